What follows belongs to an exercise in optimizing a design on an open flow for small area; a production flow would make more cautious choices.
At most, simulation tests tie the RTL to the original design; equivalence was not proved.
Runs are listed by start time; runs that overlapped did not see each other's results, and the first one shown may already differ from the original design.
Some runs may be left out. An edit can pass the tests and still lose a function that they never use.
The RTL of runs 15, 18, 19 and 21 to 23 was laid out without a check of its function.
No driver is modelled on the clock port, so clocking that relies on it looks cheaper here than on a real chip.
Power is estimated from default activity; no workload was simulated.

--- flow/design.v ---
`timescale 1ns / 1ps
module home_automation (
    input clk, 
    input rst, 
    output trig,
    input echo,
    output scl,
    input sda_i,
    output sda_o,
    input [3:0] sw,
    output [2:0] led,
    output [7:0] temp
);
    parameter CLK_FREQ = 20_000;
    parameter DISTANCE_THRESHOLD = 50; 
    parameter TEMP_THRESHOLD = 25; 
    parameter CORRECT_CODE = 4'b1010; 
    parameter BME280_ADDR = 8'b11101110; 
    parameter TEMP_REG = 8'hFA; 
    parameter CALIB_00 = 8'h88; 
    parameter [2:0] IDLE       = 3'b000;
    parameter [2:0] START      = 3'b001;
    parameter [2:0] SEND_ADDR  = 3'b010;
    parameter [2:0] SEND_REG   = 3'b011;
    parameter [2:0] REPEAT_START = 3'b100;
    parameter [2:0] READ_ADDR  = 3'b101;
    parameter [2:0] READ_DATA  = 3'b110;
    parameter [2:0] STOP       = 3'b111;
    reg trigger_pulse;
    reg [31:0] echo_duration;
    reg [31:0] distance_cm;
    reg distance_valid;
    reg [7:0] temperature;
    reg [19:0] temperature_raw;
    reg [15:0] dig_T1;
    reg [16:0] dig_T2;
    reg [16:0] dig_T3;
    reg [7:0] calib_data [0:5];
    reg calib_read_done;
    reg [2:0] state;
    reg [3:0] bit_count;
    reg [7:0] i2c_data;
    reg scl_out;
    reg sda_out;
    reg [31:0] delay_counter;
    reg [2:0] read_phase;
    reg [7:0] temp_data [0:2]; 
    reg code_correct;
    reg [31:0] blink_counter;
    reg blink_led;
    reg light_on;
    reg fan_on;
    assign scl = scl_out;
    assign sda_o = sda_out;
    reg [31:0] trigger_counter;
    always @(posedge clk or posedge rst) begin
        if (rst) begin
            trigger_pulse <= 0;
            trigger_counter <= 0;
        end else begin
            if (trigger_counter < 1000) begin 
                trigger_pulse <= 1;
                trigger_counter <= trigger_counter + 1;
            end else if (trigger_counter < CLK_FREQ) begin
                trigger_pulse <= 0;
                trigger_counter <= trigger_counter + 1;
            end else begin
                trigger_counter <= 0;
            end
        end
    end
    assign trig = trigger_pulse;
    reg measuring;
    always @(posedge clk or posedge rst) begin
        if (rst) begin
            echo_duration <= 0;
            distance_cm <= 0;
            distance_valid <= 0;
            measuring <= 0;
        end else begin
            if (echo && !measuring) begin
                measuring <= 1;
                echo_duration <= 0;
            end else if (echo && measuring) begin
                echo_duration <= echo_duration + 1;
            end else if (!echo && measuring) begin
                measuring <= 0;
                distance_valid <= 1;
                distance_cm <= (echo_duration * 343) / (2 * (CLK_FREQ / 100));
            end
        end
    end
    wire [31:0] var_temp1 = (temperature_raw / 16) - (dig_T1 * 2);
    wire [31:0] var_temp2 = (var_temp1 * dig_T2) / 2048;
    wire [31:0] var_temp3 = (var_temp2 + (dig_T3 * var_temp2) / 4096) / 1024;
    wire signed [31:0] var_temp3_s = var_temp3;
    wire signed [31:0] temp_div = var_temp3_s / 100;
    always @(posedge clk or posedge rst) begin
        if (rst) begin
            state <= IDLE;
            scl_out <= 1;
            sda_out <= 1;
            bit_count <= 0;
            delay_counter <= 0;
            read_phase <= 0;
            calib_read_done <= 0;
            temperature <= 0;
            temperature_raw <= 0;
            dig_T1 <= 0;
            dig_T2 <= 0;
            dig_T3 <= 0;
        end else begin
            case (state)
                IDLE: begin
                    if (delay_counter < CLK_FREQ/10) begin 
                        delay_counter <= delay_counter + 1;
                    end else begin
                        delay_counter <= 0;
                        state <= START;
                        i2c_data <= {BME280_ADDR, 1'b0}; 
                    end
                end
                START: begin
                    if (delay_counter < CLK_FREQ/1000) begin 
                        delay_counter <= delay_counter + 1;
                    end else begin
                        delay_counter <= 0;
                        sda_out <= 0;
                        state <= SEND_ADDR;
                        bit_count <= 7;
                    end
                end
                SEND_ADDR: begin
                    if (delay_counter < CLK_FREQ/10000) begin 
                        delay_counter <= delay_counter + 1;
                    end else begin
                        delay_counter <= 0;
                        scl_out <= ~scl_out;
                        if (scl_out) begin
                            sda_out <= i2c_data[bit_count];
                        end else begin
                            if (bit_count == 0) begin
                                scl_out <= 1;
                                state <= SEND_REG;
                                if (!calib_read_done) begin
                                    i2c_data <= CALIB_00; 
                                end else begin
                                    i2c_data <= TEMP_REG; 
                                end
                                bit_count <= 7;
                            end else begin
                                bit_count <= bit_count - 1;
                            end
                        end
                    end
                end
                SEND_REG: begin
                    if (delay_counter < CLK_FREQ/10000) begin 
                        delay_counter <= delay_counter + 1;
                    end else begin
                        delay_counter <= 0;
                        scl_out <= ~scl_out;
                        if (scl_out) begin
                            sda_out <= i2c_data[bit_count];
                        end else begin
                            if (bit_count == 0) begin
                                scl_out <= 1;
                                state <= REPEAT_START;
                            end else begin
                                bit_count <= bit_count - 1;
                            end
                        end
                    end
                end
                REPEAT_START: begin
                    if (delay_counter < CLK_FREQ/1000) begin 
                        delay_counter <= delay_counter + 1;
                    end else begin
                        delay_counter <= 0;
                        sda_out <= 1;
                        scl_out <= 1;
                        state <= READ_ADDR;
                        i2c_data <= {BME280_ADDR, 1'b1}; 
                        bit_count <= 7;
                    end
                end
                READ_ADDR: begin
                    if (delay_counter < CLK_FREQ/10000) begin 
                        delay_counter <= delay_counter + 1;
                    end else begin
                        delay_counter <= 0;
                        scl_out <= ~scl_out;
                        if (!scl_out) begin
                            if (bit_count == 0) begin
                                scl_out <= 1;
                                state <= READ_DATA;
                                bit_count <= 7;
                                if (!calib_read_done) begin
                                    read_phase <= 0;
                                end else begin
                                    read_phase <= 3;
                                end
                            end else begin
                                bit_count <= bit_count - 1;
                            end
                        end
                    end
                end
                READ_DATA: begin
                    if (delay_counter < CLK_FREQ/10000) begin 
                        delay_counter <= delay_counter + 1;
                    end else begin
                        delay_counter <= 0;
                        scl_out <= ~scl_out;
                        if (scl_out) begin
                            if (!calib_read_done) begin
                                calib_data[read_phase][bit_count] <= sda_i;
                            end else if (read_phase > 0) begin
                                temp_data[read_phase-1][bit_count] <= sda_i;
                            end
                        end else begin
                            if (bit_count == 0) begin
                                if (!calib_read_done) begin
                                    if (read_phase < 5) begin
                                        read_phase <= read_phase + 1;
                                        bit_count <= 7;
                                    end else begin
                                        dig_T1 <= {calib_data[1], calib_data[0]};
                                        dig_T2 <= {calib_data[3], calib_data[2]};
                                        dig_T3 <= {calib_data[5], calib_data[4]};
                                        calib_read_done <= 1;
                                        state <= STOP;
                                    end
                                end else if (read_phase > 1) begin
                                    read_phase <= read_phase - 1;
                                    bit_count <= 7;
                                end else begin
                                    temperature_raw <= {temp_data[0], temp_data[1], temp_data[2][7:4]};
                                    state <= STOP;
                                end
                            end else begin
                                bit_count <= bit_count - 1;
                            end
                        end
                    end
                end
                STOP: begin
                    if (delay_counter < CLK_FREQ/1000) begin  
                        delay_counter <= delay_counter + 1;
                    end else begin
                        delay_counter <= 0;
                        sda_out <= 0;
                        scl_out <= 0;
                        state <= IDLE;
                        temperature <= temp_div[7:0];
                    end
                end
            endcase
        end
    end
    always @(posedge clk or posedge rst) begin
        if (rst) begin
            code_correct <= 0;
        end else begin
            code_correct <= (sw == CORRECT_CODE);
        end
    end
    always @(posedge clk or posedge rst) begin
        if (rst) begin
            blink_counter <= 0;
            blink_led <= 0;
        end else if (!code_correct) begin
            if (blink_counter < CLK_FREQ / 2) begin
                blink_counter <= blink_counter + 1;
                blink_led <= 1;
            end else if (blink_counter < CLK_FREQ) begin
                blink_counter <= blink_counter + 1;
                blink_led <= 0;
            end else begin
                blink_counter <= 0;
            end
        end else begin
            blink_led <= 0;
        end
    end
    always @(posedge clk or posedge rst) begin
        if (rst) begin
            light_on <= 0;
            fan_on <= 0;
        end else begin
            if (distance_valid && distance_cm < DISTANCE_THRESHOLD && code_correct) begin
                light_on <= 1;
                fan_on <= 1;
            end else begin
                light_on <= 0;
            end
            if (temperature > TEMP_THRESHOLD && code_correct) begin
                fan_on <= 1;
            end else if (distance_cm >= DISTANCE_THRESHOLD) begin
                fan_on <= 0;
            end
        end
    end
    assign led[0] = light_on; 
    assign led[1] = fan_on; 
    assign led[2] = blink_led; 
    assign temp = temperature;
endmodule
--- flow/run.sh ---
#!/bin/bash
# synth_recipe.tcl (not shown) runs the flow's synth.tcl, then flattens the netlist and writes it again
# the make line also repeats each setting of config.mk as NAME=value (left out here)
make -C /OpenROAD-flow-scripts/flow DESIGN_CONFIG=/design/flow/config.mk WORK_HOME=/design/flow/orfs CLKGATE_MAP_FILE= SYNTH_SCRIPT=/design/flow/synth_recipe.tcl finish
--- flow/config.mk ---
export PLATFORM = sky130hd
export DESIGN_NAME = home_automation
export DESIGN_NICKNAME = home_automation
export VERILOG_FILES = /design/flow/design.v
export SDC_FILE = /design/flow/constraint.sdc
export NUM_CORES = 4
export LEC_CHECK = 0
export CAP_MARGIN = 20
export CORE_MARGIN = 2
export CORE_UTILIZATION = 40
export SLEW_MARGIN = 20
--- flow/constraint.sdc ---
create_clock -name core_clock -period 30.0 [get_ports {clk}]
set_input_delay 6.0000 -clock core_clock [delete_from_list [all_inputs] [get_ports {clk}]]
set_output_delay 6.0000 -clock core_clock [all_outputs]
set_load 0.01 [all_outputs]
==> impl_metrics.ini, run 1 <==
[power]
total_leakage_power_nw = 22.35
power_density_nw_per_um2 = 28.78
finalPower_mw = 1.360
max-vdd-ir-drop_mv = 0.05063

[timing]
finalCriticalPeriod_ns = 21.50
fin_setup_tns_ns = 0
transition_time_of_the_tightest_slew_check_pin_ns = 1.082
final_cycle_utilization_of_the_critical_path_pct = 71.65
maxSlewViolCount = 0
max_clock_freq_mhz = 46.52
finClkSkew_ns = 0.02490
count_of_endpoints_failing_setup_in_the_final_report = 0
final_hold_viol_count = 0
rsz0062_at_grt = no
final_critical_path_setup_slack_ns = 8.504
slew_headroom_pct = 27.81

[synthesis]
netlist_top_cells_area = sky130_fd_sc_hd__fa_1, sky130_fd_sc_hd__dfrtp_1, sky130_fd_sc_hd__ha_1
ys.flop_type = sky130_fd_sc_hd__dfrtp_1
synth_fa_ha_area_share_pct = 37.79
synth_cells = 4764
post-synth-top-area-cell = sky130_fd_sc_hd__fa_1
synth_top_family_by_area = adder cells
postSynthRegisterBits = 309
post_synth_and_or_nand_nor_area_fraction_pct = 15.67
yosys.area_share.xor_xnor_pct = 4.144
asyncSetResetFlopFracSynth_pct = 77.99
post_synth.cell_area_avg_um2 = 9.259
synthesis.area_um2 = 44110
ys_warn_count = 3
synth-edff-count = 68
synth_compound_gate_area_share_pct = 13.23
synth_cell_types = 132
ys_top_cells_by_count = sky130_fd_sc_hd__inv_1, sky130_fd_sc_hd__fa_1, sky130_fd_sc_hd__nand2_1
synth-seq-area-share_pct = 18.31
synth_top_area_share_pct = 28.64
synthMuxAreaShare_pct = 2.794
yosysMostFrequentCell = sky130_fd_sc_hd__inv_1

[die]
io-pin-count = 22
rows = 121
design.core.area_um2 = 109200
floorplan.initialDensity_pct = 40.41
fp.dieW_um = 336.1
die_area_um2 = 112900
die_y_um = 336.1

[global_route]
groute.layer.met1.usage_pct = 26.88
antenna_found_initial = 5
first_global_vias = 33883
global_route.usage.met3_pct = 2.607
grt_use_met2_pct = 30.96
grt.busiest_layer = met2
grt_use_total_pct = 18.98
gr-total-overflow = 0
pin_count_of_the_biggest_net_entering_global_routing = 122
global_route_wire_length_before_repair_um = 176300

[drt]
final_antenna_net_count = 0
detail_route.drc_violations = 0
avgViaCountPerCell = 5.281
routed_wire_length_per_instance_um = 16.70
drt-initial-drc-count = 2152
drt-pass1-iter-count = 6
total_via_count_in_the_routed_design = 32924
post_route_wl_um = 104100

[worst_setup_path]
worst_ep_arrival_time_ns = 21.91
worst_flop_to_flop_path_startpoint = temperature_raw[7]$_DFFE_PP0P_
crit_path_start_kind = flop
worstSetupStartpoint = temperature_raw[7]$_DFFE_PP0P_
setup.reg_to_reg.worst_slack_ns = 8.50
critical_path.most_common_cell = sky130_fd_sc_hd__o21a_1
crit_buf_inv = 14
critPathSlowestCell = sky130_fd_sc_hd__fa_1
cp-end-kind = flop
path_class = flop to flop
worst_path_dominant_cell_family = compound AO/OA/AOI/OAI gates
critical_path_required_ns = 30.41
rr_worst_depth = 94
critPathMaxFanout = 17
timing.rr.end = temperature[1]$_DFFE_PP0P_
worst_path_largest_cell_delay_ns = 0.53

[clock_network]
cts_resized = 0
cts_htree_levels = 2
post_cts_hold_buffer_count = 0
cts.sink_count = 309
tritoncts.num_buffers = 39
worst_skew_pair.late_latency_ns = 0.59
post-cts-setup-buffer-count = 0
cts_root_buffer = sky130_fd_sc_hd__clkbuf_16
cts.clk_slew.worst_paths_ns = 0.06
tritoncts = built
clock_tree.buffer_depth = 3

[hold_path]
worstHoldPathCells = 2
hp-start = dig_T3[8]$_DFFE_PP0P_
min_to = dig_T3[8]$_DFFE_PP0P_
worstHoldPathType = flop to flop

[layout]
synthToLayoutAreaGrowth_pct = 7.179
final_design_area_no_fill_um2 = 47280
post-route-util_pct = 43.31
final_layout_size_suffix_gt1_share_pct = 6.768
finalNetCount = 5685

[placed_design]
buffer_ports.inserted = 19
dpl-instance-area_um2 = 45990
detailedPlacementHpwl_um = 79660
gp_congestion = 0.8591
dp_worst_setup_slack_ns = 8.585

[run]
max_cap_viol_count = 0

[status]
status = complete, no violations
==> stage by stage <==
step | hold WS (ns) | instances
after floorplan | 0.4498 | 4803
after global placement | 0.4693 | 6163
after detailed placement | 0.4720 | 6163
after CTS | 0.4933 | 6233
after global routing | 0.5170 | 6234
final | 0.4859 | 6235
==> sequential cells by signal, summed over array words and instances, names as in the netlist, 3 cells and up <==
name             flops
calib_data          48
blink_counter       32
delay_counter       32
echo_duration       32
trigger_counter     32
distance_cm         23
dig_T1              16
dig_T2              16
dig_T3              16
temp_data           16
temperature_raw     16
temperature          6
bit_count            4
i2c_data             4
read_phase           3
state                3
==> power breakdown <==
group | switching [mW] | internal (mW) | total (mW)
logic | 0.204 | 0.119 | 0.322
clock network | 0.202 | 0.272 | 0.475
registers | 0.0461 | 0.517 | 0.563
==> kinds of logic after synthesis <==
family	after synthesis
multiplexers	112
buffers and inverters	924
flip-flops	309
XOR/XNOR	198
AND/OR/NAND/NOR	1479
other	1
AO/OA/AOI/OAI	786
adder cells (fa/ha/maj)	955
==> per-layer routing <==
| metal | up-vias | part of all wire (%) |
|---|---|---|
| li1 | 15505 | - |
| met1 | 16569 | 47 |
| met2 | 718 | 47 |
| met3 | 126 | 4.8 |
| met4 | 6 | 1.8 |
| met5 | - | 0.034 |
==> placed cells by master, fill, tap and decap left out, drive strengths merged, types with 22 or more instances in the layout <==
master,instances
a211oi,31
a21o,91
a21oi,153
a31oi,40
and2,200
and3,22
buf,68
clkbuf,47
conb,40
dfrtp,239
edfxtp,68
fa,631
ha,317
inv,721
mux2,80
mux2i,32
nand2,593
nand2b,27
nand3,75
nand4,36
nor2,305
nor2b,26
nor3,78
nor4,35
o211ai,46
o21a,52
o21ai,125
or2,26
or3,26
xnor2,128
xor2,70
==> tightest hold or removal path, cell delays in order (launching register included) <==
cell and delay, ns:
sky130_fd_sc_hd__dfrtp_1 0.34, sky130_fd_sc_hd__nand2_1 0.05, sky130_fd_sc_hd__o21ai_0 0.06
==> worst max-delay path by stage <==
stage	cells past startpoint	slack, ns	to
final	94	8.50	temperature[1]$_DFFE_PP0P_
after global routing	97	6.80	temperature[0]$_DFFE_PP0P_
after CTS	94	8.55	temperature[0]$_DFFE_PP0P_
after detailed placement	94	8.58	temperature[0]$_DFFE_PP0P_
after global placement	93	9.05	temperature[0]$_DFFE_PP0P_
after floorplan	94	9.70	temperature[0]$_DFFE_PP0P_
==> cell type report <==
class	count	area, um^2
antenna	1	2.502
clock buffer	46	1023
clock inverter	24	246.5
fill	10598	61880
inverter	721	2714
multi-input combinational	3570	32660
sequential	309	8075
tap	1476	1847
timing repair buffer	88	708.2
==> inputs of run 2 (changes only) <==
==> flow/design.v (replaced) <==
`timescale 1ns / 1ps
module home_automation (
    input clk,
    input rst,
    output trig,
    input echo,
    output scl,
    input sda_i,
    output sda_o,
    input [3:0] sw,
    output [2:0] led,
    output [7:0] temp
);
    localparam [2:0] IDLE = 3'd0, START = 3'd1, SEND_ADDR = 3'd2, SEND_REG = 3'd3,
                     REPEAT_START = 3'd4, READ_ADDR = 3'd5, READ_DATA = 3'd6, STOP = 3'd7;
    reg [14:0] tcnt;
    reg trig_r;
    always @(posedge clk or posedge rst) begin
        if (rst) begin
            tcnt <= 0;
            trig_r <= 0;
        end else begin
            if (tcnt < 15'd1000) begin
                trig_r <= 1;
                tcnt <= tcnt + 1'b1;
            end else if (tcnt < 15'd20000) begin
                trig_r <= 0;
                tcnt <= tcnt + 1'b1;
            end else begin
                tcnt <= 0;
            end
        end
    end
    assign trig = trig_r;
    reg meas;
    reg [5:0] dur;
    reg dvalid;
    reg near;
    always @(posedge clk or posedge rst) begin
        if (rst) begin
            meas <= 0;
            dur <= 0;
            dvalid <= 0;
            near <= 1;
        end else begin
            meas <= echo;
            if (echo && !meas) begin
                dur <= 0;
            end else if (echo && meas) begin
                if (dur != 6'd59) dur <= dur + 1'b1;
            end else if (!echo && meas) begin
                dvalid <= 1;
                near <= (dur != 6'd59);
            end
        end
    end
    reg [2:0] state;
    reg [10:0] dc;
    reg [2:0] bc;
    reg [2:0] rp;
    reg cal_done;
    reg scl_out, sda_out;
    reg [4:0] tempr;
    wire tick = (dc[1:0] == 2'd2);
    wire rd = (state == READ_DATA);
    wire sample = rd && tick && scl_out;
    wire adv = rd && tick && !scl_out;
    wire [7:0] sdata = (state == SEND_ADDR) ? 8'hDC : (cal_done ? 8'hFA : 8'h88);
    always @(posedge clk or posedge rst) begin
        if (rst) begin
            state <= IDLE;
            scl_out <= 1;
            sda_out <= 1;
            bc <= 0;
            dc <= 0;
            rp <= 0;
            cal_done <= 0;
        end else begin
            case (state)
                IDLE: begin
                    if (dc < 11'd2000) dc <= dc + 1'b1;
                    else begin
                        dc <= 0;
                        state <= START;
                    end
                end
                START, REPEAT_START: begin
                    if (dc < 11'd20) dc <= dc + 1'b1;
                    else begin
                        dc <= 0;
                        bc <= 7;
                        if (state == START) begin
                            sda_out <= 0;
                            state <= SEND_ADDR;
                        end else begin
                            sda_out <= 1;
                            scl_out <= 1;
                            state <= READ_ADDR;
                        end
                    end
                end
                SEND_ADDR, SEND_REG: begin
                    if (!tick) dc <= dc + 1'b1;
                    else begin
                        dc <= 0;
                        scl_out <= ~scl_out;
                        if (scl_out) sda_out <= sdata[bc];
                        else if (bc == 0) begin
                            bc <= 7;
                            state <= (state == SEND_ADDR) ? SEND_REG : REPEAT_START;
                        end else bc <= bc - 1'b1;
                    end
                end
                READ_ADDR: begin
                    if (!tick) dc <= dc + 1'b1;
                    else begin
                        dc <= 0;
                        scl_out <= ~scl_out;
                        if (!scl_out) begin
                            if (bc == 0) begin
                                state <= READ_DATA;
                                bc <= 7;
                                rp <= cal_done ? 3'd3 : 3'd0;
                            end else bc <= bc - 1'b1;
                        end
                    end
                end
                READ_DATA: begin
                    if (!tick) dc <= dc + 1'b1;
                    else begin
                        dc <= 0;
                        scl_out <= ~scl_out;
                        if (!scl_out) begin
                            if (bc == 0) begin
                                bc <= 7;
                                if (!cal_done) begin
                                    if (rp != 3'd5) rp <= rp + 1'b1;
                                    else begin
                                        cal_done <= 1;
                                        state <= STOP;
                                    end
                                end else if (rp != 3'd1) begin
                                    rp <= rp - 1'b1;
                                end else begin
                                    state <= STOP;
                                end
                            end else bc <= bc - 1'b1;
                        end
                    end
                end
                STOP: begin
                    if (dc < 11'd20) dc <= dc + 1'b1;
                    else begin
                        dc <= 0;
                        sda_out <= 0;
                        scl_out <= 0;
                        state <= IDLE;
                    end
                end
            endcase
        end
    end
    assign scl = scl_out;
    assign sda_o = sda_out;
    reg [15:0] t1r, t2r, t3r;
    reg [31:0] p;
    reg [20:0] x;
    wire [15:0] t2 = {t2r[7:0], t2r[15:8]};
    wire ph0 = rd && tick && (cal_done ? (rp == 3'd3) : (rp == 3'd4)) && (bc[2] || (bc == 3'd3 && scl_out));
    wire lo = sample && (cal_done ? (rp == 3'd2) : (rp == 3'd5));
    wire hi = sample && cal_done && (rp == 3'd1);
    wire shr8 = adv && cal_done && (rp == 3'd2) && (bc == 0);
    wire cap = sample && (bc == 0) && (cal_done ? (rp == 3'd1) : (rp == 3'd5));
    wire cph = (state == STOP) && !dc[4];
    wire last = (state == STOP) && (dc == 11'd20);
    wire t1bit = t1r[7] && !(lo && bc == 0);
    wire rbit = lo && cal_done && sda_i;
    wire dig_en = (ph0 || lo) && (t1bit ^ rbit);
    wire dig_neg = (ph0 || lo) && t1bit && !rbit;
    reg [34:0] yv;
    always @(*) begin
        yv = 35'd0;
        if (ph0 || lo) yv[31:0] = {{16{dig_neg}}, ({16{dig_en}} & t2) ^ {16{dig_neg}}};
        if (hi && sda_i) yv[23:8] = t2;
        if (cph && t3r[7]) yv[20:0] = x;
        if (last) yv[33:13] = x;
    end
    wire [34:0] s = {2'b00, p, 1'b0} + yv + {34'd0, dig_neg};
    wire step = ph0 || lo || hi || cph;
    always @(posedge clk) begin
        if (state == IDLE || cap) p <= 32'd0;
        else if (shr8) p <= {8'd0, p[31:8]};
        else if (step) p <= s[31:0];
        if (cap) x <= s[31:11];
        if (sample && !cal_done && rp[2:1] == 2'b00) t1r <= {t1r[14:0], sda_i};
        else if (ph0 || (lo && bc != 0)) t1r <= {t1r[14:0], t1r[15]};
        if (sample && !cal_done && rp[2:1] == 2'b01) t2r <= {t2r[14:0], sda_i};
        if (sample && !cal_done && rp[2:1] == 2'b10) t3r <= {t3r[14:0], sda_i};
        else if (cph) t3r <= {t3r[14:0], t3r[15]};
    end
    wire [9:0] u = s[34:25];
    wire [4:0] q = u / 5'd25;
    always @(posedge clk or posedge rst) begin
        if (rst) tempr <= 0;
        else if (last) tempr <= q;
    end
    assign temp = {3'b000, tempr};
    reg code_ok;
    reg [14:0] bcnt;
    reg blink_r;
    reg light_r, fan_r;
    always @(posedge clk or posedge rst) begin
        if (rst) code_ok <= 0;
        else code_ok <= (sw == 4'b1010);
    end
    always @(posedge clk or posedge rst) begin
        if (rst) begin
            bcnt <= 0;
            blink_r <= 0;
        end else if (!code_ok) begin
            if (bcnt < 15'd10000) begin
                bcnt <= bcnt + 1'b1;
                blink_r <= 1;
            end else if (bcnt < 15'd20000) begin
                bcnt <= bcnt + 1'b1;
                blink_r <= 0;
            end else begin
                bcnt <= 0;
            end
        end else begin
            blink_r <= 0;
        end
    end
    always @(posedge clk or posedge rst) begin
        if (rst) begin
            light_r <= 0;
            fan_r <= 0;
        end else begin
            if (dvalid && near && code_ok) begin
                light_r <= 1;
                fan_r <= 1;
            end else begin
                light_r <= 0;
            end
            if (tempr > 5'd25 && code_ok) fan_r <= 1;
            else if (!near) fan_r <= 0;
        end
    end
    assign led = {blink_r, fan_r, light_r};
endmodule
==> run 2 against run 1 <==
Flip-flop and latch count is 136 lower. Maximum frequency is 63% higher. Die area is 74% lower. Setup slack better by 8.3 ns. Sequential power is 54% lower. First-iteration DRC count is 68% lower. Clock skew is 0.0059 ns lower. Clock power is 52% lower. Via count is 72% lower. Synthesized cell count is 74% lower. Global-route usage is 1.3 points higher. Final cell count is 75% lower. Critical endpoint is now tempr[0]$_DFFE_PP0P_. Highest routed layer is now met4.
==> impl_metrics.ini, run 2 <==
[timing]
rsz0062_at_grt = no
finClkSkew_ns = 0.01901
max_clock_freq_mhz = 75.97
maxSlewViolCount = 0
transition_time_of_the_tightest_slew_check_pin_ns = 0.8947
count_of_endpoints_failing_setup_in_the_final_report = 0
final_cycle_utilization_of_the_critical_path_pct = 43.88
finalCriticalPeriod_ns = 13.16
slew_headroom_pct = 39.86
fin_setup_tns_ns = 0
final_hold_viol_count = 0

[placed_design]
gp_congestion = 0.9295
detailedPlacementHpwl_um = 20900
buffer_ports.inserted = 18
placedCellCount = 1551
dpl-instance-area_um2 = 11480

[layout]
largest_registers = p x32, x x21
most-common-layout-cells = sky130_fd_sc_hd__nor2_1, sky130_fd_sc_hd__nand2_1, sky130_fd_sc_hd__a21oi_1
max_flop_register = p
synthToLayoutAreaGrowth_pct = 9.214
number_of_flip_flops_under_the_largest_register_name = 32
commonest_non_fill_non_tap_cell_in_the_layout = sky130_fd_sc_hd__nor2_1
finalNetCount = 1287
final_layout_size_suffix_gt1_share_pct = 7.327
final_design_area_no_fill_um2 = 12090
instances_no_fill = 1583
insertedDiodeCount = 0

[power]
max-vdd-ir-drop_mv = 0.03790
p_int_mw = 0.3766
power_density_nw_per_um2 = 42.16
pwr-share-seq_pct = 50.9
power.switching_mw = 0.1330
swShare_pct = 26.09
pwr-share-clk_pct = 44.8
total_leakage_power_nw = 4.732
power.combinational.fraction_pct = 4.3

[global_route]
global_route_wire_length_before_repair_um = 46780
gr-total-overflow = 0
pin_count_of_the_biggest_net_entering_global_routing = 50
antenna_found_initial = 0
grt_use_total_pct = 20.29
first_global_vias = 8829

[die]
die_y_um = 170.3
design.core.area_um2 = 27030
die_area_um2 = 29010
floorplan.initialDensity_pct = 40.95
io-pin-count = 22
fp.dieW_um = 170.3
rows = 60

[worst_setup_path]
crit_path_start_kind = primary input
cp-end-kind = flop
path_class = primary input to flop
timing.rr.end = tempr[0]$_DFFE_PP0P_
critPathSlowestCell = sky130_fd_sc_hd__nand3_1
worst_ep_arrival_time_ns = 13.53
critical_path.most_common_cell = sky130_fd_sc_hd__a21oi_1
setup.reg_to_reg.worst_slack_ns = 21.12
worst_path_largest_cell_delay_ns = 0.63
critical_path_required_ns = 30.37
worst_flop_to_flop_path_startpoint = state[1]$_DFFE_PP0P_
rr_worst_depth = 33
critPathMaxFanout = 22

[clock_network]
clock_tree.buffer_depth = 2
cts.sink_count = 173
worst_skew_pair.late_latency_ns = 0.44
post_cts_hold_buffer_count = 0
cts_root_buffer = sky130_fd_sc_hd__clkbuf_16
cts.clk_slew.worst_paths_ns = 0.08
cts_htree_levels = 4
cts_resized = 0
tritoncts.num_buffers = 17
tritoncts = built
post-cts-setup-buffer-count = 0

[run]
max_cap_viol_count = 0

[drt]
final_antenna_net_count = 0
total_via_count_in_the_routed_design = 9377
avgViaCountPerCell = 5.924
detail_route.drc_violations = 0
routed_wire_length_per_instance_um = 18.09
drt-pass1-iter-count = 10
drt-initial-drc-count = 682
post_route_wl_um = 28640

[status]
status = complete, no violations

[synthesis]
post-synth-top-area-cell = sky130_fd_sc_hd__edfxtp_1
post_synth.cell_area_avg_um2 = 8.911
synth_top_area_share_pct = 18.72
synth-seq-area-share_pct = 40.83
synth_cells = 1242
synthesis.area_um2 = 11070
synth-edff-count = 69
ys_warn_count = 1
ys.flop_type = sky130_fd_sc_hd__edfxtp_1
netlist_top_cells_area = sky130_fd_sc_hd__edfxtp_1, sky130_fd_sc_hd__dfrtp_1, sky130_fd_sc_hd__dfxtp_1
yosysMostFrequentCell = sky130_fd_sc_hd__nor2_1
postSynthRegisterBits = 173
synth_cell_types = 95
ys_top_cells_by_count = sky130_fd_sc_hd__nor2_1, sky130_fd_sc_hd__nand2_1, sky130_fd_sc_hd__a21oi_1
asyncSetResetFlopFracSynth_pct = 41.62

[hold_path]
worstHoldPathCells = 0
worstHoldPathType = flop to flop
min_to = t3r[2]$_DFFE_PP_
hp-start = t3r[1]$_DFFE_PP_
==> run 2: changes by cell type in the layout (fill, tap and decap cells not counted), sizes merged, moves of 58 or more <==
| cell | change |
|---|---|
| inv | -681 |
| fa | -630 |
| nand2 | -455 |
| ha | -268 |
| and2 | -185 |
| dfrtp | -170 |
| nor2 | -158 |
| xnor2 | -96 |
| a21o | -78 |
| mux2 | -75 |
| o21ai | -61 |
| buf | -58 |
==> run 2: final cells by class <==
| class | instances | area (um^2) |
|---|---|---|
| Fill cell | 2602 | 14940 |
| Multi-Input combinational cell | 978 | 6163 |
| Sequential cell | 173 | 4518 |
| Tap cell | 341 | 426.7 |
| Clock buffer | 17 | 425.4 |
| Timing Repair Buffer | 28 | 255.2 |
| Clock inverter | 15 | 181.4 |
| Inverter | 31 | 116.4 |
==> run 2: metal layers <==
| layer | up-vias | track usage, % | part of all wire [%] |
|---|---|---|---|
| met5 | - | 0 | 0 |
| met4 | 0 | 4.831 | 1.3 |
| met3 | 28 | 3.326 | 5.2 |
| met2 | 280 | 31.83 | 46 |
| met1 | 4528 | 29.26 | 48 |
| li1 | 4541 | - | - |
==> run 2: kinds of logic (layout without fill, tap and decap cells) <==
group                      count (synthesis)  count (layout)  share of synthesized area [%]
and+or+nand+nor                          489             489                          21.27
AOI/OAI and AO/OA                        358             358                          21.93
DFF                                      173             173                          40.83
buffers and inverters                     93              91                          3.776
xor gates and xnor gates                  65              65                          5.212
adders and majority gates                 50              50                          5.721
muxes                                     13              13                          1.232
other                                      1               3                        0.03388
==> run 2: worst max-delay path by stage <==
stage	startpoint	endpoint	slack (ns)	cells after the start
floorplan	sda_i	tempr[0]$_DFFE_PP0P_	18.15	30
global placement	sda_i	tempr[0]$_DFFE_PP0P_	16.62	29
detailed placement	sda_i	tempr[0]$_DFFE_PP0P_	16.47	30
CTS	sda_i	tempr[0]$_DFFE_PP0P_	16.94	30
global route	sda_i	tempr[0]$_DFFE_PP0P_	16.14	29
finish	sda_i	tempr[0]$_DFFE_PP0P_	16.84	29
==> run 2: worst max-delay path: cells and delay by family <==
| family | cells | cell delay (ns) |
|---|---|---|
| buffers and inverters | 3 | 0.80 |
| AO/OA/AOI/OAI | 15 | 3.49 |
| XOR/XNOR | 1 | 0.17 |
| AND/OR/NAND/NOR | 7 | 2.05 |
| adder cells (fa/ha/maj) | 3 | 0.99 |
==> run 2: power by group through the flow <==
stage	combinational, mW	clock (mW)	sequential, mW
global route	0.0258	0.243	0.261
finish	0.0218	0.228	0.259
floorplan	0.0180	0	0.263
detailed placement	0.0220	0	0.265
global placement	0.0214	0	0.264
CTS	0.0223	0.234	0.259
==> run 2: stage by stage <==
stage	setup WS [ns]	utilization [%]	power, mW	hold WS (ns)
2_1_floorplan	18.15	-	0.2806	0.4003
3_3_place_gp	16.62	42.46	0.2856	0.4029
3_5_place_dp	16.47	42.48	0.2866	0.4045
4_1_cts	16.94	44.72	0.5162	0.4224
5_1_grt	16.14	44.72	0.5300	0.4299
6_report	16.84	44.72	0.5096	0.4220
==> inputs of run 3 (changes only) <==
--- a/flow/design.v
+++ b/flow/design.v
@@ -171,25 +171,41 @@
     wire hi = sample && cal_done && (rp == 3'd1);
     wire shr8 = adv && cal_done && (rp == 3'd2) && (bc == 0);
     wire cap = sample && (bc == 0) && (cal_done ? (rp == 3'd1) : (rp == 3'd5));
-    wire cph = (state == STOP) && !dc[4];
-    wire last = (state == STOP) && (dc == 11'd20);
+    wire cph = (rd && !scl_out && bc == 0 && (cal_done ? (rp == 3'd1) : (rp == 3'd5))) ||
+               ((state == STOP) && (dc[4:0] < 5'd13));
+    wire dsum = (state == STOP) && (dc[4:0] == 5'd13);
+    wire dstep = (state == STOP) && (dc[4:0] >= 5'd14) && (dc[4:0] <= 5'd18);
+    wire last = (state == STOP) && (dc[4:0] == 5'd20);
     wire t1bit = t1r[7] && !(lo && bc == 0);
     wire rbit = lo && cal_done && sda_i;
     wire dig_en = (ph0 || lo) && (t1bit ^ rbit);
     wire dig_neg = (ph0 || lo) && t1bit && !rbit;
+    wire dq = (p[9:0] >= 10'd400);
     reg [34:0] yv;
     always @(*) begin
         yv = 35'd0;
         if (ph0 || lo) yv[31:0] = {{16{dig_neg}}, ({16{dig_en}} & t2) ^ {16{dig_neg}}};
         if (hi && sda_i) yv[23:8] = t2;
         if (cph && t3r[7]) yv[20:0] = x;
-        if (last) yv[33:13] = x;
-    end
-    wire [34:0] s = {2'b00, p, 1'b0} + yv + {34'd0, dig_neg};
-    wire step = ph0 || lo || hi || cph;
+        if (dsum) yv[33:13] = x;
+        if (dstep && dq) yv[9:0] = 10'd225;
+    end
+    wire [34:0] av = {2'b00, p, 1'b0};
+    wire [35:0] cy;
+    wire [34:0] s;
+    assign cy[0] = dig_neg;
+    genvar gi;
+    generate
+        for (gi = 0; gi < 35; gi = gi + 1) begin : rca
+            assign s[gi] = av[gi] ^ yv[gi] ^ cy[gi];
+            assign cy[gi + 1] = (av[gi] & yv[gi]) | (av[gi] & cy[gi]) | (yv[gi] & cy[gi]);
+        end
+    endgenerate
+    wire step = ph0 || lo || hi || cph || dstep;
     always @(posedge clk) begin
         if (state == IDLE || cap) p <= 32'd0;
         else if (shr8) p <= {8'd0, p[31:8]};
+        else if (dsum) p[9:0] <= s[34:25];
         else if (step) p <= s[31:0];
         if (cap) x <= s[31:11];
         if (sample && !cal_done && rp[2:1] == 2'b00) t1r <= {t1r[14:0], sda_i};
@@ -198,11 +214,9 @@
         if (sample && !cal_done && rp[2:1] == 2'b10) t3r <= {t3r[14:0], sda_i};
         else if (cph) t3r <= {t3r[14:0], t3r[15]};
     end
-    wire [9:0] u = s[34:25];
-    wire [4:0] q = u / 5'd25;
     always @(posedge clk or posedge rst) begin
         if (rst) tempr <= 0;
-        else if (last) tempr <= q;
+        else if (last) tempr <= p[4:0];
     end
     assign temp = {3'b000, tempr};
     reg code_ok;
==> run 3 against run 2 <==
Sequential share of layout area up 7.5 points. Sequential power hardly changed. Largest cell class is now registers. Synthesized cell count shrank 31%. Largest power group unchanged. Still clean on timing, DRC and antenna. Highest routed layer unchanged. Register-to-register slack got worse by 5.3 ns. Critical endpoint is now p[8]$_SDFFE_PP0P_.
==> impl_metrics.ini, run 3 <==
[global_route]
global_route_wire_length_before_repair_um = 33340
antenna_found_initial = 0
pin_count_of_the_biggest_net_entering_global_routing = 73
first_global_vias = 6209
gr-total-overflow = 0
grt_use_total_pct = 17.63

[drt]
detail_route.drc_violations = 0
post_route_wl_um = 19930
drt-pass1-iter-count = 5
total_via_count_in_the_routed_design = 6333
drt-initial-drc-count = 565
avgViaCountPerCell = 5.464
routed_wire_length_per_instance_um = 17.20
final_antenna_net_count = 0

[timing]
fin_setup_tns_ns = 0
final_hold_viol_count = 0
finClkSkew_ns = 0.01053
slew_headroom_pct = 38.25
rsz0062_at_grt = no
final_cycle_utilization_of_the_critical_path_pct = 62.90
maxSlewViolCount = 0
finalCriticalPeriod_ns = 18.87
max_clock_freq_mhz = 52.99
transition_time_of_the_tightest_slew_check_pin_ns = 0.9263
whs_ns = 0.4184
count_of_endpoints_failing_setup_in_the_final_report = 0

[synthesis]
synth_top_area_share_pct = 22.75
synth-edff-count = 69
netlist_top_cells_area = sky130_fd_sc_hd__edfxtp_1, sky130_fd_sc_hd__dfrtp_1, sky130_fd_sc_hd__dfxtp_1
ys.flop_type = sky130_fd_sc_hd__edfxtp_1
yosysMostFrequentCell = sky130_fd_sc_hd__nor2_1
synth_cells = 857
synth-seq-area-share_pct = 49.61
ys_top_cells_by_count = sky130_fd_sc_hd__nor2_1, sky130_fd_sc_hd__nand2_1, sky130_fd_sc_hd__dfrtp_1, sky130_fd_sc_hd__edfxtp_1, sky130_fd_sc_hd__o21ai_0
post-synth-top-area-cell = sky130_fd_sc_hd__edfxtp_1
asyncSetResetFlopFracSynth_pct = 41.62
post_synth.cell_area_avg_um2 = 10.63
synthesis.area_um2 = 9107
postSynthRegisterBits = 173
synth_cell_types = 75
ys_warn_count = 1

[power]
total_leakage_power_nw = 3.948
power_density_nw_per_um2 = 48.87
max-vdd-ir-drop_mv = 0.02611

[placed_design]
gp_congestion = 0.8896
buffer_ports.inserted = 18
detailedPlacementHpwl_um = 13870

[worst_setup_path]
worst_path_largest_cell_delay_ns = 0.57
path_class = primary input to flop
cp-end-kind = flop
worst_flop_to_flop_path_startpoint = state[1]$_DFFE_PP0P_
critical_path_required_ns = 30.31
worst_ep_arrival_time_ns = 19.18
critPathSlowestCell = sky130_fd_sc_hd__clkdlybuf4s50_1
critical_path.most_common_cell = sky130_fd_sc_hd__fa_1
rr_worst_depth = 47
worstSetupStartpoint = sda_i
critPathMaxFanout = 12
crit_end = p[8]$_SDFFE_PP0P_
setup.reg_to_reg.worst_slack_ns = 15.83
crit_path_start_kind = primary input
timing.rr.end = p[8]$_SDFFE_PP0P_

[clock_network]
tritoncts.num_buffers = 17
post-cts-setup-buffer-count = 0
tritoncts = built
cts_root_buffer = sky130_fd_sc_hd__clkbuf_16
clock_tree.buffer_depth = 2
cts.clk_slew.worst_paths_ns = 0.07
post_cts_hold_buffer_count = 0
cts_htree_levels = 4
cts_resized = 0
cts.sink_count = 173
worst_skew_pair.late_latency_ns = 0.43

[layout]
finalNetCount = 918
final_layout_size_suffix_gt1_share_pct = 8.238
insertedDiodeCount = 0
commonest_non_fill_non_tap_cell_in_the_layout = sky130_fd_sc_hd__nor2_1
number_of_flip_flops_under_the_largest_register_name = 32
most-common-layout-cells = sky130_fd_sc_hd__nor2_1, sky130_fd_sc_hd__nand2_1, sky130_fd_sc_hd__dfrtp_1, sky130_fd_sc_hd__edfxtp_1, sky130_fd_sc_hd__o21ai_0
synthToLayoutAreaGrowth_pct = 10.52
largest_registers = p x32, x x21
max_flop_register = p

[hold_path]
worstHoldPathType = flop to flop

[die]
fp.dieW_um = 154.9
design.core.area_um2 = 22500
rows = 55
floorplan.initialDensity_pct = 40.47
io-pin-count = 22
die_y_um = 154.9
die_area_um2 = 23990

[run]
max_cap_viol_count = 0

[status]
status = complete, no violations
-- run 3: per-stage QoR --
stage / total power [mW] / cells / instance area [um^2] / setup slack [ns] / util, %
2_1_floorplan: 0.2767 / 859 / 9115 / 12.31 / -
3_3_place_gp: 0.2822 / 1127 / 9500 / 10.94 / 42.22
3_5_place_dp: 0.2825 / 1127 / 9500 / 10.72 / 42.22
4_1_cts: 0.4986 / 1159 / 10070 / 11.23 / 44.73
5_1_grt: 0.5135 / 1159 / 10070 / 10.38 / 44.73
6_report: 0.4920 / 1159 / 10070 / 11.13 / 44.73
-- run 3: cells by family (layout without fill, tap and decap cells) --
| group | Yosys count | after routing | synth area share [%] |
|---|---|---|---|
| AOI/OAI and AO/OA | 201 | 201 | 14.23 |
| muxes | 37 | 37 | 4.190 |
| adders and majority gates | 49 | 49 | 9.369 |
| xor gates and xnor gates | 33 | 33 | 3.173 |
| buffers and inverters | 79 | 94 | 3.957 |
| other | 1 | 3 | 0.04117 |
| DFF | 173 | 173 | 49.61 |
| and+or+nand+nor | 284 | 284 | 15.43 |
-- run 3: worst min path at each step --
stage | to | depth (start not counted) | startpoint | slack, ns
floorplan | t1r[10]$_DFFE_PP_ | 0 | t1r[9]$_DFFE_PP_ | 0.40
global placement | t3r[12]$_DFFE_PP_ | 0 | t3r[11]$_DFFE_PP_ | 0.40
detailed placement | t3r[1]$_DFFE_PP_ | 0 | t3r[0]$_DFFE_PP_ | 0.40
CTS | t3r[13]$_DFFE_PP_ | 0 | t3r[12]$_DFFE_PP_ | 0.42
global route | t3r[13]$_DFFE_PP_ | 0 | t3r[12]$_DFFE_PP_ | 0.42
finish | t3r[13]$_DFFE_PP_ | 0 | t3r[12]$_DFFE_PP_ | 0.42
-- run 3: power by group --
part | leakage (nW) | total [mW] | switching [mW] | internal [mW]
logic | 1.91 | 0.0211 | 0.0113 | 0.00976
clock network | 0.277 | 0.215 | 0.103 | 0.112
registers | 1.76 | 0.256 | 0.00629 | 0.250
total | 3.95 | 0.492 | 0.120 | 0.372
-- run 3: cell type report --
cell class	count	area, um^2
fill	2106	12440
tap	285	356.6
inverter	36	135.1
sequential	173	4518
multi-input combinational	607	4250
clock inverter	14	126.4
timing repair buffer	26	240.2
clock buffer	18	439.2
-- run 3: critical path: cells and delay by family --
family | cells | cell delay (ns)
compound gates | 4 | 0.87
fa+ha+maj | 34 | 10.72
buf+inv | 6 | 1.14
simple gates | 3 | 0.47
-- run 3: layer usage --
layer,GRT usage [%],share of wire [%],up-vias
li1,-,-,3073
met1,24.46,46,3092
met2,27.56,47,134
met3,3.426,3.8,34
met4,6.614,2.5,0
met5,0,0,-
==> inputs of run 4 (changes only) <==
==> flow/design.v (replaced) <==
`timescale 1ns / 1ps
module home_automation (
    input clk,
    input rst,
    output trig,
    input echo,
    output scl,
    input sda_i,
    output sda_o,
    input [3:0] sw,
    output [2:0] led,
    output [7:0] temp
);
    reg [14:0] tl;
    reg trig_r;
    wire tl_z = (tl == 15'h0000);
    wire tl_e = (tl == 15'h46c7);
    always @(posedge clk or posedge rst) begin
        if (rst) begin
            tl <= 0;
            trig_r <= 0;
        end else begin
            tl <= {tl[13] ^ tl_e, tl[12:0], ~(tl[14] ^ tl[9] ^ tl[6] ^ tl[4])};
            trig_r <= tl_z | (trig_r & !tl_e);
        end
    end
    assign trig = trig_r;
    reg meas;
    reg [5:0] dur;
    reg dvalid;
    reg near;
    always @(posedge clk or posedge rst) begin
        if (rst) begin
            meas <= 0;
            dvalid <= 0;
            near <= 1;
        end else begin
            meas <= echo;
            if (!echo && meas) begin
                dvalid <= 1;
                near <= (dur != 6'd59);
            end
        end
    end
    always @(posedge clk) begin
        if (echo && !meas) dur <= 0;
        else if (echo && dur != 6'd59) dur <= dur + 1'b1;
    end
    localparam [2:0] S_IDLE = 3'b000, S_START = 3'b001, S_RS = 3'b010, S_STOP = 3'b011,
                     S_SA = 3'b100, S_SR = 3'b101, S_RA = 3'b110, S_RD = 3'b111;
    reg [2:0] state;
    reg [10:0] dc;
    reg [2:0] bc;
    reg [2:0] bn;
    reg cal_done;
    reg scl_out, sda_out;
    reg [4:0] tempr;
    wire bus = state[2];
    wire tick = bus && dc[1];
    wire wdone = (state == S_IDLE) ? (dc[10] & dc[9] & dc[8] & dc[7] & dc[6] & dc[4]) : (dc[4] & dc[2]);
    wire rd = (state == S_RD);
    wire sample = rd && tick && scl_out;
    wire adv = rd && tick && !scl_out;
    wire bdec = tick && !scl_out;
    wire bend = bdec && (bc == 3'd0);
    wire [7:0] sdata = (state == S_SA) ? 8'hDC : (cal_done ? 8'hFA : 8'h88);
    always @(posedge clk or posedge rst) begin
        if (rst) begin
            state <= S_IDLE;
            scl_out <= 1;
            sda_out <= 1;
            dc <= 0;
            bc <= 3'd7;
            cal_done <= 0;
        end else begin
            dc <= (bus ? dc[1] : wdone) ? 11'd0 : dc + 1'b1;
            if (tick) scl_out <= ~scl_out;
            if (bdec) bc <= bc - 1'b1;
            if (tick && scl_out && !state[1]) sda_out <= sdata[bc];
            if (!bus && wdone) begin
                case (state)
                    S_IDLE: state <= S_START;
                    S_START: begin state <= S_SA; sda_out <= 0; end
                    S_RS: begin state <= S_RA; sda_out <= 1; end
                    default: begin state <= S_IDLE; sda_out <= 0; scl_out <= 0; end
                endcase
            end
            if (bend) begin
                case (state)
                    S_SA: state <= S_SR;
                    S_SR: state <= S_RS;
                    S_RA: state <= S_RD;
                    default: if (bn == 3'd5) begin
                        state <= S_STOP;
                        cal_done <= 1;
                    end
                endcase
            end
        end
    end
    always @(posedge clk) begin
        if (bend) bn <= (state == S_RA) ? {1'b0, cal_done, cal_done} : bn + 1'b1;
    end
    assign scl = scl_out;
    assign sda_o = sda_out;
    reg [15:0] t1r, t2r, t3r;
    reg [31:0] p;
    reg [20:0] x;
    wire [15:0] t2 = {t2r[7:0], t2r[15:8]};
    wire ph0 = rd && tick && (cal_done ? (bn == 3'd3) : (bn == 3'd4)) && (bc[2] || (bc == 3'd3 && scl_out));
    wire lo = sample && (cal_done ? (bn == 3'd4) : (bn == 3'd5));
    wire hi = sample && cal_done && (bn == 3'd5);
    wire shr8 = adv && cal_done && (bn == 3'd4) && (bc == 0);
    wire cap = sample && (bc == 0) && (bn == 3'd5);
    wire cph = (rd && !scl_out && bc == 0 && bn == 3'd5) ||
               ((state == S_STOP) && !dc[4] && !(dc[3] && dc[2] && (dc[1] || dc[0])));
    wire dsum = (state == S_STOP) && (dc[4:0] == 5'd13);
    wire dstep = (state == S_STOP) && (dc[4:0] >= 5'd14) && (dc[4:0] <= 5'd18);
    wire last = (state == S_STOP) && dc[4] && dc[2];
    wire t1bit = t1r[7] && !(lo && bc == 0);
    wire rbit = lo && cal_done && sda_i;
    wire dig_en = (ph0 || lo) && (t1bit ^ rbit);
    wire dig_neg = (ph0 || lo) && t1bit && !rbit;
    wire dq = (p[9:0] >= 10'd400);
    reg [34:0] yv;
    always @(*) begin
        yv = 35'd0;
        if (ph0 || lo) yv[31:0] = {{16{dig_neg}}, ({16{dig_en}} & t2) ^ {16{dig_neg}}};
        if (hi && sda_i) yv[23:8] = t2;
        if (cph && t3r[7]) yv[20:0] = x;
        if (dsum) yv[33:13] = x;
        if (dstep && dq) yv[9:0] = 10'd225;
    end
    wire [34:0] av = {2'b00, p, 1'b0};
    wire [35:0] cy;
    wire [34:0] s;
    assign cy[0] = dig_neg;
    genvar gi;
    generate
        for (gi = 0; gi < 35; gi = gi + 1) begin : rca
            assign s[gi] = av[gi] ^ yv[gi] ^ cy[gi];
            assign cy[gi + 1] = (av[gi] & yv[gi]) | (av[gi] & cy[gi]) | (yv[gi] & cy[gi]);
        end
    endgenerate
    wire step = ph0 || lo || hi || cph || dstep;
    wire pclr = (state == S_IDLE) || cap;
    wire pen = pclr || shr8 || dsum || step;
    wire [31:0] pd = ({32{shr8}} & {8'd0, p[31:8]}) | ({32{dsum}} & {p[31:10], s[34:25]}) |
                     ({32{step && !pclr}} & s[31:0]);
    always @(posedge clk) begin
        if (pen) p <= pd;
        if (cap) x <= s[31:11];
        if (sample && !cal_done && bn[2:1] == 2'b00) t1r <= {t1r[14:0], sda_i};
        else if (ph0 || (lo && bc != 0)) t1r <= {t1r[14:0], t1r[15]};
        if (sample && !cal_done && bn[2:1] == 2'b01) t2r <= {t2r[14:0], sda_i};
        if (sample && !cal_done && bn[2:1] == 2'b10) t3r <= {t3r[14:0], sda_i};
        else if (cph) t3r <= {t3r[14:0], t3r[15]};
    end
    always @(posedge clk or posedge rst) begin
        if (rst) tempr <= 0;
        else if (last) tempr <= p[4:0];
    end
    assign temp = {3'b000, tempr};
    reg code_ok;
    reg [14:0] bl;
    reg bh;
    reg blink_r;
    reg light_r, fan_r;
    always @(posedge clk or posedge rst) begin
        if (rst) code_ok <= 0;
        else code_ok <= (sw == 4'b1010);
    end
    wire bl_e = (bl == 15'h24f5);
    wire bl_h = (bl == 15'h495d);
    wire bl_w = (bl == 15'h4000);
    always @(posedge clk or posedge rst) begin
        if (rst) begin
            bl <= 0;
            bh <= 1;
            blink_r <= 0;
        end else begin
            blink_r <= !code_ok && bh;
            if (!code_ok) begin
                bl <= {bl[13:0], ~(bl[14] ^ bl[13]) ^ bl_e};
                if (bl_h) bh <= 0;
                else if (bl_w) bh <= 1;
            end
        end
    end
    always @(posedge clk or posedge rst) begin
        if (rst) begin
            light_r <= 0;
            fan_r <= 0;
        end else begin
            if (dvalid && near && code_ok) begin
                light_r <= 1;
                fan_r <= 1;
            end else begin
                light_r <= 0;
            end
            if (tempr > 5'd25 && code_ok) fan_r <= 1;
            else if (!near) fan_r <= 0;
        end
    end
    assign led = {blink_r, fan_r, light_r};
endmodule
==> run 4 against run 3 <==
Still clean on timing, DRC and antenna. Global-route usage fell by 0.22 points. Synthesized cell count fell by 19%. Routed wire length fell by 5.9%. Sequential power rose by 6%. Final cell count fell by 14%. Critical path type unchanged. Critical endpoint is now p[8]$_DFFE_PP_. Largest power group unchanged.
==> impl_metrics.ini, run 4 <==
[clock_network]
worst_skew_pair.late_latency_ns = 0.44
cts.sink_count = 174
clock_tree.buffer_depth = 2
cts_htree_levels = 4
post-cts-setup-buffer-count = 0
cts.clk_slew.worst_paths_ns = 0.08
tritoncts = built
cts_root_buffer = sky130_fd_sc_hd__clkbuf_16
tritoncts.num_buffers = 17
post_cts_hold_buffer_count = 0
cts_resized = 0

[synthesis]
post-synth-top-area-cell = sky130_fd_sc_hd__edfxtp_1
ys_warn_count = 1
ys.flop_type = sky130_fd_sc_hd__edfxtp_1
ys_top_cells_by_count = sky130_fd_sc_hd__edfxtp_1, sky130_fd_sc_hd__dfrtp_1, sky130_fd_sc_hd__inv_1
synth_cell_types = 70
synthesis.area_um2 = 8648
synth-edff-count = 104
synth-seq-area-share_pct = 56.12
synth_top_area_share_pct = 36.11
yosysMostFrequentCell = sky130_fd_sc_hd__edfxtp_1
asyncSetResetFlopFracSynth_pct = 36.78
synth_cells = 698
netlist_top_cells_area = sky130_fd_sc_hd__edfxtp_1, sky130_fd_sc_hd__dfrtp_1, sky130_fd_sc_hd__fa_1
post_synth.cell_area_avg_um2 = 12.39
postSynthRegisterBits = 174

[die]
rows = 53
fp.dieW_um = 151.0
design.core.area_um2 = 21150
io-pin-count = 22
floorplan.initialDensity_pct = 40.88
die_y_um = 151.0
die_area_um2 = 22810

[global_route]
antenna_found_initial = 0
grt_use_total_pct = 17.41
pin_count_of_the_biggest_net_entering_global_routing = 65
first_global_vias = 5463
global_route_wire_length_before_repair_um = 30140
gr-total-overflow = 0

[placed_design]
dpl-instance-area_um2 = 9059
placedCellCount = 962
dp_worst_setup_slack_ns = 9.413
gp_congestion = 0.8738
detailedPlacementHpwl_um = 13090
buffer_ports.inserted = 18

[worst_setup_path]
crit_buf_inv = 7
critPathMaxFanout = 18
path_class = primary input to flop
critPathSlowestCell = sky130_fd_sc_hd__nor3_2
cp-end-kind = flop
critical_path.most_common_cell = sky130_fd_sc_hd__fa_1
worst_path_dominant_cell_family = adder cells
critical_path_required_ns = 30.18
crit_path_start_kind = primary input
worst_ep_arrival_time_ns = 20.38
worst_path_largest_cell_delay_ns = 0.84
setup.reg_to_reg.worst_slack_ns = 14.85

[drt]
post_route_wl_um = 18760
total_via_count_in_the_routed_design = 5567
drt-initial-drc-count = 447
avgViaCountPerCell = 5.595
final_antenna_net_count = 0
drt-pass1-iter-count = 5
detail_route.drc_violations = 0
routed_wire_length_per_instance_um = 18.85

[timing]
count_of_endpoints_failing_setup_in_the_final_report = 0
finalCriticalPeriod_ns = 20.20
fin_setup_tns_ns = 0
max_clock_freq_mhz = 49.51
finClkSkew_ns = 0.01401
final_critical_path_setup_slack_ns = 9.801
final_cycle_utilization_of_the_critical_path_pct = 67.33
whs_ns = 0.3868
final_hold_viol_count = 0
slew_headroom_pct = 33.07
maxSlewViolCount = 0
rsz0062_at_grt = no
transition_time_of_the_tightest_slew_check_pin_ns = 0.9985

[run]
max_cap_viol_count = 0

[layout]
number_of_flip_flops_under_the_largest_register_name = 32
final_layout_size_suffix_gt1_share_pct = 11.94
instances_no_fill = 995
max_flop_register = p
synthToLayoutAreaGrowth_pct = 11.73
num-fill-cells = 1901
post-route-util_pct = 45.68
largest_registers = p x32, x x21
commonest_non_fill_non_tap_cell_in_the_layout = sky130_fd_sc_hd__edfxtp_1
insertedDiodeCount = 0
final_design_area_no_fill_um2 = 9663
finalNetCount = 763
most-common-layout-cells = sky130_fd_sc_hd__edfxtp_1, sky130_fd_sc_hd__dfrtp_1, sky130_fd_sc_hd__inv_1

[status]
status = complete, no violations

[power]
max-vdd-ir-drop_mv = 0.03209
total_leakage_power_nw = 3.678
finalPower_mw = 0.5097
power_density_nw_per_um2 = 52.75

[hold_path]
worstHoldPathType = flop to flop
[run 4: layer usage]
layer | global-route usage (%) | vias up | part of all wire (%)
met1 | 24.53 | 2802 | 46
met3 | 3.825 | 22 | 5.6
met5 | 0 | - | 0
li1 | - | 2590 | -
met4 | 5.234 | 0 | 1.6
met2 | 27.16 | 153 | 47
[run 4: logic make-up after synthesis]
logic type	share of synthesized area, %
and+or+nand+nor	10.68
DFF	56.12
AOI/OAI and AO/OA	14.11
buffers and inverters	4.543
adders and majority gates	9.722
muxes	3.270
xor gates and xnor gates	1.519
other	0.04336
[run 4: area by class of cell]
cell class	instances	area (um^2)	area share (%)
Clock buffer	19	454.2	4.700
Clock inverter	13	142.6	1.476
Inverter	51	191.4	1.981
Multi-Input combinational cell	436	3430	35.49
Sequential cell	174	4853	50.23
Tap cell	275	344.1	3.561
Timing Repair Buffer	27	247.7	2.564
[run 4: power by group]
part           internal [mW]  leakage (nW)  total [mW]  switching [mW]
logic                 0.0115          1.54      0.0180         0.00648
clock network          0.116         0.288       0.220           0.104
registers              0.262          1.85       0.272          0.0100
total                  0.389          3.68       0.510           0.120
[run 4: final timing paths]
check                                         from                 end  depth (start not counted)
max in group asynchronous                      rst     tl[2]$_DFF_PP0_                          3
worst max-delay path                         sda_i      p[8]$_DFFE_PP_                         47
min in group asynchronous                      rst  bl[14]$_DFFE_PP0N_                          3
worst max register to register  state[1]$_DFF_PP0_      p[8]$_DFFE_PP_                         47
worst min register to register     tl[8]$_DFF_PP0_     tl[9]$_DFF_PP0_                          0
worst min-delay path               tl[8]$_DFF_PP0_     tl[9]$_DFF_PP0_                          0
==> inputs of run 5 (changes only) <==
--- a/flow/config.mk
+++ b/flow/config.mk
@@ -8,4 +8,5 @@
 export CAP_MARGIN = 20
 export CORE_MARGIN = 2
 export CORE_UTILIZATION = 40
+export CTS_BUF_LIST = sky130_fd_sc_hd__clkbuf_8
 export SLEW_MARGIN = 20
==> run 5 against run 4 <==
Clock power is 25% lower. Still clean on timing, DRC and antenna. Critical path depth unchanged. Largest cell class unchanged. Clock skew rose by 0.00053 ns. Maximum frequency up 0.24%. Critical path type unchanged.
==> impl_metrics.ini, run 5 <==
[status]
status = complete, no violations

[global_route]
antenna_found_initial = 0
first_global_vias = 5428
gr-total-overflow = 0
pin_count_of_the_biggest_net_entering_global_routing = 65
grt_use_total_pct = 17.34
global_route_wire_length_before_repair_um = 29840

[drt]
drt-initial-drc-count = 455
post_route_wl_um = 18680
final_antenna_net_count = 0
routed_wire_length_per_instance_um = 18.77
drt-pass1-iter-count = 5
total_via_count_in_the_routed_design = 5570
avgViaCountPerCell = 5.598
detail_route.drc_violations = 0

[timing]
slew_headroom_pct = 33.92
finClkSkew_ns = 0.01454
maxSlewViolCount = 0
fin_setup_tns_ns = 0
final_cycle_utilization_of_the_critical_path_pct = 67.17
rsz0062_at_grt = no
max_clock_freq_mhz = 49.63
transition_time_of_the_tightest_slew_check_pin_ns = 0.9859
final_hold_viol_count = 0
finalCriticalPeriod_ns = 20.15
count_of_endpoints_failing_setup_in_the_final_report = 0

[layout]
number_of_flip_flops_under_the_largest_register_name = 32
num-fill-cells = 1921
largest_registers = p x32, x x21
final-seq-area_um2 = 4853
max_flop_register = p
insertedDiodeCount = 0
instances_no_fill = 995
post-route-util_pct = 44.80
area_occupied_by_multi_input_gates_um2 = 3430
synthToLayoutAreaGrowth_pct = 9.578
finalNetCount = 763
final_layout_size_suffix_gt1_share_pct = 11.94
commonest_non_fill_non_tap_cell_in_the_layout = sky130_fd_sc_hd__edfxtp_1
most-common-layout-cells = sky130_fd_sc_hd__edfxtp_1, sky130_fd_sc_hd__dfrtp_1, sky130_fd_sc_hd__inv_1

[die]
rows = 53
die_area_um2 = 22810
fp.dieW_um = 151.0
io-pin-count = 22
die_y_um = 151.0
floorplan.initialDensity_pct = 40.88
design.core.area_um2 = 21150

[hold_path]
hp-start = tl[8]$_DFF_PP0_
worstHoldPathCells = 0
worstHoldPathType = flop to flop
min_to = tl[9]$_DFF_PP0_

[synthesis]
ys.flop_type = sky130_fd_sc_hd__edfxtp_1
synthesis.area_um2 = 8648
synth-edff-count = 104
synth_cells = 698
post-synth-top-area-cell = sky130_fd_sc_hd__edfxtp_1
synth-seq-area-share_pct = 56.12
yosysMostFrequentCell = sky130_fd_sc_hd__edfxtp_1
post_synth.cell_area_avg_um2 = 12.39
postSynthRegisterBits = 174
asyncSetResetFlopFracSynth_pct = 36.78
synth_top_area_share_pct = 36.11
netlist_top_cells_area = sky130_fd_sc_hd__edfxtp_1, sky130_fd_sc_hd__dfrtp_1, sky130_fd_sc_hd__fa_1
ys_warn_count = 1
synth_cell_types = 70
ys_top_cells_by_count = sky130_fd_sc_hd__edfxtp_1, sky130_fd_sc_hd__dfrtp_1, sky130_fd_sc_hd__inv_1

[clock_network]
post_cts_hold_buffer_count = 0
cts.sink_count = 174
post-cts-setup-buffer-count = 0
tritoncts.num_buffers = 17
cts_htree_levels = 4
worst_skew_pair.late_latency_ns = 0.47
clock_tree.buffer_depth = 2
cts_root_buffer = sky130_fd_sc_hd__clkbuf_8
cts_resized = 0
tritoncts = built
cts.clk_slew.worst_paths_ns = 0.10

[worst_setup_path]
crit_path_start_kind = primary input
timing.rr.end = p[8]$_DFFE_PP_
worstSetupStartpoint = sda_i
worst_ep_arrival_time_ns = 20.37
path_class = primary input to flop
worst_path_largest_cell_delay_ns = 0.83
critical_path.most_common_cell = sky130_fd_sc_hd__fa_1
critical_path_required_ns = 30.22
setup.reg_to_reg.worst_slack_ns = 14.87
critPathMaxFanout = 18
worst_flop_to_flop_path_startpoint = state[1]$_DFF_PP0_
critPathSlowestCell = sky130_fd_sc_hd__nor3_2
rr_worst_depth = 47
cp-end-kind = flop

[placed_design]
detailedPlacementHpwl_um = 13090
placedCellCount = 962
buffer_ports.inserted = 18
gp_congestion = 0.8738

[run]
max_cap_viol_count = 0

[power]
power_density_nw_per_um2 = 48.10
total_leakage_power_nw = 3.597
max-vdd-ir-drop_mv = 0.02448
[run 5: cell counts after synthesis]
No cell type changed its count.
[run 5: logic make-up after synthesis]
group                      count (synthesis)  share of synthesized area (%)
DFF                                      174                          56.12
and+or+nand+nor                          175                          10.68
muxes                                     25                          3.270
xor gates and xnor gates                  15                          1.519
other                                      1                        0.04336
adders and majority gates                 48                          9.722
AOI/OAI and AO/OA                        170                          14.11
buffers and inverters                     90                          4.543
[run 5: power breakdown]
group / switching [mW] / total, mW / internal (mW)
Clock: 0.0958 / 0.166 / 0.0700
Sequential: 0.0101 / 0.272 / 0.262
Combinational: 0.00648 / 0.0180 / 0.0115
[run 5: layout make-up]
type | count | share of cell area [%]
clock buffers | 17 | 2.469
clock inverters | 15 | 1.862
inverters | 51 | 2.020
multi-input cells | 436 | 36.19
flip-flops and latches | 174 | 51.21
well taps | 275 | 3.631
repair buffers | 27 | 2.614
[run 5: worst max-delay path, delay by kind of cell]
kind                       cells  cell delay (ns)
AOI/OAI and AO/OA              4             0.52
adders and majority gates     33            11.64
buffers and inverters          7             0.95
and+or+nand+nor                3             1.29
[run 5: per-stage QoR]
step	hold WS, ns	setup WS [ns]	total power, mW	cell area (um^2)
6_report	0.3946	9.850	0.4558	9477
5_1_grt	0.4085	9.243	0.4746	9477
4_1_cts	0.3987	9.920	0.4624	9469
3_5_place_dp	0.3723	9.413	0.2956	9059
3_3_place_gp	0.3601	9.651	0.2942	9059
2_1_floorplan	0.3540	10.84	0.2893	8656
[run 5: routing by layer]
metal  vias to the layer above  global-route usage (%)  part of all wire [%]
li1                       2589                       -                     -
met1                      2832                   24.33                    47
met2                       135                   27.16                    48
met3                        14                   4.127                   4.8
met4                         0                   4.673                   1.2
met5                         -                       0                     0
[run 5: how the worst max path moves through the flow]
stage / to
final: p[8]$_DFFE_PP_
after global routing: p[8]$_DFFE_PP_
after CTS: p[8]$_DFFE_PP_
after detailed placement: p[8]$_DFFE_PP_
after global placement: p[8]$_DFFE_PP_
after floorplan: p[8]$_DFFE_PP_
==> inputs of run 6 (changes only) <==
--- a/flow/config.mk
+++ b/flow/config.mk
@@ -5,8 +5,8 @@
 export SDC_FILE = /design/flow/constraint.sdc
 export NUM_CORES = 4
 export LEC_CHECK = 0
-export CAP_MARGIN = 20
+export CAP_MARGIN = 0
 export CORE_MARGIN = 2
 export CORE_UTILIZATION = 40
 export CTS_BUF_LIST = sky130_fd_sc_hd__clkbuf_8
-export SLEW_MARGIN = 20
+export SLEW_MARGIN = 0
==> run 6 against run 5 <==
Die area unchanged. Utilization about the same. Combinational power about the same. Cell area about the same. Worst hold slack got worse by 0.013 ns. Largest power group unchanged.
==> impl_metrics.ini, run 6 <==
[status]
status = complete, no violations

[die]
design.core.area_um2 = 21150
die_area_um2 = 22810
floorplan.initialDensity_pct = 40.88
io-pin-count = 22
die_y_um = 151.0
rows = 53
fp.dieW_um = 151.0

[worst_setup_path]
setup.reg_to_reg.worst_slack_ns = 14.82
cp-end-kind = flop
critical_path.most_common_cell = sky130_fd_sc_hd__fa_1
rr_worst_depth = 47
worst_path_largest_cell_delay_ns = 0.85
critPathSlowestCell = sky130_fd_sc_hd__nor3_2
worstSetupStartpoint = sda_i
worst_ep_arrival_time_ns = 20.42
path_class = primary input to flop
critical_path_required_ns = 30.18
critPathMaxFanout = 18
crit_path_start_kind = primary input
worst_flop_to_flop_path_startpoint = state[1]$_DFF_PP0_

[drt]
avgViaCountPerCell = 5.665
final_antenna_net_count = 0
post_route_wl_um = 18750
detail_route.drc_violations = 0
total_via_count_in_the_routed_design = 5631
routed_wire_length_per_instance_um = 18.86
drt-pass1-iter-count = 5
drt-initial-drc-count = 457

[clock_network]
post-cts-setup-buffer-count = 0
tritoncts = built
post_cts_hold_buffer_count = 0
cts_resized = 0
cts.clk_slew.worst_paths_ns = 0.11
tritoncts.num_buffers = 17
cts_root_buffer = sky130_fd_sc_hd__clkbuf_8
worst_skew_pair.late_latency_ns = 0.48
cts.sink_count = 174
clock_tree.buffer_depth = 2
cts_htree_levels = 4

[synthesis]
post-synth-top-area-cell = sky130_fd_sc_hd__edfxtp_1
synth-seq-area-share_pct = 56.12
synth-edff-count = 104
ys.flop_type = sky130_fd_sc_hd__edfxtp_1
yosysMostFrequentCell = sky130_fd_sc_hd__edfxtp_1
synth_cells = 698
asyncSetResetFlopFracSynth_pct = 36.78
synth_cell_types = 70
synthesis.area_um2 = 8648
synth_top_area_share_pct = 36.11
netlist_top_cells_area = sky130_fd_sc_hd__edfxtp_1, sky130_fd_sc_hd__dfrtp_1, sky130_fd_sc_hd__fa_1
postSynthRegisterBits = 174
ys_warn_count = 1
post_synth.cell_area_avg_um2 = 12.39
ys_top_cells_by_count = sky130_fd_sc_hd__edfxtp_1, sky130_fd_sc_hd__dfrtp_1, sky130_fd_sc_hd__inv_1

[timing]
maxSlewViolCount = 0
slew_headroom_pct = 9.952
count_of_endpoints_failing_setup_in_the_final_report = 0
rsz0062_at_grt = no
fin_setup_tns_ns = 0
final_hold_viol_count = 0
finClkSkew_ns = 0.01817
final_cycle_utilization_of_the_critical_path_pct = 67.47
transition_time_of_the_tightest_slew_check_pin_ns = 1.337
finalCriticalPeriod_ns = 20.24
max_clock_freq_mhz = 49.41

[hold_path]
hp-start = tl[5]$_DFF_PP0_
worstHoldPathType = flop to flop
worstHoldPathCells = 0

[layout]
commonest_non_fill_non_tap_cell_in_the_layout = sky130_fd_sc_hd__edfxtp_1
num-fill-cells = 1921
final_design_area_no_fill_um2 = 9483
number_of_flip_flops_under_the_largest_register_name = 32
finalNetCount = 762
area_occupied_by_multi_input_gates_um2 = 3430
max_flop_register = p
most-common-layout-cells = sky130_fd_sc_hd__edfxtp_1, sky130_fd_sc_hd__dfrtp_1, sky130_fd_sc_hd__inv_1
insertedDiodeCount = 0
synthToLayoutAreaGrowth_pct = 9.650
final_layout_size_suffix_gt1_share_pct = 11.96
final-seq-area_um2 = 4853
largest_registers = p x32, x x21

[placed_design]
detailedPlacementHpwl_um = 13120
buffer_ports.inserted = 18
dpl-instance-area_um2 = 9059
gp_congestion = 0.8738

[global_route]
pin_count_of_the_biggest_net_entering_global_routing = 65
grt_use_total_pct = 17.36
global_route_wire_length_before_repair_um = 30090
gr-total-overflow = 0
first_global_vias = 5442
antenna_found_initial = 0

[power]
power_density_nw_per_um2 = 48.91
max-vdd-ir-drop_mv = 0.03210
total_leakage_power_nw = 3.598

[run]
max_cap_viol_count = 0
==> run 6: cell types whose count changed in the layout (fill, tap and decap cells not counted) <==
| cell | previous run | this run |
|---|---|---|
| sky130_fd_sc_hd__clkinv_4 | 3 | 1 |
| sky130_fd_sc_hd__inv_12 | 0 | 2 |
| sky130_fd_sc_hd__inv_8 | 3 | 5 |
| sky130_fd_sc_hd__buf_4 | 9 | 8 |
| sky130_fd_sc_hd__clkinv_2 | 0 | 1 |
| sky130_fd_sc_hd__clkinv_8 | 3 | 2 |
| sky130_fd_sc_hd__inv_1 | 51 | 50 |
| sky130_fd_sc_hd__inv_6 | 3 | 2 |
| sky130_fd_sc_hd__o21ai_0 | 42 | 43 |
| sky130_fd_sc_hd__o21ai_1 | 1 | 0 |
==> run 6: cells by family (layout without fill, tap and decap cells) <==
group	Yosys count	after routing	share of synthesized area (%)
AOI/OAI and AO/OA	170	170	14.11
xor gates and xnor gates	15	15	1.519
adders and majority gates	48	48	9.722
buffers and inverters	90	109	4.543
DFF	174	174	56.12
muxes	25	25	3.270
other	1	3	0.04336
and+or+nand+nor	175	175	10.68
==> run 6: metrics by stage <==
step	std cells	worst slack [ns]	util [%]	power, mW	hold WS [ns]
after CTS	994	9.913	44.83	0.4691	0.3852
final	994	9.760	44.83	0.4638	0.3811
after floorplan	700	10.84	-	0.2893	0.3540
after global routing	994	9.189	44.83	0.4820	0.4091
after detailed placement	962	9.380	42.82	0.2956	0.3715
after global placement	962	9.651	42.82	0.2942	0.3601
==> run 6: worst paths after layout <==
kind                                      end
setup / recovery               p[8]$_DFFE_PP_
hold reg to reg               tl[6]$_DFF_PP0_
hold / removal                tl[6]$_DFF_PP0_
min in group asynchronous  bl[13]$_DFFE_PP0N_
setup reg to reg               p[8]$_DFFE_PP_
max in group asynchronous     tl[4]$_DFF_PP0_
==> run 6: power by group <==
| part | switching [mW] | internal, mW |
|---|---|---|
| Combinational | 0.00651 | 0.0115 |
| Clock | 0.101 | 0.0723 |
| Sequential | 0.0101 | 0.262 |
| Total | 0.118 | 0.346 |
==> run 6: area by class of cell <==
class	instances	area share [%]
clock buffers	17	2.467
clock inverters	15	2.006
inverters	51	2.019
multi-input cells	436	36.17
flip-flops and latches	174	51.18
well taps	275	3.628
repair buffers	26	2.533
==> run 6: layer usage <==
metal / routed length (um) / up-vias / GRT usage [%] / share of wire, %
met4: 248 / 0 / 5.374 / 1.3
met2: 8952 / 159 / 26.77 / 48
li1: - / 2588 / - / -
met5: 0 / - / 0 / 0
met3: 855 / 16 / 3.524 / 4.6
met1: 8693 / 2868 / 24.83 / 46
==> run 6: critical path, delay by kind of cell <==
family | cells | cell delay, ns
adder cells (fa/ha/maj) | 33 | 11.65
AO/OA/AOI/OAI | 4 | 0.52
AND/OR/NAND/NOR | 3 | 1.32
buffers and inverters | 7 | 0.95
==> inputs of run 7 (changes only) <==
--- a/flow/config.mk
+++ b/flow/config.mk
@@ -5,8 +5,8 @@
 export SDC_FILE = /design/flow/constraint.sdc
 export NUM_CORES = 4
 export LEC_CHECK = 0
-export CAP_MARGIN = 0
+export CAP_MARGIN = 20
 export CORE_MARGIN = 2
-export CORE_UTILIZATION = 40
+export CORE_UTILIZATION = 65
 export CTS_BUF_LIST = sky130_fd_sc_hd__clkbuf_8
-export SLEW_MARGIN = 0
+export SLEW_MARGIN = 20
==> run 7 against run 6 <==
Clock-buffer cell count unchanged. Final cell count decreased by 9.8%. Register-to-register slack about the same. Synthesized cell count unchanged. Critical endpoint unchanged. Largest cell class unchanged. Highest routed layer unchanged.
==> impl_metrics.ini, run 7 <==
[clock_network]
clock_tree.buffer_depth = 2
cts_htree_levels = 4
cts.clk_slew.worst_paths_ns = 0.09
tritoncts = built
cts_root_buffer = sky130_fd_sc_hd__clkbuf_8
cts_resized = 0
worst_skew_pair.late_latency_ns = 0.45
tritoncts.num_buffers = 17
cts.sink_count = 174
post_cts_hold_buffer_count = 0
post-cts-setup-buffer-count = 0

[global_route]
pin_count_of_the_biggest_net_entering_global_routing = 65
gr-total-overflow = 0
antenna_found_initial = 1
first_global_vias = 5531
global_route_wire_length_before_repair_um = 28890
grt_use_total_pct = 26.64

[timing]
slew_headroom_pct = 37.71
finClkSkew_ns = 0.01175
max_clock_freq_mhz = 49.25
maxSlewViolCount = 0
final_hold_viol_count = 0
whs_ns = 0.3801
finalCriticalPeriod_ns = 20.31
rsz0062_at_grt = no
count_of_endpoints_failing_setup_in_the_final_report = 0
final_cycle_utilization_of_the_critical_path_pct = 67.68
fin_setup_tns_ns = 0
transition_time_of_the_tightest_slew_check_pin_ns = 0.9293

[synthesis]
synth_top_area_share_pct = 36.11
yosysMostFrequentCell = sky130_fd_sc_hd__edfxtp_1
ys_top_cells_by_count = sky130_fd_sc_hd__edfxtp_1, sky130_fd_sc_hd__dfrtp_1, sky130_fd_sc_hd__inv_1
asyncSetResetFlopFracSynth_pct = 36.78
post_synth.cell_area_avg_um2 = 12.39
postSynthRegisterBits = 174
synth_cells = 698
synth_cell_types = 70
post-synth-top-area-cell = sky130_fd_sc_hd__edfxtp_1
ys.flop_type = sky130_fd_sc_hd__edfxtp_1
synth-edff-count = 104
ys_warn_count = 1
netlist_top_cells_area = sky130_fd_sc_hd__edfxtp_1, sky130_fd_sc_hd__dfrtp_1, sky130_fd_sc_hd__fa_1
synthesis.area_um2 = 8648
synth-seq-area-share_pct = 56.12

[die]
io-pin-count = 22
rows = 42
floorplan.initialDensity_pct = 65.83
die_area_um2 = 14240
fp.dieW_um = 119.3
design.core.area_um2 = 13140
die_y_um = 119.3

[worst_setup_path]
critical_path.most_common_cell = sky130_fd_sc_hd__fa_1
crit_path_start_kind = primary input
critical_path_required_ns = 30.20
worst_path_largest_cell_delay_ns = 0.78
critPathMaxFanout = 18
worst_ep_arrival_time_ns = 20.51
path_class = primary input to flop
cp-end-kind = flop
critPathSlowestCell = sky130_fd_sc_hd__nor3_2

[drt]
total_via_count_in_the_routed_design = 5657
routed_wire_length_per_instance_um = 19.99
post_route_wl_um = 17930
drt-initial-drc-count = 592
drt-pass1-iter-count = 5
detail_route.drc_violations = 0
avgViaCountPerCell = 6.307
final_antenna_net_count = 0

[placed_design]
detailedPlacementHpwl_um = 12610
buffer_ports.inserted = 18
dpl-instance-area_um2 = 8935
gp_congestion = 0.9127

[layout]
most-common-layout-cells = sky130_fd_sc_hd__edfxtp_1, sky130_fd_sc_hd__dfrtp_1, sky130_fd_sc_hd__inv_1
num-fill-cells = 945
final_layout_size_suffix_gt1_share_pct = 11.94
number_of_flip_flops_under_the_largest_register_name = 32
commonest_non_fill_non_tap_cell_in_the_layout = sky130_fd_sc_hd__edfxtp_1
area_occupied_by_multi_input_gates_um2 = 3430
finalNetCount = 763
final-seq-area_um2 = 4853
largest_registers = p x32, x x21
final_design_area_no_fill_um2 = 9318
synthToLayoutAreaGrowth_pct = 7.740
max_flop_register = p

[power]
total_leakage_power_nw = 3.574
power_density_nw_per_um2 = 47.72
max-vdd-ir-drop_mv = 0.04006

[status]
status = complete, no violations

[hold_path]
worstHoldPathType = flop to flop

[run]
max_cap_viol_count = 0
## run 7: cell count changes in the layout (fill, tap and decap cells not counted), moves of 2 or more
cell / previous run / this run
sky130_fd_sc_hd__clkinv_4: 1 / 3
sky130_fd_sc_hd__inv_8: 5 / 2
sky130_fd_sc_hd__inv_12: 2 / 0
sky130_fd_sc_hd__clkinv_8: 2 / 0
## run 7: layout make-up
type,count,area share (%)
antenna,1,0.02686
clock buffer,17,2.511
clock inverter,15,1.491
inverter,51,2.055
multi-input combinational,436,36.81
sequential,174,52.09
tap,176,2.363
timing repair buffer,27,2.659
## run 7: path summary, 6_finish.rpt
check	slack, ns	from	depth (start not counted)	end
worst max-delay path	9.69	sda_i	47	p[8]$_DFFE_PP_
worst min-delay path	0.38	tl[3]$_DFF_PP0_	0	tl[4]$_DFF_PP0_
worst max register to register	14.81	state[1]$_DFF_PP0_	47	p[8]$_DFFE_PP_
worst min register to register	0.38	tl[3]$_DFF_PP0_	0	tl[4]$_DFF_PP0_
max in group asynchronous	23.43	rst	3	tempr[4]$_DFFE_PP0P_
min in group asynchronous	6.09	rst	3	state[1]$_DFF_PP0_
## run 7: worst max-delay path, delay by kind of cell
| kind | cells | cell delay, ns |
|---|---|---|
| adders and majority gates | 33 | 11.80 |
| and+or+nand+nor | 3 | 1.24 |
| buffers and inverters | 7 | 0.99 |
| AOI/OAI and AO/OA | 4 | 0.51 |
## run 7: logic make-up after synthesis
| logic type | count (synthesis) | share of synthesized area [%] |
|---|---|---|
| adder cells (fa/ha/maj) | 48 | 9.722 |
| other | 1 | 0.04336 |
| flip-flops | 174 | 56.12 |
| buffers and inverters | 90 | 4.543 |
| AND/OR/NAND/NOR | 175 | 10.68 |
| AO/OA/AOI/OAI | 170 | 14.11 |
| XOR/XNOR | 15 | 1.519 |
| multiplexers | 25 | 3.270 |
## run 7: power by group
part,internal (mW),leakage (nW),switching [mW],total [mW]
logic,0.0115,1.54,0.00711,0.0186
clock network,0.0669,0.184,0.0863,0.153
registers,0.262,1.85,0.0108,0.273
## run 7: stage by stage
stage	instances	util (%)	worst slack [ns]	power, mW
after floorplan	700	-	10.84	0.2893
after global placement	863	68.01	9.736	0.2941
after detailed placement	863	68.01	9.305	0.2960
after CTS	895	70.85	9.795	0.4481
after global routing	896	70.90	9.126	0.4610
final	897	70.92	9.695	0.4446
## run 7: per-layer routing
layer  vias up  global-route usage [%]  part of all wire (%)
li1       2592                       -                     -
met1      2810                   36.53                    43
met2       212                   40.55                    47
met3        43                   6.753                   6.7
met4         0                   12.28                   3.6
met5         -                       0                     0
==> inputs of run 8 (changes only) <==
--- a/flow/config.mk
+++ b/flow/config.mk
@@ -7,6 +7,6 @@
 export LEC_CHECK = 0
 export CAP_MARGIN = 20
 export CORE_MARGIN = 2
-export CORE_UTILIZATION = 65
+export CORE_UTILIZATION = 80
 export CTS_BUF_LIST = sky130_fd_sc_hd__clkbuf_8
 export SLEW_MARGIN = 20
==> run 8 against run 7 <==
Clock-buffer cell count up 2. Die area down 18%. Critical path depth unchanged. Largest power group unchanged.
==> impl_metrics.ini, run 8 <==
[status]
status = complete, no violations

[drt]
drt-pass1-iter-count = 8
final_antenna_net_count = 0
drt-initial-drc-count = 812
post_route_wl_um = 21050
detail_route.drc_violations = 0
avgViaCountPerCell = 7.184
total_via_count_in_the_routed_design = 6157
routed_wire_length_per_instance_um = 24.57

[clock_network]
clock_tree.buffer_depth = 2
cts_root_buffer = sky130_fd_sc_hd__clkbuf_8
worst_skew_pair.late_latency_ns = 0.48
cts.sink_count = 174
tritoncts.num_buffers = 17
post-cts-setup-buffer-count = 0
cts_htree_levels = 4
cts.clk_slew.worst_paths_ns = 0.08
tritoncts = built
cts_resized = 0
post_cts_hold_buffer_count = 0

[layout]
max_flop_register = p
number_of_flip_flops_under_the_largest_register_name = 32
area_occupied_by_multi_input_gates_um2 = 3430
final_design_area_no_fill_um2 = 9309
largest_registers = p x32, x x21
finalNetCount = 764
most-common-layout-cells = sky130_fd_sc_hd__edfxtp_1, sky130_fd_sc_hd__dfrtp_1, sky130_fd_sc_hd__inv_1
commonest_non_fill_non_tap_cell_in_the_layout = sky130_fd_sc_hd__edfxtp_1
num-fill-cells = 423
insertedDiodeCount = 0
synthToLayoutAreaGrowth_pct = 7.639
final_layout_size_suffix_gt1_share_pct = 11.51
final-seq-area_um2 = 4853

[worst_setup_path]
timing.rr.end = p[8]$_DFFE_PP_
crit_path_start_kind = primary input
critical_path_required_ns = 30.22
worst_ep_arrival_time_ns = 20.83
path_class = primary input to flop
rr_worst_depth = 47
cp-end-kind = flop
worst_flop_to_flop_path_startpoint = state[1]$_DFF_PP0_
critPathSlowestCell = sky130_fd_sc_hd__nor3_2
worst_path_largest_cell_delay_ns = 0.79
setup.reg_to_reg.worst_slack_ns = 14.46
critical_path.most_common_cell = sky130_fd_sc_hd__fa_1
critPathMaxFanout = 18

[synthesis]
synth-edff-count = 104
synth_top_area_share_pct = 36.11
netlist_top_cells_area = sky130_fd_sc_hd__edfxtp_1, sky130_fd_sc_hd__dfrtp_1, sky130_fd_sc_hd__fa_1
ys_top_cells_by_count = sky130_fd_sc_hd__edfxtp_1, sky130_fd_sc_hd__dfrtp_1, sky130_fd_sc_hd__inv_1
yosysMostFrequentCell = sky130_fd_sc_hd__edfxtp_1
synth_compound_gate_area_share_pct = 14.11
synth-seq-area-share_pct = 56.12
synthesis.area_um2 = 8648
asyncSetResetFlopFracSynth_pct = 36.78
yosys.area_share.xor_xnor_pct = 1.519
synthMuxAreaShare_pct = 3.270
post_synth_and_or_nand_nor_area_fraction_pct = 10.68
synth_fa_ha_area_share_pct = 9.722
postSynthRegisterBits = 174
ys_warn_count = 1
post_synth.cell_area_avg_um2 = 12.39
synth_cell_types = 70
synth_top_family_by_area = compound AO/OA/AOI/OAI gates
ys.flop_type = sky130_fd_sc_hd__edfxtp_1
post-synth-top-area-cell = sky130_fd_sc_hd__edfxtp_1
synth_cells = 698

[timing]
maxSlewViolCount = 0
finalCriticalPeriod_ns = 20.61
max_clock_freq_mhz = 48.51
final_cycle_utilization_of_the_critical_path_pct = 68.71
fin_setup_tns_ns = 0
count_of_endpoints_failing_setup_in_the_final_report = 0
slew_headroom_pct = 37.61
final_critical_path_setup_slack_ns = 9.387
rsz0062_at_grt = no
final_hold_viol_count = 0
finClkSkew_ns = 0.008905
transition_time_of_the_tightest_slew_check_pin_ns = 0.9307
whs_ns = 0.3809

[die]
die_y_um = 108.0
die_area_um2 = 11660
floorplan.initialDensity_pct = 83.03
rows = 37
io-pin-count = 22
fp.dieW_um = 108.0
design.core.area_um2 = 10420

[hold_path]
worstHoldPathType = flop to flop
min_to = tl[9]$_DFF_PP0_
hp-start = tl[8]$_DFF_PP0_
worstHoldPathCells = 0

[run]
max_cap_viol_count = 0

[global_route]
global_route_wire_length_before_repair_um = 33030
antenna_found_initial = 0
grt_use_total_pct = 39.11
gr-total-overflow = 0
first_global_vias = 6142
pin_count_of_the_biggest_net_entering_global_routing = 65

[placed_design]
dp_worst_setup_slack_ns = 9.285
detailedPlacementHpwl_um = 13440
gp_congestion = 1.006
dpl-instance-area_um2 = 8892
buffer_ports.inserted = 18

[power]
finalPower_mw = 0.4630
power_density_nw_per_um2 = 49.74
total_leakage_power_nw = 3.609
max-vdd-ir-drop_mv = 0.05278
-- run 8: cell counts after synthesis --
Identical to the previous run, type by type.
-- run 8: worst max-delay path: cells and delay by family --
family                   cells  cell delay [ns]
adder cells (fa/ha/maj)     33            12.07
AND/OR/NAND/NOR              3             1.25
buffers and inverters        7             0.96
AO/OA/AOI/OAI                4             0.53
-- run 8: report_power, final --
group          internal [mW]  switching (mW)  total [mW]
Clock                 0.0856          0.0835       0.169
Sequential             0.262          0.0118       0.274
Combinational         0.0116         0.00866      0.0202
Total                  0.359           0.104       0.463
-- run 8: stage by stage --
stage / utilization [%] / std cells
global route: 89.37 / 857
floorplan: - / 700
detailed placement: 85.37 / 824
global placement: 85.37 / 824
CTS: 89.30 / 856
finish: 89.37 / 857
-- run 8: how the worst max path moves through the flow --
stage / endpoint / start / depth (start not counted) / slack, ns
after floorplan: p[8]$_DFFE_PP_ / sda_i / 47 / 10.84
after global placement: p[8]$_DFFE_PP_ / sda_i / 47 / 9.73
after detailed placement: p[8]$_DFFE_PP_ / sda_i / 47 / 9.29
after CTS: p[8]$_DFFE_PP_ / sda_i / 47 / 9.59
after global routing: p[8]$_DFFE_PP_ / sda_i / 47 / 9.04
final: p[8]$_DFFE_PP_ / sda_i / 47 / 9.39
-- run 8: area by class of cell --
type	count	area share (%)
multi-input combinational	436	36.84
tap	136	1.828
sequential	174	52.14
inverter	51	2.056
clock inverter	13	1.586
timing repair buffer	28	2.742
clock buffer	19	2.809
-- run 8: metal layers --
metal  wire length (um)  up-vias  global-route usage, %  part of all wire (%)
met5                  0        -                      0                     0
met4               1178        0                  20.42                   5.6
met3               2242      118                  12.84                    11
met2              10060      472                  62.22                    48
met1               7569     2979                  48.35                    36
li1                   -     2588                      -                     -
-- run 8: cell families (layout without fill, tap and decap cells) --
logic type      after synthesis  in the layout
simple gates                175            175
buf+inv                      90            111
fa+ha+maj                    48             48
compound gates              170            170
xor+xnor                     15             15
mux                          25             25
other cells                   1              3
flops                       174            174
==> inputs of run 9 (changes only) <==
--- a/flow/design.v
+++ b/flow/design.v
@@ -49,7 +49,7 @@
     localparam [2:0] S_IDLE = 3'b000, S_START = 3'b001, S_RS = 3'b010, S_STOP = 3'b011,
                      S_SA = 3'b100, S_SR = 3'b101, S_RA = 3'b110, S_RD = 3'b111;
     reg [2:0] state;
-    reg [10:0] dc;
+    reg [4:0] dc;
     reg [2:0] bc;
     reg [2:0] bn;
     reg cal_done;
@@ -57,7 +57,9 @@
     reg [4:0] tempr;
     wire bus = state[2];
     wire tick = bus && dc[1];
-    wire wdone = (state == S_IDLE) ? (dc[10] & dc[9] & dc[8] & dc[7] & dc[6] & dc[4]) : (dc[4] & dc[2]);
+    wire idle = (state == S_IDLE);
+    wire iblk = idle && (dc == 5'd31);
+    wire wdone = idle ? (bn == 3'd5 && bc == 3'd1 && dc == 5'd16) : (dc[4] & dc[2]);
     wire rd = (state == S_RD);
     wire sample = rd && tick && scl_out;
     wire adv = rd && tick && !scl_out;
@@ -71,11 +73,13 @@
             sda_out <= 1;
             dc <= 0;
             bc <= 3'd7;
+            bn <= 3'd6;
             cal_done <= 0;
         end else begin
-            dc <= (bus ? dc[1] : wdone) ? 11'd0 : dc + 1'b1;
+            dc <= (bus ? dc[1] : wdone) ? 5'd0 : dc + 1'b1;
             if (tick) scl_out <= ~scl_out;
-            if (bdec) bc <= bc - 1'b1;
+            if (bdec || iblk) bc <= bc - 1'b1;
+            else if (state == S_START && wdone) bc <= 3'd7;
             if (tick && scl_out && !state[1]) sda_out <= sdata[bc];
             if (!bus && wdone) begin
                 case (state)
@@ -85,6 +89,8 @@
                     default: begin state <= S_IDLE; sda_out <= 0; scl_out <= 0; end
                 endcase
             end
+            if (bend) bn <= (state == S_RA) ? {1'b0, cal_done, cal_done} : bn + 1'b1;
+            else if (iblk && bc == 3'd0) bn <= bn + 1'b1;
             if (bend) begin
                 case (state)
                     S_SA: state <= S_SR;
@@ -97,9 +103,6 @@
                 endcase
             end
         end
-    end
-    always @(posedge clk) begin
-        if (bend) bn <= (state == S_RA) ? {1'b0, cal_done, cal_done} : bn + 1'b1;
     end
     assign scl = scl_out;
     assign sda_o = sda_out;
--- a/flow/config.mk
+++ b/flow/config.mk
@@ -7,6 +7,6 @@
 export LEC_CHECK = 0
 export CAP_MARGIN = 20
 export CORE_MARGIN = 2
-export CORE_UTILIZATION = 80
+export CORE_UTILIZATION = 65
 export CTS_BUF_LIST = sky130_fd_sc_hd__clkbuf_8
 export SLEW_MARGIN = 20
==> run 9 against run 8 <==
Cell area fell by 1.8%. Sequential share of layout area fell by 0.82 points. Clock power fell by 11%. Clock-buffer cell count fell by 2. Register-to-register slack improved by 0.34 ns. Critical path type unchanged. Critical endpoint unchanged. Still clean on timing, DRC and antenna. Setup slack improved by 0.47 ns. Utilization fell by 18 points.
==> impl_metrics.ini, run 9 <==
[status]
status = complete, no violations

[synthesis]
post_synth.cell_area_avg_um2 = 12.82
asyncSetResetFlopFracSynth_pct = 36.31
synth-edff-count = 101
ys_warn_count = 1
synth_top_area_share_pct = 35.58
synth-seq-area-share_pct = 55.04
netlist_top_cells_area = sky130_fd_sc_hd__edfxtp_1, sky130_fd_sc_hd__dfrtp_1, sky130_fd_sc_hd__fa_1
synthesis.area_um2 = 8523
ys.flop_type = sky130_fd_sc_hd__edfxtp_1
yosysMostFrequentCell = sky130_fd_sc_hd__edfxtp_1
post-synth-top-area-cell = sky130_fd_sc_hd__edfxtp_1
ys_top_cells_by_count = sky130_fd_sc_hd__edfxtp_1, sky130_fd_sc_hd__dfrtp_1, sky130_fd_sc_hd__nand2_1
postSynthRegisterBits = 168
synth_cell_types = 69
synth_cells = 665

[worst_setup_path]
critical_path_required_ns = 30.24
rr_worst_depth = 49
timing.rr.end = p[8]$_DFFE_PP_
critPathSlowestCell = sky130_fd_sc_hd__clkdlybuf4s50_1
cp-end-kind = flop
worst_path_largest_cell_delay_ns = 0.58
critical_path.most_common_cell = sky130_fd_sc_hd__fa_1
worstSetupStartpoint = sda_i
worst_ep_arrival_time_ns = 20.39
setup.reg_to_reg.worst_slack_ns = 14.80
path_class = primary input to flop
worst_flop_to_flop_path_startpoint = bc[1]$_DFFE_PP1P_
crit_path_start_kind = primary input
critPathMaxFanout = 9

[die]
rows = 41
io-pin-count = 22
design.core.area_um2 = 12720
die_y_um = 118.5
floorplan.initialDensity_pct = 66.99
fp.dieW_um = 118.5
die_area_um2 = 14040

[clock_network]
worst_skew_pair.late_latency_ns = 0.48
cts.clk_slew.worst_paths_ns = 0.09
clock_tree.buffer_depth = 2
post-cts-setup-buffer-count = 0
cts_root_buffer = sky130_fd_sc_hd__clkbuf_8
cts_htree_levels = 4
cts.sink_count = 168
post_cts_hold_buffer_count = 0
cts_resized = 0
tritoncts = built
tritoncts.num_buffers = 17

[timing]
final_hold_viol_count = 0
count_of_endpoints_failing_setup_in_the_final_report = 0
max_clock_freq_mhz = 49.65
maxSlewViolCount = 0
fin_setup_tns_ns = 0
slew_headroom_pct = 22.62
rsz0062_at_grt = no
finalCriticalPeriod_ns = 20.14
whs_ns = 0.3892
transition_time_of_the_tightest_slew_check_pin_ns = 1.159
finClkSkew_ns = 0.01052
final_cycle_utilization_of_the_critical_path_pct = 67.14

[layout]
insertedDiodeCount = 0
number_of_flip_flops_under_the_largest_register_name = 32
synthToLayoutAreaGrowth_pct = 7.237
final_layout_size_suffix_gt1_share_pct = 12.85
largest_registers = p x32, x x21
most-common-layout-cells = sky130_fd_sc_hd__edfxtp_1, sky130_fd_sc_hd__dfrtp_1, sky130_fd_sc_hd__nand2_1
max_flop_register = p
finalNetCount = 730
commonest_non_fill_non_tap_cell_in_the_layout = sky130_fd_sc_hd__edfxtp_1

[drt]
total_via_count_in_the_routed_design = 5436
avgViaCountPerCell = 6.343
final_antenna_net_count = 0
post_route_wl_um = 17770
routed_wire_length_per_instance_um = 20.73
detail_route.drc_violations = 0
drt-pass1-iter-count = 5
drt-initial-drc-count = 493

[placed_design]
buffer_ports.inserted = 18
detailedPlacementHpwl_um = 12410
gp_congestion = 0.8936

[hold_path]
worstHoldPathCells = 0
worstHoldPathType = flop to flop
min_to = tl[4]$_DFF_PP0_
hp-start = tl[3]$_DFF_PP0_

[global_route]
antenna_found_initial = 0
pin_count_of_the_biggest_net_entering_global_routing = 58
grt_use_total_pct = 27.21
gr-total-overflow = 0
global_route_wire_length_before_repair_um = 29070
first_global_vias = 5434

[power]
max-vdd-ir-drop_mv = 0.04537
power_density_nw_per_um2 = 47.29
total_leakage_power_nw = 3.802

[run]
max_cap_viol_count = 0
run 9: cell types whose count changed after synthesis, moves of 7 or more:
cell / change
sky130_fd_sc_hd__nor2_1: -17
sky130_fd_sc_hd__clkbuf_1: -8
sky130_fd_sc_hd__nor2b_1: +7
sky130_fd_sc_hd__o21ai_0: -21
sky130_fd_sc_hd__nand2_1: +11
sky130_fd_sc_hd__a22oi_1: -23
sky130_fd_sc_hd__a21o_1: +25
sky130_fd_sc_hd__a22o_1: +28
sky130_fd_sc_hd__inv_1: -21
run 9: power breakdown:
part,total [mW],leakage [nW],switching [mW],internal [mW]
registers,0.263,1.78,0.0101,0.253
clock network,0.150,0.181,0.0844,0.0655
logic,0.0189,1.84,0.00753,0.0113
run 9: per-layer routing:
metal	GRT usage [%]	vias up	wire length, um
li1	-	2494	-
met1	39.24	2717	7955
met2	40.72	190	8138
met3	6.612	35	1293
met4	9.896	0	380
met5	0	-	0
run 9: worst max-delay path, delay by kind of cell:
family | cells | cell delay [ns]
buffers and inverters | 7 | 0.97
AO/OA/AOI/OAI | 5 | 1.00
adder cells (fa/ha/maj) | 34 | 11.92
AND/OR/NAND/NOR | 2 | 0.48
run 9: logic make-up after synthesis:
kind of cell,after synthesis,synth area share (%)
fa+ha+maj,50,10.16
xor+xnor,6,0.6166
compound gates,172,15.59
flops,168,55.04
mux,29,3.773
other cells,1,0.04400
simple gates,169,10.83
buf+inv,70,3.949
run 9: area by class of cell:
type                            count  area, um^2
Clock buffer                       17       234.0
Multi-Input combinational cell    429        3516
Clock inverter                     15       131.4
Sequential cell                   168        4691
Inverter                           30       112.6
Tap cell                          172       215.2
Fill cell                         914        3582
Timing Repair Buffer               26       240.2
run 9: how the worst max path moves through the flow:
stage / end / cells after the start
final: p[8]$_DFFE_PP_ / 48
after CTS: p[8]$_DFFE_PP_ / 48
after detailed placement: p[8]$_DFFE_PP_ / 48
after floorplan: p[8]$_DFFE_PP_ / 47
after global placement: p[8]$_DFFE_PP_ / 48
after global routing: p[8]$_DFFE_PP_ / 48
run 9: through the flow:
| stage | power, mW | instances | setup slack (ns) | instance area (um^2) | util [%] |
|---|---|---|---|---|---|
| 2_1_floorplan | 0.2805 | 667 | 10.76 | 8531 | - |
| 3_3_place_gp | 0.2854 | 824 | 9.737 | 8767 | 68.91 |
| 3_5_place_dp | 0.2874 | 824 | 9.435 | 8767 | 68.91 |
| 4_1_cts | 0.4355 | 856 | 9.949 | 9133 | 71.78 |
| 5_1_grt | 0.4489 | 857 | 9.197 | 9140 | 71.84 |
| 6_report | 0.4323 | 857 | 9.858 | 9140 | 71.84 |
==> inputs of run 10 (changes only) <==
--- a/flow/design.v
+++ b/flow/design.v
@@ -49,7 +49,7 @@
     localparam [2:0] S_IDLE = 3'b000, S_START = 3'b001, S_RS = 3'b010, S_STOP = 3'b011,
                      S_SA = 3'b100, S_SR = 3'b101, S_RA = 3'b110, S_RD = 3'b111;
     reg [2:0] state;
-    reg [4:0] dc;
+    reg [10:0] dc;
     reg [2:0] bc;
     reg [2:0] bn;
     reg cal_done;
@@ -57,9 +57,7 @@
     reg [4:0] tempr;
     wire bus = state[2];
     wire tick = bus && dc[1];
-    wire idle = (state == S_IDLE);
-    wire iblk = idle && (dc == 5'd31);
-    wire wdone = idle ? (bn == 3'd5 && bc == 3'd1 && dc == 5'd16) : (dc[4] & dc[2]);
+    wire wdone = (state == S_IDLE) ? (dc[10] & dc[9] & dc[8] & dc[7] & dc[6] & dc[4]) : (dc[4] & dc[2]);
     wire rd = (state == S_RD);
     wire sample = rd && tick && scl_out;
     wire adv = rd && tick && !scl_out;
@@ -73,13 +71,11 @@
             sda_out <= 1;
             dc <= 0;
             bc <= 3'd7;
-            bn <= 3'd6;
             cal_done <= 0;
         end else begin
-            dc <= (bus ? dc[1] : wdone) ? 5'd0 : dc + 1'b1;
+            dc <= (bus ? dc[1] : wdone) ? 11'd0 : dc + 1'b1;
             if (tick) scl_out <= ~scl_out;
-            if (bdec || iblk) bc <= bc - 1'b1;
-            else if (state == S_START && wdone) bc <= 3'd7;
+            if (bdec) bc <= bc - 1'b1;
             if (tick && scl_out && !state[1]) sda_out <= sdata[bc];
             if (!bus && wdone) begin
                 case (state)
@@ -89,8 +85,6 @@
                     default: begin state <= S_IDLE; sda_out <= 0; scl_out <= 0; end
                 endcase
             end
-            if (bend) bn <= (state == S_RA) ? {1'b0, cal_done, cal_done} : bn + 1'b1;
-            else if (iblk && bc == 3'd0) bn <= bn + 1'b1;
             if (bend) begin
                 case (state)
                     S_SA: state <= S_SR;
@@ -103,6 +97,9 @@
                 endcase
             end
         end
+    end
+    always @(posedge clk) begin
+        if (bend) bn <= (state == S_RA) ? {1'b0, cal_done, cal_done} : bn + 1'b1;
     end
     assign scl = scl_out;
     assign sda_o = sda_out;
==> flow/flow/run.sh (new file) <==
#!/bin/bash
export BUFFER_PORTS_ARGS="-buffer_cell sky130_fd_sc_hd__buf_1"
bash standard.sh > standard_flow.log 2>&1
==> flow/standard.sh (new file) <==
#!/bin/bash
# synth_recipe.tcl (not shown) runs the flow's synth.tcl, then flattens the netlist and writes it again
# the make line also repeats each setting of config.mk as NAME=value (left out here)
make -C /OpenROAD-flow-scripts/flow DESIGN_CONFIG=/design/flow/config.mk WORK_HOME=/design/flow/orfs CLKGATE_MAP_FILE= SYNTH_SCRIPT=/design/flow/synth_recipe.tcl "${@:-finish}"
removed: flow/run.sh
==> run 10 against run 9 <==
Flip-flop and latch count up 6. Critical path depth down 1. Non-clock buffer count up 1. Final cell count up 4.6%. Cell area up 0.71%. Maximum frequency up 1.1%. Area after synthesis up 1.5%. Die area up 1.4%. Setup slack better by 0.23 ns.
==> impl_metrics.ini, run 10 <==
[timing]
rsz0062_at_grt = no
count_of_endpoints_failing_setup_in_the_final_report = 0
final_cycle_utilization_of_the_critical_path_pct = 66.38
fin_setup_tns_ns = 0
maxSlewViolCount = 0
whs_ns = 0.3829
final_hold_viol_count = 0
max_clock_freq_mhz = 50.22
finalCriticalPeriod_ns = 19.91
final_critical_path_setup_slack_ns = 10.09
slew_headroom_pct = 38.42
finClkSkew_ns = 0.01381
transition_time_of_the_tightest_slew_check_pin_ns = 0.9186

[power]
p_int_mw = 0.3393
power.combinational.fraction_pct = 4.0
power.switching_mw = 0.1023
power_density_nw_per_um2 = 47.97
max-vdd-ir-drop_mv = 0.04106
pwr-share-clk_pct = 34.4
total_leakage_power_nw = 3.526
pwr-share-seq_pct = 61.7
swShare_pct = 23.16
finalPower_mw = 0.4415

[global_route]
grt_use_total_pct = 27.07
pin_count_of_the_biggest_net_entering_global_routing = 65
gr-total-overflow = 0
first_global_vias = 5485
global_route_wire_length_before_repair_um = 29150
antenna_found_initial = 0

[layout]
number_of_flip_flops_under_the_largest_register_name = 32
instances_no_fill = 896
finalNetCount = 763
final_layout_size_suffix_gt1_share_pct = 11.94
insertedDiodeCount = 0
post-route-util_pct = 70.07
commonest_non_fill_non_tap_cell_in_the_layout = sky130_fd_sc_hd__edfxtp_1
max_flop_register = p
final_design_area_no_fill_um2 = 9205
largest_registers = p x32, x x21
most-common-layout-cells = sky130_fd_sc_hd__edfxtp_1, sky130_fd_sc_hd__dfrtp_1, sky130_fd_sc_hd__inv_1
num-fill-cells = 950
synthToLayoutAreaGrowth_pct = 6.438

[drt]
drt-pass1-iter-count = 6
routed_wire_length_per_instance_um = 20.02
post_route_wl_um = 17940
total_via_count_in_the_routed_design = 5689
met3_wirelength_um = 1148
wirelength_met1_um = 7839
met2RoutedLength_um = 8448
final_antenna_net_count = 0
avgViaCountPerCell = 6.349
drt-initial-drc-count = 570
routed.top_layer = met4
detail_route.drc_violations = 0

[clock_network]
cts_resized = 0
tritoncts = built
clock_tree.buffer_depth = 2
cts.sink_count = 174
worst_skew_pair.late_latency_ns = 0.46
tritoncts.num_buffers = 17
cts_htree_levels = 4
post_cts_hold_buffer_count = 0
post-cts-setup-buffer-count = 0
cts.clk_slew.worst_paths_ns = 0.09
cts_root_buffer = sky130_fd_sc_hd__clkbuf_8

[placed_design]
dpl-instance-area_um2 = 8822
gp_congestion = 0.9204
buffer_ports.inserted = 18
detailedPlacementHpwl_um = 12780
dp_worst_setup_slack_ns = 9.728
placedCellCount = 863

[hold_path]
min_to = tl[6]$_DFF_PP0_
worstHoldPathCells = 0
worstHoldPathType = flop to flop
hp-start = tl[5]$_DFF_PP0_

[synthesis]
yosysMostFrequentCell = sky130_fd_sc_hd__edfxtp_1
synth-seq-area-share_pct = 56.12
ys_top_cells_by_count = sky130_fd_sc_hd__edfxtp_1, sky130_fd_sc_hd__dfrtp_1, sky130_fd_sc_hd__inv_1
post_synth.cell_area_avg_um2 = 12.39
ys.flop_type = sky130_fd_sc_hd__edfxtp_1
netlist_top_cells_area = sky130_fd_sc_hd__edfxtp_1, sky130_fd_sc_hd__dfrtp_1, sky130_fd_sc_hd__fa_1
synth_cell_types = 70
synth_top_area_share_pct = 36.11
synth-edff-count = 104
ys_warn_count = 1
asyncSetResetFlopFracSynth_pct = 36.78
postSynthRegisterBits = 174
synthesis.area_um2 = 8648
synth_cells = 698
post-synth-top-area-cell = sky130_fd_sc_hd__edfxtp_1

[worst_setup_path]
worst_ep_arrival_time_ns = 20.12
worst_path_largest_cell_delay_ns = 0.77
crit_buf_inv = 7
crit_path_start_kind = primary input
critPathSlowestCell = sky130_fd_sc_hd__nor3_2
critical_path.most_common_cell = sky130_fd_sc_hd__fa_1
worst_path_dominant_cell_family = adder cells
setup.reg_to_reg.worst_slack_ns = 14.75
worst_flop_to_flop_path_startpoint = state[1]$_DFF_PP0_
rr_worst_depth = 47
timing.rr.end = p[8]$_DFFE_PP_
cp-end-kind = flop
path_class = primary input to flop
critPathMaxFanout = 18
critical_path_required_ns = 30.21

[die]
rows = 42
floorplan.initialDensity_pct = 65.83
io-pin-count = 22
die_y_um = 119.3
die_area_um2 = 14240
design.core.area_um2 = 13140
fp.dieW_um = 119.3

[run]
max_cap_viol_count = 0

[status]
status = complete, no violations
-- run 10: cell types whose count changed in the layout (fill, tap and decap cells not counted), sizes merged, moves of 20 or more --
cell   previous run  this run
o21ai            23        43
a22oi             3        27
buf               7        27
inv              33        56
a22o             39        11
a21o             37        12
-- run 10: kinds of logic after synthesis --
| logic type | count (synthesis) | synth area share (%) |
|---|---|---|
| compound gates | 170 | 14.11 |
| mux | 25 | 3.270 |
| other cells | 1 | 0.04336 |
| simple gates | 175 | 10.68 |
| buf+inv | 90 | 4.543 |
| xor+xnor | 15 | 1.519 |
| fa+ha+maj | 48 | 9.722 |
| flops | 174 | 56.12 |
-- run 10: power by group through the flow --
stage / logic [mW] / clock network, mW / registers (mW)
floorplan: 0.0155 / 0 / 0.274
global placement: 0.0170 / 0 / 0.276
detailed placement: 0.0179 / 0 / 0.277
CTS: 0.0180 / 0.155 / 0.272
global route: 0.0197 / 0.166 / 0.274
finish: 0.0176 / 0.152 / 0.272
-- run 10: cell type report --
| type | count | area (um^2) | share of cell area [%] |
|---|---|---|---|
| sequential | 174 | 4853 | 52.73 |
| clock buffer | 17 | 234.0 | 2.542 |
| tap | 176 | 220.2 | 2.392 |
| timing repair buffer | 27 | 138.9 | 1.509 |
| clock inverter | 15 | 137.6 | 1.495 |
| multi-input combinational | 436 | 3430 | 37.26 |
| inverter | 51 | 191.4 | 2.080 |
-- run 10: how the worst max path moves through the flow --
stage / depth (start not counted) / to / slack, ns / start
global placement: 47 / p[8]$_DFFE_PP_ / 10.08 / sda_i
detailed placement: 47 / p[8]$_DFFE_PP_ / 9.73 / sda_i
global route: 47 / p[8]$_DFFE_PP_ / 9.54 / sda_i
finish: 47 / p[8]$_DFFE_PP_ / 10.09 / sda_i
floorplan: 47 / p[8]$_DFFE_PP_ / 10.84 / sda_i
CTS: 47 / p[8]$_DFFE_PP_ / 10.21 / sda_i
-- run 10: per-layer routing --
metal  GRT usage, %  up-vias
li1               -     2586
met1          38.78     2827
met2          41.38      233
met3          5.412       43
met4          10.66        0
met5              0        -
==> inputs of run 11 (changes only) <==
--- a/flow/design.v
+++ b/flow/design.v
@@ -49,7 +49,7 @@
     localparam [2:0] S_IDLE = 3'b000, S_START = 3'b001, S_RS = 3'b010, S_STOP = 3'b011,
                      S_SA = 3'b100, S_SR = 3'b101, S_RA = 3'b110, S_RD = 3'b111;
     reg [2:0] state;
-    reg [10:0] dc;
+    reg [4:0] dc;
     reg [2:0] bc;
     reg [2:0] bn;
     reg cal_done;
@@ -57,7 +57,9 @@
     reg [4:0] tempr;
     wire bus = state[2];
     wire tick = bus && dc[1];
-    wire wdone = (state == S_IDLE) ? (dc[10] & dc[9] & dc[8] & dc[7] & dc[6] & dc[4]) : (dc[4] & dc[2]);
+    wire idle = (state == S_IDLE);
+    wire iblk = idle && (dc == 5'd31);
+    wire wdone = idle ? (bn == 3'd5 && bc == 3'd1 && dc == 5'd16) : (dc[4] & dc[2]);
     wire rd = (state == S_RD);
     wire sample = rd && tick && scl_out;
     wire adv = rd && tick && !scl_out;
@@ -71,11 +73,13 @@
             sda_out <= 1;
             dc <= 0;
             bc <= 3'd7;
+            bn <= 3'd6;
             cal_done <= 0;
         end else begin
-            dc <= (bus ? dc[1] : wdone) ? 11'd0 : dc + 1'b1;
+            dc <= (bus ? dc[1] : wdone) ? 5'd0 : dc + 1'b1;
             if (tick) scl_out <= ~scl_out;
-            if (bdec) bc <= bc - 1'b1;
+            if (bdec || iblk) bc <= bc - 1'b1;
+            else if (state == S_START && wdone) bc <= 3'd7;
             if (tick && scl_out && !state[1]) sda_out <= sdata[bc];
             if (!bus && wdone) begin
                 case (state)
@@ -85,6 +89,8 @@
                     default: begin state <= S_IDLE; sda_out <= 0; scl_out <= 0; end
                 endcase
             end
+            if (bend) bn <= (state == S_RA) ? {1'b0, cal_done, cal_done} : bn + 1'b1;
+            else if (iblk && bc == 3'd0) bn <= bn + 1'b1;
             if (bend) begin
                 case (state)
                     S_SA: state <= S_SR;
@@ -97,9 +103,6 @@
                 endcase
             end
         end
-    end
-    always @(posedge clk) begin
-        if (bend) bn <= (state == S_RA) ? {1'b0, cal_done, cal_done} : bn + 1'b1;
     end
     assign scl = scl_out;
     assign sda_o = sda_out;
@@ -121,11 +124,12 @@
     wire rbit = lo && cal_done && sda_i;
     wire dig_en = (ph0 || lo) && (t1bit ^ rbit);
     wire dig_neg = (ph0 || lo) && t1bit && !rbit;
+    wire dig_pos = (ph0 || lo) && !t1bit && rbit;
     wire dq = (p[9:0] >= 10'd400);
     reg [34:0] yv;
     always @(*) begin
         yv = 35'd0;
-        if (ph0 || lo) yv[31:0] = {{16{dig_neg}}, ({16{dig_en}} & t2) ^ {16{dig_neg}}};
+        if (ph0 || lo) yv[31:0] = {{16{dig_neg}}, (t2 & {16{dig_pos}}) | (~t2 & {16{dig_neg}})};
         if (hi && sda_i) yv[23:8] = t2;
         if (cph && t3r[7]) yv[20:0] = x;
         if (dsum) yv[33:13] = x;
--- a/flow/config.mk
+++ b/flow/config.mk
@@ -9,4 +9,6 @@
 export CORE_MARGIN = 2
 export CORE_UTILIZATION = 65
 export CTS_BUF_LIST = sky130_fd_sc_hd__clkbuf_8
+export CTS_CLUSTER_DIAMETER = 300
+export CTS_CLUSTER_SIZE = 40
 export SLEW_MARGIN = 20
==> run 11 against run 10 <==
Still clean. Register-to-register slack better by 0.11 ns. Utilization up 1.4 points. Final cell count down 4.4%. Cell area down 1.6%. Flip-flop and latch count down 6. Largest cell class unchanged. Largest power group unchanged.
==> impl_metrics.ini, run 11 <==
[global_route]
pin_count_of_the_biggest_net_entering_global_routing = 52
antenna_found_initial = 0
first_global_vias = 5268
gr-total-overflow = 0
grt_use_total_pct = 26.19
global_route_wire_length_before_repair_um = 28130

[synthesis]
asyncSetResetFlopFracSynth_pct = 36.31
synth-edff-count = 101
yosysMostFrequentCell = sky130_fd_sc_hd__edfxtp_1
netlist_top_cells_area = sky130_fd_sc_hd__edfxtp_1, sky130_fd_sc_hd__dfrtp_1, sky130_fd_sc_hd__fa_1
postSynthRegisterBits = 168
synthesis.area_um2 = 8443
post_synth.cell_area_avg_um2 = 12.79
ys_warn_count = 1
post-synth-top-area-cell = sky130_fd_sc_hd__edfxtp_1
synth_cells = 660
ys.flop_type = sky130_fd_sc_hd__edfxtp_1
synth_top_area_share_pct = 35.92
synth_cell_types = 65
synth-seq-area-share_pct = 55.56
ys_top_cells_by_count = sky130_fd_sc_hd__edfxtp_1, sky130_fd_sc_hd__nand2_1, sky130_fd_sc_hd__dfrtp_1

[timing]
count_of_endpoints_failing_setup_in_the_final_report = 0
final_critical_path_setup_slack_ns = 10.34
fin_setup_tns_ns = 0
rsz0062_at_grt = no
slew_headroom_pct = 30.47
final_hold_viol_count = 0
transition_time_of_the_tightest_slew_check_pin_ns = 1.035
finalCriticalPeriod_ns = 19.66
final_cycle_utilization_of_the_critical_path_pct = 65.53
maxSlewViolCount = 0
max_clock_freq_mhz = 50.87
finClkSkew_ns = 0.01288

[run]
max_cap_viol_count = 0

[power]
power_density_nw_per_um2 = 49.90
max-vdd-ir-drop_mv = 0.04650
power.switching_mw = 0.1036
pwr-share-clk_pct = 37.7
p_int_mw = 0.3482
total_leakage_power_nw = 3.883
pwr-share-seq_pct = 58.3
power.combinational.fraction_pct = 4.0
swShare_pct = 22.92

[placed_design]
gp_congestion = 0.9143
buffer_ports.inserted = 18
dp_worst_setup_slack_ns = 9.943
detailedPlacementHpwl_um = 11990

[drt]
final_antenna_net_count = 0
post_route_wl_um = 17020
total_via_count_in_the_routed_design = 5433
avgViaCountPerCell = 6.340
routed_wire_length_per_instance_um = 19.86
detail_route.drc_violations = 0
drt-pass1-iter-count = 5
drt-initial-drc-count = 482

[worst_setup_path]
critPathMaxFanout = 9
worst_ep_arrival_time_ns = 19.88
crit_path_start_kind = primary input
critical_path.most_common_cell = sky130_fd_sc_hd__fa_1
worst_path_largest_cell_delay_ns = 0.41
critPathSlowestCell = sky130_fd_sc_hd__fa_1
critical_path_required_ns = 30.22
path_class = primary input to flop
cp-end-kind = flop

[layout]
max_flop_register = p
finalNetCount = 730
largest_registers = p x32, x x21
commonest_non_fill_non_tap_cell_in_the_layout = sky130_fd_sc_hd__edfxtp_1
final_layout_size_suffix_gt1_share_pct = 12.99
synthToLayoutAreaGrowth_pct = 7.247
most-common-layout-cells = sky130_fd_sc_hd__edfxtp_1, sky130_fd_sc_hd__nand2_1, sky130_fd_sc_hd__dfrtp_1
number_of_flip_flops_under_the_largest_register_name = 32
insertedDiodeCount = 0

[clock_network]
post_cts_hold_buffer_count = 0
clock_tree.buffer_depth = 2
worst_skew_pair.late_latency_ns = 0.46
tritoncts.num_buffers = 17
post-cts-setup-buffer-count = 0
cts_resized = 0
cts_root_buffer = sky130_fd_sc_hd__clkbuf_8
cts.sink_count = 168
tritoncts = built
cts_htree_levels = 4
cts.clk_slew.worst_paths_ns = 0.09

[die]
io-pin-count = 22
die_y_um = 118.0
fp.dieW_um = 118.0
design.core.area_um2 = 12670
floorplan.initialDensity_pct = 66.63
rows = 41
die_area_um2 = 13920

[hold_path]
worstHoldPathType = flop to flop

[status]
status = complete, no violations
-- run 11: cell count changes after synthesis, moves of 10 or more --
cell and delta:
sky130_fd_sc_hd__a211o_1 +12, sky130_fd_sc_hd__nand2_1 +20, sky130_fd_sc_hd__a22o_1 +28, sky130_fd_sc_hd__a22oi_1 -24
sky130_fd_sc_hd__nor2_1 -12, sky130_fd_sc_hd__a21o_1 +13, sky130_fd_sc_hd__nand3_1 -10, sky130_fd_sc_hd__inv_1 -18
sky130_fd_sc_hd__o21ai_0 -30
-- run 11: cells by family after synthesis --
kind of cell             Yosys count  share of synthesized area (%)
multiplexers                      33                          4.268
adder cells (fa/ha/maj)           50                          10.25
AND/OR/NAND/NOR                  172                          10.65
buffers and inverters             69                          3.645
AO/OA/AOI/OAI                    160                          14.85
XOR/XNOR                           7                         0.7262
flip-flops                       168                          55.56
other                              1                        0.04441
-- run 11: power groups by stage --
stage               registers, mW  logic (mW)  clock network [mW]
global route                0.265      0.0207               0.185
finish                      0.263      0.0180               0.170
CTS                         0.263      0.0184               0.175
floorplan                   0.265      0.0159                   0
global placement            0.268      0.0173                   0
detailed placement          0.268      0.0181                   0
-- run 11: stage by stage --
| step | util (%) | cells | instance area, um^2 | hold slack [ns] | total power [mW] |
|---|---|---|---|---|---|
| final | 71.46 | 857 | 9055 | 0.3847 | 0.4518 |
| after global routing | 71.46 | 857 | 9055 | 0.3990 | 0.4711 |
| after CTS | 71.46 | 857 | 9055 | 0.3856 | 0.4563 |
| after detailed placement | 68.13 | 825 | 8633 | 0.3602 | 0.2865 |
| after global placement | 68.13 | 825 | 8633 | 0.3610 | 0.2851 |
| after floorplan | - | 662 | 8451 | 0.3540 | 0.2811 |
-- run 11: critical path, delay by kind of cell --
kind / cells / cell delay [ns]
buf+inv: 7 / 0.54
simple gates: 2 / 0.60
mux: 1 / 0.18
compound gates: 4 / 0.70
fa+ha+maj: 34 / 11.83
-- run 11: area by class of cell --
cell class | count | area [um^2]
flip-flops and latches | 168 | 4691
fillers | 873 | 3616
multi-input cells | 425 | 3468
clock buffers | 17 | 234.0
well taps | 172 | 215.2
clock inverters | 15 | 187.7
repair buffers | 27 | 135.1
inverters | 33 | 123.9
-- run 11: path summary, 6_finish.rpt --
| kind | cells after the start | slack [ns] | to | startpoint |
|---|---|---|---|---|
| setup reg to reg | 48 | 14.86 | p[8]$_DFFE_PP_ | bn[1]$_DFFE_PP1P_ |
| setup / recovery | 48 | 10.34 | p[8]$_DFFE_PP_ | sda_i |
| max in group asynchronous | 3 | 23.58 | bh$_DFFE_PP1P_ | rst |
| min in group asynchronous | 2 | 5.56 | bn[0]$_DFFE_PP0P_ | rst |
| hold reg to reg | 0 | 0.38 | tl[12]$_DFF_PP0_ | tl[11]$_DFF_PP0_ |
| hold / removal | 0 | 0.38 | tl[12]$_DFF_PP0_ | tl[11]$_DFF_PP0_ |
-- run 11: metal layers --
| metal | share of wire (%) | vias up | track usage (%) |
|---|---|---|---|
| li1 | - | 2471 | - |
| met2 | 48 | 201 | 40.77 |
| met1 | 44 | 2738 | 37.73 |
| met4 | 1.6 | 0 | 7.154 |
| met5 | 0 | - | 0 |
| met3 | 6.2 | 23 | 5.814 |
==> inputs of run 12 (changes only) <==
==> flow/flow/run.sh (replaced) <==
#!/bin/bash
export BUFFER_PORTS_ARGS="-buffer_cell sky130_fd_sc_hd__buf_1"
export CTS_ARGS="-sink_clustering_enable -sink_clustering_size 40 -sink_clustering_max_diameter 300 -sink_buffer_max_cap_derate 1.0 -buf_list sky130_fd_sc_hd__clkbuf_8 -repair_clock_nets"
bash standard.sh > standard_flow.log 2>&1
==> run 12 against run 11 <==
Still clean on timing, DRC and antenna. Combinational power barely moved. Global-route usage did not move. Register-to-register slack barely moved. Clock-buffer cell count did not move. Utilization did not move. Flip-flop and latch count did not move. Die area did not move. Sequential share of layout area did not move. Worst hold slack did not move. Critical path depth did not move. Largest cell class unchanged.
==> impl_metrics.ini, run 12 <==
[power]
p_int_mw = 0.3482
power_density_nw_per_um2 = 49.90
max-vdd-ir-drop_mv = 0.04650
total_leakage_power_nw = 3.883
power.combinational.fraction_pct = 4.0
swShare_pct = 22.92
pwr-share-seq_pct = 58.3
pwr-share-clk_pct = 37.7
power.switching_mw = 0.1036

[layout]
insertedDiodeCount = 0
finalNetCount = 730
number_of_flip_flops_under_the_largest_register_name = 32
max_flop_register = p
largest_registers = p x32, x x21
final_layout_size_suffix_gt1_share_pct = 12.99
synthToLayoutAreaGrowth_pct = 7.247
most-common-layout-cells = sky130_fd_sc_hd__edfxtp_1, sky130_fd_sc_hd__nand2_1, sky130_fd_sc_hd__dfrtp_1
num-fill-cells = 873
final_design_area_no_fill_um2 = 9055
commonest_non_fill_non_tap_cell_in_the_layout = sky130_fd_sc_hd__edfxtp_1

[drt]
avgViaCountPerCell = 6.340
drt-pass1-iter-count = 5
final_antenna_net_count = 0
drt-initial-drc-count = 482
total_via_count_in_the_routed_design = 5433
post_route_wl_um = 17020
routed_wire_length_per_instance_um = 19.86
detail_route.drc_violations = 0

[die]
fp.dieW_um = 118.0
die_area_um2 = 13920
die_y_um = 118.0
io-pin-count = 22
floorplan.initialDensity_pct = 66.63
design.core.area_um2 = 12670
rows = 41

[timing]
slew_headroom_pct = 30.47
final_hold_viol_count = 0
finClkSkew_ns = 0.01288
finalCriticalPeriod_ns = 19.66
rsz0062_at_grt = no
maxSlewViolCount = 0
count_of_endpoints_failing_setup_in_the_final_report = 0
max_clock_freq_mhz = 50.87
transition_time_of_the_tightest_slew_check_pin_ns = 1.035
final_cycle_utilization_of_the_critical_path_pct = 65.53
fin_setup_tns_ns = 0

[synthesis]
netlist_top_cells_area = sky130_fd_sc_hd__edfxtp_1, sky130_fd_sc_hd__dfrtp_1, sky130_fd_sc_hd__fa_1
asyncSetResetFlopFracSynth_pct = 36.31
yosysMostFrequentCell = sky130_fd_sc_hd__edfxtp_1
synthesis.area_um2 = 8443
ys_top_cells_by_count = sky130_fd_sc_hd__edfxtp_1, sky130_fd_sc_hd__nand2_1, sky130_fd_sc_hd__dfrtp_1
post-synth-top-area-cell = sky130_fd_sc_hd__edfxtp_1
synth_cell_types = 65
synth-edff-count = 101
synth-seq-area-share_pct = 55.56
ys.flop_type = sky130_fd_sc_hd__edfxtp_1
ys_warn_count = 1
postSynthRegisterBits = 168
synth_cells = 660
synth_top_area_share_pct = 35.92
post_synth.cell_area_avg_um2 = 12.79

[hold_path]
worstHoldPathType = flop to flop

[clock_network]
clock_tree.buffer_depth = 2
cts_htree_levels = 4
tritoncts = built
post-cts-setup-buffer-count = 0
cts.sink_count = 168
cts_root_buffer = sky130_fd_sc_hd__clkbuf_8
post_cts_hold_buffer_count = 0
cts.clk_slew.worst_paths_ns = 0.09
tritoncts.num_buffers = 17
cts_resized = 0
worst_skew_pair.late_latency_ns = 0.46

[placed_design]
detailedPlacementHpwl_um = 11990
buffer_ports.inserted = 18
dpl-instance-area_um2 = 8633
gp_congestion = 0.9143

[global_route]
grt_use_total_pct = 26.19
gr-total-overflow = 0
global_route_wire_length_before_repair_um = 28130
pin_count_of_the_biggest_net_entering_global_routing = 52
first_global_vias = 5268
antenna_found_initial = 0

[worst_setup_path]
cp-end-kind = flop
path_class = primary input to flop
critPathSlowestCell = sky130_fd_sc_hd__fa_1
worst_path_largest_cell_delay_ns = 0.41
critPathMaxFanout = 9
worst_ep_arrival_time_ns = 19.88
crit_path_start_kind = primary input
critical_path.most_common_cell = sky130_fd_sc_hd__fa_1
critical_path_required_ns = 30.22

[status]
status = complete, no violations

[run]
max_cap_viol_count = 0
-- run 12: cell counts after synthesis --
Identical to the previous run, type by type.
-- run 12: cells by family (layout without fill, tap and decap cells) --
kind of cell | count (synthesis) | in the layout | share of synthesized area, %
AO/OA/AOI/OAI | 160 | 160 | 14.85
XOR/XNOR | 7 | 7 | 0.7262
adder cells (fa/ha/maj) | 50 | 50 | 10.25
buffers and inverters | 69 | 92 | 3.645
flip-flops | 168 | 168 | 55.56
multiplexers | 33 | 33 | 4.268
other | 1 | 3 | 0.04441
AND/OR/NAND/NOR | 172 | 172 | 10.65
-- run 12: path summary, 6_finish.rpt --
kind	start	to	slack, ns	cells after the start
setup / recovery	sda_i	p[8]$_DFFE_PP_	10.34	48
hold / removal	tl[11]$_DFF_PP0_	tl[12]$_DFF_PP0_	0.38	0
setup reg to reg	bn[1]$_DFFE_PP1P_	p[8]$_DFFE_PP_	14.86	48
hold reg to reg	tl[11]$_DFF_PP0_	tl[12]$_DFF_PP0_	0.38	0
max in group asynchronous	rst	bh$_DFFE_PP1P_	23.58	3
min in group asynchronous	rst	bn[0]$_DFFE_PP0P_	5.56	2
-- run 12: worst max-delay path: cells and delay by family --
| family | cells | cell delay, ns |
|---|---|---|
| AO/OA/AOI/OAI | 4 | 0.70 |
| AND/OR/NAND/NOR | 2 | 0.60 |
| multiplexers | 1 | 0.18 |
| adder cells (fa/ha/maj) | 34 | 11.83 |
| buffers and inverters | 7 | 0.54 |
-- run 12: power groups by stage --
stage	combinational, mW	clock, mW	sequential (mW)
CTS	0.0184	0.175	0.263
global placement	0.0173	0	0.268
detailed placement	0.0181	0	0.268
finish	0.0180	0.170	0.263
floorplan	0.0159	0	0.265
global route	0.0207	0.185	0.265
-- run 12: area by class of cell --
| cell class | instances | area [um^2] | area share (%) |
|---|---|---|---|
| Clock buffer | 17 | 234.0 | 2.584 |
| Tap cell | 172 | 215.2 | 2.377 |
| Inverter | 33 | 123.9 | 1.368 |
| Clock inverter | 15 | 187.7 | 2.073 |
| Multi-Input combinational cell | 425 | 3468 | 38.30 |
| Sequential cell | 168 | 4691 | 51.80 |
| Timing Repair Buffer | 27 | 135.1 | 1.492 |
-- run 12: routing by layer --
layer	wire length [um]	part of all wire (%)	vias up	track usage [%]
li1	-	-	2471	-
met1	7573	44	2738	37.73
met2	8126	48	201	40.77
met3	1053	6.2	23	5.814
met4	270	1.6	0	7.154
met5	0	0	-	0
-- run 12: stage by stage --
step | hold WS, ns | total power, mW | utilization (%) | std cells | worst slack, ns
after floorplan | 0.3540 | 0.2811 | - | 662 | 10.79
after global placement | 0.3610 | 0.2851 | 68.13 | 825 | 10.14
after detailed placement | 0.3602 | 0.2865 | 68.13 | 825 | 9.943
after CTS | 0.3856 | 0.4563 | 71.46 | 857 | 10.43
after global routing | 0.3990 | 0.4711 | 71.46 | 857 | 9.790
final | 0.3847 | 0.4518 | 71.46 | 857 | 10.34
==> inputs of run 13 (changes only) <==
==> flow/flow/run.sh (replaced) <==
#!/bin/bash
export BUFFER_PORTS_ARGS="-buffer_cell sky130_fd_sc_hd__buf_1"
export CTS_ARGS="-sink_clustering_enable -sink_clustering_size 30 -sink_clustering_max_diameter 200 -sink_buffer_max_cap_derate 0.5 -dont_use_dummy_load -buf_list sky130_fd_sc_hd__clkbuf_8 -repair_clock_nets"
bash standard.sh > standard_flow.log 2>&1
==> run 13 against run 12 <==
Still clean on timing, DRC and antenna. Clock-buffer cell count stayed put. Routed wire length is 0.31% lower. Sequential power hardly changed. Critical path depth stayed put. Cell area is 2.1% lower. Maximum frequency is 0.20% lower. Clock skew is 0.0099 ns higher. Combinational power hardly changed. Non-clock buffer count stayed put. Utilization is 1.5 points lower. Critical path type unchanged. Critical endpoint unchanged. Largest power group unchanged. Highest routed layer unchanged.
==> impl_metrics.ini, run 13 <==
[synthesis]
ys_warn_count = 1
yosysMostFrequentCell = sky130_fd_sc_hd__edfxtp_1
ys_top_cells_by_count = sky130_fd_sc_hd__edfxtp_1, sky130_fd_sc_hd__nand2_1, sky130_fd_sc_hd__dfrtp_1
netlist_top_cells_area = sky130_fd_sc_hd__edfxtp_1, sky130_fd_sc_hd__dfrtp_1, sky130_fd_sc_hd__fa_1
synth_cell_types = 65
postSynthRegisterBits = 168
synthesis.area_um2 = 8443
asyncSetResetFlopFracSynth_pct = 36.31
synth_top_area_share_pct = 35.92
synth-seq-area-share_pct = 55.56
post-synth-top-area-cell = sky130_fd_sc_hd__edfxtp_1
synth_cells = 660
synth-edff-count = 101
post_synth.cell_area_avg_um2 = 12.79
ys.flop_type = sky130_fd_sc_hd__edfxtp_1

[timing]
count_of_endpoints_failing_setup_in_the_final_report = 0
maxSlewViolCount = 0
transition_time_of_the_tightest_slew_check_pin_ns = 1.030
slew_headroom_pct = 30.78
finClkSkew_ns = 0.02281
fin_setup_tns_ns = 0
final_cycle_utilization_of_the_critical_path_pct = 65.66
final_hold_viol_count = 0
max_clock_freq_mhz = 50.77
finalCriticalPeriod_ns = 19.70
final_critical_path_setup_slack_ns = 10.30
rsz0062_at_grt = no

[drt]
drt-pass1-iter-count = 5
drt-initial-drc-count = 461
routed_wire_length_per_instance_um = 20.16
total_via_count_in_the_routed_design = 5365
post_route_wl_um = 16970
detail_route.drc_violations = 0
final_antenna_net_count = 0
avgViaCountPerCell = 6.372

[worst_setup_path]
path_class = primary input to flop
timing.rr.end = p[8]$_DFFE_PP_
crit_end = p[8]$_DFFE_PP_
rr_worst_depth = 48
cp-end-kind = flop
critPathSlowestCell = sky130_fd_sc_hd__fa_1
crit_path_start_kind = primary input
worst_flop_to_flop_path_startpoint = bn[1]$_DFFE_PP1P_
worst_ep_arrival_time_ns = 19.90
setup.reg_to_reg.worst_slack_ns = 14.86
critPathMaxFanout = 9
worst_path_largest_cell_delay_ns = 0.41
worstSetupStartpoint = sda_i
critical_path.most_common_cell = sky130_fd_sc_hd__fa_1
critical_path_required_ns = 30.21

[clock_network]
post-cts-setup-buffer-count = 0
cts_root_buffer = sky130_fd_sc_hd__clkbuf_8
cts_resized = 0
cts.sink_count = 168
cts_htree_levels = 4
post_cts_hold_buffer_count = 0
tritoncts.num_buffers = 17
cts.clk_slew.worst_paths_ns = 0.08
worst_skew_pair.late_latency_ns = 0.44
clock_tree.buffer_depth = 2
tritoncts = built

[run]
max_cap_viol_count = 0

[placed_design]
dp_worst_setup_slack_ns = 9.943
detailedPlacementHpwl_um = 11990
placedCellCount = 825
gp_congestion = 0.9143
dpl-instance-area_um2 = 8633
buffer_ports.inserted = 18

[power]
max-vdd-ir-drop_mv = 0.03778
power_density_nw_per_um2 = 45.02
p_int_mw = 0.3142
pwr-share-clk_pct = 29.5
pwr-share-seq_pct = 66.0
power.combinational.fraction_pct = 4.5
total_leakage_power_nw = 3.794
finalPower_mw = 0.3992
power.switching_mw = 0.08492
swShare_pct = 21.27

[layout]
commonest_non_fill_non_tap_cell_in_the_layout = sky130_fd_sc_hd__edfxtp_1
insertedDiodeCount = 0
most-common-layout-cells = sky130_fd_sc_hd__edfxtp_1, sky130_fd_sc_hd__nand2_1, sky130_fd_sc_hd__dfrtp_1
final-seq-area_um2 = 4691
finalNetCount = 730
area_occupied_by_multi_input_gates_um2 = 3468
final_design_area_no_fill_um2 = 8867
final_layout_size_suffix_gt1_share_pct = 11.19
instances_no_fill = 842
synthToLayoutAreaGrowth_pct = 5.024
num-fill-cells = 897
max_flop_register = p
number_of_flip_flops_under_the_largest_register_name = 32
largest_registers = p x32, x x21

[hold_path]
hp-start = tl[3]$_DFF_PP0_
worstHoldPathType = flop to flop

[die]
design.core.area_um2 = 12670
rows = 41
floorplan.initialDensity_pct = 66.63
die_y_um = 118.0
die_area_um2 = 13920
io-pin-count = 22
fp.dieW_um = 118.0

[global_route]
global_route_wire_length_before_repair_um = 27900
grt_use_total_pct = 26.01
first_global_vias = 5237
antenna_found_initial = 0
gr-total-overflow = 0
pin_count_of_the_biggest_net_entering_global_routing = 52

[status]
status = complete, no violations
## run 13: logic make-up after synthesis
| logic type | Yosys count | synth area share [%] |
|---|---|---|
| and+or+nand+nor | 172 | 10.65 |
| DFF | 168 | 55.56 |
| AOI/OAI and AO/OA | 160 | 14.85 |
| buffers and inverters | 69 | 3.645 |
| adders and majority gates | 50 | 10.25 |
| muxes | 33 | 4.268 |
| xor gates and xnor gates | 7 | 0.7262 |
| other | 1 | 0.04441 |
## run 13: metal layers
metal / vias to the layer above / part of all wire [%] / wire [um] / track usage [%]
met4: 0 / 1.2 / 199 / 7.380
met1: 2710 / 45 / 7614 / 37.45
met5: - / 0 / 0 / 0
li1: 2453 / - / - / -
met3: 19 / 5.7 / 959 / 5.378
met2: 183 / 48 / 8198 / 40.70
## run 13: critical path: cells and delay by family
| family | cells | cell delay, ns |
|---|---|---|
| adder cells (fa/ha/maj) | 34 | 11.87 |
| AO/OA/AOI/OAI | 4 | 0.70 |
| buffers and inverters | 7 | 0.54 |
| multiplexers | 1 | 0.18 |
| AND/OR/NAND/NOR | 2 | 0.60 |
## run 13: how the worst min path moves through the flow
stage                                   to  depth (start not counted)
after detailed placement   tl[4]$_DFF_PP0_                          0
after global routing       tl[4]$_DFF_PP0_                          0
after floorplan            tl[9]$_DFF_PP0_                          0
after CTS                  tl[4]$_DFF_PP0_                          0
after global placement    tl[12]$_DFF_PP0_                          0
final                      tl[4]$_DFF_PP0_                          0
## run 13: power groups by stage
stage / registers [mW] / clock network, mW / logic, mW
floorplan: 0.265 / 0 / 0.0159
global placement: 0.268 / 0 / 0.0173
detailed placement: 0.268 / 0 / 0.0181
CTS: 0.264 / 0.121 / 0.0183
global route: 0.266 / 0.131 / 0.0207
finish: 0.264 / 0.118 / 0.0179
## run 13: metrics by stage
step / utilization, % / hold slack, ns
finish: 69.98 / 0.3695
CTS: 69.98 / 0.3767
global route: 69.98 / 0.3843
global placement: 68.13 / 0.3610
floorplan: - / 0.3540
detailed placement: 68.13 / 0.3602
## run 13: layout make-up
type / instances / area share (%)
repair buffers: 27 / 1.524
flip-flops and latches: 168 / 52.90
inverters: 33 / 1.397
clock buffers: 17 / 2.639
well taps: 172 / 2.427
multi-input cells: 425 / 39.11
==> inputs of run 14 (changes only) <==
==> flow/flow/run.sh (replaced) <==
#!/bin/bash
export BUFFER_PORTS_ARGS="-buffer_cell sky130_fd_sc_hd__buf_1"
export CTS_ARGS="-sink_clustering_enable -dont_use_dummy_load -root_buf sky130_fd_sc_hd__clkbuf_8 -buf_list \"sky130_fd_sc_hd__clkbuf_4 sky130_fd_sc_hd__clkbuf_8\" -repair_clock_nets"
bash standard.sh > standard_flow.log 2>&1
==> run 14 against run 13 <==
First-iteration DRC count did not move. Largest cell class unchanged. Synthesized cell count did not move. Worst hold slack did not move. Combinational power barely moved. Sequential power barely moved. Critical path depth did not move. Critical endpoint unchanged. Still clean. Global-route usage did not move.
==> impl_metrics.ini, run 14 <==
[worst_setup_path]
worst_ep_arrival_time_ns = 19.90
crit_buf_inv = 7
critical_path.most_common_cell = sky130_fd_sc_hd__fa_1
critPathSlowestCell = sky130_fd_sc_hd__fa_1
crit_path_start_kind = primary input
critPathMaxFanout = 9
critical_path_required_ns = 30.21
cp-end-kind = flop
worst_path_dominant_cell_family = adder cells
worst_path_largest_cell_delay_ns = 0.41
path_class = primary input to flop

[drt]
post_route_wl_um = 16970
drt-pass1-iter-count = 5
total_via_count_in_the_routed_design = 5365
avgViaCountPerCell = 6.372
drt-initial-drc-count = 461
routed_wire_length_per_instance_um = 20.16
final_antenna_net_count = 0
detail_route.drc_violations = 0

[synthesis]
synth-edff-count = 101
postSynthRegisterBits = 168
synth-seq-area-share_pct = 55.56
synthesis.area_um2 = 8443
asyncSetResetFlopFracSynth_pct = 36.31
synth_cells = 660
ys_warn_count = 1
synth_top_area_share_pct = 35.92
netlist_top_cells_area = sky130_fd_sc_hd__edfxtp_1, sky130_fd_sc_hd__dfrtp_1, sky130_fd_sc_hd__fa_1
ys_top_cells_by_count = sky130_fd_sc_hd__edfxtp_1, sky130_fd_sc_hd__nand2_1, sky130_fd_sc_hd__dfrtp_1
synth_cell_types = 65
ys.flop_type = sky130_fd_sc_hd__edfxtp_1
yosysMostFrequentCell = sky130_fd_sc_hd__edfxtp_1
post_synth.cell_area_avg_um2 = 12.79
post-synth-top-area-cell = sky130_fd_sc_hd__edfxtp_1

[global_route]
first_global_vias = 5237
grt_use_total_pct = 26.01
global_route_wire_length_before_repair_um = 27900
antenna_found_initial = 0
pin_count_of_the_biggest_net_entering_global_routing = 52
gr-total-overflow = 0

[placed_design]
gp_congestion = 0.9143
dp_worst_setup_slack_ns = 9.943
dpl-instance-area_um2 = 8633
detailedPlacementHpwl_um = 11990
buffer_ports.inserted = 18

[die]
io-pin-count = 22
design.core.area_um2 = 12670
die_y_um = 118.0
floorplan.initialDensity_pct = 66.63
die_area_um2 = 13920
rows = 41
fp.dieW_um = 118.0

[layout]
insertedDiodeCount = 0
synthToLayoutAreaGrowth_pct = 5.024
finalNetCount = 730
commonest_non_fill_non_tap_cell_in_the_layout = sky130_fd_sc_hd__edfxtp_1
max_flop_register = p
number_of_flip_flops_under_the_largest_register_name = 32
most-common-layout-cells = sky130_fd_sc_hd__edfxtp_1, sky130_fd_sc_hd__nand2_1, sky130_fd_sc_hd__dfrtp_1
largest_registers = p x32, x x21
final_layout_size_suffix_gt1_share_pct = 11.19
final_design_area_no_fill_um2 = 8867

[power]
total_leakage_power_nw = 3.794
max-vdd-ir-drop_mv = 0.03778
pwr-share-seq_pct = 66.0
power.combinational.fraction_pct = 4.5
p_int_mw = 0.3142
power_density_nw_per_um2 = 45.02
power.switching_mw = 0.08492
swShare_pct = 21.27
pwr-share-clk_pct = 29.5

[timing]
transition_time_of_the_tightest_slew_check_pin_ns = 1.030
final_hold_viol_count = 0
finClkSkew_ns = 0.02281
finalCriticalPeriod_ns = 19.70
final_critical_path_setup_slack_ns = 10.30
maxSlewViolCount = 0
rsz0062_at_grt = no
final_cycle_utilization_of_the_critical_path_pct = 65.66
fin_setup_tns_ns = 0
slew_headroom_pct = 30.78
count_of_endpoints_failing_setup_in_the_final_report = 0
max_clock_freq_mhz = 50.77

[clock_network]
cts_htree_levels = 4
clock_tree.buffer_depth = 2
tritoncts.num_buffers = 17
tritoncts = built
cts_resized = 0
post-cts-setup-buffer-count = 0
cts_root_buffer = sky130_fd_sc_hd__clkbuf_8
post_cts_hold_buffer_count = 0
worst_skew_pair.late_latency_ns = 0.44
cts.clk_slew.worst_paths_ns = 0.08
cts.sink_count = 168

[run]
max_cap_viol_count = 0

[status]
status = complete, no violations

[hold_path]
worstHoldPathType = flop to flop
## run 14: cell counts in the layout (fill, tap and decap cells not counted)
No cell type changed its count.
## run 14: kinds of logic (layout without fill, tap and decap cells)
group                    Yosys count  in the layout  share of synthesized area, %
AND/OR/NAND/NOR                  172            172                         10.65
flip-flops                       168            168                         55.56
AO/OA/AOI/OAI                    160            160                         14.85
buffers and inverters             69             77                         3.645
adder cells (fa/ha/maj)           50             50                         10.25
multiplexers                      33             33                         4.268
XOR/XNOR                           7              7                        0.7262
other                              1              3                       0.04441
## run 14: power by group through the flow
stage / registers [mW] / clock network, mW / logic (mW)
after floorplan: 0.265 / 0 / 0.0159
after CTS: 0.264 / 0.121 / 0.0183
after global routing: 0.266 / 0.131 / 0.0207
after global placement: 0.268 / 0 / 0.0173
final: 0.264 / 0.118 / 0.0179
after detailed placement: 0.268 / 0 / 0.0181
## run 14: metrics by stage
step | utilization [%] | instances | hold WS, ns | power [mW]
finish | 69.98 | 842 | 0.3695 | 0.3992
CTS | 69.98 | 842 | 0.3767 | 0.4033
global route | 69.98 | 842 | 0.3843 | 0.4174
detailed placement | 68.13 | 825 | 0.3602 | 0.2865
floorplan | - | 662 | 0.3540 | 0.2811
global placement | 68.13 | 825 | 0.3610 | 0.2851
## run 14: worst paths after layout
path	from	to	slack [ns]	cells past startpoint
min reg2reg	tl[3]$_DFF_PP0_	tl[4]$_DFF_PP0_	0.37	0
min	tl[3]$_DFF_PP0_	tl[4]$_DFF_PP0_	0.37	0
max reg2reg	bn[1]$_DFFE_PP1P_	p[8]$_DFFE_PP_	14.86	48
max	sda_i	p[8]$_DFFE_PP_	10.30	48
max in group asynchronous	rst	bh$_DFFE_PP1P_	23.56	3
min in group asynchronous	rst	bn[0]$_DFFE_PP0P_	5.58	2
## run 14: per-layer routing
layer / GRT usage, % / vias up / part of all wire (%)
li1: - / 2453 / -
met1: 37.45 / 2710 / 45
met2: 40.70 / 183 / 48
met3: 5.378 / 19 / 5.7
met4: 7.380 / 0 / 1.2
met5: 0 / - / 0
## run 14: cell type report
cell class	instances	area [um^2]
sequential	168	4691
fill	897	3804
multi-input combinational	425	3468
clock buffer	17	234.0
tap	172	215.2
timing repair buffer	27	135.1
inverter	33	123.9
## run 14: worst reg2reg max path, delay by kind of cell, from the launching register on
family                     cells  cell delay, ns
AOI/OAI and AO/OA              4            1.22
muxes                          1            0.31
buffers and inverters          7            0.46
and+or+nand+nor                1            0.20
DFF                            1            0.58
adders and majority gates     35           12.13
==> inputs of run 15 (changes only) <==
--- a/flow/design.v
+++ b/flow/design.v
@@ -13,15 +13,15 @@
 );
     reg [14:0] tl;
     reg trig_r;
-    wire tl_z = (tl == 15'h0000);
-    wire tl_e = (tl == 15'h46c7);
-    always @(posedge clk or posedge rst) begin
-        if (rst) begin
-            tl <= 0;
+    wire tl_s = (tl == 15'h24f5);
+    wire tl_c = (tl == 15'h74ac);
+    always @(posedge clk or posedge rst) begin
+        if (rst) begin
+            tl <= 15'h24f5;
             trig_r <= 0;
         end else begin
-            tl <= {tl[13] ^ tl_e, tl[12:0], ~(tl[14] ^ tl[9] ^ tl[6] ^ tl[4])};
-            trig_r <= tl_z | (trig_r & !tl_e);
+            tl <= {tl[13:0], ~(tl[14] ^ tl[13]) ^ tl_s};
+            trig_r <= tl_s | (trig_r & !tl_c);
         end
     end
     assign trig = trig_r;
@@ -149,8 +149,7 @@
     wire step = ph0 || lo || hi || cph || dstep;
     wire pclr = (state == S_IDLE) || cap;
     wire pen = pclr || shr8 || dsum || step;
-    wire [31:0] pd = ({32{shr8}} & {8'd0, p[31:8]}) | ({32{dsum}} & {p[31:10], s[34:25]}) |
-                     ({32{step && !pclr}} & s[31:0]);
+    wire [31:0] pd = shr8 ? {8'd0, p[31:8]} : ({32{!pclr}} & (dsum ? {s[31:10], s[34:25]} : s[31:0]));
     always @(posedge clk) begin
         if (pen) p <= pd;
         if (cap) x <= s[31:11];
@@ -175,11 +174,10 @@
         else code_ok <= (sw == 4'b1010);
     end
     wire bl_e = (bl == 15'h24f5);
-    wire bl_h = (bl == 15'h495d);
-    wire bl_w = (bl == 15'h4000);
-    always @(posedge clk or posedge rst) begin
-        if (rst) begin
-            bl <= 0;
+    wire bl_h = (bl == 15'h7843);
+    always @(posedge clk or posedge rst) begin
+        if (rst) begin
+            bl <= 15'h49eb;
             bh <= 1;
             blink_r <= 0;
         end else begin
@@ -187,7 +185,7 @@
             if (!code_ok) begin
                 bl <= {bl[13:0], ~(bl[14] ^ bl[13]) ^ bl_e};
                 if (bl_h) bh <= 0;
-                else if (bl_w) bh <= 1;
+                else if (bl_e) bh <= 1;
             end
         end
     end
==> flow/flow/run.sh (replaced) <==
#!/bin/bash
export BUFFER_PORTS_ARGS="-buffer_cell sky130_fd_sc_hd__buf_1"
export CTS_ARGS="-sink_clustering_enable -sink_clustering_size 30 -sink_clustering_max_diameter 200 -sink_buffer_max_cap_derate 0.5 -dont_use_dummy_load -buf_list sky130_fd_sc_hd__clkbuf_8 -repair_clock_nets"
bash standard.sh > standard_flow.log 2>&1
==> run 15 against run 14 <==
Still clean on timing, DRC and antenna. Flip-flop and latch count is the same. Register-to-register slack improved by 0.06 ns. Cell area down 1.1%. Global-route usage rose by 0.54 points. Clock-buffer cell count stayed put. Non-clock buffer count is 1 lower. Critical path depth fell by 1. Setup slack worse by 0.092 ns. Routed wire length up 1.9%. Sequential share of layout area grew 0.83 points. Final cell count grew 0.24%. First-iteration DRC count increased by 33%. Highest routed layer unchanged.
==> impl_metrics.ini, run 15 <==
[status]
status = complete, no violations

[timing]
count_of_endpoints_failing_setup_in_the_final_report = 0
finClkSkew_ns = 0.01861
final_hold_viol_count = 0
slew_headroom_pct = 36.40
final_cycle_utilization_of_the_critical_path_pct = 65.97
finalCriticalPeriod_ns = 19.79
max_clock_freq_mhz = 50.53
whs_ns = 0.3764
fin_setup_tns_ns = 0
transition_time_of_the_tightest_slew_check_pin_ns = 0.9469
maxSlewViolCount = 0
rsz0062_at_grt = no

[clock_network]
cts.sink_count = 168
cts.clk_slew.worst_paths_ns = 0.08
cts_resized = 0
worst_skew_pair.late_latency_ns = 0.44
post_cts_hold_buffer_count = 0
cts_root_buffer = sky130_fd_sc_hd__clkbuf_8
post-cts-setup-buffer-count = 0
clock_tree.buffer_depth = 2
cts_htree_levels = 4
tritoncts = built
tritoncts.num_buffers = 17

[worst_setup_path]
critPathMaxFanout = 25
worst_path_largest_cell_delay_ns = 0.54
critical_path_required_ns = 30.18
crit_buf_inv = 7
cp-end-kind = flop
worst_ep_arrival_time_ns = 19.97
crit_path_start_kind = primary input
critPathSlowestCell = sky130_fd_sc_hd__a22o_1
path_class = primary input to flop
critical_path.most_common_cell = sky130_fd_sc_hd__fa_1
worst_path_dominant_cell_family = adder cells

[synthesis]
synth_top_family_by_area = simple AND/OR/NAND/NOR gates
synth_compound_gate_area_share_pct = 11.82
synth_cells = 665
synthMuxAreaShare_pct = 4.225
synth_cell_types = 72
synth-edff-count = 101
post-synth-top-area-cell = sky130_fd_sc_hd__edfxtp_1
synth_top_area_share_pct = 36.32
yosysMostFrequentCell = sky130_fd_sc_hd__edfxtp_1
ys_warn_count = 1
post_synth_and_or_nand_nor_area_fraction_pct = 12.90
ys.flop_type = sky130_fd_sc_hd__edfxtp_1
yosys.area_share.xor_xnor_pct = 0.4195
netlist_top_cells_area = sky130_fd_sc_hd__edfxtp_1, sky130_fd_sc_hd__dfrtp_1, sky130_fd_sc_hd__dfstp_2
asyncSetResetFlopFracSynth_pct = 36.31
ys_top_cells_by_count = sky130_fd_sc_hd__edfxtp_1, sky130_fd_sc_hd__nand2_1, sky130_fd_sc_hd__nor2_1
post_synth.cell_area_avg_um2 = 12.56
synthesis.area_um2 = 8351
synth_fa_ha_area_share_pct = 10.37
synth-seq-area-share_pct = 56.43
postSynthRegisterBits = 168

[die]
floorplan.initialDensity_pct = 66.44
design.core.area_um2 = 12570
die_area_um2 = 13770
die_y_um = 117.3
rows = 41
fp.dieW_um = 117.3
io-pin-count = 22

[power]
total_leakage_power_nw = 3.662
power_density_nw_per_um2 = 45.89
finalPower_mw = 0.4025
max-vdd-ir-drop_mv = 0.04114

[drt]
final_antenna_net_count = 0
routed_wire_length_per_instance_um = 20.48
drt-initial-drc-count = 614
avgViaCountPerCell = 6.431
detail_route.drc_violations = 0
post_route_wl_um = 17290
total_via_count_in_the_routed_design = 5428
drt-pass1-iter-count = 5

[layout]
largest_registers = p x32, x x21
finalNetCount = 732
synthToLayoutAreaGrowth_pct = 5.019
commonest_non_fill_non_tap_cell_in_the_layout = sky130_fd_sc_hd__edfxtp_1
final-seq-area_um2 = 4712
max_flop_register = p
instances_no_fill = 844
final_layout_size_suffix_gt1_share_pct = 13.54
num-fill-cells = 912
number_of_flip_flops_under_the_largest_register_name = 32
insertedDiodeCount = 0
most-common-layout-cells = sky130_fd_sc_hd__edfxtp_1, sky130_fd_sc_hd__nand2_1, sky130_fd_sc_hd__nor2_1
area_occupied_by_multi_input_gates_um2 = 3361

[hold_path]
worstHoldPathType = flop to flop

[placed_design]
buffer_ports.inserted = 18
placedCellCount = 827
detailedPlacementHpwl_um = 12160
gp_congestion = 0.9419

[global_route]
grt_use_total_pct = 26.55
pin_count_of_the_biggest_net_entering_global_routing = 62
global_route_wire_length_before_repair_um = 28100
first_global_vias = 5301
gr-total-overflow = 0
antenna_found_initial = 0

[run]
max_cap_viol_count = 0
==> run 15: cell count changes in the layout (fill, tap and decap cells not counted), sizes merged, moves of 9 or more <==
cell / previous run / this run
a22o: 39 / 23
a21o: 25 / 16
dfrtp: 52 / 35
a211o: 12 / 1
nand2: 57 / 73
dfstp: 9 / 26
a211oi: 0 / 12
==> run 15: report_power, final <==
group	internal (mW)	switching (mW)
combinational	0.0114	0.00716
sequential	0.258	0.00954
clock	0.0500	0.0661
==> run 15: routing by layer <==
metal	part of all wire, %	GRT usage, %	routed length [um]	vias up
met1	44	39.58	7534	2704
met4	2.1	8.283	363	0
met5	0	0	0	-
met3	8.6	7.344	1481	40
met2	46	38.49	7908	261
li1	-	-	-	2423
==> run 15: through the flow <==
step / utilization, % / worst slack (ns) / area [um^2]
2_1_floorplan: - / 11.10 / 8358
3_3_place_gp: 67.86 / 10.26 / 8529
3_5_place_dp: 67.91 / 9.900 / 8536
4_1_cts: 69.78 / 10.36 / 8770
5_1_grt: 69.78 / 9.657 / 8770
6_report: 69.78 / 10.21 / 8770
==> run 15: cell type report <==
class	instances	area share (%)
clock buffer	17	2.668
timing repair buffer	26	1.455
multi-input combinational	429	38.32
sequential	168	53.73
tap	172	2.454
inverter	32	1.370
==> run 15: worst paths after layout <==
| kind | startpoint | to | slack [ns] | depth (start not counted) |
|---|---|---|---|---|
| max in group asynchronous | rst | state[0]$_DFF_PP0_ | 23.78 | 3 |
| worst max-delay path | sda_i | p[8]$_DFFE_PP_ | 10.21 | 47 |
| worst min register to register | tl[4]$_DFF_PP1_ | tl[5]$_DFF_PP1_ | 0.38 | 0 |
| worst max register to register | bn[1]$_DFFE_PP1P_ | p[8]$_DFFE_PP_ | 14.92 | 49 |
| worst min-delay path | tl[4]$_DFF_PP1_ | tl[5]$_DFF_PP1_ | 0.38 | 0 |
| min in group asynchronous | rst | dc[2]$_DFF_PP0_ | 5.74 | 3 |
==> run 15: kinds of logic (layout without fill, tap and decap cells) <==
family	count (synthesis)	count (layout)
AND/OR/NAND/NOR	205	205
flip-flops	168	168
AO/OA/AOI/OAI	135	135
buffers and inverters	70	75
adder cells (fa/ha/maj)	50	50
multiplexers	32	32
XOR/XNOR	4	4
other	1	3
==> inputs of run 16 (changes only) <==
--- a/flow/design.v
+++ b/flow/design.v
@@ -13,15 +13,15 @@
 );
     reg [14:0] tl;
     reg trig_r;
-    wire tl_s = (tl == 15'h24f5);
-    wire tl_c = (tl == 15'h74ac);
-    always @(posedge clk or posedge rst) begin
-        if (rst) begin
-            tl <= 15'h24f5;
+    wire tl_z = (tl == 15'h0000);
+    wire tl_e = (tl == 15'h46c7);
+    always @(posedge clk or posedge rst) begin
+        if (rst) begin
+            tl <= 0;
             trig_r <= 0;
         end else begin
-            tl <= {tl[13:0], ~(tl[14] ^ tl[13]) ^ tl_s};
-            trig_r <= tl_s | (trig_r & !tl_c);
+            tl <= {tl[13] ^ tl_e, tl[12:0], ~(tl[14] ^ tl[9] ^ tl[6] ^ tl[4])};
+            trig_r <= tl_z | (trig_r & !tl_e);
         end
     end
     assign trig = trig_r;
@@ -174,10 +174,11 @@
         else code_ok <= (sw == 4'b1010);
     end
     wire bl_e = (bl == 15'h24f5);
-    wire bl_h = (bl == 15'h7843);
-    always @(posedge clk or posedge rst) begin
-        if (rst) begin
-            bl <= 15'h49eb;
+    wire bl_h = (bl == 15'h495d);
+    wire bl_w = (bl == 15'h4000);
+    always @(posedge clk or posedge rst) begin
+        if (rst) begin
+            bl <= 0;
             bh <= 1;
             blink_r <= 0;
         end else begin
@@ -185,7 +186,7 @@
             if (!code_ok) begin
                 bl <= {bl[13:0], ~(bl[14] ^ bl[13]) ^ bl_e};
                 if (bl_h) bh <= 0;
-                else if (bl_e) bh <= 1;
+                else if (bl_w) bh <= 1;
             end
         end
     end
--- a/flow/config.mk
+++ b/flow/config.mk
@@ -5,10 +5,9 @@
 export SDC_FILE = /design/flow/constraint.sdc
 export NUM_CORES = 4
 export LEC_CHECK = 0
+export ABC_AREA = 1
 export CAP_MARGIN = 20
 export CORE_MARGIN = 2
 export CORE_UTILIZATION = 65
 export CTS_BUF_LIST = sky130_fd_sc_hd__clkbuf_8
-export CTS_CLUSTER_DIAMETER = 300
-export CTS_CLUSTER_SIZE = 40
 export SLEW_MARGIN = 20
==> run 16 against run 15 <==
Cell area increased by 0.46%. Synthesized cell count increased by 22%. Via count increased by 5.2%. Die area about the same. Routed wire length fell by 0.80%. Sequential share of layout area is 0.49 points lower. Area after synthesis hardly changed. Final cell count is 19% higher. Maximum frequency rose by 1.9%. Clock power about the same. Register-to-register slack worse by 0.28 ns. Critical endpoint unchanged. Worst hold slack got worse by 0.015 ns.
==> impl_metrics.ini, run 16 <==
[status]
status = complete, no violations

[clock_network]
cts_htree_levels = 4
post_cts_hold_buffer_count = 0
tritoncts = built
worst_skew_pair.late_latency_ns = 0.45
cts_root_buffer = sky130_fd_sc_hd__clkbuf_8
post-cts-setup-buffer-count = 0
cts.sink_count = 168
clock_tree.buffer_depth = 2
cts_resized = 0
tritoncts.num_buffers = 17
cts.clk_slew.worst_paths_ns = 0.09

[drt]
final_antenna_net_count = 0
detail_route.drc_violations = 0
post_route_wl_um = 17150
drt-initial-drc-count = 547
routed_wire_length_per_instance_um = 17.08
total_via_count_in_the_routed_design = 5710
drt-pass1-iter-count = 5
avgViaCountPerCell = 5.687

[placed_design]
detailedPlacementHpwl_um = 12600
gp_congestion = 0.9407
buffer_ports.inserted = 18

[worst_setup_path]
crit_path_start_kind = primary input
critical_path.most_common_cell = sky130_fd_sc_hd__fa_1
cp-end-kind = flop
path_class = primary input to flop
critPathSlowestCell = sky130_fd_sc_hd__fa_1
critical_path_required_ns = 30.18
worst_path_largest_cell_delay_ns = 0.42
worst_ep_arrival_time_ns = 19.61
critPathMaxFanout = 11

[layout]
final_layout_size_suffix_gt1_share_pct = 6.971
largest_registers = p x32, x x21
max_flop_register = p
most-common-layout-cells = sky130_fd_sc_hd__nand2_1, sky130_fd_sc_hd__inv_1, sky130_fd_sc_hd__edfxtp_1
commonest_non_fill_non_tap_cell_in_the_layout = sky130_fd_sc_hd__nand2_1
number_of_flip_flops_under_the_largest_register_name = 32
insertedDiodeCount = 0
finalNetCount = 892
synthToLayoutAreaGrowth_pct = 5.404

[global_route]
global_route.usage.met3_pct = 5.204
global_route_wire_length_before_repair_um = 28780
antenna_found_initial = 0
grt_use_met2_pct = 41.30
first_global_vias = 5617
grt.busiest_layer = met2
pin_count_of_the_biggest_net_entering_global_routing = 42
groute.layer.met1.usage_pct = 39.18
grt_use_total_pct = 26.88
gr-total-overflow = 0

[timing]
rsz0062_at_grt = no
fin_setup_tns_ns = 0
transition_time_of_the_tightest_slew_check_pin_ns = 0.8890
finClkSkew_ns = 0.03038
count_of_endpoints_failing_setup_in_the_final_report = 0
final_hold_viol_count = 0
slew_headroom_pct = 40.10
final_cycle_utilization_of_the_critical_path_pct = 64.77
maxSlewViolCount = 0
finalCriticalPeriod_ns = 19.43
max_clock_freq_mhz = 51.47

[synthesis]
ys.flop_type = sky130_fd_sc_hd__edfxtp_1
synth_cells = 813
postSynthRegisterBits = 168
asyncSetResetFlopFracSynth_pct = 36.31
ys_warn_count = 1
synthesis.area_um2 = 8358
yosysMostFrequentCell = sky130_fd_sc_hd__nand2_1
synth-seq-area-share_pct = 56.12
netlist_top_cells_area = sky130_fd_sc_hd__edfxtp_1, sky130_fd_sc_hd__dfrtp_1, sky130_fd_sc_hd__fa_1
synth_cell_types = 43
synth_top_area_share_pct = 36.29
synth-edff-count = 101
ys_top_cells_by_count = sky130_fd_sc_hd__nand2_1, sky130_fd_sc_hd__inv_1, sky130_fd_sc_hd__edfxtp_1
post_synth.cell_area_avg_um2 = 10.28
post-synth-top-area-cell = sky130_fd_sc_hd__edfxtp_1

[die]
die_area_um2 = 13780
fp.dieW_um = 117.4
rows = 41
io-pin-count = 22
die_y_um = 117.4
design.core.area_um2 = 12570
floorplan.initialDensity_pct = 66.50

[power]
power_density_nw_per_um2 = 45.30
finalPower_mw = 0.3991
total_leakage_power_nw = 3.668
max-vdd-ir-drop_mv = 0.03577

[run]
max_cap_viol_count = 0

[hold_path]
worstHoldPathType = flop to flop
-- run 16: cell count changes in the layout (fill, tap and decap cells not counted), moves of 16 or more --
cell,previous run,this run
sky130_fd_sc_hd__and2_1,17,0
sky130_fd_sc_hd__nor2_1,36,68
sky130_fd_sc_hd__inv_1,30,102
sky130_fd_sc_hd__a21o_1,16,0
sky130_fd_sc_hd__dfstp_2,26,9
sky130_fd_sc_hd__nand2_1,73,149
sky130_fd_sc_hd__o21ai_0,15,79
sky130_fd_sc_hd__mux2_2,25,0
sky130_fd_sc_hd__dfrtp_1,35,52
sky130_fd_sc_hd__nand3_1,13,36
-- run 16: kinds of logic (layout without fill, tap and decap cells) --
group,count (synthesis),count (layout),synth area share [%]
xor+xnor,6,6,0.6287
buf+inv,131,148,6.437
compound gates,147,147,10.09
simple gates,310,310,16.32
fa+ha+maj,50,50,10.36
flops,168,168,56.12
other cells,1,3,0.04487
-- run 16: layout make-up --
cell class	count	area [um^2]
Sequential cell	168	4691
Fill cell	951	3759
Multi-Input combinational cell	516	3148
Inverter	105	394.1
Clock buffer	17	234.0
Tap cell	172	215.2
Timing Repair Buffer	26	127.6
-- run 16: final timing paths --
path,end,cells past startpoint,slack (ns),start
max,p[8]$_DFFE_PP_,51,10.57,sda_i
min,tl[13]$_DFF_PP0_,0,0.36,tl[12]$_DFF_PP0_
max reg2reg,p[8]$_DFFE_PP_,53,14.64,bn[1]$_DFFE_PP1P_
min reg2reg,tl[13]$_DFF_PP0_,0,0.36,tl[12]$_DFF_PP0_
max in group asynchronous,bn[1]$_DFFE_PP1P_,3,23.59,rst
min in group asynchronous,meas$_DFF_PP0_,2,5.50,rst
-- run 16: metal layers --
layer  part of all wire, %  vias up
li1                      -     2750
met1                    45     2729
met2                    47      205
met3                   5.8       26
met4                   2.3        0
met5                     0        -
-- run 16: report_power, final --
part / switching, mW / internal [mW]
Sequential: 0.00893 / 0.253
Clock: 0.0663 / 0.0500
Combinational: 0.0131 / 0.00735
Total: 0.0884 / 0.311
-- run 16: per-stage QoR --
| step | instances | hold slack [ns] | utilization (%) | area (um^2) | setup slack [ns] |
|---|---|---|---|---|---|
| 4_1_cts | 1004 | 0.3640 | 70.09 | 8810 | 10.65 |
| 2_1_floorplan | 815 | 0.3545 | - | 8366 | 11.09 |
| 3_5_place_dp | 987 | 0.3719 | 68.23 | 8576 | 10.15 |
| 5_1_grt | 1004 | 0.3750 | 70.09 | 8810 | 10.01 |
| 3_3_place_gp | 987 | 0.3595 | 68.23 | 8576 | 10.53 |
| 6_report | 1004 | 0.3618 | 70.09 | 8810 | 10.57 |
-- run 16: worst max-delay path, delay by kind of cell --
kind	cells	cell delay, ns
simple gates	6	0.51
fa+ha+maj	34	11.94
buf+inv	8	0.70
compound gates	3	0.45
==> inputs of run 17 (changes only) <==
==> flow/flow/run.sh (replaced) <==
#!/bin/bash
export BUFFER_PORTS_ARGS="-buffer_cell sky130_fd_sc_hd__buf_1"
export CTS_ARGS="-dont_use_dummy_load -buf_list sky130_fd_sc_hd__clkbuf_8 -repair_clock_nets"
bash standard.sh > standard_flow.log 2>&1
--- a/flow/config.mk
+++ b/flow/config.mk
@@ -5,9 +5,10 @@
 export SDC_FILE = /design/flow/constraint.sdc
 export NUM_CORES = 4
 export LEC_CHECK = 0
-export ABC_AREA = 1
 export CAP_MARGIN = 20
 export CORE_MARGIN = 2
 export CORE_UTILIZATION = 65
 export CTS_BUF_LIST = sky130_fd_sc_hd__clkbuf_8
+export CTS_CLUSTER_DIAMETER = 300
+export CTS_CLUSTER_SIZE = 40
 export SLEW_MARGIN = 20
==> run 17 against run 16 <==
Global-route usage is 0.15 points lower. Largest cell class unchanged. Still clean on timing, DRC and antenna. Clock skew fell by 0.0070 ns. Critical endpoint unchanged. Area after synthesis shrank 2.4%. Critical path depth shrank 2. Largest power group unchanged. Sequential share of layout area is 1.3 points higher. Highest routed layer unchanged. Maximum frequency is 2.0% lower.
==> impl_metrics.ini, run 17 <==
[status]
status = complete, no violations

[timing]
rsz0062_at_grt = no
final_critical_path_setup_slack_ns = 10.17
maxSlewViolCount = 0
transition_time_of_the_tightest_slew_check_pin_ns = 1.005
fin_setup_tns_ns = 0
count_of_endpoints_failing_setup_in_the_final_report = 0
final_cycle_utilization_of_the_critical_path_pct = 66.08
max_clock_freq_mhz = 50.44
final_hold_viol_count = 0
whs_ns = 0.3652
finalCriticalPeriod_ns = 19.83
finClkSkew_ns = 0.02335
slew_headroom_pct = 32.38

[layout]
most-common-layout-cells = sky130_fd_sc_hd__edfxtp_1, sky130_fd_sc_hd__nand2_1, sky130_fd_sc_hd__dfrtp_1
synthToLayoutAreaGrowth_pct = 5.427
insertedDiodeCount = 0
finalNetCount = 730
commonest_non_fill_non_tap_cell_in_the_layout = sky130_fd_sc_hd__edfxtp_1
max_flop_register = p
final-seq-area_um2 = 4691
num-fill-cells = 866
area_occupied_by_multi_input_gates_um2 = 3226
number_of_flip_flops_under_the_largest_register_name = 32
final_layout_size_suffix_gt1_share_pct = 11.19
largest_registers = p x32, x x21

[drt]
total_via_count_in_the_routed_design = 5256
drt-pass1-iter-count = 6
post_route_wl_um = 16430
detail_route.drc_violations = 0
drt-initial-drc-count = 570
final_antenna_net_count = 0
avgViaCountPerCell = 6.272
routed_wire_length_per_instance_um = 19.61

[placed_design]
gp_congestion = 0.9937
buffer_ports.inserted = 18
dp_worst_setup_slack_ns = 9.861
detailedPlacementHpwl_um = 11670

[global_route]
first_global_vias = 5085
antenna_found_initial = 0
gr-total-overflow = 0
grt.busiest_layer = met2
groute.layer.met1.usage_pct = 37.50
global_route_wire_length_before_repair_um = 26340
pin_count_of_the_biggest_net_entering_global_routing = 37
grt_use_total_pct = 26.73
global_route.usage.met3_pct = 6.747
grt_use_met2_pct = 41.29

[clock_network]
cts.clk_slew.worst_paths_ns = 0.09
cts_htree_levels = 4
cts.sink_count = 168
tritoncts = built
post-cts-setup-buffer-count = 0
tritoncts.num_buffers = 17
worst_skew_pair.late_latency_ns = 0.45
clock_tree.buffer_depth = 2
cts_resized = 0
cts_root_buffer = sky130_fd_sc_hd__clkbuf_8
post_cts_hold_buffer_count = 0

[synthesis]
synthMuxAreaShare_pct = 3.955
yosysMostFrequentCell = sky130_fd_sc_hd__edfxtp_1
synth_top_family_by_area = simple AND/OR/NAND/NOR gates
synth_top_area_share_pct = 37.16
asyncSetResetFlopFracSynth_pct = 36.31
synth_cell_types = 62
netlist_top_cells_area = sky130_fd_sc_hd__edfxtp_1, sky130_fd_sc_hd__dfrtp_1, sky130_fd_sc_hd__fa_1
synth-edff-count = 101
post_synth_and_or_nand_nor_area_fraction_pct = 12.66
synth_cells = 656
postSynthRegisterBits = 168
ys_top_cells_by_count = sky130_fd_sc_hd__edfxtp_1, sky130_fd_sc_hd__nand2_1, sky130_fd_sc_hd__dfrtp_1
synth_compound_gate_area_share_pct = 11.33
synth_fa_ha_area_share_pct = 10.61
yosys.area_share.xor_xnor_pct = 0.6439
synth-seq-area-share_pct = 57.47
ys_warn_count = 1
post-synth-top-area-cell = sky130_fd_sc_hd__edfxtp_1
synthesis.area_um2 = 8162
post_synth.cell_area_avg_um2 = 12.44
ys.flop_type = sky130_fd_sc_hd__edfxtp_1

[die]
fp.dieW_um = 116.1
die_y_um = 116.1
floorplan.initialDensity_pct = 67.39
io-pin-count = 22
design.core.area_um2 = 12110
rows = 40
die_area_um2 = 13470

[power]
max-vdd-ir-drop_mv = 0.04051
p_int_mw = 0.3137
power.switching_mw = 0.08277
pwr-share-seq_pct = 66.4
pwr-share-clk_pct = 29.3
total_leakage_power_nw = 3.355
power.combinational.fraction_pct = 4.3
swShare_pct = 20.88
power_density_nw_per_um2 = 46.07

[worst_setup_path]
critical_path_required_ns = 30.18
worst_path_largest_cell_delay_ns = 0.42
cp-end-kind = flop
critical_path.most_common_cell = sky130_fd_sc_hd__fa_1
path_class = primary input to flop
critPathMaxFanout = 14
worst_ep_arrival_time_ns = 20.01
critPathSlowestCell = sky130_fd_sc_hd__fa_1
setup.reg_to_reg.worst_slack_ns = 14.78
crit_path_start_kind = primary input

[hold_path]
worstHoldPathType = flop to flop

[run]
max_cap_viol_count = 0
## run 17: changes by cell type after synthesis, sizes merged, moves of 7 or more
cell	previous run	this run
nand2	155	79
inv	104	29
o21ai	90	38
nor2	72	25
mux2	0	26
nand3	36	12
and2	0	16
nor3	15	27
a22oi	0	10
a22o	18	27
a221o	0	7
## run 17: cells by family after synthesis
logic type	after synthesis
muxes	29
AOI/OAI and AO/OA	135
and+or+nand+nor	206
buffers and inverters	61
other	1
DFF	168
xor gates and xnor gates	6
adders and majority gates	50
## run 17: power groups by stage
stage / combinational (mW) / sequential, mW / clock, mW
2_1_floorplan: 0.0152 / 0.265 / 0
3_3_place_gp: 0.0164 / 0.267 / 0
3_5_place_dp: 0.0174 / 0.268 / 0
4_1_cts: 0.0174 / 0.263 / 0.120
5_1_grt: 0.0192 / 0.265 / 0.128
6_report: 0.0170 / 0.263 / 0.116
## run 17: layout make-up
type | count | area share, %
Timing Repair Buffer | 27 | 1.570
Sequential cell | 168 | 54.52
Tap cell | 168 | 2.443
Inverter | 29 | 1.265
Multi-Input combinational cell | 429 | 37.49
Clock buffer | 17 | 2.719
## run 17: final timing paths
kind / cells past startpoint / from / end
max: 49 / sda_i / p[8]$_DFFE_PP_
min: 0 / tl[8]$_DFF_PP0_ / tl[9]$_DFF_PP0_
max reg2reg: 48 / state[2]$_DFF_PP0_ / p[8]$_DFFE_PP_
min reg2reg: 0 / tl[8]$_DFF_PP0_ / tl[9]$_DFF_PP0_
max in group asynchronous: 3 / rst / bc[2]$_DFFE_PP1P_
min in group asynchronous: 2 / rst / bl[0]$_DFFE_PP0N_
## run 17: critical path: cells and delay by family
family / cells / cell delay, ns
compound gates: 4 / 0.86
fa+ha+maj: 34 / 11.91
buf+inv: 8 / 0.62
simple gates: 3 / 0.61
## run 17: per-stage QoR
step	cell area, um^2	total power [mW]	instances	utilization [%]
2_1_floorplan	8169	0.2800	658	-
3_3_place_gp	8371	0.2838	821	69.11
3_5_place_dp	8371	0.2852	821	69.11
4_1_cts	8605	0.4008	838	71.04
5_1_grt	8605	0.4125	838	71.04
6_report	8605	0.3964	838	71.04
## run 17: routing by layer
metal	wire, um	vias up
met1	7098	2605
met4	351	0
met2	7808	211
met3	1175	26
li1	-	2414
met5	0	-
==> inputs of run 18 (changes only) <==
--- a/flow/design.v
+++ b/flow/design.v
@@ -29,6 +29,7 @@
     reg [5:0] dur;
     reg dvalid;
     reg near;
+    reg far;
     always @(posedge clk or posedge rst) begin
         if (rst) begin
             meas <= 0;
@@ -38,13 +39,13 @@
             meas <= echo;
             if (!echo && meas) begin
                 dvalid <= 1;
-                near <= (dur != 6'd59);
+                near <= !far;
             end
         end
     end
     always @(posedge clk) begin
-        if (echo && !meas) dur <= 0;
-        else if (echo && dur != 6'd59) dur <= dur + 1'b1;
+        dur <= (echo && !meas) ? 6'd0 : {dur[4:0], ~(dur[5] ^ dur[4])};
+        far <= !(echo && !meas) && (far || dur == 6'h2a);
     end
     localparam [2:0] S_IDLE = 3'b000, S_START = 3'b001, S_RS = 3'b010, S_STOP = 3'b011,
                      S_SA = 3'b100, S_SR = 3'b101, S_RA = 3'b110, S_RD = 3'b111;
==> run 18 against run 17 <==
Via count rose by 1.2%. Still clean. Final cell count up 0.95%. Global-route usage shrank 0.58 points. Setup slack better by 0.22 ns. Critical path depth shrank 2. Routed wire length is 3.0% higher. Worst hold slack improved by 0.00078 ns.
==> impl_metrics.ini, run 18 <==
[worst_setup_path]
crit_path_start_kind = primary input
critPathMaxFanout = 8
critical_path.most_common_cell = sky130_fd_sc_hd__fa_1
cp-end-kind = flop
worst_path_largest_cell_delay_ns = 0.41
worst_ep_arrival_time_ns = 19.79
path_class = primary input to flop
critical_path_required_ns = 30.18
critPathSlowestCell = sky130_fd_sc_hd__fa_1

[timing]
rsz0062_at_grt = no
maxSlewViolCount = 0
finalCriticalPeriod_ns = 19.61
slew_headroom_pct = 44.41
final_hold_viol_count = 0
whs_ns = 0.3660
final_cycle_utilization_of_the_critical_path_pct = 65.36
max_clock_freq_mhz = 51.00
transition_time_of_the_tightest_slew_check_pin_ns = 0.8339
count_of_endpoints_failing_setup_in_the_final_report = 0
fin_setup_tns_ns = 0
finClkSkew_ns = 0.02483

[die]
floorplan.initialDensity_pct = 66.40
rows = 41
io-pin-count = 22
die_area_um2 = 13820
die_y_um = 117.5
fp.dieW_um = 117.5
design.core.area_um2 = 12620

[synthesis]
synthMuxAreaShare_pct = 3.300
post_synth_and_or_nand_nor_area_fraction_pct = 13.39
yosysMostFrequentCell = sky130_fd_sc_hd__edfxtp_1
synth_top_family_by_area = simple AND/OR/NAND/NOR gates
synth-edff-count = 101
synthesis.area_um2 = 8379
post-synth-top-area-cell = sky130_fd_sc_hd__edfxtp_1
ys.flop_type = sky130_fd_sc_hd__edfxtp_1
synth-seq-area-share_pct = 56.22
synth_cell_types = 73
asyncSetResetFlopFracSynth_pct = 36.09
synth_compound_gate_area_share_pct = 12.75
netlist_top_cells_area = sky130_fd_sc_hd__edfxtp_1, sky130_fd_sc_hd__dfrtp_1, sky130_fd_sc_hd__fa_1
ys_warn_count = 1
synth_top_area_share_pct = 36.20
synth_cells = 663
synth_fa_ha_area_share_pct = 10.33
post_synth.cell_area_avg_um2 = 12.64
postSynthRegisterBits = 169
ys_top_cells_by_count = sky130_fd_sc_hd__edfxtp_1, sky130_fd_sc_hd__nand2_1, sky130_fd_sc_hd__dfrtp_1
yosys.area_share.xor_xnor_pct = 0.5226

[clock_network]
worst_skew_pair.late_latency_ns = 0.45
clock_tree.buffer_depth = 2
cts.clk_slew.worst_paths_ns = 0.07
tritoncts = built
tritoncts.num_buffers = 17
cts_htree_levels = 4
post_cts_hold_buffer_count = 0
cts_root_buffer = sky130_fd_sc_hd__clkbuf_8
cts_resized = 0
cts.sink_count = 169
post-cts-setup-buffer-count = 0

[power]
finalPower_mw = 0.4016
max-vdd-ir-drop_mv = 0.03933
power_density_nw_per_um2 = 45.62
total_leakage_power_nw = 3.635

[layout]
largest_registers = p x32, x x21
final_layout_size_suffix_gt1_share_pct = 11.42
most-common-layout-cells = sky130_fd_sc_hd__edfxtp_1, sky130_fd_sc_hd__nand2_1, sky130_fd_sc_hd__dfrtp_1
insertedDiodeCount = 0
synthToLayoutAreaGrowth_pct = 5.062
number_of_flip_flops_under_the_largest_register_name = 32
instances_no_fill = 846
finalNetCount = 734
commonest_non_fill_non_tap_cell_in_the_layout = sky130_fd_sc_hd__edfxtp_1
max_flop_register = p

[drt]
avgViaCountPerCell = 6.288
post_route_wl_um = 16930
drt-initial-drc-count = 519
detail_route.drc_violations = 0
final_antenna_net_count = 0
routed_wire_length_per_instance_um = 20.01
total_via_count_in_the_routed_design = 5320
drt-pass1-iter-count = 5

[global_route]
global_route_wire_length_before_repair_um = 27850
pin_count_of_the_biggest_net_entering_global_routing = 62
first_global_vias = 5241
gr-total-overflow = 0
grt_use_total_pct = 26.14
antenna_found_initial = 0

[status]
status = complete, no violations

[placed_design]
detailedPlacementHpwl_um = 12210
placedCellCount = 828
buffer_ports.inserted = 18
gp_congestion = 0.9089

[hold_path]
worstHoldPathType = flop to flop

[run]
max_cap_viol_count = 0
==> run 18: path summary, 6_finish.rpt <==
| check | depth (start not counted) | start | to | slack (ns) |
|---|---|---|---|---|
| worst max-delay path | 47 | sda_i | p[8]$_DFFE_PP_ | 10.39 |
| worst min-delay path | 0 | tl[8]$_DFF_PP0_ | tl[9]$_DFF_PP0_ | 0.37 |
| worst max register to register | 48 | bn[1]$_DFFE_PP1P_ | p[8]$_DFFE_PP_ | 14.81 |
| worst min register to register | 0 | tl[8]$_DFF_PP0_ | tl[9]$_DFF_PP0_ | 0.37 |
| max in group asynchronous | 3 | rst | bl[2]$_DFFE_PP0N_ | 23.77 |
| min in group asynchronous | 3 | rst | state[1]$_DFF_PP0_ | 5.75 |
==> run 18: cell families after synthesis <==
logic type	Yosys count
compound gates	140
xor+xnor	5
fa+ha+maj	50
buf+inv	60
flops	169
mux	25
other cells	1
simple gates	213
==> run 18: routing by layer <==
| layer | global-route usage, % | wire length (um) | up-vias |
|---|---|---|---|
| met1 | 37.79 | 7412 | 2627 |
| li1 | - | - | 2445 |
| met4 | 7.229 | 303 | 0 |
| met5 | 0 | 0 | - |
| met2 | 40.68 | 8033 | 215 |
| met3 | 5.814 | 1179 | 33 |
==> run 18: per-stage QoR <==
step	instance area [um^2]	util [%]	worst slack (ns)
after global placement	8558	67.82	10.46
final	8803	69.76	10.39
after floorplan	8387	-	11.09
after CTS	8792	69.67	10.45
after global routing	8803	69.76	9.932
after detailed placement	8558	67.82	9.957
==> run 18: final cells by class <==
cell class	instances	area, um^2
sequential	169	4711
fill	886	3816
multi-input combinational	436	3411
clock buffer	17	234.0
tap	172	215.2
timing repair buffer	27	138.9
inverter	25	93.84
==> run 18: power breakdown <==
part	internal, mW	switching (mW)
sequential	0.256	0.0100
combinational	0.0106	0.00731
clock	0.0500	0.0679
==> run 18: critical path: cells and delay by family <==
kind                       cells  cell delay (ns)
adders and majority gates     34            11.97
and+or+nand+nor                1             0.11
buffers and inverters          7             0.62
AOI/OAI and AO/OA              5             1.09
==> inputs of run 19 (changes only) <==
--- a/flow/design.v
+++ b/flow/design.v
@@ -13,15 +13,15 @@
 );
     reg [14:0] tl;
     reg trig_r;
-    wire tl_z = (tl == 15'h0000);
-    wire tl_e = (tl == 15'h46c7);
-    always @(posedge clk or posedge rst) begin
-        if (rst) begin
-            tl <= 0;
+    wire tl_s = (tl == 15'h24f5);
+    wire tl_c = (tl == 15'h74ac);
+    always @(posedge clk or posedge rst) begin
+        if (rst) begin
+            tl <= 15'h24f5;
             trig_r <= 0;
         end else begin
-            tl <= {tl[13] ^ tl_e, tl[12:0], ~(tl[14] ^ tl[9] ^ tl[6] ^ tl[4])};
-            trig_r <= tl_z | (trig_r & !tl_e);
+            tl <= {tl[13:0], ~(tl[14] ^ tl[13]) ^ tl_s};
+            trig_r <= tl_s | (trig_r & !tl_c);
         end
     end
     assign trig = trig_r;
@@ -175,11 +175,10 @@
         else code_ok <= (sw == 4'b1010);
     end
     wire bl_e = (bl == 15'h24f5);
-    wire bl_h = (bl == 15'h495d);
-    wire bl_w = (bl == 15'h4000);
-    always @(posedge clk or posedge rst) begin
-        if (rst) begin
-            bl <= 0;
+    wire bl_h = (bl == 15'h7843);
+    always @(posedge clk or posedge rst) begin
+        if (rst) begin
+            bl <= 15'h49eb;
             bh <= 1;
             blink_r <= 0;
         end else begin
@@ -187,7 +186,7 @@
             if (!code_ok) begin
                 bl <= {bl[13:0], ~(bl[14] ^ bl[13]) ^ bl_e};
                 if (bl_h) bh <= 0;
-                else if (bl_w) bh <= 1;
+                else if (bl_e) bh <= 1;
             end
         end
     end
==> run 19 against run 18 <==
Still clean. Flip-flop and latch count stayed put. Clock power hardly changed. Via count down 3.0%. Combinational power rose by 9%. Synthesized cell count shrank 2.3%. First-iteration DRC count rose by 5.6%. Cell area down 0.60%. Register-to-register slack worse by 0.12 ns. Clock skew shrank 0.0056 ns. Sequential power increased by 2%. Routed wire length decreased by 1.3%. Critical path type unchanged. Highest routed layer unchanged.
==> impl_metrics.ini, run 19 <==
[die]
io-pin-count = 22
fp.dieW_um = 117.1
die_area_um2 = 13720
floorplan.initialDensity_pct = 66.20
rows = 41
design.core.area_um2 = 12570
die_y_um = 117.1

[synthesis]
netlist_top_cells_area = sky130_fd_sc_hd__edfxtp_1, sky130_fd_sc_hd__dfrtp_1, sky130_fd_sc_hd__dfstp_2
post-synth-top-area-cell = sky130_fd_sc_hd__edfxtp_1
ys_top_cells_by_count = sky130_fd_sc_hd__edfxtp_1, sky130_fd_sc_hd__nand2_1, sky130_fd_sc_hd__dfrtp_1
yosysMostFrequentCell = sky130_fd_sc_hd__edfxtp_1
synth-edff-count = 101
ys_warn_count = 1
synthesis.area_um2 = 8320
synth-seq-area-share_pct = 56.87
post_synth.cell_area_avg_um2 = 12.84
postSynthRegisterBits = 169
synth_cell_types = 67
synth_top_area_share_pct = 36.45
ys.flop_type = sky130_fd_sc_hd__edfxtp_1
synth_cells = 648
asyncSetResetFlopFracSynth_pct = 36.09

[clock_network]
cts.clk_slew.worst_paths_ns = 0.08
tritoncts.num_buffers = 17
cts.sink_count = 169
cts_resized = 0
tritoncts = built
cts_htree_levels = 4
clock_tree.buffer_depth = 2
worst_skew_pair.late_latency_ns = 0.45
post_cts_hold_buffer_count = 0
post-cts-setup-buffer-count = 0
cts_root_buffer = sky130_fd_sc_hd__clkbuf_8

[drt]
drt-pass1-iter-count = 5
final_antenna_net_count = 0
detail_route.drc_violations = 0
drt-initial-drc-count = 548
avgViaCountPerCell = 6.214
routed_wire_length_per_instance_um = 20.12
post_route_wl_um = 16700
total_via_count_in_the_routed_design = 5158

[timing]
maxSlewViolCount = 0
whs_ns = 0.3680
final_cycle_utilization_of_the_critical_path_pct = 66.32
finalCriticalPeriod_ns = 19.90
fin_setup_tns_ns = 0
finClkSkew_ns = 0.01927
max_clock_freq_mhz = 50.26
slew_headroom_pct = 27.60
transition_time_of_the_tightest_slew_check_pin_ns = 1.078
final_hold_viol_count = 0
count_of_endpoints_failing_setup_in_the_final_report = 0
rsz0062_at_grt = no

[worst_setup_path]
critPathSlowestCell = sky130_fd_sc_hd__fa_1
path_class = primary input to flop
setup.reg_to_reg.worst_slack_ns = 14.69
critical_path.most_common_cell = sky130_fd_sc_hd__fa_1
rr_worst_depth = 49
crit_path_start_kind = primary input
critical_path_required_ns = 30.20
worst_path_largest_cell_delay_ns = 0.42
worst_ep_arrival_time_ns = 20.10
critPathMaxFanout = 10
timing.rr.end = p[8]$_DFFE_PP_
cp-end-kind = flop
worst_flop_to_flop_path_startpoint = bc[0]$_DFFE_PP1P_

[placed_design]
detailedPlacementHpwl_um = 11940
buffer_ports.inserted = 18
gp_congestion = 0.9581

[power]
max-vdd-ir-drop_mv = 0.03889
total_leakage_power_nw = 3.649
power_density_nw_per_um2 = 46.67

[status]
status = complete, no violations

[layout]
final_layout_size_suffix_gt1_share_pct = 13.98
commonest_non_fill_non_tap_cell_in_the_layout = sky130_fd_sc_hd__edfxtp_1
insertedDiodeCount = 0
area_occupied_by_multi_input_gates_um2 = 3314
finalNetCount = 718
max_flop_register = p
final-seq-area_um2 = 4732
num-fill-cells = 942
synthToLayoutAreaGrowth_pct = 5.173
most-common-layout-cells = sky130_fd_sc_hd__edfxtp_1, sky130_fd_sc_hd__nand2_1, sky130_fd_sc_hd__dfrtp_1
largest_registers = p x32, x x21
number_of_flip_flops_under_the_largest_register_name = 32

[global_route]
pin_count_of_the_biggest_net_entering_global_routing = 37
first_global_vias = 5068
gr-total-overflow = 0
antenna_found_initial = 0
global_route_wire_length_before_repair_um = 26790
grt_use_total_pct = 26.81

[hold_path]
worstHoldPathCells = 0
worstHoldPathType = flop to flop
hp-start = tl[5]$_DFF_PP1_
min_to = tl[6]$_DFF_PP1_

[run]
max_cap_viol_count = 0
-- run 19: worst max-delay path by stage --
stage,to,slack [ns],startpoint
floorplan,p[8]$_DFFE_PP_,10.78,sda_i
global placement,p[8]$_DFFE_PP_,10.11,sda_i
detailed placement,p[8]$_DFFE_PP_,9.65,sda_i
CTS,p[8]$_DFFE_PP_,10.18,sda_i
global route,p[8]$_DFFE_PP_,9.52,sda_i
finish,p[8]$_DFFE_PP_,10.10,sda_i
-- run 19: area by class of cell --
class | instances | share of cell area, %
Tap cell | 172 | 2.459
Clock buffer | 17 | 2.674
Inverter | 30 | 1.287
Multi-Input combinational cell | 414 | 37.88
Timing Repair Buffer | 28 | 1.630
Sequential cell | 169 | 54.07
-- run 19: logic make-up (layout without fill, tap and decap cells) --
logic type               after synthesis  in the layout  share of synthesized area, %
AO/OA/AOI/OAI                        138            138                         12.17
XOR/XNOR                               4              4                        0.4211
adder cells (fa/ha/maj)               50             50                         10.41
buffers and inverters                 67             75                         3.639
flip-flops                           169            169                         56.87
multiplexers                          32             32                         4.166
other                                  1              3                       0.04507
AND/OR/NAND/NOR                      187            187                         12.29
-- run 19: stage by stage --
step	cell area (um^2)	instances	power (mW)	util [%]	setup WS, ns
after floorplan	8328	650	0.2893	-	10.78
after global placement	8517	813	0.2939	67.77	10.11
after detailed placement	8517	813	0.2959	67.77	9.649
after CTS	8751	830	0.4126	69.63	10.18
after global routing	8751	830	0.4258	69.63	9.520
final	8751	830	0.4084	69.63	10.10
-- run 19: power by group --
part	switching [mW]	internal, mW	total [mW]	leakage (nW)
clock network	0.0675	0.0500	0.117	0.122
registers	0.0105	0.261	0.271	1.87
logic	0.00783	0.0116	0.0195	1.66
total	0.0858	0.323	0.408	3.65
-- run 19: per-layer routing --
layer	track usage (%)	vias to the layer above	routed length (um)
met5	0	-	0
met4	8.941	0	365
met3	8.342	26	1138
met2	41.15	176	7974
met1	36.90	2585	7221
li1	-	2371	-
-- run 19: worst max-delay path: cells and delay by family --
family          cells  cell delay (ns)
compound gates      4             0.86
fa+ha+maj          34            11.93
buf+inv             7             0.56
mux                 1             0.12
simple gates        3             0.61
==> inputs of run 20 (changes only) <==
--- a/flow/design.v
+++ b/flow/design.v
@@ -13,15 +13,15 @@
 );
     reg [14:0] tl;
     reg trig_r;
-    wire tl_s = (tl == 15'h24f5);
-    wire tl_c = (tl == 15'h74ac);
-    always @(posedge clk or posedge rst) begin
-        if (rst) begin
-            tl <= 15'h24f5;
+    wire tl_z = (tl == 15'h0000);
+    wire tl_e = (tl == 15'h46c7);
+    always @(posedge clk or posedge rst) begin
+        if (rst) begin
+            tl <= 0;
             trig_r <= 0;
         end else begin
-            tl <= {tl[13:0], ~(tl[14] ^ tl[13]) ^ tl_s};
-            trig_r <= tl_s | (trig_r & !tl_c);
+            tl <= {tl[13] ^ tl_e, tl[12:0], ~(tl[14] ^ tl[9] ^ tl[6] ^ tl[4])};
+            trig_r <= tl_z | (trig_r & !tl_e);
         end
     end
     assign trig = trig_r;
@@ -29,7 +29,6 @@
     reg [5:0] dur;
     reg dvalid;
     reg near;
-    reg far;
     always @(posedge clk or posedge rst) begin
         if (rst) begin
             meas <= 0;
@@ -39,13 +38,13 @@
             meas <= echo;
             if (!echo && meas) begin
                 dvalid <= 1;
-                near <= !far;
+                near <= (dur != 6'd59);
             end
         end
     end
     always @(posedge clk) begin
-        dur <= (echo && !meas) ? 6'd0 : {dur[4:0], ~(dur[5] ^ dur[4])};
-        far <= !(echo && !meas) && (far || dur == 6'h2a);
+        if (echo && !meas) dur <= 0;
+        else if (echo && dur != 6'd59) dur <= dur + 1'b1;
     end
     localparam [2:0] S_IDLE = 3'b000, S_START = 3'b001, S_RS = 3'b010, S_STOP = 3'b011,
                      S_SA = 3'b100, S_SR = 3'b101, S_RA = 3'b110, S_RD = 3'b111;
@@ -175,10 +174,11 @@
         else code_ok <= (sw == 4'b1010);
     end
     wire bl_e = (bl == 15'h24f5);
-    wire bl_h = (bl == 15'h7843);
-    always @(posedge clk or posedge rst) begin
-        if (rst) begin
-            bl <= 15'h49eb;
+    wire bl_h = (bl == 15'h495d);
+    wire bl_w = (bl == 15'h4000);
+    always @(posedge clk or posedge rst) begin
+        if (rst) begin
+            bl <= 0;
             bh <= 1;
             blink_r <= 0;
         end else begin
@@ -186,7 +186,7 @@
             if (!code_ok) begin
                 bl <= {bl[13:0], ~(bl[14] ^ bl[13]) ^ bl_e};
                 if (bl_h) bh <= 0;
-                else if (bl_e) bh <= 1;
+                else if (bl_w) bh <= 1;
             end
         end
     end
==> flow/flow/run.sh (replaced) <==
#!/bin/bash
export BUFFER_PORTS_ARGS="-buffer_cell sky130_fd_sc_hd__buf_1"
export CTS_ARGS="-sink_clustering_enable -dont_use_dummy_load -root_buf sky130_fd_sc_hd__clkbuf_8 -buf_list sky130_fd_sc_hd__clkbuf_4 -repair_clock_nets"
export POST_CTS_TCL="$PWD/flow/post_cts.tcl"
bash standard.sh > standard_flow.log 2>&1
==> flow/flow/post_cts.tcl (new file) <==
set n_up 0
foreach inst [get_cells *] {
  if { [get_property $inst ref_name] ne "sky130_fd_sc_hd__clkbuf_4" } { continue }
  set fanout 0
  foreach pin [get_pins -of_objects $inst] {
    if { [get_property $pin direction] eq "output" } {
      set net [get_nets -of_objects $pin]
      set fanout [expr { [llength [get_pins -of_objects $net]] - 1 }]
    }
  }
  if { $fanout > 11 } {
    replace_cell $inst sky130_fd_sc_hd__clkbuf_8
    incr n_up
  }
}
puts "post_cts: upsized $n_up clock buffers"
if { $n_up > 0 } {
  detailed_placement
  estimate_parasitics -placement
}
==> run 20 against run 19 <==
Sequential power decreased by 3%. Utilization up 0.75 points. Routed wire length fell by 2.1%. Clock-buffer cell count unchanged. Clock skew up 0.013 ns. Sequential share of layout area rose by 0.96 points. Critical endpoint unchanged. Largest cell class unchanged.
==> impl_metrics.ini, run 20 <==
[drt]
detail_route.drc_violations = 0
total_via_count_in_the_routed_design = 5265
avgViaCountPerCell = 6.283
post_route_wl_um = 16340
drt-initial-drc-count = 523
routed_wire_length_per_instance_um = 19.50
drt-pass1-iter-count = 9
final_antenna_net_count = 0

[worst_setup_path]
critical_path_required_ns = 30.17
critPathMaxFanout = 14
critPathSlowestCell = sky130_fd_sc_hd__fa_1
worst_ep_arrival_time_ns = 19.98
worst_path_dominant_cell_family = adder cells
worst_flop_to_flop_path_startpoint = state[2]$_DFF_PP0_
crit_buf_inv = 8
worst_path_largest_cell_delay_ns = 0.41
path_class = primary input to flop
crit_path_start_kind = primary input
critical_path.most_common_cell = sky130_fd_sc_hd__fa_1
cp-end-kind = flop
worstSetupStartpoint = sda_i

[layout]
num-fill-cells = 874
max_flop_register = p
most-common-layout-cells = sky130_fd_sc_hd__edfxtp_1, sky130_fd_sc_hd__nand2_1, sky130_fd_sc_hd__dfrtp_1
synthToLayoutAreaGrowth_pct = 4.430
number_of_flip_flops_under_the_largest_register_name = 32
instances_no_fill = 838
finalNetCount = 730
largest_registers = p x32, x x21
final_layout_size_suffix_gt1_share_pct = 11.19
post-route-util_pct = 70.37
insertedDiodeCount = 0
commonest_non_fill_non_tap_cell_in_the_layout = sky130_fd_sc_hd__edfxtp_1

[global_route]
antenna_found_initial = 0
grt_use_total_pct = 26.58
first_global_vias = 5080
pin_count_of_the_biggest_net_entering_global_routing = 37
global_route_wire_length_before_repair_um = 26260
gr-total-overflow = 0

[run]
max_cap_viol_count = 0

[power]
pwr-share-clk_pct = 25.4
max-vdd-ir-drop_mv = 0.04545
finalPower_mw = 0.3750
power_density_nw_per_um2 = 44.00
pwr-share-seq_pct = 70.1
p_int_mw = 0.2955
power.combinational.fraction_pct = 4.5
swShare_pct = 21.20
total_leakage_power_nw = 3.321
power.switching_mw = 0.07949

[status]
status = complete, no violations

[synthesis]
ys_warn_count = 1
asyncSetResetFlopFracSynth_pct = 36.31
post-synth-top-area-cell = sky130_fd_sc_hd__edfxtp_1
synth_cell_types = 62
postSynthRegisterBits = 168
yosysMostFrequentCell = sky130_fd_sc_hd__edfxtp_1
synth_cells = 656
synth-seq-area-share_pct = 57.47
synth-edff-count = 101
synth_top_area_share_pct = 37.16
post_synth.cell_area_avg_um2 = 12.44
netlist_top_cells_area = sky130_fd_sc_hd__edfxtp_1, sky130_fd_sc_hd__dfrtp_1, sky130_fd_sc_hd__fa_1
ys.flop_type = sky130_fd_sc_hd__edfxtp_1
synthesis.area_um2 = 8162
ys_top_cells_by_count = sky130_fd_sc_hd__edfxtp_1, sky130_fd_sc_hd__nand2_1, sky130_fd_sc_hd__dfrtp_1

[timing]
finClkSkew_ns = 0.03219
transition_time_of_the_tightest_slew_check_pin_ns = 0.9965
finalCriticalPeriod_ns = 19.81
maxSlewViolCount = 0
rsz0062_at_grt = no
slew_headroom_pct = 32.96
whs_ns = 0.3872
fin_setup_tns_ns = 0
final_cycle_utilization_of_the_critical_path_pct = 66.03
final_hold_viol_count = 0
max_clock_freq_mhz = 50.48
count_of_endpoints_failing_setup_in_the_final_report = 0

[clock_network]
cts.clk_slew.worst_paths_ns = 0.09
tritoncts = built
cts.sink_count = 168
worst_skew_pair.late_latency_ns = 0.43

[die]
fp.dieW_um = 116.1
die_area_um2 = 13470
io-pin-count = 22
design.core.area_um2 = 12110
floorplan.initialDensity_pct = 67.39
die_y_um = 116.1
rows = 40

[placed_design]
gp_congestion = 0.9937
buffer_ports.inserted = 18
placedCellCount = 821
detailedPlacementHpwl_um = 11670

[hold_path]
hp-start = tl[11]$_DFF_PP0_
worstHoldPathType = flop to flop
[run 20: cell count changes in the layout (fill, tap and decap cells not counted), moves of 11 or more]
| cell | delta |
|---|---|
| sky130_fd_sc_hd__dfrtp_1 | +17 |
| sky130_fd_sc_hd__o21ai_0 | +12 |
| sky130_fd_sc_hd__dfstp_2 | -17 |
| sky130_fd_sc_hd__nand2_1 | +22 |
| sky130_fd_sc_hd__clkbuf_8 | -13 |
| sky130_fd_sc_hd__nor3_1 | +18 |
| sky130_fd_sc_hd__clkbuf_4 | +13 |
| sky130_fd_sc_hd__a21o_1 | -11 |
[run 20: stage by stage]
stage | cell area, um^2 | setup slack (ns)
after global placement | 8371 | 10.15
final | 8523 | 10.19
after global routing | 8523 | 9.608
after detailed placement | 8371 | 9.861
after floorplan | 8169 | 10.84
[run 20: power by group through the flow]
stage          Sequential [mW]  Combinational, mW  Clock [mW]
2_1_floorplan            0.265             0.0152           0
3_3_place_gp             0.267             0.0164           0
3_5_place_dp             0.268             0.0174           0
5_1_grt                  0.265             0.0192       0.107
6_report                 0.263             0.0170      0.0951
[run 20: cell families after synthesis]
| logic type | count (synthesis) | synth area share, % |
|---|---|---|
| XOR/XNOR | 6 | 0.6439 |
| other | 1 | 0.04595 |
| buffers and inverters | 61 | 3.281 |
| multiplexers | 29 | 3.955 |
| adder cells (fa/ha/maj) | 50 | 10.61 |
| flip-flops | 168 | 57.47 |
| AO/OA/AOI/OAI | 135 | 11.33 |
| AND/OR/NAND/NOR | 206 | 12.66 |
[run 20: worst paths after layout]
check,end,slack (ns),cells after the start
max,p[8]$_DFFE_PP_,10.19,49
max reg2reg,p[8]$_DFFE_PP_,14.85,48
max in group asynchronous,sda_out$_DFF_PP1_,23.52,3
min,tl[12]$_DFF_PP0_,0.39,0
min reg2reg,tl[12]$_DFF_PP0_,0.39,0
min in group asynchronous,bl[2]$_DFFE_PP0N_,5.60,2
[run 20: layout make-up]
type	count	area [um^2]	area share [%]
Multi-Input combinational cell	429	3226	37.84
Timing Repair Buffer	27	135.1	1.585
Tap cell	168	210.2	2.466
Inverter	29	108.9	1.277
Sequential cell	168	4691	55.04
Clock buffer	17	152.6	1.791
[run 20: layer usage]
metal / track usage [%] / vias up / wire length, um
li1: - / 2419 / -
met1: 36.77 / 2623 / 7091
met2: 41.05 / 186 / 7652
met3: 6.067 / 37 / 1076
met4: 11.59 / 0 / 520
met5: 0 / - / 0
[run 20: worst register-to-register path: cells and delay by family (launching register included)]
kind	cells	cell delay (ns)
AO/OA/AOI/OAI	4	1.00
AND/OR/NAND/NOR	3	0.82
adder cells (fa/ha/maj)	34	11.90
flip-flops	1	0.73
buffers and inverters	7	0.48
==> inputs of run 21 (changes only) <==
--- a/flow/design.v
+++ b/flow/design.v
@@ -113,12 +113,12 @@
     wire ph0 = rd && tick && (cal_done ? (bn == 3'd3) : (bn == 3'd4)) && (bc[2] || (bc == 3'd3 && scl_out));
     wire lo = sample && (cal_done ? (bn == 3'd4) : (bn == 3'd5));
     wire hi = sample && cal_done && (bn == 3'd5);
-    wire shr8 = adv && cal_done && (bn == 3'd4) && (bc == 0);
+    wire shr8 = (adv && cal_done && (bn == 3'd4) && (bc == 0)) || ((state == S_STOP) && (dc[4:0] == 5'd13));
     wire cap = sample && (bc == 0) && (bn == 3'd5);
     wire cph = (rd && !scl_out && bc == 0 && bn == 3'd5) ||
                ((state == S_STOP) && !dc[4] && !(dc[3] && dc[2] && (dc[1] || dc[0])));
-    wire dsum = (state == S_STOP) && (dc[4:0] == 5'd13);
-    wire dstep = (state == S_STOP) && (dc[4:0] >= 5'd14) && (dc[4:0] <= 5'd18);
+    wire dsum = (state == S_STOP) && (dc[4:0] == 5'd14);
+    wire dstep = (state == S_STOP) && (dc[4:0] >= 5'd15) && (dc[4:0] <= 5'd19);
     wire last = (state == S_STOP) && dc[4] && dc[2];
     wire t1bit = t1r[7] && !(lo && bc == 0);
     wire rbit = lo && cal_done && sda_i;
@@ -126,22 +126,22 @@
     wire dig_neg = (ph0 || lo) && t1bit && !rbit;
     wire dig_pos = (ph0 || lo) && !t1bit && rbit;
     wire dq = (p[9:0] >= 10'd400);
-    reg [34:0] yv;
+    reg [31:0] yv;
     always @(*) begin
-        yv = 35'd0;
+        yv = 32'd0;
         if (ph0 || lo) yv[31:0] = {{16{dig_neg}}, (t2 & {16{dig_pos}}) | (~t2 & {16{dig_neg}})};
         if (hi && sda_i) yv[23:8] = t2;
         if (cph && t3r[7]) yv[20:0] = x;
-        if (dsum) yv[33:13] = x;
+        if (dsum) yv[25:5] = x;
         if (dstep && dq) yv[9:0] = 10'd225;
     end
-    wire [34:0] av = {2'b00, p, 1'b0};
-    wire [35:0] cy;
-    wire [34:0] s;
+    wire [31:0] av = {p[30:0], 1'b0};
+    wire [32:0] cy;
+    wire [31:0] s;
     assign cy[0] = dig_neg;
     genvar gi;
     generate
-        for (gi = 0; gi < 35; gi = gi + 1) begin : rca
+        for (gi = 0; gi < 32; gi = gi + 1) begin : rca
             assign s[gi] = av[gi] ^ yv[gi] ^ cy[gi];
             assign cy[gi + 1] = (av[gi] & yv[gi]) | (av[gi] & cy[gi]) | (yv[gi] & cy[gi]);
         end
@@ -149,7 +149,7 @@
     wire step = ph0 || lo || hi || cph || dstep;
     wire pclr = (state == S_IDLE) || cap;
     wire pen = pclr || shr8 || dsum || step;
-    wire [31:0] pd = shr8 ? {8'd0, p[31:8]} : ({32{!pclr}} & (dsum ? {s[31:10], s[34:25]} : s[31:0]));
+    wire [31:0] pd = shr8 ? {8'd0, p[31:8]} : ({32{!pclr}} & (dsum ? {s[31:10], s[26:17]} : s[31:0]));
     always @(posedge clk) begin
         if (pen) p <= pd;
         if (cap) x <= s[31:11];
==> flow/flow/run.sh (replaced) <==
#!/bin/bash
export BUFFER_PORTS_ARGS="-buffer_cell sky130_fd_sc_hd__buf_1"
export CTS_ARGS="-sink_clustering_enable -dont_use_dummy_load -root_buf sky130_fd_sc_hd__clkbuf_8 -buf_list sky130_fd_sc_hd__clkbuf_4 -repair_clock_nets"
export POST_CTS_TCL="$PWD/flow/post_cts.tcl"
export POST_FLOORPLAN_TCL="$PWD/flow/post_floorplan.tcl"
bash standard.sh > standard_flow.log 2>&1
==> flow/flow/post_floorplan.tcl (new file) <==
# After floorplan: every combinational cell is set to the lowest drive strength
# of its function (synthesis sized some up for its own load model); repair_design
# in placement then upsizes or buffers wherever slew or load needs it.
set n_down 0
foreach inst [get_cells *] {
  set m [get_property $inst ref_name]
  if { ![regexp {^(sky130_fd_sc_hd__[a-z0-9]+)_([0-9]+)$} $m -> base drv] } { continue }
  if { $drv <= 1 } { continue }
  if { [regexp {df|clk|conb|tap|dly|fill|decap|lpflow|diode} $base] } { continue }
  foreach d {1 0} {
    if { [llength [get_lib_cells -quiet */${base}_$d]] > 0 } {
      replace_cell $inst ${base}_$d
      incr n_down
      break
    }
  }
}
puts "post_floorplan: set $n_down cells to their lowest drive strength"
==> run 21 against run 20 <==
Via count rose by 4.5%. Setup slack improved by 1.6 ns. Largest power group unchanged. Worst hold slack got worse by 0.011 ns. Highest routed layer unchanged.
==> impl_metrics.ini, run 21 <==
[status]
status = complete, no violations

[synthesis]
ys_warn_count = 1
synth_cells = 688
yosysMostFrequentCell = sky130_fd_sc_hd__edfxtp_1
synth-seq-area-share_pct = 55.12
synth-edff-count = 101
netlist_top_cells_area = sky130_fd_sc_hd__edfxtp_1, sky130_fd_sc_hd__dfrtp_1, sky130_fd_sc_hd__fa_1
synthesis.area_um2 = 8511
synth_top_family_by_area = compound AO/OA/AOI/OAI gates
asyncSetResetFlopFracSynth_pct = 36.31
synth_fa_ha_area_share_pct = 9.703
yosys.area_share.xor_xnor_pct = 1.029
synthMuxAreaShare_pct = 4.131
post_synth_and_or_nand_nor_area_fraction_pct = 12.88
ys_top_cells_by_count = sky130_fd_sc_hd__edfxtp_1, sky130_fd_sc_hd__nand2_1, sky130_fd_sc_hd__dfrtp_1, sky130_fd_sc_hd__nor2_1, sky130_fd_sc_hd__inv_1
post_synth.cell_area_avg_um2 = 12.37
synth_top_area_share_pct = 35.64
post-synth-top-area-cell = sky130_fd_sc_hd__edfxtp_1
ys.flop_type = sky130_fd_sc_hd__edfxtp_1
synth_cell_types = 78
synth_compound_gate_area_share_pct = 13.23
postSynthRegisterBits = 168

[timing]
finalCriticalPeriod_ns = 18.19
rsz0062_at_grt = no
fin_setup_tns_ns = 0
whs_ns = 0.3759
slew_headroom_pct = 42.65
final_hold_viol_count = 0
transition_time_of_the_tightest_slew_check_pin_ns = 0.8537
count_of_endpoints_failing_setup_in_the_final_report = 0
finClkSkew_ns = 0.03355
maxSlewViolCount = 0
final_cycle_utilization_of_the_critical_path_pct = 60.65
max_clock_freq_mhz = 54.96

[layout]
instances_no_fill = 869
final_layout_size_suffix_gt1_share_pct = 5.739
max_flop_register = p
finalNetCount = 755
synthToLayoutAreaGrowth_pct = 2.279
num-fill-cells = 990
most-common-layout-cells = sky130_fd_sc_hd__edfxtp_1, sky130_fd_sc_hd__nand2_1, sky130_fd_sc_hd__dfrtp_1
number_of_flip_flops_under_the_largest_register_name = 32
insertedDiodeCount = 0
commonest_non_fill_non_tap_cell_in_the_layout = sky130_fd_sc_hd__edfxtp_1
largest_registers = p x32, x x21

[clock_network]
cts.sink_count = 168
worst_skew_pair.late_latency_ns = 0.44
cts.clk_slew.worst_paths_ns = 0.11
tritoncts = built

[worst_setup_path]
path_class = primary input to flop
crit_path_start_kind = primary input
worst_ep_arrival_time_ns = 18.41
rr_worst_depth = 44
timing.rr.end = p[31]$_SDFFCE_PP0P_
cp-end-kind = flop
critical_path_required_ns = 30.21
worst_path_largest_cell_delay_ns = 0.43
setup.reg_to_reg.worst_slack_ns = 16.37
critical_path.most_common_cell = sky130_fd_sc_hd__fa_1
critPathSlowestCell = sky130_fd_sc_hd__fa_1
worst_flop_to_flop_path_startpoint = state[2]$_DFF_PP0_
critPathMaxFanout = 11

[power]
total_leakage_power_nw = 3.323
power.switching_mw = 0.08122
finalPower_mw = 0.3790
max-vdd-ir-drop_mv = 0.03822
swShare_pct = 21.43
pwr-share-clk_pct = 25.9
p_int_mw = 0.2978
power_density_nw_per_um2 = 43.54
power.combinational.fraction_pct = 4.3
pwr-share-seq_pct = 69.8

[placed_design]
gp_congestion = 0.9178
detailedPlacementHpwl_um = 12760
placedCellCount = 852
buffer_ports.inserted = 18

[die]
design.core.area_um2 = 12720
rows = 41
fp.dieW_um = 118.4
die_y_um = 118.4
floorplan.initialDensity_pct = 66.90
die_area_um2 = 14020
io-pin-count = 22

[hold_path]
min_to = tl[13]$_DFF_PP0_
worstHoldPathCells = 0
worstHoldPathType = flop to flop
hp-start = tl[12]$_DFF_PP0_

[global_route]
first_global_vias = 5522
grt_use_total_pct = 26.73
pin_count_of_the_biggest_net_entering_global_routing = 62
antenna_found_initial = 0
global_route_wire_length_before_repair_um = 28810
gr-total-overflow = 0

[run]
max_cap_viol_count = 0

[drt]
total_via_count_in_the_routed_design = 5500
detail_route.drc_violations = 0
final_antenna_net_count = 0
drt-pass1-iter-count = 5
avgViaCountPerCell = 6.329
drt-initial-drc-count = 659
routed_wire_length_per_instance_um = 19.95
post_route_wl_um = 17340
==> run 21: final cells by class <==
cell class	instances	area (um^2)	area share, %
Multi-Input combinational cell	448	3359	38.59
Clock buffer	17	165.2	1.897
Sequential cell	168	4691	53.89
Timing Repair Buffer	27	135.1	1.552
Tap cell	172	215.2	2.472
Inverter	37	138.9	1.596
==> run 21: metrics by stage <==
step / instance area (um^2) / worst slack (ns) / util, %
after floorplan: 8518 / 12.40 / -
final: 8705 / 11.81 / 68.42
after global placement: 8534 / 11.83 / 67.08
after global routing: 8705 / 11.25 / 68.42
after detailed placement: 8534 / 11.38 / 67.08
==> run 21: cell families (layout without fill, tap and decap cells) <==
kind of cell | after synthesis | count (layout)
AND/OR/NAND/NOR | 211 | 211
adder cells (fa/ha/maj) | 48 | 48
multiplexers | 31 | 31
AO/OA/AOI/OAI | 145 | 145
other | 1 | 3
XOR/XNOR | 10 | 10
flip-flops | 168 | 168
buffers and inverters | 74 | 81
==> run 21: how the worst max path moves through the flow <==
stage,from,endpoint,slack (ns),cells past startpoint
floorplan,sda_i,p[31]$_SDFFCE_PP0P_,12.40,45
global placement,sda_i,p[31]$_SDFFCE_PP0P_,11.83,45
detailed placement,sda_i,p[31]$_SDFFCE_PP0P_,11.38,45
global route,sda_i,p[31]$_SDFFCE_PP0P_,11.25,45
finish,sda_i,p[31]$_SDFFCE_PP0P_,11.81,45
==> run 21: metal layers <==
metal,track usage [%],part of all wire [%]
met1,37.13,42
met2,41.84,49
met3,6.660,6.7
met4,8.780,2.5
met5,0,0
==> run 21: worst max-delay path, delay by kind of cell <==
family,cells,cell delay [ns]
AOI/OAI and AO/OA,3,0.65
adders and majority gates,30,10.02
buffers and inverters,7,0.58
xor gates and xnor gates,2,0.27
and+or+nand+nor,3,0.88
==> run 21: power groups by stage <==
stage	Combinational (mW)	Clock, mW	Sequential, mW
after floorplan	0.0164	0	0.266
after global placement	0.0156	0	0.269
after detailed placement	0.0166	0	0.270
after global routing	0.0192	0.111	0.267
final	0.0162	0.0981	0.265
==> inputs of run 22 (changes only) <==
==> flow/design.v: back to that of run 19 <==
==> run 22 against run 21 <==
Sequential power up 2%. Clock-buffer cell count unchanged. Via count decreased by 6.3%. Non-clock buffer count increased by 1. Largest power group unchanged.
==> impl_metrics.ini, run 22 <==
[drt]
routed_wire_length_per_instance_um = 19.79
total_via_count_in_the_routed_design = 5155
final_antenna_net_count = 0
post_route_wl_um = 16430
avgViaCountPerCell = 6.211
drt-initial-drc-count = 577
detail_route.drc_violations = 0
drt-pass1-iter-count = 5

[worst_setup_path]
critPathMaxFanout = 10
crit_buf_inv = 7
worst_path_largest_cell_delay_ns = 0.41
cp-end-kind = flop
worstSetupStartpoint = sda_i
critical_path.most_common_cell = sky130_fd_sc_hd__fa_1
worst_flop_to_flop_path_startpoint = state[2]$_DFF_PP0_
critical_path_required_ns = 30.20
path_class = primary input to flop
critPathSlowestCell = sky130_fd_sc_hd__fa_1
worst_path_dominant_cell_family = adder cells
crit_path_start_kind = primary input
worst_ep_arrival_time_ns = 20.09

[timing]
finClkSkew_ns = 0.03847
max_clock_freq_mhz = 50.27
fin_setup_tns_ns = 0
final_cycle_utilization_of_the_critical_path_pct = 66.31
finalCriticalPeriod_ns = 19.89
rsz0062_at_grt = no
count_of_endpoints_failing_setup_in_the_final_report = 0
slew_headroom_pct = 34.63
maxSlewViolCount = 0
final_hold_viol_count = 0
transition_time_of_the_tightest_slew_check_pin_ns = 0.9731

[global_route]
antenna_found_initial = 0
global_route_wire_length_before_repair_um = 26380
gr-total-overflow = 0
pin_count_of_the_biggest_net_entering_global_routing = 62
grt_use_total_pct = 26.05
first_global_vias = 5019

[layout]
finalNetCount = 718
commonest_non_fill_non_tap_cell_in_the_layout = sky130_fd_sc_hd__edfxtp_1
max_flop_register = p
insertedDiodeCount = 0
final-seq-area_um2 = 4732
most-common-layout-cells = sky130_fd_sc_hd__edfxtp_1, sky130_fd_sc_hd__nand2_1, sky130_fd_sc_hd__dfrtp_1
number_of_flip_flops_under_the_largest_register_name = 32
area_occupied_by_multi_input_gates_um2 = 3269
largest_registers = p x32, x x21
synthToLayoutAreaGrowth_pct = 3.804
final_design_area_no_fill_um2 = 8637
final_layout_size_suffix_gt1_share_pct = 8.815
num-fill-cells = 953

[die]
die_y_um = 117.1
die_area_um2 = 13720
rows = 41
fp.dieW_um = 117.1
design.core.area_um2 = 12570
io-pin-count = 22
floorplan.initialDensity_pct = 66.20

[synthesis]
netlist_top_cells_area = sky130_fd_sc_hd__edfxtp_1, sky130_fd_sc_hd__dfrtp_1, sky130_fd_sc_hd__dfstp_2
asyncSetResetFlopFracSynth_pct = 36.09
postSynthRegisterBits = 169
post_synth.cell_area_avg_um2 = 12.84
synth_top_area_share_pct = 36.45
synth_cells = 648
yosysMostFrequentCell = sky130_fd_sc_hd__edfxtp_1
ys.flop_type = sky130_fd_sc_hd__edfxtp_1
synth-edff-count = 101
synth_cell_types = 67
ys_top_cells_by_count = sky130_fd_sc_hd__edfxtp_1, sky130_fd_sc_hd__nand2_1, sky130_fd_sc_hd__dfrtp_1
synth-seq-area-share_pct = 56.87
synthesis.area_um2 = 8320
ys_warn_count = 1
post-synth-top-area-cell = sky130_fd_sc_hd__edfxtp_1

[power]
power_density_nw_per_um2 = 44.90
finalPower_mw = 0.3878
total_leakage_power_nw = 3.607
max-vdd-ir-drop_mv = 0.03743

[hold_path]
worstHoldPathType = flop to flop
hp-start = tl[5]$_DFF_PP1_

[placed_design]
gp_congestion = 0.8587
dpl-instance-area_um2 = 8472
buffer_ports.inserted = 18
detailedPlacementHpwl_um = 11670

[clock_network]
worst_skew_pair.late_latency_ns = 0.44
cts.clk_slew.worst_paths_ns = 0.10
tritoncts = built
cts.sink_count = 169

[status]
status = complete, no violations

[run]
max_cap_viol_count = 0
## run 22: changes by cell type after synthesis, moves of 7 or more
cell / delta
sky130_fd_sc_hd__a22oi_1: +8
sky130_fd_sc_hd__dfstp_2: +17
sky130_fd_sc_hd__nor2_1: -27
sky130_fd_sc_hd__and2_1: +17
sky130_fd_sc_hd__a22o_1: +7
sky130_fd_sc_hd__a21o_1: +11
sky130_fd_sc_hd__nand3b_1: +8
sky130_fd_sc_hd__a21oi_1: -9
sky130_fd_sc_hd__nor3_1: -10
sky130_fd_sc_hd__dfrtp_1: -17
## run 22: final cells by class
type | count | area share [%]
timing repair buffer | 28 | 1.651
multi-input combinational | 414 | 37.85
tap | 172 | 2.492
sequential | 169 | 54.79
inverter | 30 | 1.304
clock buffer | 17 | 1.912
## run 22: worst register-to-register path, delay by kind of cell, from the launching register on
kind	cells	cell delay [ns]
simple gates	3	0.90
compound gates	4	1.14
mux	1	0.12
flops	1	0.69
fa+ha+maj	34	11.98
buf+inv	6	0.39
## run 22: where the power goes
group | internal, mW | switching (mW)
Sequential | 0.261 | 0.00996
Clock | 0.0349 | 0.0649
Combinational | 0.00971 | 0.00768
## run 22: worst paths after layout
path                                   endpoint  slack (ns)  cells after the start
worst max-delay path             p[8]$_DFFE_PP_       10.11                     49
worst min-delay path            tl[6]$_DFF_PP1_        0.37                      0
worst max register to register   p[8]$_DFFE_PP_       14.59                     48
worst min register to register  tl[6]$_DFF_PP1_        0.37                      0
max in group asynchronous        meas$_DFF_PP0_       23.76                      3
min in group asynchronous       tl[1]$_DFF_PP0_        5.74                      3
## run 22: layer usage
layer,track usage [%],wire length [um],vias to the layer above
li1,-,-,2386
met1,37.18,7262,2522
met2,39.12,7607,214
met3,6.643,1121,33
met4,9.647,436,0
met5,0,0,-
## run 22: logic make-up (layout without fill, tap and decap cells)
logic type / Yosys count / after routing / synth area share [%]
DFF: 169 / 169 / 56.87
other: 1 / 3 / 0.04507
buffers and inverters: 67 / 75 / 3.639
AOI/OAI and AO/OA: 138 / 138 / 12.17
xor gates and xnor gates: 4 / 4 / 0.4211
and+or+nand+nor: 187 / 187 / 12.29
muxes: 32 / 32 / 4.166
adders and majority gates: 50 / 50 / 10.41
## run 22: through the flow
step / instances / hold WS [ns] / utilization (%) / worst slack (ns)
detailed placement: 813 / 0.3542 / 67.41 / 9.635
global placement: 813 / 0.3545 / 67.41 / 10.15
global route: 830 / 0.3753 / 68.72 / 9.590
floorplan: 650 / 0.3478 / - / 10.78
finish: 830 / 0.3678 / 68.72 / 10.11
==> inputs of run 23 (changes only) <==
--- a/flow/design.v
+++ b/flow/design.v
@@ -114,12 +114,12 @@
     wire ph0 = rd && tick && (cal_done ? (bn == 3'd3) : (bn == 3'd4)) && (bc[2] || (bc == 3'd3 && scl_out));
     wire lo = sample && (cal_done ? (bn == 3'd4) : (bn == 3'd5));
     wire hi = sample && cal_done && (bn == 3'd5);
-    wire shr8 = adv && cal_done && (bn == 3'd4) && (bc == 0);
+    wire shr8 = (adv && cal_done && (bn == 3'd4) && (bc == 0)) || ((state == S_STOP) && (dc[4:0] == 5'd13));
     wire cap = sample && (bc == 0) && (bn == 3'd5);
     wire cph = (rd && !scl_out && bc == 0 && bn == 3'd5) ||
                ((state == S_STOP) && !dc[4] && !(dc[3] && dc[2] && (dc[1] || dc[0])));
-    wire dsum = (state == S_STOP) && (dc[4:0] == 5'd13);
-    wire dstep = (state == S_STOP) && (dc[4:0] >= 5'd14) && (dc[4:0] <= 5'd18);
+    wire dsum = (state == S_STOP) && (dc[4:0] == 5'd14);
+    wire dstep = (state == S_STOP) && (dc[4:0] >= 5'd15) && (dc[4:0] <= 5'd19);
     wire last = (state == S_STOP) && dc[4] && dc[2];
     wire t1bit = t1r[7] && !(lo && bc == 0);
     wire rbit = lo && cal_done && sda_i;
@@ -127,22 +127,22 @@
     wire dig_neg = (ph0 || lo) && t1bit && !rbit;
     wire dig_pos = (ph0 || lo) && !t1bit && rbit;
     wire dq = (p[9:0] >= 10'd400);
-    reg [34:0] yv;
+    reg [31:0] yv;
     always @(*) begin
-        yv = 35'd0;
+        yv = 32'd0;
         if (ph0 || lo) yv[31:0] = {{16{dig_neg}}, (t2 & {16{dig_pos}}) | (~t2 & {16{dig_neg}})};
         if (hi && sda_i) yv[23:8] = t2;
         if (cph && t3r[7]) yv[20:0] = x;
-        if (dsum) yv[33:13] = x;
+        if (dsum) yv[25:5] = x;
         if (dstep && dq) yv[9:0] = 10'd225;
     end
-    wire [34:0] av = {2'b00, p, 1'b0};
-    wire [35:0] cy;
-    wire [34:0] s;
+    wire [31:0] av = {p[30:0], 1'b0};
+    wire [32:0] cy;
+    wire [31:0] s;
     assign cy[0] = dig_neg;
     genvar gi;
     generate
-        for (gi = 0; gi < 35; gi = gi + 1) begin : rca
+        for (gi = 0; gi < 32; gi = gi + 1) begin : rca
             assign s[gi] = av[gi] ^ yv[gi] ^ cy[gi];
             assign cy[gi + 1] = (av[gi] & yv[gi]) | (av[gi] & cy[gi]) | (yv[gi] & cy[gi]);
         end
@@ -150,7 +150,7 @@
     wire step = ph0 || lo || hi || cph || dstep;
     wire pclr = (state == S_IDLE) || cap;
     wire pen = pclr || shr8 || dsum || step;
-    wire [31:0] pd = shr8 ? {8'd0, p[31:8]} : ({32{!pclr}} & (dsum ? {s[31:10], s[34:25]} : s[31:0]));
+    wire [31:0] pd = shr8 ? {8'd0, p[31:8]} : ({32{!pclr}} & (dsum ? {s[31:10], s[26:17]} : s[31:0]));
     always @(posedge clk) begin
         if (pen) p <= pd;
         if (cap) x <= s[31:11];
==> run 23 against run 22 <==
Flip-flop and latch count unchanged. Register-to-register slack improved by 1.7 ns. Clock-buffer cell count unchanged. Synthesized cell count increased by 1.4%. Critical path type unchanged. Highest routed layer unchanged. Cell area decreased by 0.28%. Sequential share of layout area grew 0.15 points. Combinational power is essentially flat. Via count is 1.9% higher. Utilization shrank 0.19 points. Critical endpoint is now p[31]$_SDFFCE_PP0P_. Final cell count is 0.72% higher. Area after synthesis up 0.44%.
==> impl_metrics.ini, run 23 <==
[drt]
post_route_wl_um = 17240
drt-initial-drc-count = 527
routed_wire_length_per_instance_um = 20.62
detail_route.drc_violations = 0
avgViaCountPerCell = 6.282
total_via_count_in_the_routed_design = 5252
drt-pass1-iter-count = 5
final_antenna_net_count = 0

[worst_setup_path]
worst_ep_arrival_time_ns = 18.38
worst_path_largest_cell_delay_ns = 0.72
crit_buf_inv = 7
rr_worst_depth = 44
crit_path_start_kind = primary input
setup.reg_to_reg.worst_slack_ns = 16.30
critPathMaxFanout = 6
cp-end-kind = flop
worst_path_dominant_cell_family = adder cells
critPathSlowestCell = sky130_fd_sc_hd__o21ai_0
path_class = primary input to flop
timing.rr.end = p[31]$_SDFFCE_PP0P_
critical_path.most_common_cell = sky130_fd_sc_hd__fa_1
critical_path_required_ns = 30.17
worst_flop_to_flop_path_startpoint = state[1]$_DFF_PP0_

[synthesis]
post_synth.cell_area_avg_um2 = 12.72
synth-edff-count = 101
post-synth-top-area-cell = sky130_fd_sc_hd__edfxtp_1
ys_top_cells_by_count = sky130_fd_sc_hd__edfxtp_1, sky130_fd_sc_hd__nand2_1, sky130_fd_sc_hd__inv_1
synth-seq-area-share_pct = 56.63
ys.flop_type = sky130_fd_sc_hd__edfxtp_1
synth_top_area_share_pct = 36.29
synthesis.area_um2 = 8357
ys_warn_count = 1
yosysMostFrequentCell = sky130_fd_sc_hd__edfxtp_1
netlist_top_cells_area = sky130_fd_sc_hd__edfxtp_1, sky130_fd_sc_hd__dfrtp_1, sky130_fd_sc_hd__dfstp_2
asyncSetResetFlopFracSynth_pct = 36.09
synth_cell_types = 74
synth_cells = 657
postSynthRegisterBits = 169

[timing]
final_cycle_utilization_of_the_critical_path_pct = 60.73
transition_time_of_the_tightest_slew_check_pin_ns = 1.010
slew_headroom_pct = 32.14
finClkSkew_ns = 0.04474
final_hold_viol_count = 0
rsz0062_at_grt = no
max_clock_freq_mhz = 54.89
count_of_endpoints_failing_setup_in_the_final_report = 0
whs_ns = 0.3797
fin_setup_tns_ns = 0
maxSlewViolCount = 0
final_critical_path_setup_slack_ns = 11.78
finalCriticalPeriod_ns = 18.22

[global_route]
grt_use_total_pct = 26.36
antenna_found_initial = 0
pin_count_of_the_biggest_net_entering_global_routing = 62
first_global_vias = 5130
gr-total-overflow = 0
global_route_wire_length_before_repair_um = 27760

[hold_path]
min_to = tl[6]$_DFF_PP1_
worstHoldPathType = flop to flop
hp-start = tl[5]$_DFF_PP1_
worstHoldPathCells = 0

[layout]
instances_no_fill = 836
number_of_flip_flops_under_the_largest_register_name = 32
finalNetCount = 722
final_layout_size_suffix_gt1_share_pct = 8.434
synthToLayoutAreaGrowth_pct = 3.069
max_flop_register = p
final_design_area_no_fill_um2 = 8613
insertedDiodeCount = 0
commonest_non_fill_non_tap_cell_in_the_layout = sky130_fd_sc_hd__edfxtp_1
largest_registers = p x32, x x21
num-fill-cells = 935
most-common-layout-cells = sky130_fd_sc_hd__edfxtp_1, sky130_fd_sc_hd__nand2_1, sky130_fd_sc_hd__inv_1

[status]
status = complete, no violations

[power]
power_density_nw_per_um2 = 44.88
total_leakage_power_nw = 3.450
max-vdd-ir-drop_mv = 0.03739

[placed_design]
detailedPlacementHpwl_um = 12510
gp_congestion = 0.9296
dpl-instance-area_um2 = 8454
dp_worst_setup_slack_ns = 11.50
buffer_ports.inserted = 18
placedCellCount = 819

[die]
design.core.area_um2 = 12570
rows = 41
die_area_um2 = 13780
fp.dieW_um = 117.4
io-pin-count = 22
floorplan.initialDensity_pct = 66.49
die_y_um = 117.4

[clock_network]
cts.sink_count = 169
tritoncts = built
worst_skew_pair.late_latency_ns = 0.44
cts.clk_slew.worst_paths_ns = 0.10

[run]
max_cap_viol_count = 0
-- run 23: layout make-up --
| type | instances | area, um^2 | area share [%] |
|---|---|---|---|
| clock buffers | 17 | 158.9 | 1.845 |
| inverters | 41 | 153.9 | 1.787 |
| multi-input cells | 411 | 3226 | 37.45 |
| repair buffers | 26 | 127.6 | 1.482 |
| flip-flops and latches | 169 | 4732 | 54.94 |
| well taps | 172 | 215.2 | 2.499 |
-- run 23: cells by family (layout without fill, tap and decap cells) --
| logic type | Yosys count | count (layout) | share of synthesized area [%] |
|---|---|---|---|
| multiplexers | 34 | 34 | 4.372 |
| buffers and inverters | 79 | 84 | 4.342 |
| flip-flops | 169 | 169 | 56.63 |
| other | 1 | 3 | 0.04487 |
| XOR/XNOR | 5 | 5 | 0.5240 |
| AND/OR/NAND/NOR | 187 | 187 | 12.29 |
| AO/OA/AOI/OAI | 134 | 134 | 11.92 |
| adder cells (fa/ha/maj) | 48 | 48 | 9.882 |
-- run 23: per-layer routing --
layer	vias up	global-route usage, %	wire (um)
met2	194	40.50	8035
met5	-	0	0
met1	2614	37.61	7691
li1	2410	-	-
met4	0	8.886	374
met3	34	6.128	1135
-- run 23: how the worst max path moves through the flow --
stage | startpoint | cells past startpoint | slack, ns | endpoint
after detailed placement | sda_i | 44 | 11.50 | p[31]$_SDFFCE_PP0P_
after floorplan | sda_i | 45 | 12.52 | p[31]$_SDFFCE_PP0P_
final | sda_i | 44 | 11.78 | p[31]$_SDFFCE_PP0P_
after global routing | sda_i | 44 | 11.29 | p[31]$_SDFFCE_PP0P_
after global placement | sda_i | 44 | 11.63 | p[31]$_SDFFCE_PP0P_
-- run 23: power breakdown --
group / switching, mW / total (mW) / internal (mW)
Clock: 0.0639 / 0.0974 / 0.0335
Combinational: 0.00796 / 0.0177 / 0.00974
Sequential: 0.0107 / 0.271 / 0.261
-- run 23: stage by stage --
stage,util (%),total power [mW]
final,68.53,0.3866
after detailed placement,67.27,0.2940
after global placement,67.27,0.2922
after global routing,68.53,0.4038
after floorplan,-,0.2893
==> inputs of run 24 (changes only) <==
==> flow/design.v: back to that of run 16 <==
==> run 24 against run 23 <==
Still clean on timing, DRC and antenna. Die area fell by 2.3%. Cell area is 1.2% lower. Register-to-register slack got worse by 2.0 ns. Sequential power shrank 3%. Combinational power shrank 15%. First-iteration DRC count shrank 12%. Maximum frequency decreased by 10%. Clock skew down 0.0061 ns.
==> impl_metrics.ini, run 24 <==
[layout]
finalNetCount = 731
largest_registers = p x32, x x21
most-common-layout-cells = sky130_fd_sc_hd__edfxtp_1, sky130_fd_sc_hd__nand2_1, sky130_fd_sc_hd__dfrtp_1
insertedDiodeCount = 0
instances_no_fill = 839
commonest_non_fill_non_tap_cell_in_the_layout = sky130_fd_sc_hd__edfxtp_1
max_flop_register = p
number_of_flip_flops_under_the_largest_register_name = 32
final_layout_size_suffix_gt1_share_pct = 6.110
num-fill-cells = 866
final_design_area_no_fill_um2 = 8513
synthToLayoutAreaGrowth_pct = 4.308

[timing]
slew_headroom_pct = 42.95
finalCriticalPeriod_ns = 20.34
rsz0062_at_grt = no
maxSlewViolCount = 0
final_cycle_utilization_of_the_critical_path_pct = 67.79
transition_time_of_the_tightest_slew_check_pin_ns = 0.8479
fin_setup_tns_ns = 0
max_clock_freq_mhz = 49.17
finClkSkew_ns = 0.03864
count_of_endpoints_failing_setup_in_the_final_report = 0
final_hold_viol_count = 0

[synthesis]
post-synth-top-area-cell = sky130_fd_sc_hd__edfxtp_1
synth_cell_types = 62
postSynthRegisterBits = 168
synth-seq-area-share_pct = 57.47
synth_top_area_share_pct = 37.16
yosysMostFrequentCell = sky130_fd_sc_hd__edfxtp_1
ys.flop_type = sky130_fd_sc_hd__edfxtp_1
asyncSetResetFlopFracSynth_pct = 36.31
synthesis.area_um2 = 8162
ys_top_cells_by_count = sky130_fd_sc_hd__edfxtp_1, sky130_fd_sc_hd__nand2_1, sky130_fd_sc_hd__dfrtp_1
synth-edff-count = 101
post_synth.cell_area_avg_um2 = 12.44
synth_cells = 656
netlist_top_cells_area = sky130_fd_sc_hd__edfxtp_1, sky130_fd_sc_hd__dfrtp_1, sky130_fd_sc_hd__fa_1
ys_warn_count = 1

[worst_setup_path]
worst_ep_arrival_time_ns = 20.52
critPathMaxFanout = 14
critical_path_required_ns = 30.18
worst_path_largest_cell_delay_ns = 0.63
path_class = primary input to flop
setup.reg_to_reg.worst_slack_ns = 14.32
critical_path.most_common_cell = sky130_fd_sc_hd__fa_1
crit_path_start_kind = primary input
critPathSlowestCell = sky130_fd_sc_hd__a21oi_1
cp-end-kind = flop

[drt]
drt-initial-drc-count = 466
avgViaCountPerCell = 6.180
routed_wire_length_per_instance_um = 19.53
drt-pass1-iter-count = 6
met3_wirelength_um = 1010
wirelength_met1_um = 7219
met2RoutedLength_um = 7739
final_antenna_net_count = 0
total_via_count_in_the_routed_design = 5185
routed.top_layer = met4
detail_route.drc_violations = 0
post_route_wl_um = 16390

[die]
io-pin-count = 22
fp.dieW_um = 116.1
die_y_um = 116.1
rows = 40
die_area_um2 = 13470
floorplan.initialDensity_pct = 67.39
design.core.area_um2 = 12110

[placed_design]
buffer_ports.inserted = 18
placedCellCount = 822
dpl-instance-area_um2 = 8348
gp_congestion = 0.9859
detailedPlacementHpwl_um = 11830

[clock_network]
tritoncts = built
worst_skew_pair.late_latency_ns = 0.43
cts.clk_slew.worst_paths_ns = 0.10
cts.sink_count = 168

[global_route]
pin_count_of_the_biggest_net_entering_global_routing = 37
grt_use_total_pct = 26.47
first_global_vias = 5065
antenna_found_initial = 0
gr-total-overflow = 0
global_route_wire_length_before_repair_um = 26290

[hold_path]
worstHoldPathType = flop to flop

[power]
total_leakage_power_nw = 3.331
finalPower_mw = 0.3772
power_density_nw_per_um2 = 44.31
max-vdd-ir-drop_mv = 0.04232

[status]
status = complete, no violations

[run]
max_cap_viol_count = 0
==> run 24: changes by cell type after synthesis, sizes merged, moves of 6 or more <==
cell / previous run / this run
dfstp: 26 / 9
a21oi: 15 / 21
o22ai: 0 / 6
a211oi: 11 / 1
nand2: 54 / 79
inv: 41 / 29
o211ai: 9 / 2
a22o: 15 / 27
dfrtp: 35 / 52
o21ai: 31 / 38
a22oi: 1 / 10
nor3: 15 / 27
mux2: 20 / 26
mux2i: 14 / 3
==> run 24: final timing paths <==
kind,from,endpoint,cells after the start
setup / recovery,sda_i,p[8]$_DFFE_PP_,49
hold / removal,tl[8]$_DFF_PP0_,tl[9]$_DFF_PP0_,0
setup reg to reg,state[2]$_DFF_PP0_,p[8]$_DFFE_PP_,48
hold reg to reg,tl[8]$_DFF_PP0_,tl[9]$_DFF_PP0_,0
max in group asynchronous,rst,sda_out$_DFF_PP1_,3
min in group asynchronous,rst,bl[6]$_DFFE_PP0N_,2
==> run 24: final cells by class <==
class | count | area (um^2) | share of cell area [%]
inverters | 29 | 108.9 | 1.279
clock buffers | 17 | 165.2 | 1.940
repair buffers | 28 | 142.6 | 1.675
well taps | 168 | 210.2 | 2.469
multi-input cells | 429 | 3196 | 37.54
flip-flops and latches | 168 | 4691 | 55.10
==> run 24: kinds of logic (layout without fill, tap and decap cells) <==
group	count (synthesis)	after routing	synth area share (%)
flops	168	168	57.47
simple gates	206	206	12.66
buf+inv	61	74	3.281
other cells	1	3	0.04595
xor+xnor	6	6	0.6439
mux	29	29	3.955
compound gates	135	135	11.33
fa+ha+maj	50	50	10.61
==> run 24: through the flow <==
| step | utilization (%) | hold WS, ns | setup WS, ns |
|---|---|---|---|
| 2_1_floorplan | - | 0.3540 | 10.84 |
| 3_3_place_gp | 68.93 | 0.3589 | 9.794 |
| 3_5_place_dp | 68.93 | 0.3676 | 9.280 |
| 5_1_grt | 70.29 | 0.3879 | 9.128 |
| 6_report | 70.29 | 0.3757 | 9.664 |
==> run 24: layer usage <==
layer	vias up	track usage, %
li1	2408	-
met1	2554	36.64
met2	195	41.25
met3	28	6.276
met4	0	10.24
met5	-	0
==> run 24: worst max-delay path: cells and delay by family <==
family / cells / cell delay [ns]
simple gates: 3 / 0.73
compound gates: 4 / 1.07
fa+ha+maj: 34 / 12.02
buf+inv: 8 / 0.69
==> run 24: power by group <==
group	internal, mW	switching, mW	total [mW]
clock network	0.0349	0.0639	0.0988
registers	0.253	0.0100	0.263
logic	0.00800	0.00698	0.0150
total	0.296	0.0809	0.377

## afterwards: timing with drivers on the ports
No port has a modelled driver above. Below, the same layouts with a new extraction and two added sets of constraints. Step 1 assumes that a clkbuf_16 drives the clock port and a buf_2 every other input. Step 2 adds t to the input delays and takes it off the output delays; t is the mean of the earliest and latest rising clock arrival at the registers after step 1. Input paths then give back, and output paths get back, about the clock's delay inside the block. Slacks: ideal / step 1 / step 2; pairs: ideal / step 1.
| run | t, ns | setup WS [ns] | worst setup path after step 2 | clock arrival spread, ns | cell pins on the clock port's net |
|---|---|---|---|---|---|
| run 1 | 0.641 | 8.504 / 8.504 / 8.504 | register to register | 0.027 / 0.027 | 1 |
| run 2 | 0.483 | 16.837 / 16.865 / 16.382 | input to register | 0.025 / 0.024 | 1 |
| run 3 | 0.475 | 11.130 / 11.153 / 10.678 | input to register | 0.011 / 0.011 | 1 |
| run 4 | 0.478 | 9.801 / 9.821 / 9.343 | input to register | 0.014 / 0.014 | 1 |
| run 5 | 0.508 | 9.850 / 9.867 / 9.359 | input to register | 0.018 / 0.018 | 1 |
| run 6 | 0.509 | 9.760 / 9.776 / 9.267 | input to register | 0.019 / 0.018 | 1 |
| run 7 | 0.489 | 9.695 / 9.709 / 9.220 | input to register | 0.013 / 0.013 | 1 |
| run 8 | 0.518 | 9.387 / 9.404 / 8.886 | input to register | 0.010 / 0.011 | 1 |
| run 9 | 0.512 | 9.858 / 9.868 / 9.357 | input to register | 0.011 / 0.011 | 1 |
| run 10 | 0.499 | 10.086 / 10.102 / 9.603 | input to register | 0.015 / 0.014 | 1 |
| run 11 | 0.492 | 10.341 / 10.361 / 9.869 | input to register | 0.013 / 0.013 | 1 |
| run 12 | 0.492 | 10.341 / 10.361 / 9.869 | input to register | 0.013 / 0.013 | 1 |
| run 13 | 0.475 | 10.302 / 10.324 / 9.849 | input to register | 0.024 / 0.024 | 1 |
| run 14 | 0.475 | 10.302 / 10.324 / 9.849 | input to register | 0.024 / 0.024 | 1 |
| run 15 | 0.471 | 10.210 / 10.224 / 9.753 | input to register | 0.019 / 0.018 | 1 |
| run 16 | 0.479 | 10.570 / 10.590 / 10.111 | input to register | 0.031 / 0.031 | 1 |
| run 17 | 0.472 | 10.175 / 10.183 / 9.711 | input to register | 0.023 / 0.023 | 1 |
| run 18 | 0.479 | 10.391 / 10.410 / 9.931 | input to register | 0.025 / 0.025 | 1 |
| run 19 | 0.480 | 10.103 / 10.117 / 9.636 | input to register | 0.019 / 0.019 | 1 |
| run 20 | 0.452 | 10.190 / 10.202 / 9.750 | input to register | 0.032 / 0.032 | 1 |
| run 21 | 0.461 | 11.806 / 11.822 / 11.361 | input to register | 0.033 / 0.034 | 1 |
| run 22 | 0.460 | 10.108 / 10.126 / 9.666 | input to register | 0.038 / 0.038 | 1 |
| run 23 | 0.458 | 11.782 / 11.794 / 11.336 | input to register | 0.045 / 0.045 | 1 |
| run 24 | 0.451 | 9.664 / 9.681 / 9.230 | input to register | 0.038 / 0.038 | 1 |
After both steps every run listed still meets setup and hold.
